Context: an optimization exercise on an open-source flow, tuned for small area. The choices shown serve that exercise and are no tape-out recipe.
At most, simulation tests tie the RTL to the original design; equivalence was not proved.
The runs stand in the order in which they began. Some may have run side by side, so a run need not build on the results above it, and the first need not be the original design.
The series may have gaps, and a smaller design here may also do less where the tests do not look.
The RTL of run 8 was laid out without a check of its function.
No activity file was given, so power comes from the tool's default toggle rates.

## flow/config.mk

```make
export PLATFORM = sky130hd
export DESIGN_NAME = calc
export DESIGN_NICKNAME = calc
export VERILOG_FILES = /design/flow/design.v
export SDC_FILE = /design/flow/constraint.sdc
export NUM_CORES = 4
export LEC_CHECK = 0
export CAP_MARGIN = 20
export CORE_MARGIN = 2
export CORE_UTILIZATION = 40
export SLEW_MARGIN = 20
```

## flow/constraint.sdc

```tcl
create_clock -name core_clock -period 10.0 [get_ports {clk}]
set_input_delay 2.0000 -clock core_clock [delete_from_list [all_inputs] [get_ports {clk}]]
set_output_delay 2.0000 -clock core_clock [all_outputs]
set_load 0.01 [all_outputs]
```

## flow/design.v

```verilog
`timescale 1ns / 1ps
module timer_1ms(
	input wire clk,
	input wire rst,
	output reg clk_1ms,
	output wire tick);
	reg[1:0] cnt;
	assign tick = (cnt >= 1) & ~clk_1ms;
	always @(posedge clk)
		if (rst) begin
			cnt <= 0;
			clk_1ms <= 0;
		end
		else if (cnt >= 1) begin
			cnt <= 0;
			clk_1ms <= ~clk_1ms;
		end
		else begin
			cnt <= cnt+1;
		end
endmodule
`timescale 1ns / 1ps
module pbdebounce(
	input wire clk,
	input wire rst,
	input wire button,
	output reg pbreg);
	reg[7:0] pbshift;
	wire clk_1ms, tick_1ms;
	timer_1ms m0(clk, rst, clk_1ms, tick_1ms);
	wire[7:0] pbshift_next = {pbshift[6:0], button};
	always @(posedge clk) begin
		if (rst) begin
			pbshift <= 8'h00;
			pbreg <= 1'b0;
		end
		else if (tick_1ms) begin
			pbshift <= pbshift_next;
			if (pbshift_next == 8'h00)
				pbreg <= 1'b0;
			if (pbshift_next == 8'hFF)
				pbreg <= 1'b1;
		end
	end
endmodule
`timescale 1ns / 1ps
module timer_1ps(
	input wire clk,
	input wire rst,
	output reg clk_1ps,
	output wire tick);
	reg[1:0] cnt;
	assign tick = (cnt >= 2) & ~clk_1ps;
	always @(posedge clk)
		if (rst) begin
			cnt <= 0;
			clk_1ps <= 0;
		end
		else if (cnt >= 2) begin
			cnt <= 0;
			clk_1ps <= ~clk_1ps;
		end
		else begin
			cnt <= cnt+1;
		end
endmodule
`timescale 1ns / 1ps
module sw_gen_psec(
	input wire clk,
	input wire reset,
	input wire en,
	output wire carry,
	output reg[3:0] psec_low, psec_high);
	assign carry = en & (psec_low == 9) & (psec_high == 9);
	always @(posedge clk) begin
		if (reset) begin
			psec_low <= 0;
			psec_high <= 0;
		end
		else if (en)
			if (psec_low == 9) begin
				psec_low <= 0;
				if (psec_high == 9)
					psec_high <= 0;
				else
					psec_high <= psec_high + 1;
				end
			else
				psec_low <= psec_low + 1;
	end
endmodule
`timescale 1ns / 1ps
module sw_gen_sec(
	input wire clk,
	input wire reset,
	input wire en,
	output wire carry,
	output reg[3:0] sec_low, sec_high);
	assign carry = en & (sec_low == 9) & (sec_high == 5);
	always @(posedge clk) begin
		if (reset) begin
			sec_low <= 0;
			sec_high <= 0;
		end
		else if (en)
			if (sec_low == 9) begin
				sec_low <= 0;
				if (sec_high == 5)
					sec_high <= 0;
				else
					sec_high <= sec_high + 1;
				end
			else
				sec_low <= sec_low + 1;
	end
endmodule
`timescale 1ns / 1ps
module sw_gen_min(
	input wire clk,
	input wire reset,
	input wire en,
	output reg[3:0] min_low, min_high);
	always @(posedge clk) begin
		if (reset) begin
			min_low <= 0;
			min_high <= 0;
		end
		else if (en)
			if (min_low == 9) begin
				min_low <= 0;
				if (min_high == 9)
					min_high <= 0;
				else
					min_high <= min_high + 1;
				end
			else
				min_low <= min_low + 1;
	end
endmodule
`timescale 1ns / 1ps
module register24(
	input wire clk,
	input wire rst,
	input wire we,
	input wire[23:0] data_in,
	output reg[23:0] data_out);
	always @(posedge clk)
		if (rst)
			data_out <= 24'b0;
		else if (we)
			data_out <= data_in;
endmodule
`timescale 1ns / 1ps
module decoder_4_16(
	input wire[3:0] address,
	input wire wclk,
	output reg[15:0] Yi);
	always @* begin
		if (wclk == 1'b1)
			case (address[3:0])
				4'b0000: Yi = 16'h0001;
				4'b0001: Yi = 16'h0002;
				4'b0010: Yi = 16'h0004;
				4'b0011: Yi = 16'h0008;
				4'b0100: Yi = 16'h0010;
				4'b0101: Yi = 16'h0020;
				4'b0110: Yi = 16'h0040;
				4'b0111: Yi = 16'h0080;
				4'b1000: Yi = 16'h0100;
				4'b1001: Yi = 16'h0200;
				4'b1010: Yi = 16'h0400;
				4'b1011: Yi = 16'h0800;
				4'b1100: Yi = 16'h1000;
				4'b1101: Yi = 16'h2000;
				4'b1110: Yi = 16'h4000;
				4'b1111: Yi = 16'h8000;
			endcase
		else
			Yi = 16'h0000;
	end
endmodule
`timescale 1ns / 1ps
module mux_16_1(
	input wire clk,
	input wire rst,
	input wire rclk,
	input wire[3:0] address,
	input wire[23:0] regQ0, regQ1, regQ2, regQ3, regQ4,
		regQ5, regQ6, regQ7, regQ8, regQ9, regQ10,
		regQ11, regQ12, regQ13, regQ14, regQ15,
	output reg[23:0] data_out);
	always @(posedge clk) begin
		if (rst)
			data_out <= 24'b0;
		else if (rclk)
		case (address[3:0])
			4'b0000: data_out <= regQ0;
			4'b0001: data_out <= regQ1;
			4'b0010: data_out <= regQ2;
			4'b0011: data_out <= regQ3;
			4'b0100: data_out <= regQ4;
			4'b0101: data_out <= regQ5;
			4'b0110: data_out <= regQ6;
			4'b0111: data_out <= regQ7;
			4'b1000: data_out <= regQ8;
			4'b1001: data_out <= regQ9;
			4'b1010: data_out <= regQ10;
			4'b1011: data_out <= regQ11;
			4'b1100: data_out <= regQ12;
			4'b1101: data_out <= regQ13;
			4'b1110: data_out <= regQ14;
			4'b1111: data_out <= regQ15;
		endcase
	end
endmodule
`timescale 1ns / 1ps
module regfile(
	input wire clk, rst,
	input wire wclk, rclk,
	input wire[3:0] address,
	input wire[23:0] data_in,
	output wire[23:0] data_out);
	wire[15:0] Yi;
	wire[23:0] regQ0, regQ1, regQ2, regQ3, regQ4,
		regQ5, regQ6, regQ7, regQ8, regQ9, regQ10,
		regQ11, regQ12, regQ13, regQ14, regQ15;
	decoder_4_16 m0(address, wclk, Yi);
	mux_16_1 m1(clk, rst, rclk, address, regQ0, regQ1, regQ2, regQ3, regQ4,
		regQ5, regQ6, regQ7, regQ8, regQ9, regQ10,
		regQ11, regQ12, regQ13, regQ14, regQ15, data_out);
	register24 r0(clk, rst, Yi[0], data_in, regQ0),
		r1(clk, rst, Yi[1], data_in, regQ1),
		r2(clk, rst, Yi[2], data_in, regQ2),
		r3(clk, rst, Yi[3], data_in, regQ3),
		r4(clk, rst, Yi[4], data_in, regQ4),
		r5(clk, rst, Yi[5], data_in, regQ5),
		r6(clk, rst, Yi[6], data_in, regQ6),
		r7(clk, rst, Yi[7], data_in, regQ7),
		r8(clk, rst, Yi[8], data_in, regQ8),
		r9(clk, rst, Yi[9], data_in, regQ9),
		r10(clk, rst, Yi[10], data_in, regQ10),
		r11(clk, rst, Yi[11], data_in, regQ11),
		r12(clk, rst, Yi[12], data_in, regQ12),
		r13(clk, rst, Yi[13], data_in, regQ13),
		r14(clk, rst, Yi[14], data_in, regQ14),
		r15(clk, rst, Yi[15], data_in, regQ15);
endmodule
`timescale 1ns / 1ps
module display_16(
	input wire clk,
	input wire rst,
	input wire[15:0] digit,
	output reg[3:0] node,
	output reg[7:0] segment);
	reg[3:0] code;
	reg[3:0] count;
	always @(posedge clk) begin
		if (rst) begin
			node <= 4'b1111;
			code <= 4'b0;
			segment <= 8'b11111111;
			count <= 4'b0;
		end
		else begin
		case (count[3:2])
			2'b00: begin
				node <= 4'b1110;
				code <= digit[3:0];
			end
			2'b01: begin
				node <= 4'b1101;
				code <= digit[7:4];
			end
			2'b10: begin
				node <= 4'b1011;
				code <= digit[11:8];
			end
			2'b11: begin
				node <= 4'b0111;
				code <= digit[15:12];
			end
		endcase
		case (code)
			4'b0000: segment <= 8'b11000000;
			4'b0001: segment <= 8'b11111001;
			4'b0010: segment <= 8'b10100100;
			4'b0011: segment <= 8'b10110000;
			4'b0100: segment <= 8'b10011001;
			4'b0101: segment <= 8'b10010010;
			4'b0110: segment <= 8'b10000010;
			4'b0111: segment <= 8'b11111000;
			4'b1000: segment <= 8'b10000000;
			4'b1001: segment <= 8'b10010000;
			4'b1010: segment <= 8'b10001000;
			4'b1011: segment <= 8'b10000011;
			4'b1100: segment <= 8'b11000110;
			4'b1101: segment <= 8'b01111111;
			4'b1110: segment <= 8'b10000110;
			4'b1111: segment <= 8'b10001101;
			default: segment <= 8'b00000000;
		endcase
		count <= count + 1;
		end
	end
endmodule
`timescale 1ns / 1ps
module stop_watch(
	input wire clk,
	input wire rst,
	input wire start_stop, pause_resume,
	input wire record_recall, recall_mode,
	input wire[3:0] reg_address,
	output wire reg_exceed,
	output reg started, paused,
	output wire write, rmode,
	output wire[23:0] result);
	reg[3:0] rec_pos, dis_pos;
	reg start_d, pause_d, record_d;
	wire start_rise  = start_stop & ~start_d;
	wire pause_rise  = pause_resume & ~pause_d;
	wire record_rise = record_recall & ~record_d;
	wire record_fall = ~record_recall & record_d;
	reg reset;
	always @(posedge clk) begin
		if (rst) begin
			start_d <= 0;
			pause_d <= 0;
			record_d <= 0;
			started <= 0;
			paused <= 0;
			rec_pos <= 0;
			dis_pos <= 0;
			reset <= 0;
		end
		else begin
			start_d <= start_stop;
			pause_d <= pause_resume;
			record_d <= record_recall;
			if (start_rise) started <= ~started;
			if (pause_rise) paused <= ~paused;
			if (record_fall) begin
				if (started) begin
					rec_pos <= rec_pos + 1;
					dis_pos <= dis_pos + 1;
				end
				else
					if (dis_pos == rec_pos)
						dis_pos <= 0;
					else
						dis_pos <= dis_pos + 1;
			end
			if (reset) reset <= 0;
			else if (~started & start_stop) reset <= 1;
		end
	end
	wire clk_psec, tick_psec, clock_psec;
	timer_1ps psec_clock(clk, rst, clk_psec, tick_psec);
	assign clock_psec = started & (~paused) & tick_psec;
	wire clk_sec, clk_min;
	wire[3:0] sec_low, sec_high, min_low, min_high, psec_low, psec_high;
	sw_gen_psec PSEC(clk, rst | reset, clock_psec, clk_sec, psec_low, psec_high);
	sw_gen_sec SEC(clk, rst | reset, clk_sec, clk_min, sec_low, sec_high);
	sw_gen_min MIN(clk, rst | reset, clk_min, min_low, min_high);
	wire[23:0] timer_result;
	assign timer_result[23:20] = min_high[3:0] ;
	assign timer_result[19:16] = min_low[3:0] ;
	assign timer_result[15:12] = sec_high[3:0] ;
	assign timer_result[11:8]  = sec_low[3:0] ;
	assign timer_result[7:4]   = psec_high[3:0];
	assign timer_result[3:0]   = psec_low[3:0];
	wire[3:0] address;
	assign reg_exceed = recall_mode & (reg_address > rec_pos);
	assign address = (started) ? rec_pos : ((recall_mode) ? reg_address : dis_pos);
	wire[23:0] reg_out;
	assign write = (started & record_recall) | start_stop;
	regfile registers(clk, rst, started & record_rise, ~started, address, timer_result, reg_out);
	assign result = (started) ? timer_result : reg_out;
	assign rmode = recall_mode;
endmodule
`timescale 1ns / 1ps
module calc(
	input wire clk, 
	input wire rst,
	input wire start_in, pause_in,
	input wire record_in, recall_mode_in,
	input wire display_mode,  
	input wire[3:0] reg_address,
	output wire[3:0] anode,
	output wire[7:0] segment,
	output wire started_LED,
	output wire paused_LED,
	output wire write_LED,
	output wire mode_LED);
	reg[15:0] display_num;
	display_16 seven_seg(clk, rst, display_num, anode[3:0], segment[7:0]);
	wire start_stop, pause_resume, record_recall, recall_mode;
	pbdebounce p0(clk, rst, start_in, start_stop);
	pbdebounce p1(clk, rst, pause_in, pause_resume);
	pbdebounce p2(clk, rst, record_in, record_recall);
	pbdebounce p3(clk, rst, recall_mode_in, recall_mode);
	wire[23:0] result;
	wire reg_exceed;
	stop_watch sw(clk, rst,
		start_stop, pause_resume,
		record_recall, recall_mode,
		reg_address,
		reg_exceed,
		started_LED, paused_LED,
		write_LED, mode_LED,
		result);
	always @* begin
		if (reg_exceed)
			display_num = 16'hEFFD;  
		else
			case(display_mode)
				1'b0: display_num = result[23:8];
				1'b1: display_num = result[15:0];
			endcase
	end
endmodule
```

## flow/run.sh

```bash
#!/bin/bash
# synth_recipe.tcl (not shown) runs the flow's synth.tcl, then flattens the netlist and writes it again
# the make line also repeats each setting of config.mk as NAME=value (left out here)
make -C /OpenROAD-flow-scripts/flow DESIGN_CONFIG=/design/flow/config.mk WORK_HOME=/design/flow/orfs CLKGATE_MAP_FILE= SYNTH_SCRIPT=/design/flow/synth_recipe.tcl finish
```

==> results of run 1 <==
## per-layer routing
metal | vias to the layer above | routed length [microns] | share of wire [%]
met3 | 168 | 5950 | 8.0
met5 | - | 14 | 0.019
met2 | 852 | 32800 | 44
li1 | 9571 | - | -
met1 | 9722 | 31900 | 43
met4 | 2 | 3620 | 4.9
## per-stage QoR
step,hold WS (ps),std cells,total power (uW),setup WS [ps],utilization [%]
floorplan,398,2858,2270,6250,-
global placement,404,3425,2310,4400,41.6
detailed placement,413,3426,2320,4530,41.7
CTS,422,3528,4300,5140,44.9
global route,435,3531,4400,4930,45.0
finish,417,3532,4260,5060,45.0
## cells by family after synthesis
group / count (synthesis)
simple gates: 1175
compound gates: 772
flops: 513
buf+inv: 291
mux: 61
xor+xnor: 27
fa+ha+maj: 19
## where the power goes
group | switching, uW | leakage (uW) | internal, uW | total [uW]
Combinational | 114 | 0.00282 | 55.3 | 169
Clock | 856 | 0.000869 | 1130 | 1990
Sequential | 29.5 | 0.00414 | 2080 | 2110
## synthesized netlist by cell type, drive strengths merged, types with 5 or more instances
| cell type | instances |
|---|---|
| a2111oi | 23 |
| a211o | 5 |
| a21oi | 436 |
| a221o | 40 |
| a221oi | 21 |
| a222oi | 20 |
| a22oi | 64 |
| a31oi | 23 |
| and2 | 7 |
| and3 | 7 |
| buf | 74 |
| clkbuf | 190 |
| dfxtp | 513 |
| ha | 19 |
| inv | 27 |
| mux2 | 26 |
| mux2i | 17 |
| mux4 | 18 |
| nand2 | 910 |
| nand2b | 10 |
| nand3 | 28 |
| nand4 | 10 |
| nor2 | 96 |
| nor2b | 14 |
| nor3 | 48 |
| nor3b | 8 |
| nor4 | 12 |
| o211ai | 6 |
| o21ai | 85 |
| o22ai | 25 |
| or2 | 8 |
| xnor2 | 12 |
| xor2 | 15 |
## layout by cell type, fill, tap and decap left out, types with 18 or more instances in the layout
master	count
clkdlybuf4s50_1	24
a31oi_1	23
clkbuf_1	18
a221oi_1	21
o22ai_1	25
a21oi_1	435
ha_1	19
o21ai_1	20
inv_1	27
buf_4	56
nor3_1	41
nor2_1	85
nand3_1	27
mux2_2	24
a221o_1	40
dfxtp_1	510
a2111oi_0	23
o21ai_0	62
clkbuf_16	55
mux4_2	18
a22oi_1	64
nand2_1	906
a222oi_1	20
## cell type report
class | instances | share of cell area (%)
multi-input cells | 2054 | 44.3
diodes | 1 | 0.0101
clock inverters | 17 | 0.615
repair buffers | 87 | 3.08
well taps | 748 | 3.77
flip-flops and latches | 513 | 41.4
clock buffers | 85 | 6.48
inverters | 27 | 0.408
## worst max-delay path: stages
cell             delay, ps
clkdlybuf4s50_1        540
mux2i_2                150
a21oi_4                180
buf_4                  650
nor4_1                 240
a22oi_1                510
o211ai_1               160
a2111oi_0              780
o21ai_0                150
## path summary, 6_finish.rpt
check	start	to	slack, ps	cells after the start
worst min register to register	p1.m0.cnt[0]	p1.m0.cnt[0]	420	1
worst max-delay path	reg_address[1]	sw.registers.m1.data_out[1]	5060	9
worst max register to register	sw.started	sw.registers.m1.data_out[1]	6020	8
worst min-delay path	p1.m0.cnt[0]	p1.m0.cnt[0]	420	1
==> flow_summary.ini, run 1 <==
[synthesis]
synth-xor-area-share_pct = 1.05
post_synth_instance_area_sq_um = 22400
synth.top_cells.by_area = dfxtp_1 46%, nand2_1 15%, a21oi_1 9.7%
synth_fa_ha_area_share_pct = 1.06
cell_accounting_for_the_most_synthesized_area = dfxtp_1
main_combinational_cell_family_by_area_after_synthesis = simple AND/OR/NAND/NOR gates
synth_edf_count = 0
post_synthesis_compound_gate_area_fraction_pct = 20.9
synth_sequential_area_ratio_pct = 45.8
ys_ff_latch = 513
share_of_flip_flops_with_an_asynchronous_set_or_reset_pct = 0
most_used_flip_flop_cell_after_synthesis = dfxtp_1
post-synth-top-area-fraction_pct = 45.8
multiplexer_share_of_the_synthesized_area_pct = 3.92
syn_nets = 2888
synth_simple_gate_area_share_pct = 21.8
syn_area_per_cell_sq_um = 7.84
synth.lib_cells_used.distinct = 71
syn-instance-count = 2858
yosys_warnings = 12

[floorplanning]
initial_utilization_pct = 40.6
dieWidth_microns = 241
rows = 86
fp.dieArea_sq_um = 57900
fp.coreArea_sq_um = 55200
die_y_extent_microns = 241
io-pin-count = 27

[sta]
fmaxAchievable_mhz = 203
worst_pin_slew_ps = 1160
post-route-min-period_ps = 4940
post-route-period-util_pct = 49.4
final_number_of_setup_violating_endpoints = 0
drv_slew = 0
tns_ps = 0
grt_setup_unrepaired = false
clock-skew-final_ps = 34.1
finalHoldViolCount = 0
maxSlewHeadroom_pct = 22.4

[clock_tree]
cts.root.buffer_cell = clkbuf_16
htreeDepth = 2
worstSkewPairLatency_ps = 640
clockBufferDepth = 3
cts_num_sinks = 513
post_cts_hold_buffer_count = 0
cts_setup_buffers = 0
worst_setup_hold_path_clk_slew_ps = 60
tritoncts.num_buffers = 55
post_cts.resized_instances = 0
clock_tree_from_tritoncts = yes

[drt]
route.final.wire_length_microns = 74300
vias = 20315
drt_pre_antenna_iters = 6
routedWlPerCell_microns = 21.0
drt-initial-drc-count = 2367
drt_drc_violations_left = 0
avgViaCountPerCell = 5.75
route.antenna.remaining_nets = 0

[min_path]
min-delay-path-class = reg2reg

[cells_and_area]
area_taken_by_multi_input_logic_gates_sq_um = 11000
share_of_layout_cells_above_drive_strength_1_pct = 8.55
nets = 2768
flow.area_growth_from_synthesis_pct = 10.8
final.fill_count = 5372
post-route-cell-area_sq_um = 24800
seq_area_sq_um = 10300

[power_and_ir_drop]
power_density_nw_per_um2 = 172
ir_drop_v = 0.000117
power.static_leakage_uw = 0.00782

[setup_path]
critical_path_required_ps = 10470
critPathKind = in2reg
path_max_fanout = 61
crit_path_end_kind = flop
cp_data_arrival_time_ps = 5410
worst_setup_path_start_kind = primary input

[grt]
grt_pass1_wl_microns = 113000
grtUsageMet1_pct = 34.1
first_global_vias = 18663
initial_antenna_violation_count = 1
grt_busiest_layer = met2
grt_usage_pct = 25.2
overflow = 0
globalRouteMet2Util_pct = 38.9
maximum_number_of_pins_on_one_net_before_global_route_repair = 245
grt.met3_usage_pct = 4.44

[placement]
place.gp.congestion = 0.903
place.port_buffers = 26
post-dp-hpwl_microns = 45800
placement_stage_cell_area_sq_um = 23000

[status]
run_status = no timing/DRC/antenna violations

[flow_run]
drv_cap = 0
==> inputs of run 2 (changes only) <==
==> flow/design.v (replaced) <==
`timescale 1ns / 1ps
module calc(
	input wire clk,
	input wire rst,
	input wire start_in, pause_in,
	input wire record_in, recall_mode_in,
	input wire display_mode,
	input wire[3:0] reg_address,
	output wire[3:0] anode,
	output wire[7:0] segment,
	output wire started_LED,
	output wire paused_LED,
	output wire write_LED,
	output wire mode_LED);
	reg[3:0] count;
	reg done;	 
	always @(posedge clk) begin
		if (rst) count <= 4'd0;
		else count <= count + 4'd1;
		done <= ~rst & (done | (count == 4'd15));
	end
	wire first = ~done & (count == 4'd0);	 
	wire tick4 = (count[1:0] == 2'd1);
	reg[2:0] j6;
	always @(posedge clk)
		if (rst) j6 <= 3'b000;
		else j6 <= {j6[1:0], ~j6[2]};
	wire tick6 = j6[1] & ~j6[2];
	wire[3:0] btn = {recall_mode_in, record_in, pause_in, start_in};
	reg[3:0] pb;
	reg[2:0] dc0, dc1, dc2, dc3;
	wire[11:0] dc = {dc3, dc2, dc1, dc0};
	reg[11:0] dc_n;
	reg[3:0] pb_n;
	integer b;
	always @* begin
		dc_n = dc;
		pb_n = pb;
		for (b = 0; b < 4; b = b + 1)
			if (tick4) begin
				if (btn[b] == pb[b])
					dc_n[3*b +: 3] = 3'd0;
				else if (dc[3*b +: 3] == 3'd7) begin
					dc_n[3*b +: 3] = 3'd0;
					pb_n[b] = btn[b];
				end
				else
					dc_n[3*b +: 3] = dc[3*b +: 3] + 3'd1;
			end
	end
	always @(posedge clk)
		if (rst) begin
			pb <= 4'd0;
			{dc3, dc2, dc1, dc0} <= 12'd0;
		end
		else begin
			pb <= pb_n;
			{dc3, dc2, dc1, dc0} <= dc_n;
		end
	wire start_stop = pb[0], pause_resume = pb[1];
	wire record_recall = pb[2], recall_mode = pb[3];
	reg start_d, pause_d, record_d;
	reg started, paused;
	reg[3:0] rec_pos, dis_pos;
	wire start_rise  = start_stop & ~start_d;
	wire pause_rise  = pause_resume & ~pause_d;
	wire record_rise = record_recall & ~record_d;
	wire record_fall = ~record_recall & record_d;
	always @(posedge clk) begin
		start_d <= start_stop;
		pause_d <= pause_resume;
		if (rst) begin
			record_d <= 1'b0;
			started <= 1'b0;
			paused <= 1'b0;
			rec_pos <= 4'd0;
			dis_pos <= 4'd0;
		end
		else begin
			record_d <= record_recall;
			if (start_rise) started <= ~started;
			if (pause_rise) paused <= ~paused;
			if (record_fall) begin
				if (started) begin
					rec_pos <= rec_pos + 4'd1;
					dis_pos <= dis_pos + 4'd1;
				end
				else if (dis_pos == rec_pos)
					dis_pos <= 4'd0;
				else
					dis_pos <= dis_pos + 4'd1;
			end
		end
	end
	reg[6:0] hs;	 
	reg[5:0] sc;	 
	reg[6:0] mn;	 
	wire inc = started & ~paused & tick6;
	always @(posedge clk)
		if (~started) begin
			hs <= 7'd0;
			sc <= 6'd0;
			mn <= 7'd0;
		end
		else if (inc) begin
			if (hs == 7'd99) begin
				hs <= 7'd0;
				if (sc == 6'd59) begin
					sc <= 6'd0;
					if (mn == 7'd99) mn <= 7'd0;
					else mn <= mn + 7'd1;
				end
				else sc <= sc + 6'd1;
			end
			else hs <= hs + 7'd1;
		end
	wire[19:0] timer = {mn, sc, hs};
	wire we = started & record_rise;
	reg pend;
	reg[3:0] pa;
	reg[19:0] pdata;
	reg[319:0] ring;
	wire ins = pend & (pa == ~count);
	always @(posedge clk) begin
		if (rst) pend <= 1'b0;
		else if (we) pend <= 1'b1;
		else if (ins) pend <= 1'b0;
		if (we) begin
			pa <= rec_pos;
			pdata <= timer;
		end
	end
	wire[19:0] ring_in = ins ? pdata : (done ? ring[319:300] : 20'd0);
	always @(posedge clk)
		ring <= {ring[299:0], ring_in};
	wire[3:0] raddr = recall_mode ? reg_address : dis_pos;
	wire[4:0] rsum = {1'b0, raddr} + {1'b0, count};
	wire cleared = done | rsum[4];
	wire bypass = pend & (pa == raddr);
	wire[19:0] ring_rd = ring[20*rsum[3:0] +: 20];
	wire[19:0] rd = bypass ? pdata : (cleared ? ring_rd : 20'd0);
	reg[19:0] reg_out;
	always @(posedge clk)
		if (rst) reg_out <= 20'd0;
		else if (~started) reg_out <= rd;
	wire[19:0] result = started ? timer : reg_out;
	wire reg_exceed = recall_mode & (reg_address > rec_pos);
	wire[1:0] dj = count[3:2];
	reg[6:0] pair;
	always @*
		case ({display_mode, dj[1]})
			2'b00: pair = {1'b0, result[12:7]};	 
			2'b01: pair = result[19:13];		 
			2'b10: pair = result[6:0];		 
			default: pair = {1'b0, result[12:7]};	 
		endcase
	wire[3:0] tens = pair / 7'd10;
	wire[3:0] ones = pair % 7'd10;
	reg[3:0] errd;
	always @*
		case (dj)
			2'd0: errd = 4'hD;
			2'd1: errd = 4'hF;
			2'd2: errd = 4'hF;
			default: errd = 4'hE;
		endcase
	wire[3:0] code_n = reg_exceed ? errd : (dj[0] ? tens : ones);
	reg[3:0] code, code2;
	always @(posedge clk) begin
		if (rst) code <= 4'd0;
		else code <= code_n;
		code2 <= code;
	end
	reg[7:0] seg7;
	always @*
		case (code2)
			4'b0000: seg7 = 8'b11000000;
			4'b0001: seg7 = 8'b11111001;
			4'b0010: seg7 = 8'b10100100;
			4'b0011: seg7 = 8'b10110000;
			4'b0100: seg7 = 8'b10011001;
			4'b0101: seg7 = 8'b10010010;
			4'b0110: seg7 = 8'b10000010;
			4'b0111: seg7 = 8'b11111000;
			4'b1000: seg7 = 8'b10000000;
			4'b1001: seg7 = 8'b10010000;
			4'b1010: seg7 = 8'b10001000;
			4'b1011: seg7 = 8'b10000011;
			4'b1100: seg7 = 8'b11000110;
			4'b1101: seg7 = 8'b01111111;
			4'b1110: seg7 = 8'b10000110;
			default: seg7 = 8'b10001101;
		endcase
	assign segment = first ? 8'hFF : seg7;
	wire[3:0] cprev = count - 4'd1;
	assign anode = first ? 4'b1111 : ~(4'b0001 << cprev[3:2]);
	assign started_LED = started;
	assign paused_LED = paused;
	assign write_LED = (started & record_recall) | start_stop;
	assign mode_LED = recall_mode;
endmodule
==> flow_summary.ini, run 2 <==
[cells_and_area]
share_of_layout_cells_above_drive_strength_1_pct = 15.4
register_containing_the_most_flip_flops_in_the_final_layout = ring
antenna_cells_inserted = 0
flow.area_growth_from_synthesis_pct = 14.1
largest_reg_flops = 320
post-route-cell-area_sq_um = 17400
layout_commonest_cell = dfxtp_1
layout_common_cells = 409 x dfxtp_1, 154 x nand2_1, 91 x nor2_1
final_cell_count_no_fill = 1842
post-route-util_pct = 46.3
nets = 1349

[flow_run]
drv_cap = 0

[placement]
post-dp-hpwl_microns = 18100
place.gp.congestion = 0.826
placement_stage_cell_area_sq_um = 16100
dpl.cell_count = 1765
place.port_buffers = 26
place_worst_setup_slack_ps = 3040

[synthesis]
syn_nets = 1333
synth_sequential_area_ratio_pct = 58.5
synth.lib_cells_used.distinct = 70
syn-instance-count = 1284
yosys_warnings = 1
most_used_flip_flop_cell_after_synthesis = dfxtp_1
ys_ff_latch = 434
post-synth-top-area-fraction_pct = 53.8
cell_accounting_for_the_most_synthesized_area = dfxtp_1
most_instantiated_library_cell_after_synthesis = dfxtp_1
synth.top_cells.by_area = dfxtp_1 54%, mux4_2 12%, edfxtp_1 4.7%
synth_edf_count = 24
post_synth_instance_area_sq_um = 15300
syn_area_per_cell_sq_um = 11.9
synth_top_cells_by_count = 410 x dfxtp_1, 155 x nand2_1, 91 x nor2_1
share_of_flip_flops_with_an_asynchronous_set_or_reset_pct = 0

[clock_tree]
cts_num_sinks = 434
post_cts.resized_instances = 0
cts_setup_buffers = 0
htreeDepth = 2
cts.root.buffer_cell = clkbuf_16
clockBufferDepth = 3
worstSkewPairLatency_ps = 530
tritoncts.num_buffers = 44
clock_tree_from_tritoncts = yes
post_cts_hold_buffer_count = 0
worst_setup_hold_path_clk_slew_ps = 60

[setup_path]
crit_slowest_cell = a222oi_1
crit_path_cell_trace = clkdlybuf4s50_1 > inv_1 > ha_1 > nor2b_1 > a222oi_1 > o21ai_2 > o221ai_1 > inv_1 > ha_1 > o31ai_1 > o31a_1 > nor2_2 > xnor2_1 > ha_1 > inv_1 > o211ai_1 > nand4_1 > a211o_1 > a31oi_1
crit_path_end_kind = flop
cp_top_family = compound AO/OA/AOI/OAI gates
cp_data_arrival_time_ps = 6970
critPathKind = in2reg
cp_num_buf_inv = 4
path_max_fanout = 13
critPathMaxStageDelay_ps = 940
worst_setup_path_start_kind = primary input
critical_path_required_ps = 10460

[grt]
grt_pass1_wl_microns = 50100
maximum_number_of_pins_on_one_net_before_global_route_repair = 58
initial_antenna_violation_count = 0
first_global_vias = 9421
grt_usage_pct = 15.8
overflow = 0

[sta]
grt_setup_unrepaired = false
tns_ps = 0
fmaxAchievable_mhz = 154
drv_slew = 0
post_route_worst_setup_slack_ps = 3490
maxSlewHeadroom_pct = 24.4
finalHoldViolCount = 0
post-route-min-period_ps = 6510
post-route-period-util_pct = 65.1
worst_pin_slew_ps = 1130
final_number_of_setup_violating_endpoints = 0
clock-skew-final_ps = 6.97

[drt]
avgViaCountPerCell = 5.10
route.final.wire_length_microns = 30500
routedWlPerCell_microns = 16.6
route.antenna.remaining_nets = 0
drt-initial-drc-count = 615
drt_pre_antenna_iters = 5
vias = 9392
drt_drc_violations_left = 0

[power_and_ir_drop]
ir_drop_v = 0.000100
power_density_nw_per_um2 = 197
power.static_leakage_uw = 0.00643

[floorplanning]
fp.dieArea_sq_um = 39700
die_y_extent_microns = 199
io-pin-count = 27
fp.coreArea_sq_um = 37600
rows = 71
initial_utilization_pct = 40.6
dieWidth_microns = 199

[min_path]
min-delay-path-class = reg2reg

[status]
run_status = no timing/DRC/antenna violations
==> run 2: cell count changes in the layout (fill, tap and decap cells not counted), sizes merged, moves of 64 or more <==
cell   previous run  this run
nand2           910       155
a21oi           436        46
o21ai            85        15
a22oi            64         0
dfxtp           513       410
mux4             18        82
==> run 2: area by class of cell <==
cell class,instances,area (sq um)
fill,3402,20200
sequential,434,8930
timing repair buffer,41,368
inverter,27,101
tap,511,639
clock inverter,14,90.1
clock buffer,63,1260
multi-input combinational,752,6020
==> run 2: per-stage QoR <==
| stage | total power, uW | hold WS (ps) |
|---|---|---|
| finish | 3430 | 344 |
| global route | 3560 | 350 |
| CTS | 3470 | 343 |
| detailed placement | 1950 | 331 |
| global placement | 1950 | 329 |
| floorplan | 1900 | 326 |
==> run 2: path summary, 6_finish.rpt <==
| check | end | startpoint | depth (start not counted) | slack, ps |
|---|---|---|---|---|
| worst max-delay path | code[1] | display_mode | 19 | 3490 |
| worst max register to register | code[1] | started | 17 | 4750 |
| worst min-delay path | ring[248] | ring[228] | 0 | 340 |
| worst min register to register | ring[248] | ring[228] | 0 | 340 |
==> run 2: cell families (layout without fill, tap and decap cells) <==
| kind of cell | Yosys count | count (layout) | synth area share, % |
|---|---|---|---|
| simple gates | 425 | 425 | 13.1 |
| compound gates | 132 | 132 | 5.99 |
| flops | 434 | 434 | 58.5 |
| buf+inv | 98 | 145 | 2.48 |
| xor+xnor | 45 | 45 | 2.58 |
| fa+ha+maj | 39 | 39 | 3.23 |
| mux | 111 | 111 | 14.1 |
==> run 2: report_power, final <==
part | total, uW | internal [uW] | switching (uW)
combinational | 150 | 68.9 | 80.7
clock | 1520 | 880 | 640
sequential | 1760 | 1750 | 9.84
==> run 2: per-layer routing <==
metal | vias up | share of wire [%] | track usage (%)
met5 | - | 0 | 0
met2 | 177 | 45 | 25.5
met1 | 4587 | 49 | 22.4
met4 | 0 | 2.1 | 4.26
li1 | 4580 | - | -
met3 | 48 | 3.9 | 2.18
==> inputs of run 3 (changes only) <==
--- a/flow/design.v
+++ b/flow/design.v
@@ -139,4 +139,10 @@
 	wire bypass = pend & (pa == raddr);
-	wire[19:0] ring_rd = ring[20*rsum[3:0] +: 20];
-	wire[19:0] rd = bypass ? pdata : (cleared ? ring_rd : 20'd0);
+	wire[15:0] rsel = (cleared & ~bypass) ? (16'd1 << rsum[3:0]) : 16'd0;
+	reg[19:0] rd;
+	integer k;
+	always @* begin
+		rd = bypass ? pdata : 20'd0;
+		for (k = 0; k < 16; k = k + 1)
+			rd = rd | (ring[20*k +: 20] & {20{rsel[k]}});
+	end
 	reg[19:0] reg_out;
--- a/flow/config.mk
+++ b/flow/config.mk
@@ -9,3 +9,6 @@
 export CORE_MARGIN = 2
-export CORE_UTILIZATION = 40
+export CORE_UTILIZATION = 60
+export CTS_BUF_LIST = sky130_fd_sc_hd__clkbuf_8
+export CTS_CLUSTER_DIAMETER = 100
+export CTS_CLUSTER_SIZE = 18
 export SLEW_MARGIN = 20
==> flow_summary.ini, run 3 <==
[status]
run_status = no timing/DRC/antenna violations

[clock_tree]
htreeDepth = 1
worst_setup_hold_path_clk_slew_ps = 120
post_cts_hold_buffer_count = 0
clockBufferDepth = 3
worstSkewPairLatency_ps = 640
cts_setup_buffers = 0
clock_tree_from_tritoncts = yes
tritoncts.num_buffers = 28
post_cts.resized_instances = 0
cts.root.buffer_cell = clkbuf_8
cts_num_sinks = 434

[drt]
drt_drc_violations_left = 0
vias = 10341
drt_pre_antenna_iters = 5
drt-initial-drc-count = 1071
routedWlPerCell_microns = 22.0
route.antenna.remaining_nets = 0
avgViaCountPerCell = 6.10
route.final.wire_length_microns = 37300

[synthesis]
synth.lib_cells_used.distinct = 80
synth_top_cells_by_count = 410 x dfxtp_1, 91 x nand2_1, 81 x nand3_1
syn_nets = 1394
share_of_flip_flops_with_an_asynchronous_set_or_reset_pct = 0
most_instantiated_library_cell_after_synthesis = dfxtp_1
synth_edf_count = 24
most_used_flip_flop_cell_after_synthesis = dfxtp_1
synth.top_cells.by_area = dfxtp_1 55%, edfxtp_1 4.9%, a22oi_1 3.9%
yosys_warnings = 1
cell_accounting_for_the_most_synthesized_area = dfxtp_1
ys_ff_latch = 434
syn-instance-count = 1345
post_synth_instance_area_sq_um = 14800
post-synth-top-area-fraction_pct = 55.3
synth_sequential_area_ratio_pct = 60.2
syn_area_per_cell_sq_um = 11.0

[flow_run]
drv_cap = 0

[grt]
grt_pass1_wl_microns = 57900
overflow = 0
maximum_number_of_pins_on_one_net_before_global_route_repair = 62
initial_antenna_violation_count = 0
first_global_vias = 10170
grt_usage_pct = 28.7

[placement]
placement_stage_cell_area_sq_um = 15500
place.port_buffers = 26
place.gp.congestion = 0.854
post-dp-hpwl_microns = 23500

[setup_path]
path_max_fanout = 13
cp_data_arrival_time_ps = 7440
timing.critical_path.mode_cell = inv_1
critPathMaxStageDelay_ps = 880
critical_path_required_ps = 10530
critPathKind = in2reg
crit_path_cell_trace = clkdlybuf4s50_1 > inv_1 > ha_1 > nor2b_1 > a222oi_1 > o21ai_1 > a221o_1 > inv_1 > ha_1 > inv_1 > a41o_1 > and2b_1 > a211oi_2 > and2_1 > xnor2_1 > ha_1 > inv_1 > nand4_1 > o311a_4 > o21ai_1 > a311oi_2
crit_path_end_kind = flop
crit_slowest_cell = a222oi_1
worst_setup_path_start_kind = primary input

[floorplanning]
io-pin-count = 27
dieWidth_microns = 161
initial_utilization_pct = 61.0
fp.coreArea_sq_um = 24300
die_y_extent_microns = 161
rows = 57
fp.dieArea_sq_um = 26000

[cells_and_area]
antenna_cells_inserted = 0
post-route-util_pct = 65.7
layout_common_cells = 409 x dfxtp_1, 91 x nand2_1, 81 x nand3_1
nets = 1412
largest_reg_flops = 320
post-route-cell-area_sq_um = 16000
register_containing_the_most_flip_flops_in_the_final_layout = ring
layout_commonest_cell = dfxtp_1
flow.area_growth_from_synthesis_pct = 7.68
share_of_layout_cells_above_drive_strength_1_pct = 7.51

[sta]
post-route-period-util_pct = 69.1
timing.hold.ws_ps = 316
fmaxAchievable_mhz = 145
tns_ps = 0
grt_setup_unrepaired = false
maxSlewHeadroom_pct = 30.3
worst_pin_slew_ps = 1040
clock-skew-final_ps = 64.5
final_number_of_setup_violating_endpoints = 0
drv_slew = 0
post-route-min-period_ps = 6910
finalHoldViolCount = 0

[power_and_ir_drop]
power_density_nw_per_um2 = 166
ir_drop_v = 0.000112
power.static_leakage_uw = 0.00592

[min_path]
min-delay-path-class = reg2reg
run 3: cell types whose count changed after synthesis, sizes merged, moves of 19 or more:
cell,previous run,this run
a22oi,0,78
nor3,8,29
nand3b,21,2
nand2,155,91
nor2,92,66
mux4,82,2
a32oi,20,1
nand2b,5,24
a221oi,4,34
run 3: layer usage:
metal	GRT usage (%)	vias to the layer above	wire length (microns)
met5	0	-	0
met4	8.32	0	957
met3	4.21	66	2300
met2	47.1	360	17100
met1	39.7	5011	16900
li1	-	4904	-
run 3: final timing paths:
path                            depth (start not counted)  slack, ps         start        end
worst max register to register                         19       4020       started    code[2]
worst max-delay path                                   21       3090  display_mode    code[2]
worst min register to register                          0        320     ring[248]  ring[268]
worst min-delay path                                    0        320     ring[248]  ring[268]
run 3: logic make-up after synthesis:
logic type      share of synthesized area, %
xor+xnor                                2.83
buf+inv                                 2.89
flops                                   60.2
mux                                     3.36
fa+ha+maj                               3.26
compound gates                          14.6
simple gates                            12.9
run 3: layout make-up:
class | count | area [sq um]
Sequential cell | 434 | 8930
Fill cell | 1918 | 8350
Multi-Input combinational cell | 803 | 5560
Timing Repair Buffer | 54 | 463
Tap cell | 324 | 405
Clock buffer | 28 | 385
Inverter | 42 | 158
Clock inverter | 10 | 63.8
run 3: per-stage QoR:
step	setup WS, ps	cells	power [uW]
finish	3090	1695	2650
floorplan	3870	1345	1850
global placement	2710	1656	1890
detailed placement	2530	1656	1890
CTS	3140	1694	2660
global route	2590	1695	2730
run 3: worst max-delay path: cells and delay by family:
family | cells | cell delay [ps]
compound gates | 8 | 2770
fa+ha+maj | 3 | 950
buf+inv | 5 | 810
simple gates | 4 | 720
xor+xnor | 1 | 180
run 3: report_power, final:
part	internal [uW]	switching, uW	leakage, uW	total, uW
logic	41.1	56.5	0.00212	97.5
registers	1750	7.42	0.00355	1750
clock network	262	532	0.000256	794
==> inputs of run 4 (changes only) <==
==> flow/flow/run.sh (new file) <==
#!/bin/bash
# Standard ORFS layout, except that synthesis maps the logic with an
# area-oriented ABC script (flow/area.abc) and without the adder cell
# mapping. Registers, flattening and renaming are as in the standard flow's synthesis.
set -euo pipefail
HERE=$(pwd)
export MY_ABC_SCRIPT=$HERE/flow/area.abc
{ echo "source $HERE/flow/abc_hook.tcl"; cat synth_recipe.tcl; } > my_synth.tcl
bash standard.sh SYNTH_SCRIPT=$HERE/my_synth.tcl ADDER_MAP_FILE= finish > standard.log 2>&1
==> flow/flow/abc_hook.tcl (new file) <==
# Make every abc call use the script named by MY_ABC_SCRIPT.
proc abc {args} {
  set i [lsearch $args -script]
  if {$i >= 0} { lset args [expr {$i + 1}] $::env(MY_ABC_SCRIPT) }
  yosys abc {*}$args
}
==> flow/flow/area.abc (new file) <==
strash
&get -n
&dch -f
&nf -R 1000 -p -F 8
&put
==> flow/standard.sh (new file) <==
#!/bin/bash
# synth_recipe.tcl (not shown) runs the flow's synth.tcl, then flattens the netlist and writes it again
# the make line also repeats each setting of config.mk as NAME=value (left out here)
make -C /OpenROAD-flow-scripts/flow DESIGN_CONFIG=/design/flow/config.mk WORK_HOME=/design/flow/orfs CLKGATE_MAP_FILE= SYNTH_SCRIPT=/design/flow/synth_recipe.tcl "${@:-finish}"
--- a/flow/config.mk
+++ b/flow/config.mk
@@ -12,3 +12,3 @@
 export CTS_CLUSTER_DIAMETER = 100
-export CTS_CLUSTER_SIZE = 18
+export CTS_CLUSTER_SIZE = 15
 export SLEW_MARGIN = 20
removed: flow/run.sh
==> flow_summary.ini, run 4 <==
[grt]
initial_antenna_violation_count = 0
maximum_number_of_pins_on_one_net_before_global_route_repair = 61
first_global_vias = 8527
grt_usage_pct = 27.1
overflow = 0
grt_pass1_wl_microns = 49200

[sta]
post-route-period-util_pct = 61.3
final_number_of_setup_violating_endpoints = 0
finalHoldViolCount = 0
timing.hold.ws_ps = 338
worst_pin_slew_ps = 905
grt_setup_unrepaired = false
clock-skew-final_ps = 24.0
drv_slew = 0
maxSlewHeadroom_pct = 39.5
post-route-min-period_ps = 6130
fmaxAchievable_mhz = 163
tns_ps = 0

[placement]
place.gp.congestion = 0.916
place.port_buffers = 26
post-dp-hpwl_microns = 18900

[power_and_ir_drop]
power_density_nw_per_um2 = 185
power.static_leakage_uw = 0.00514
ir_drop_v = 0.000109

[drt]
drt_drc_violations_left = 0
routedWlPerCell_microns = 21.4
route.antenna.remaining_nets = 0
vias = 9012
drt_pre_antenna_iters = 8
avgViaCountPerCell = 6.11
route.final.wire_length_microns = 31500
drt-initial-drc-count = 1037

[clock_tree]
tritoncts.num_buffers = 34
clockBufferDepth = 3
worst_setup_hold_path_clk_slew_ps = 100
cts_setup_buffers = 0
post_cts.resized_instances = 0
post_cts_hold_buffer_count = 0
htreeDepth = 2
cts.root.buffer_cell = clkbuf_8
cts_num_sinks = 434
clock_tree_from_tritoncts = yes
worstSkewPairLatency_ps = 550

[floorplanning]
rows = 54
fp.coreArea_sq_um = 21700
fp.dieArea_sq_um = 23100
initial_utilization_pct = 60.6
dieWidth_microns = 152
die_y_extent_microns = 152
io-pin-count = 27

[cells_and_area]
share_of_layout_cells_above_drive_strength_1_pct = 6.03
final.fill_count = 1699
layout_common_cells = 409 x dfxtp_1, 93 x nand2_1, 93 x a222oi_1
post-route-util_pct = 66.8
layout_commonest_cell = dfxtp_1
nets = 1195
antenna_cells_inserted = 0
register_containing_the_most_flip_flops_in_the_final_layout = ring
largest_reg_flops = 320
flow.area_growth_from_synthesis_pct = 10.2

[synthesis]
share_of_flip_flops_with_an_asynchronous_set_or_reset_pct = 0
ys_ff_latch = 434
yosys_warnings = 1
post-synth-top-area-fraction_pct = 62.4
most_used_flip_flop_cell_after_synthesis = dfxtp_1
post_synth_instance_area_sq_um = 13200
synth_top_cells_by_count = 410 x dfxtp_1, 93 x a222oi_1, 93 x nand2_1
syn_area_per_cell_sq_um = 11.9
syn_nets = 1114
synth_sequential_area_ratio_pct = 67.9
synth.top_cells.by_area = dfxtp_1 62%, a222oi_1 7.1%, edfxtp_1 5.5%
synth.lib_cells_used.distinct = 44
syn-instance-count = 1103
cell_accounting_for_the_most_synthesized_area = dfxtp_1
synth_edf_count = 24
most_instantiated_library_cell_after_synthesis = dfxtp_1

[min_path]
min-delay-start = ring[156]
hold-path-endpoint = ring[176]
worst_hold_path.num_cells = 0
min-delay-path-class = reg2reg

[setup_path]
crit-reg2reg-capture = code[2]
critical_path_required_ps = 10410
critPathMaxStageDelay_ps = 540
crit_slowest_cell = mux4_2
crit-reg2reg-launch = started
rr_worst_depth = 21
path_max_fanout = 8
timing.critical_path.mode_cell = nand2_1
critPathKind = in2reg
crit_path_cell_trace = clkdlybuf4s50_1 > nand2_1 > mux4_2 > o21ai_0 > nand2_1 > nand2_1 > xor2_1 > nand2b_1 > clkinv_1 > o21ai_0 > xor2_1 > nand2_1 > a21oi_1 > xor2_1 > nand2b_1 > nand2_1 > nand2_1 > nand2_1 > xor2_1 > nor2_1 > a211oi_1 > nor2_1
reg2reg_setup_slack_ps = 4580
cp_num_cells = 22
worst_setup_path_start_kind = primary input
cp_data_arrival_time_ps = 6530
cp_top_family = simple AND/OR/NAND/NOR gates
crit_path_end_kind = flop
cp_num_buf_inv = 2

[flow_run]
drv_cap = 0

[status]
run_status = no timing/DRC/antenna violations
run 4: how the worst max path moves through the flow:
stage            startpoint  endpoint  slack (ps)
2_1_floorplan  display_mode   code[2]        4430
3_3_place_gp   display_mode   code[2]        3600
6_report       display_mode   code[2]        3870
4_1_cts        display_mode   code[2]        4000
3_5_place_dp   display_mode   code[2]        3430
5_1_grt        display_mode   code[2]        3440
run 4: cells by family after synthesis:
logic type | count (synthesis) | share of synthesized area [%]
flops | 434 | 67.9
simple gates | 363 | 13.3
compound gates | 228 | 13.6
xor+xnor | 35 | 2.33
buf+inv | 11 | 0.314
mux | 29 | 2.35
fa+ha+maj | 3 | 0.228
run 4: metrics by stage:
| stage | instances | instance area, sq um | total power, uW | worst slack (ps) |
|---|---|---|---|---|
| 2_1_floorplan | 1103 | 13200 | 1840 | 4430 |
| 3_3_place_gp | 1428 | 14000 | 1880 | 3600 |
| 3_5_place_dp | 1428 | 14000 | 1880 | 3430 |
| 4_1_cts | 1474 | 14500 | 2700 | 4000 |
| 5_1_grt | 1474 | 14500 | 2770 | 3440 |
| 6_report | 1474 | 14500 | 2690 | 3870 |
run 4: area by class of cell:
class	count	area, sq um	area share [%]
clock buffers	35	482	3.32
inverters	11	41.3	0.285
clock inverters	11	45.0	0.311
repair buffers	45	398	2.75
well taps	280	350	2.42
flip-flops and latches	434	8930	61.6
multi-input cells	658	4250	29.3
run 4: power breakdown:
| group | switching (uW) | internal (uW) |
|---|---|---|
| Combinational | 39.8 | 37.8 |
| Clock | 528 | 322 |
| Sequential | 10.8 | 1750 |
| Total | 579 | 2110 |
run 4: routing by layer:
| metal | track usage, % | up-vias | part of all wire, % |
|---|---|---|---|
| met1 | 40.0 | 4329 | 45 |
| met2 | 41.8 | 331 | 45 |
| met4 | 7.97 | 0 | 2.2 |
| li1 | - | 4302 | - |
| met5 | 0 | - | 0 |
| met3 | 4.05 | 50 | 7.9 |
==> inputs of run 5 (changes only) <==
--- a/flow/flow/run.sh
+++ b/flow/flow/run.sh
@@ -7,2 +7,5 @@
 export MY_ABC_SCRIPT=$HERE/flow/area.abc
+# smallest buffers on the ports; clock tree without dummy loads
+export BUFFER_PORTS_ARGS="-buffer_cell sky130_fd_sc_hd__buf_1"
+export CTS_ARGS="-sink_clustering_enable -repair_clock_nets -sink_clustering_size 15 -sink_clustering_max_diameter 100 -buf_list sky130_fd_sc_hd__clkbuf_8 -dont_use_dummy_load"
 { echo "source $HERE/flow/abc_hook.tcl"; cat synth_recipe.tcl; } > my_synth.tcl
--- a/flow/config.mk
+++ b/flow/config.mk
@@ -7,5 +7,5 @@
 export LEC_CHECK = 0
-export CAP_MARGIN = 20
+export CAP_MARGIN = 0
 export CORE_MARGIN = 2
-export CORE_UTILIZATION = 60
+export CORE_UTILIZATION = 70
 export CTS_BUF_LIST = sky130_fd_sc_hd__clkbuf_8
@@ -13,2 +13,2 @@
 export CTS_CLUSTER_SIZE = 15
-export SLEW_MARGIN = 20
+export SLEW_MARGIN = 0
==> flow_summary.ini, run 5 <==
[status]
run_status = no timing/DRC/antenna violations

[setup_path]
worst_setup_path_startpoint = display_mode
rr_worst_depth = 21
worst_setup_path_start_kind = primary input
crit_path_end_kind = flop
crit_slowest_cell = mux4_2
crit-reg2reg-launch = started
critPathKind = in2reg
crit-reg2reg-capture = code[2]
reg2reg_setup_slack_ps = 4550
critPathMaxStageDelay_ps = 540
path_max_fanout = 8
crit_path_cell_trace = buf_1 > nand2_1 > mux4_2 > o21ai_0 > nand2_1 > nand2_1 > xor2_1 > nand2b_1 > clkinv_1 > o21ai_0 > xor2_1 > nand2_1 > a21oi_1 > xor2_1 > nand2b_1 > nand2_1 > nand2_1 > nand2_1 > xor2_1 > nor2_1 > a211oi_1 > nor2_1
crit_path_end = code[2]
critical_path_required_ps = 10390
cp_data_arrival_time_ps = 6130
timing.critical_path.mode_cell = nand2_1

[cells_and_area]
share_of_layout_cells_above_drive_strength_1_pct = 6.07
area_taken_by_multi_input_logic_gates_sq_um = 4210
final_cell_count_no_fill = 1422
largest_reg_flops = 320
register_containing_the_most_flip_flops_in_the_final_layout = ring
seq_area_sq_um = 8930
final.fill_count = 1249
flow.area_growth_from_synthesis_pct = 8.16
layout_commonest_cell = dfxtp_1
post-route-util_pct = 76.6
post-route-cell-area_sq_um = 14200
layout_common_cells = 409 x dfxtp_1, 93 x nand2_1, 93 x a222oi_1
nets = 1200

[sta]
post-route-min-period_ps = 5740
drv_slew = 0
tns_ps = 0
post-route-period-util_pct = 57.4
fmaxAchievable_mhz = 174
grt_setup_unrepaired = false
final_number_of_setup_violating_endpoints = 0
finalHoldViolCount = 0
maxSlewHeadroom_pct = 22.5
clock-skew-final_ps = 34.9
worst_pin_slew_ps = 1160

[synthesis]
synth.lib_cells_used.distinct = 44
yosys_warnings = 1
post-synth-top-area-fraction_pct = 62.4
cell_accounting_for_the_most_synthesized_area = dfxtp_1
synth_edf_count = 24
post_synth_instance_area_sq_um = 13200
most_instantiated_library_cell_after_synthesis = dfxtp_1
share_of_flip_flops_with_an_asynchronous_set_or_reset_pct = 0
synth.top_cells.by_area = dfxtp_1 62%, a222oi_1 7.1%, edfxtp_1 5.5%
syn_area_per_cell_sq_um = 11.9
ys_ff_latch = 434
synth_top_cells_by_count = 410 x dfxtp_1, 93 x a222oi_1, 93 x nand2_1
synth_sequential_area_ratio_pct = 67.9
most_used_flip_flop_cell_after_synthesis = dfxtp_1
syn-instance-count = 1103
syn_nets = 1114

[clock_tree]
clock_tree_from_tritoncts = yes
worst_setup_hold_path_clk_slew_ps = 100
htreeDepth = 2
post_cts_hold_buffer_count = 0
cts.root.buffer_cell = clkbuf_8
post_cts.resized_instances = 0
tritoncts.num_buffers = 34
clockBufferDepth = 3
cts_num_sinks = 434
cts_setup_buffers = 0
worstSkewPairLatency_ps = 550

[drt]
route.antenna.remaining_nets = 0
drt-initial-drc-count = 1485
vias = 9250
avgViaCountPerCell = 6.50
route.final.wire_length_microns = 31300
drt_pre_antenna_iters = 9
routedWlPerCell_microns = 22.0
drt_drc_violations_left = 0

[min_path]
min-delay-start = ring[136]
min-delay-path-class = reg2reg
worst_hold_path.num_cells = 0

[grt]
overflow = 0
globalRouteMet2Util_pct = 47.0
grt_pass1_wl_microns = 48000
grtUsageMet1_pct = 45.4
first_global_vias = 8778
grt_busiest_layer = met2
grt.met3_usage_pct = 7.24
maximum_number_of_pins_on_one_net_before_global_route_repair = 61
grt_usage_pct = 31.4
initial_antenna_violation_count = 1

[flow_run]
drv_cap = 0

[placement]
place.gp.congestion = 0.892
dpl.cell_count = 1387
place.port_buffers = 26
placement_stage_cell_area_sq_um = 13800
post-dp-hpwl_microns = 18800

[floorplanning]
fp.dieArea_sq_um = 19900
initial_utilization_pct = 70.8
io-pin-count = 27
rows = 50
fp.coreArea_sq_um = 18600
die_y_extent_microns = 141
dieWidth_microns = 141

[power_and_ir_drop]
power.static_leakage_uw = 0.00504
power_density_nw_per_um2 = 185
design_power_total_uw = 2640
ir_drop_v = 0.000125
run 5: layout make-up:
class | count | share of cell area [%]
flip-flops and latches | 434 | 62.8
multi-input cells | 658 | 29.6
clock buffers | 34 | 3.29
well taps | 234 | 2.06
repair buffers | 50 | 1.96
inverters | 11 | 0.290
diodes | 1 | 0.0176
run 5: critical path, delay by kind of cell:
kind	cells	cell delay, ps
and+or+nand+nor	11	1320
AOI/OAI and AO/OA	4	1140
xor gates and xnor gates	4	970
muxes	1	540
buffers and inverters	2	170
run 5: power breakdown:
| part | total (uW) | internal [uW] | switching [uW] |
|---|---|---|---|
| registers | 1760 | 1750 | 10.7 |
| clock network | 811 | 307 | 504 |
| logic | 64.6 | 26.0 | 38.7 |
run 5: layer usage:
layer	wire [microns]	vias up
met1	13400	4418
li1	-	4289
met4	866	0
met2	13600	475
met5	0	-
met3	3480	68
run 5: cells by family after synthesis:
family / count (synthesis) / synth area share (%)
flip-flops: 434 / 67.9
AND/OR/NAND/NOR: 363 / 13.3
AO/OA/AOI/OAI: 228 / 13.6
XOR/XNOR: 35 / 2.33
multiplexers: 29 / 2.35
buffers and inverters: 11 / 0.314
adder cells (fa/ha/maj): 3 / 0.228
run 5: worst min path at each step:
stage           endpoint  slack [ps]
5_1_grt        ring[156]         330
3_3_place_gp    ring[46]         330
3_5_place_dp    ring[58]         340
4_1_cts        ring[156]         320
2_1_floorplan  ring[106]         330
6_report       ring[156]         330
run 5: through the flow:
stage	setup slack (ps)	hold WS [ps]
after detailed placement	3840	336
after floorplan	4430	330
final	4260	334
after CTS	4350	320
after global placement	3970	331
after global routing	3820	331
==> inputs of run 6 (changes only) <==
==> flow/flow/area.abc (replaced) <==
strash
 &get -n
 &dch -f
 &nf -R 1000 -p -F 16 -A 8 -C 32
 &put
==> flow_summary.ini, run 6 <==
[power_and_ir_drop]
design_power_total_uw = 2640
seq_power_share_pct = 66.7
power.static_leakage_uw = 0.00494
pwr-share-comb_pct = 2.6
power_density_nw_per_um2 = 187
ir_drop_v = 0.000161
sw_frac_of_total_pct = 21.0
power_report.internal_total_uw = 2080
net-switching-power_uw = 554
share_clk_of_total_power_pct = 30.7

[synthesis]
syn-instance-count = 1075
syn_area_per_cell_sq_um = 12.1
post-synth-top-area-fraction_pct = 62.9
synth.top_cells.by_area = dfxtp_1 63%, a222oi_1 7.1%, edfxtp_1 5.5%
cell_accounting_for_the_most_synthesized_area = dfxtp_1
synth_edf_count = 24
most_instantiated_library_cell_after_synthesis = dfxtp_1
ys_ff_latch = 434
synth_top_cells_by_count = 410 x dfxtp_1, 95 x nor2_1, 93 x a222oi_1
synth_sequential_area_ratio_pct = 68.4
synth.lib_cells_used.distinct = 42
yosys_warnings = 1
syn_nets = 1086
post_synth_instance_area_sq_um = 13100
most_used_flip_flop_cell_after_synthesis = dfxtp_1
share_of_flip_flops_with_an_asynchronous_set_or_reset_pct = 0

[setup_path]
critPathKind = in2reg
crit_path_cell_trace = buf_1 > nor2b_1 > mux4_2 > o21ai_0 > nand2_1 > nand2_1 > xor2_1 > nand2b_1 > clkinv_1 > o21ai_0 > xor2_1 > nand2_1 > a21oi_1 > xnor2_1 > nand2_1 > nand2_1 > o21ai_0 > nand2_1 > xnor2_1 > nor2_1 > a211oi_1 > nor2_1
critical_path_required_ps = 10380
crit_slowest_cell = nor2b_1
cp_data_arrival_time_ps = 6630
reg2reg_setup_slack_ps = 4920
critPathMaxStageDelay_ps = 580
worst_setup_path_start_kind = primary input
cp_num_cells = 22
cp_num_buf_inv = 2
path_max_fanout = 10
timing.critical_path.mode_cell = nand2_1
cp_top_family = simple AND/OR/NAND/NOR gates
rr_worst_depth = 21
crit_path_end_kind = flop

[clock_tree]
worstSkewPairLatency_ps = 560
worst_setup_hold_path_clk_slew_ps = 90
clock_tree_from_tritoncts = yes
clockBufferDepth = 3
htreeDepth = 2
post_cts.resized_instances = 0
post_cts_hold_buffer_count = 0
cts.root.buffer_cell = clkbuf_8
tritoncts.num_buffers = 34
cts_num_sinks = 434
cts_setup_buffers = 0

[cells_and_area]
share_of_layout_cells_above_drive_strength_1_pct = 6.04
layout_common_cells = 410 x dfxtp_1, 93 x a222oi_1, 85 x nor2_1
final_cell_count_no_fill = 1388
register_containing_the_most_flip_flops_in_the_final_layout = ring
final.fill_count = 1184
flow.area_growth_from_synthesis_pct = 8.15
largest_reg_flops = 320
antenna_cells_inserted = 0
seq_area_sq_um = 8930
layout_commonest_cell = dfxtp_1
area_taken_by_multi_input_logic_gates_sq_um = 4100
nets = 1172
post-route-util_pct = 77.8
post-route-cell-area_sq_um = 14100

[sta]
clock-skew-final_ps = 59.5
worst_pin_slew_ps = 1180
drv_slew = 0
post-route-min-period_ps = 6250
tns_ps = 0
grt_setup_unrepaired = false
post-route-period-util_pct = 62.5
fmaxAchievable_mhz = 160
finalHoldViolCount = 0
maxSlewHeadroom_pct = 20.7
final_number_of_setup_violating_endpoints = 0

[grt]
first_global_vias = 9035
overflow = 0
grt_usage_pct = 32.3
maximum_number_of_pins_on_one_net_before_global_route_repair = 42
grt_pass1_wl_microns = 49100
initial_antenna_violation_count = 0

[min_path]
worst_hold_path.num_cells = 0
min-delay-path-class = reg2reg

[drt]
wl_met1_microns = 13000
drt_drc_violations_left = 0
routedWlPerCell_microns = 22.9
route.antenna.remaining_nets = 0
vias = 9184
max_used_layer = met4
drt-initial-drc-count = 1294
drt_pre_antenna_iters = 7
avgViaCountPerCell = 6.62
met2RoutedLength_microns = 14800
route.final.wire_length_microns = 31800
met3WireLength_microns = 2870

[floorplanning]
initial_utilization_pct = 71.9
io-pin-count = 27
die_y_extent_microns = 141
rows = 49
fp.coreArea_sq_um = 18100
fp.dieArea_sq_um = 19800
dieWidth_microns = 141

[status]
run_status = no timing/DRC/antenna violations

[flow_run]
drv_cap = 0

[placement]
place.gp.congestion = 0.873
place.port_buffers = 26
post-dp-hpwl_microns = 19700
dpl.cell_count = 1354
placement_stage_cell_area_sq_um = 13600
## run 6: layout make-up
cell class / count / area share [%]
clock buffers: 34 / 3.32
flip-flops and latches: 434 / 63.3
repair buffers: 50 / 1.97
well taps: 229 / 2.03
multi-input cells: 628 / 29.1
inverters: 13 / 0.346
## run 6: power groups by stage
stage | logic (uW) | registers, uW | clock network [uW]
6_report | 67.4 | 1760 | 810
5_1_grt | 76.3 | 1760 | 879
4_1_cts | 67.4 | 1760 | 818
3_5_place_dp | 67.2 | 1800 | 0
3_3_place_gp | 65.4 | 1800 | 0
2_1_floorplan | 48.4 | 1800 | 0
## run 6: cells by family (layout without fill, tap and decap cells)
logic type | Yosys count | in the layout | synth area share [%]
AND/OR/NAND/NOR | 313 | 313 | 11.3
AO/OA/AOI/OAI | 257 | 257 | 15.7
adder cells (fa/ha/maj) | 3 | 3 | 0.230
flip-flops | 434 | 434 | 68.4
multiplexers | 20 | 20 | 1.66
XOR/XNOR | 35 | 35 | 2.35
buffers and inverters | 13 | 97 | 0.374
## run 6: worst paths after layout
| kind | startpoint | to |
|---|---|---|
| setup / recovery | display_mode | code[2] |
| hold / removal | ring[258] | ring[278] |
| setup reg to reg | count[3] | code[2] |
| hold reg to reg | ring[258] | ring[278] |
## run 6: stage by stage
stage	setup WS [ps]	hold slack, ps
after floorplan	3470	330
after global placement	3520	331
after detailed placement	3320	335
after CTS	3830	339
after global routing	3200	339
final	3750	331
## run 6: routing by layer
layer	vias to the layer above	track usage [%]
li1	4250	-
met1	4403	42.6
met2	439	52.9
met3	92	5.44
met4	0	14.2
met5	-	0
==> inputs of run 7 (changes only) <==
--- a/flow/flow/run.sh
+++ b/flow/flow/run.sh
@@ -9,3 +9,3 @@
 export BUFFER_PORTS_ARGS="-buffer_cell sky130_fd_sc_hd__buf_1"
-export CTS_ARGS="-sink_clustering_enable -repair_clock_nets -sink_clustering_size 15 -sink_clustering_max_diameter 100 -buf_list sky130_fd_sc_hd__clkbuf_8 -dont_use_dummy_load"
+export CTS_ARGS='-sink_clustering_enable -repair_clock_nets -sink_clustering_size 15 -sink_clustering_max_diameter 100 -buf_list {sky130_fd_sc_hd__clkbuf_4 sky130_fd_sc_hd__clkbuf_8} -dont_use_dummy_load'
 { echo "source $HERE/flow/abc_hook.tcl"; cat synth_recipe.tcl; } > my_synth.tcl
--- a/flow/config.mk
+++ b/flow/config.mk
@@ -13,2 +13,3 @@
 export CTS_CLUSTER_SIZE = 15
+export GPL_TIMING_DRIVEN = 0
 export SLEW_MARGIN = 0
==> flow_summary.ini, run 7 <==
[drt]
route.final.wire_length_microns = 31100
avgViaCountPerCell = 6.63
routedWlPerCell_microns = 22.5
vias = 9171
drt_pre_antenna_iters = 7
drt_drc_violations_left = 0
drt-initial-drc-count = 1210
route.antenna.remaining_nets = 0

[clock_tree]
cts_setup_buffers = 0
cts.root.buffer_cell = clkbuf_8
clock_tree_from_tritoncts = yes
post_cts_hold_buffer_count = 0
htreeDepth = 2
post_cts.resized_instances = 0
cts_num_sinks = 434
worstSkewPairLatency_ps = 540
worst_setup_hold_path_clk_slew_ps = 90
clockBufferDepth = 3
tritoncts.num_buffers = 34

[sta]
post-route-period-util_pct = 71.7
grt_setup_unrepaired = false
drv_slew = 0
timing.hold.ws_ps = 340
finalHoldViolCount = 0
tns_ps = 0
fmaxAchievable_mhz = 139
maxSlewHeadroom_pct = 17.7
worst_pin_slew_ps = 1230
clock-skew-final_ps = 24.2
final_number_of_setup_violating_endpoints = 0
post-route-min-period_ps = 7170

[cells_and_area]
largest_reg_flops = 320
layout_common_cells = 409 x dfxtp_1, 93 x a222oi_1, 79 x nand2_1
post-route-util_pct = 79.0
register_containing_the_most_flip_flops_in_the_final_layout = ring
layout_commonest_cell = dfxtp_1
flow.area_growth_from_synthesis_pct = 9.85
share_of_layout_cells_above_drive_strength_1_pct = 6.59
nets = 1167
antenna_cells_inserted = 0

[grt]
initial_antenna_violation_count = 0
grt_usage_pct = 31.2
overflow = 0
maximum_number_of_pins_on_one_net_before_global_route_repair = 54
grt_pass1_wl_microns = 48100
first_global_vias = 8847

[setup_path]
rr_worst_depth = 21
critPathKind = in2reg
worst_setup_path_startpoint = display_mode
crit-reg2reg-capture = code[2]
path_max_fanout = 10
worst_setup_path_start_kind = primary input
cp_data_arrival_time_ps = 7560
critical_path_required_ps = 10390
crit_path_end_kind = flop
crit-reg2reg-launch = started
reg2reg_setup_slack_ps = 3760

[status]
run_status = no timing/DRC/antenna violations

[placement]
post-dp-hpwl_microns = 19800
place.gp.congestion = 0.810
place.port_buffers = 26

[power_and_ir_drop]
net-switching-power_uw = 548
share_clk_of_total_power_pct = 30.5
power_density_nw_per_um2 = 184
seq_power_share_pct = 66.9
power.static_leakage_uw = 0.00499
power_report.internal_total_uw = 2080
pwr-share-comb_pct = 2.7
ir_drop_v = 0.000145
sw_frac_of_total_pct = 20.8

[synthesis]
post-synth-top-area-fraction_pct = 62.9
cell_accounting_for_the_most_synthesized_area = dfxtp_1
synth_top_cells_by_count = 410 x dfxtp_1, 95 x nor2_1, 93 x a222oi_1
most_used_flip_flop_cell_after_synthesis = dfxtp_1
share_of_flip_flops_with_an_asynchronous_set_or_reset_pct = 0
post_synth_instance_area_sq_um = 13100
syn_area_per_cell_sq_um = 12.1
synth.lib_cells_used.distinct = 42
ys_ff_latch = 434
yosys_warnings = 1
synth_sequential_area_ratio_pct = 68.4
synth_edf_count = 24
syn-instance-count = 1075
most_instantiated_library_cell_after_synthesis = dfxtp_1
syn_nets = 1086
synth.top_cells.by_area = dfxtp_1 63%, a222oi_1 7.1%, edfxtp_1 5.5%

[min_path]
min-delay-path-class = reg2reg
hold-path-endpoint = ring[193]
min-delay-start = ring[173]
worst_hold_path.num_cells = 0

[floorplanning]
fp.coreArea_sq_um = 18100
initial_utilization_pct = 71.9
dieWidth_microns = 141
fp.dieArea_sq_um = 19800
die_y_extent_microns = 141
rows = 49
io-pin-count = 27

[flow_run]
drv_cap = 0
-- run 7: logic make-up (layout without fill, tap and decap cells) --
group	after synthesis	after routing	share of synthesized area, %
multiplexers	20	20	1.66
AO/OA/AOI/OAI	257	257	15.7
AND/OR/NAND/NOR	313	313	11.3
flip-flops	434	434	68.4
adder cells (fa/ha/maj)	3	3	0.230
buffers and inverters	13	92	0.374
XOR/XNOR	35	35	2.35
-- run 7: final cells by class --
type / instances / area [sq um]
clock buffers: 34 / 468
repair buffers: 45 / 472
multi-input cells: 628 / 4130
flip-flops and latches: 434 / 8930
fillers: 1136 / 3810
inverters: 13 / 50.0
well taps: 229 / 287
-- run 7: power groups by stage --
| stage | Combinational, uW | Sequential (uW) | Clock, uW |
|---|---|---|---|
| final | 70.2 | 1760 | 802 |
| after global routing | 78.3 | 1760 | 875 |
| after CTS | 70.0 | 1760 | 815 |
| after detailed placement | 69.5 | 1800 | 0 |
| after global placement | 66.1 | 1800 | 0 |
| after floorplan | 48.4 | 1800 | 0 |
-- run 7: per-layer routing --
layer  GRT usage, %  part of all wire [%]  vias up
met5              0                     0        -
met4           12.7                   3.3        0
met3           6.53                   9.3       81
met2           50.3                    46      430
met1           41.6                    41     4410
li1               -                     -     4250
-- run 7: metrics by stage --
stage                     instances  instance area [sq um]  power, uW  worst slack [ps]
final                          1383                  14300       2630              2830
after global routing           1383                  14300       2720              2520
after CTS                      1383                  14300       2640              3070
after detailed placement       1349                  13900       1870              2540
after global placement         1330                  13400       1870             -1010
after floorplan                1075                  13100       1850              3470
-- run 7: critical path: stages --
cell and delay [ps]:
buf_1 140, nor2b_1 970, nor2b_1 510, a21oi_1 390, o21ai_0 290, nand2_1 160, nand2_1 120, xor2_1 310
nand2b_1 210, clkinv_1 80, o21ai_0 430, xor2_1 300, nand2_1 110, a21oi_1 320, nor2b_1 100, xnor2_1 190
nand2_1 90, o21ai_0 210, nand2_1 140, xnor2_1 170, nor2_1 50, a211oi_1 220, nor2_1 70
-- run 7: worst max path at each step --
stage | to | slack, ps | cells past startpoint
6_report | code[2] | 2830 | 23
5_1_grt | code[2] | 2520 | 23
2_1_floorplan | reg_out[0] | 3470 | 11
4_1_cts | code[2] | 3070 | 23
3_3_place_gp | reg_out[16] | -1010 | 12
3_5_place_dp | code[2] | 2540 | 23
==> inputs of run 8 (changes only) <==
--- a/flow/design.v
+++ b/flow/design.v
@@ -99,3 +99,3 @@
 	always @(posedge clk)
-		if (~started) begin
+		if (~started & start_rise) begin
 			hs <= 7'd0;
@@ -120,3 +120,3 @@
 	reg[3:0] pa;
-	reg[19:0] pdata;
+	reg[1:0] pk;	 
 	reg[319:0] ring;
@@ -129,5 +129,13 @@
 			pa <= rec_pos;
-			pdata <= timer;
-		end
-	end
+			pk <= {1'b0, inc};
+		end
+		else if (inc) pk <= pk + 2'd1;
+	end
+	wire hs_b = hs < {5'd0, pk};
+	wire[6:0] hs_d = hs - {5'd0, pk};
+	wire sc_b = hs_b & (sc == 6'd0);
+	wire[6:0] pd_hs = hs_b ? hs_d + 7'd100 : hs_d;
+	wire[5:0] pd_sc = hs_b ? ((sc == 6'd0) ? 6'd59 : sc - 6'd1) : sc;
+	wire[6:0] pd_mn = sc_b ? ((mn == 7'd0) ? 7'd99 : mn - 7'd1) : mn;
+	wire[19:0] pdata = {pd_mn, pd_sc, pd_hs};
 	wire[19:0] ring_in = ins ? pdata : (done ? ring[319:300] : 20'd0);
--- a/flow/flow/run.sh
+++ b/flow/flow/run.sh
@@ -9,3 +9,3 @@
 export BUFFER_PORTS_ARGS="-buffer_cell sky130_fd_sc_hd__buf_1"
-export CTS_ARGS='-sink_clustering_enable -repair_clock_nets -sink_clustering_size 15 -sink_clustering_max_diameter 100 -buf_list {sky130_fd_sc_hd__clkbuf_4 sky130_fd_sc_hd__clkbuf_8} -dont_use_dummy_load'
+export CTS_ARGS="-sink_clustering_enable -repair_clock_nets -sink_clustering_size 15 -sink_clustering_max_diameter 100 -buf_list sky130_fd_sc_hd__clkbuf_8 -dont_use_dummy_load"
 { echo "source $HERE/flow/abc_hook.tcl"; cat synth_recipe.tcl; } > my_synth.tcl
--- a/flow/config.mk
+++ b/flow/config.mk
@@ -13,3 +13,2 @@
 export CTS_CLUSTER_SIZE = 15
-export GPL_TIMING_DRIVEN = 0
 export SLEW_MARGIN = 0
==> flow_summary.ini, run 8 <==
[synthesis]
synth_top_cells_by_count = 411 x dfxtp_1, 91 x nand2_1, 87 x nor2_1
yosys_warnings = 1
share_of_flip_flops_with_an_asynchronous_set_or_reset_pct = 0
synth_edf_count = 5
syn_nets = 1149
post_synth_instance_area_sq_um = 12900
most_used_flip_flop_cell_after_synthesis = dfxtp_1
ys_ff_latch = 416
syn_area_per_cell_sq_um = 11.4
most_instantiated_library_cell_after_synthesis = dfxtp_1
synth.lib_cells_used.distinct = 45
cell_accounting_for_the_most_synthesized_area = dfxtp_1
syn-instance-count = 1138
synth.top_cells.by_area = dfxtp_1 64%, a222oi_1 5.4%, xnor2_1 2.7%
synth_sequential_area_ratio_pct = 64.8
post-synth-top-area-fraction_pct = 63.6

[sta]
worst_pin_slew_ps = 1070
post_route_worst_setup_slack_ps = 4800
clock-skew-final_ps = 37.3
finalHoldViolCount = 0
fmaxAchievable_mhz = 192
maxSlewHeadroom_pct = 28.4
grt_setup_unrepaired = false
drv_slew = 0
tns_ps = 0
post-route-period-util_pct = 52.0
timing.hold.ws_ps = 338
final_number_of_setup_violating_endpoints = 0
post-route-min-period_ps = 5200

[setup_path]
rr_worst_depth = 19
critPathMaxStageDelay_ps = 870
worst_setup_path_startpoint = reg_address[1]
crit_path_cell_trace = buf_1 > mux2i_1 > xor2_1 > o21ai_0 > a21oi_1 > maj3_1 > a21oi_1 > nand2_1 > nor2_1 > buf_4 > a22o_1 > a221oi_1 > nand4_1 > nor3_1 > nor3_1
cp_data_arrival_time_ps = 5710
crit_path_end_kind = flop
path_max_fanout = 12
worst_setup_path_start_kind = primary input
critical_path_required_ps = 10500
crit-reg2reg-launch = hs[1]
reg2reg_setup_slack_ps = 4840
critPathKind = in2reg
cp_num_buf_inv = 2
crit_slowest_cell = nor2_1
crit-reg2reg-capture = reg_out[18]
cp_top_family = simple AND/OR/NAND/NOR gates

[floorplanning]
fp.dieArea_sq_um = 19600
fp.coreArea_sq_um = 18000
initial_utilization_pct = 71.7
die_y_extent_microns = 140
rows = 49
dieWidth_microns = 140
io-pin-count = 27

[clock_tree]
post_cts_hold_buffer_count = 0
clockBufferDepth = 3
worst_setup_hold_path_clk_slew_ps = 90
cts.root.buffer_cell = clkbuf_8
tritoncts.num_buffers = 31
clock_tree_from_tritoncts = yes
cts_num_sinks = 416
worstSkewPairLatency_ps = 610
cts_setup_buffers = 0
htreeDepth = 1
post_cts.resized_instances = 0

[cells_and_area]
share_of_layout_cells_above_drive_strength_1_pct = 4.77
post-route-cell-area_sq_um = 13900
flow.area_growth_from_synthesis_pct = 7.60
antenna_cells_inserted = 0
register_containing_the_most_flip_flops_in_the_final_layout = ring
layout_commonest_cell = dfxtp_1
nets = 1229
largest_reg_flops = 320
layout_common_cells = 410 x dfxtp_1, 91 x nand2_1, 84 x nor2_1

[drt]
routedWlPerCell_microns = 21.7
drt-initial-drc-count = 1105
drt_drc_violations_left = 0
drt_pre_antenna_iters = 8
vias = 9382
route.final.wire_length_microns = 31400
avgViaCountPerCell = 6.49
route.antenna.remaining_nets = 0

[flow_run]
drv_cap = 0

[grt]
grt_usage_pct = 31.6
maximum_number_of_pins_on_one_net_before_global_route_repair = 61
grt_pass1_wl_microns = 49300
overflow = 0
first_global_vias = 9269
initial_antenna_violation_count = 0

[power_and_ir_drop]
power.static_leakage_uw = 0.00510
power_density_nw_per_um2 = 181
design_power_total_uw = 2520
ir_drop_v = 0.000179

[placement]
placement_stage_cell_area_sq_um = 13500
post-dp-hpwl_microns = 18900
place.port_buffers = 26
place_worst_setup_slack_ps = 4250
place.gp.congestion = 0.904

[min_path]
min-delay-start = ring[178]
hold-path-endpoint = ring[198]
min-delay-path-class = reg2reg
worst_hold_path.num_cells = 0

[status]
run_status = no timing/DRC/antenna violations
==> run 8: area by class of cell <==
type / instances / area [sq um]
sequential: 416 / 8380
multi-input combinational: 706 / 4500
fill: 1249 / 4110
clock buffer: 31 / 427
tap: 229 / 287
timing repair buffer: 47 / 256
inverter: 16 / 60.1
==> run 8: worst max-delay path by stage <==
| stage | endpoint | slack, ps | cells past startpoint |
|---|---|---|---|
| floorplan | code[1] | 4840 | 18 |
| global placement | reg_out[2] | 4350 | 15 |
| detailed placement | reg_out[2] | 4250 | 15 |
| CTS | reg_out[2] | 4840 | 15 |
| global route | code[2] | 4310 | 19 |
| finish | reg_out[2] | 4800 | 15 |
==> run 8: power breakdown <==
group | total, uW | internal [uW] | leakage, uW | switching [uW]
Clock | 754 | 276 | 0.000223 | 478
Sequential | 1680 | 1670 | 0.00336 | 12.8
Combinational | 80.4 | 32.1 | 0.00152 | 48.3
Total | 2520 | 1980 | 0.00510 | 539
==> run 8: cell families (layout without fill, tap and decap cells) <==
kind of cell / count (synthesis) / count (layout) / share of synthesized area [%]
AOI/OAI and AO/OA: 258 / 258 / 15.3
xor gates and xnor gates: 53 / 53 / 3.59
adders and majority gates: 3 / 3 / 0.232
buffers and inverters: 16 / 94 / 0.465
DFF: 416 / 416 / 64.8
muxes: 23 / 23 / 1.82
and+or+nand+nor: 369 / 369 / 13.8
==> run 8: per-layer routing <==
layer,part of all wire (%),GRT usage (%),wire length [microns],up-vias
met3,8.5,4.79,2660,58
met5,0,0,0,-
li1,-,-,-,4398
met4,3.1,10.9,966,0
met2,46,49.9,14300,434
met1,43,45.1,13400,4492
==> run 8: worst reg2reg max path: cells and delay by family, from the launching register on <==
| family | cells | cell delay, ps |
|---|---|---|
| AO/OA/AOI/OAI | 4 | 770 |
| buffers and inverters | 1 | 140 |
| XOR/XNOR | 1 | 130 |
| flip-flops | 1 | 430 |
| AND/OR/NAND/NOR | 13 | 3550 |
==> run 8: stage by stage <==
step / utilization [%] / cells
4_1_cts: 77.2 / 1445
5_1_grt: 77.2 / 1445
3_5_place_dp: 74.8 / 1414
6_report: 77.2 / 1445
3_3_place_gp: 74.8 / 1414
2_1_floorplan: - / 1138
==> inputs of run 9 (changes only) <==
--- a/flow/design.v
+++ b/flow/design.v
@@ -23,7 +23,7 @@
 	wire tick4 = (count[1:0] == 2'd1);
-	reg[2:0] j6;
-	always @(posedge clk)
-		if (rst) j6 <= 3'b000;
-		else j6 <= {j6[1:0], ~j6[2]};
-	wire tick6 = j6[1] & ~j6[2];
+	reg[1:0] m3;
+	always @(posedge clk)
+		if (rst) m3 <= 2'd0;
+		else m3 <= {m3[0], ~m3[0] & ~m3[1]};
+	wire tick6 = ~count[0] & m3[1];
 	wire[3:0] btn = {recall_mode_in, record_in, pause_in, start_in};
==> flow_summary.ini, run 9 <==
[sta]
post-route-period-util_pct = 56.7
final_number_of_setup_violating_endpoints = 0
grt_setup_unrepaired = false
drv_slew = 0
clock-skew-final_ps = 35.5
post-route-min-period_ps = 5670
fmaxAchievable_mhz = 176
worst_pin_slew_ps = 1320
tns_ps = 0
finalHoldViolCount = 0
maxSlewHeadroom_pct = 11.4

[placement]
post-dp-hpwl_microns = 19800
place.gp.congestion = 0.908
place.port_buffers = 26
dpl.cell_count = 1402
placement_stage_cell_area_sq_um = 13500

[clock_tree]
htreeDepth = 1
clock_tree_from_tritoncts = yes
post_cts_hold_buffer_count = 0
post_cts.resized_instances = 0
tritoncts.num_buffers = 31
cts_setup_buffers = 0
worst_setup_hold_path_clk_slew_ps = 90
cts_num_sinks = 415
cts.root.buffer_cell = clkbuf_8
clockBufferDepth = 3
worstSkewPairLatency_ps = 600

[grt]
overflow = 0
maximum_number_of_pins_on_one_net_before_global_route_repair = 72
grt_pass1_wl_microns = 49600
initial_antenna_violation_count = 0
first_global_vias = 9140
grt_usage_pct = 32.0

[floorplanning]
rows = 49
fp.dieArea_sq_um = 19500
io-pin-count = 27
dieWidth_microns = 140
die_y_extent_microns = 140
fp.coreArea_sq_um = 18000
initial_utilization_pct = 71.5

[synthesis]
syn_nets = 1137
syn-instance-count = 1126
post-synth-top-area-fraction_pct = 63.7
synth_sequential_area_ratio_pct = 64.9
ys_ff_latch = 415
most_instantiated_library_cell_after_synthesis = dfxtp_1
synth_edf_count = 5
post_synth_instance_area_sq_um = 12900
syn_area_per_cell_sq_um = 11.4
yosys_warnings = 1
share_of_flip_flops_with_an_asynchronous_set_or_reset_pct = 0
synth_top_cells_by_count = 410 x dfxtp_1, 85 x nand2_1, 84 x nor2_1
synth.top_cells.by_area = dfxtp_1 64%, a222oi_1 6.1%, nor3_1 3.0%
most_used_flip_flop_cell_after_synthesis = dfxtp_1
cell_accounting_for_the_most_synthesized_area = dfxtp_1
synth.lib_cells_used.distinct = 41

[setup_path]
crit-reg2reg-capture = code[1]
crit_path_end_kind = flop
reg2reg_setup_slack_ps = 4880
crit-reg2reg-launch = count[3]
worst_setup_path_start_kind = primary input
critical_path_required_ps = 10430
critPathKind = in2reg
path_max_fanout = 10
cp_data_arrival_time_ps = 6110
rr_worst_depth = 19

[power_and_ir_drop]
ir_drop_v = 0.000238
power_density_nw_per_um2 = 180
power.static_leakage_uw = 0.00509
design_power_total_uw = 2510

[cells_and_area]
register_containing_the_most_flip_flops_in_the_final_layout = ring
layout_common_cells = 409 x dfxtp_1, 85 x nand2_1, 79 x a222oi_1
antenna_cells_inserted = 0
layout_commonest_cell = dfxtp_1
share_of_layout_cells_above_drive_strength_1_pct = 5.32
post-route-util_pct = 77.0
largest_reg_flops = 320
nets = 1217
flow.area_growth_from_synthesis_pct = 7.77
final_cell_count_no_fill = 1433
post-route-cell-area_sq_um = 13900

[min_path]
min-delay-start = ring[201]
worst_hold_path.num_cells = 0
hold-path-endpoint = ring[221]
min-delay-path-class = reg2reg

[drt]
drt_pre_antenna_iters = 6
drt-initial-drc-count = 1205
routedWlPerCell_microns = 22.2
drt_drc_violations_left = 0
avgViaCountPerCell = 6.58
route.antenna.remaining_nets = 0
vias = 9433
route.final.wire_length_microns = 31800

[flow_run]
drv_cap = 0

[status]
run_status = no timing/DRC/antenna violations
run 9: changes by cell type in the layout (fill, tap and decap cells not counted), sizes merged, moves of 5 or more:
cell	change
a22o	+7
nand2	-6
a221oi	-10
a222oi	+9
nor2b	-5
o21ai	-6
nor3	+7
a22oi	+5
run 9: worst max-delay path by stage:
stage / startpoint / to / slack (ps) / cells after the start
floorplan: display_mode / code[1] / 4830 / 18
global route: display_mode / code[1] / 4050 / 19
detailed placement: display_mode / code[1] / 3950 / 19
finish: display_mode / code[1] / 4330 / 19
CTS: display_mode / code[1] / 4550 / 19
global placement: display_mode / code[1] / 4060 / 19
run 9: report_power, final:
| group | switching [uW] | total [uW] | internal, uW | leakage [uW] |
|---|---|---|---|---|
| Combinational | 45.7 | 75.1 | 29.4 | 0.00152 |
| Sequential | 11.4 | 1680 | 1660 | 0.00335 |
| Clock | 478 | 754 | 276 | 0.000223 |
| Total | 535 | 2510 | 1970 | 0.00509 |
run 9: final cells by class:
type,count,area [sq um]
clock buffers,31,427
inverters,13,48.8
fillers,1263,4140
repair buffers,47,256
well taps,229,287
flip-flops and latches,415,8360
multi-input cells,698,4510
run 9: metrics by stage:
| stage | worst slack [ps] | hold WS [ps] |
|---|---|---|
| CTS | 4550 | 339 |
| global route | 4050 | 344 |
| detailed placement | 3950 | 336 |
| finish | 4330 | 335 |
| global placement | 4060 | 331 |
| floorplan | 4830 | 330 |
run 9: critical path: stages:
cell and delay, ps:
buf_1 90, nand2b_1 360, nand2_1 240, o221ai_1 370, nand2_1 100, nand2_1 170
xor2_1 150, nand2b_1 210, a22oi_1 480, xor2_1 290, nor2b_1 110, o21ai_0 410
xor2_1 260, nand2_1 120, a21o_1 250, nand2_1 110, nand2_1 70, o221ai_1 190
a21oi_1 120
run 9: kinds of logic after synthesis:
| logic type | synth area share, % |
|---|---|
| xor+xnor | 3.60 |
| simple gates | 13.7 |
| buf+inv | 0.379 |
| compound gates | 15.3 |
| mux | 1.90 |
| fa+ha+maj | 0.233 |
| flops | 64.9 |
run 9: routing by layer:
| metal | wire length [microns] | vias to the layer above | GRT usage, % |
|---|---|---|---|
| li1 | - | 4367 | - |
| met1 | 13700 | 4510 | 45.0 |
| met2 | 14200 | 474 | 50.3 |
| met3 | 3140 | 82 | 6.92 |
| met4 | 833 | 0 | 9.53 |
| met5 | 0 | - | 0 |
==> inputs of run 10 (changes only) <==
--- a/flow/design.v
+++ b/flow/design.v
@@ -119,6 +119,5 @@
 	reg pend;
-	reg[3:0] pa;
 	reg[1:0] pk;	 
 	reg[319:0] ring;
-	wire ins = pend & (pa == ~count);
+	wire ins = pend & (rec_pos == ~count);
 	always @(posedge clk) begin
@@ -127,6 +126,3 @@
 		else if (ins) pend <= 1'b0;
-		if (we) begin
-			pa <= rec_pos;
-			pk <= {1'b0, inc};
-		end
+		if (we) pk <= {1'b0, inc};
 		else if (inc) pk <= pk + 2'd1;
@@ -146,3 +142,3 @@
 	wire cleared = done | rsum[4];
-	wire bypass = pend & (pa == raddr);
+	wire bypass = pend & (rec_pos == raddr);
 	wire[15:0] rsel = (cleared & ~bypass) ? (16'd1 << rsum[3:0]) : 16'd0;
==> flow_summary.ini, run 10 <==
[status]
run_status = no timing/DRC/antenna violations

[floorplanning]
die_y_extent_microns = 139
fp.coreArea_sq_um = 18000
dieWidth_microns = 139
initial_utilization_pct = 71.3
fp.dieArea_sq_um = 19400
rows = 49
io-pin-count = 27

[min_path]
min-delay-start = ring[71]
worst_hold_path.num_cells = 0
hold-path-endpoint = ring[91]
min-delay-path-class = reg2reg

[cells_and_area]
layout_common_cells = 409 x dfxtp_1, 89 x nand2_1, 87 x nor2_1
largest_reg_flops = 320
flow.area_growth_from_synthesis_pct = 7.60
layout_commonest_cell = dfxtp_1
nets = 1223
post-route-util_pct = 76.7
register_containing_the_most_flip_flops_in_the_final_layout = ring
post-route-cell-area_sq_um = 13800
final.fill_count = 1232
antenna_cells_inserted = 0
final_cell_count_no_fill = 1439
share_of_layout_cells_above_drive_strength_1_pct = 4.55

[sta]
grt_setup_unrepaired = false
final_number_of_setup_violating_endpoints = 0
tns_ps = 0
post_route_worst_setup_slack_ps = 4280
maxSlewHeadroom_pct = 28.2
drv_slew = 0
clock-skew-final_ps = 63.5
fmaxAchievable_mhz = 175
post-route-period-util_pct = 57.2
worst_pin_slew_ps = 1070
post-route-min-period_ps = 5720
finalHoldViolCount = 0

[drt]
drt-initial-drc-count = 1142
drt_pre_antenna_iters = 8
route.final.wire_length_microns = 30800
avgViaCountPerCell = 6.43
drt_drc_violations_left = 0
routedWlPerCell_microns = 21.4
route.antenna.remaining_nets = 0
vias = 9246

[setup_path]
timing.critical_path.mode_cell = nand2_1
crit-reg2reg-capture = code[3]
cp_num_buf_inv = 2
crit_slowest_cell = nor2b_1
crit_path_end_kind = flop
critPathKind = in2reg
critPathMaxStageDelay_ps = 470
rr_worst_depth = 21
crit_path_cell_trace = buf_1 > nand2b_1 > nor2b_1 > a22oi_1 > o21ai_0 > nand2_1 > nand2_1 > xor2_1 > nand2b_1 > a22oi_1 > xor2_1 > nor2b_1 > o21ai_0 > xor2_1 > nand2_1 > nand2_1 > and3_1 > clkinv_1 > a21oi_1 > nor3b_1 > a31oi_1 > a21oi_1
cp_data_arrival_time_ps = 6150
critical_path_required_ps = 10430
reg2reg_setup_slack_ps = 4820
path_max_fanout = 9
crit-reg2reg-launch = started
cp_top_family = simple AND/OR/NAND/NOR gates
worst_setup_path_start_kind = primary input

[synthesis]
multiplexer_share_of_the_synthesized_area_pct = 2.23
synth_sequential_area_ratio_pct = 64.3
yosys_warnings = 1
ys_ff_latch = 411
most_used_flip_flop_cell_after_synthesis = dfxtp_1
synth_top_cells_by_count = 410 x dfxtp_1, 89 x nand2_1, 88 x nor2_1
post-synth-top-area-fraction_pct = 64.1
post_synthesis_compound_gate_area_fraction_pct = 14.7
main_combinational_cell_family_by_area_after_synthesis = compound AO/OA/AOI/OAI gates
synth_simple_gate_area_share_pct = 14.5
synth_fa_ha_area_share_pct = 0.234
syn-instance-count = 1132
synth-xor-area-share_pct = 3.62
syn_nets = 1143
syn_area_per_cell_sq_um = 11.3
share_of_flip_flops_with_an_asynchronous_set_or_reset_pct = 0
post_synth_instance_area_sq_um = 12800
cell_accounting_for_the_most_synthesized_area = dfxtp_1
synth_edf_count = 1
synth.lib_cells_used.distinct = 41
most_instantiated_library_cell_after_synthesis = dfxtp_1
synth.top_cells.by_area = dfxtp_1 64%, a222oi_1 6.1%, nor3_1 2.9%

[clock_tree]
clockBufferDepth = 3
clock_tree_from_tritoncts = yes
tritoncts.num_buffers = 31
htreeDepth = 1
post_cts.resized_instances = 0
cts_setup_buffers = 0
worstSkewPairLatency_ps = 620
cts.root.buffer_cell = clkbuf_8
worst_setup_hold_path_clk_slew_ps = 90
cts_num_sinks = 411
post_cts_hold_buffer_count = 0

[placement]
place.gp.congestion = 0.928
placement_stage_cell_area_sq_um = 13400
dpl.cell_count = 1408
place_worst_setup_slack_ps = 3800
place.port_buffers = 26
post-dp-hpwl_microns = 18400

[power_and_ir_drop]
power.static_leakage_uw = 0.00506
seq_power_share_pct = 66.9
share_clk_of_total_power_pct = 30.1
sw_frac_of_total_pct = 21.3
power_density_nw_per_um2 = 180
net-switching-power_uw = 527
ir_drop_v = 0.000181
power_report.internal_total_uw = 1950
pwr-share-comb_pct = 3.0

[grt]
grt_pass1_wl_microns = 48300
initial_antenna_violation_count = 0
first_global_vias = 8964
maximum_number_of_pins_on_one_net_before_global_route_repair = 60
overflow = 0
grt_usage_pct = 31.4

[flow_run]
drv_cap = 0
[run 10: layer usage]
layer  vias up  share of wire (%)  global-route usage (%)
met1      4410                 42                    42.7
li1       4380                  -                       -
met4         0                2.7                    9.09
met2       391                 46                    51.3
met5         -                  0                       0
met3        65                8.9                    6.61
[run 10: power groups by stage]
stage / clock [uW] / combinational (uW) / sequential, uW
floorplan: 0 / 54.1 / 1690
global placement: 0 / 72.2 / 1700
detailed placement: 0 / 73.8 / 1700
CTS: 757 / 74.1 / 1660
global route: 810 / 84.2 / 1660
finish: 747 / 74.3 / 1660
[run 10: worst max path at each step]
stage | depth (start not counted) | startpoint | end | slack (ps)
after floorplan | 21 | display_mode | code[3] | 4510
after global placement | 22 | display_mode | code[3] | 4040
after detailed placement | 22 | display_mode | code[3] | 3800
after CTS | 22 | display_mode | code[3] | 4390
after global routing | 22 | display_mode | code[3] | 3790
final | 22 | display_mode | code[3] | 4280
[run 10: cell type report]
cell class	count	area (sq um)	share of cell area [%]
Inverter	14	52.6	0.381
Multi-Input combinational cell	707	4520	32.8
Clock buffer	31	427	3.10
Tap cell	229	287	2.08
Sequential cell	411	8240	59.8
Timing Repair Buffer	47	256	1.86
[run 10: cell families (layout without fill, tap and decap cells)]
kind of cell / count (synthesis) / count (layout)
flip-flops: 411 / 411
AO/OA/AOI/OAI: 240 / 240
adder cells (fa/ha/maj): 3 / 3
multiplexers: 28 / 28
XOR/XNOR: 53 / 53
buffers and inverters: 14 / 92
AND/OR/NAND/NOR: 383 / 383
[run 10: metrics by stage]
stage                     hold WS, ps  power, uW
after global routing              319       2560
after CTS                         301       2490
after global placement            330       1770
after floorplan                   330       1750
final                             316       2480
after detailed placement          336       1770
==> inputs of run 11 (changes only) <==
--- a/flow/config.mk
+++ b/flow/config.mk
@@ -9,3 +9,3 @@
 export CORE_MARGIN = 2
-export CORE_UTILIZATION = 70
+export CORE_UTILIZATION = 80
 export CTS_BUF_LIST = sky130_fd_sc_hd__clkbuf_8
@@ -13,2 +13,3 @@
 export CTS_CLUSTER_SIZE = 15
+export PLACE_DENSITY = 0.85
 export SLEW_MARGIN = 0
==> flow_summary.ini, run 11 <==
[power_and_ir_drop]
power.static_leakage_uw = 0.00507
share_clk_of_total_power_pct = 30.5
net-switching-power_uw = 545
power_report.internal_total_uw = 1950
sw_frac_of_total_pct = 21.8
seq_power_share_pct = 66.4
power_density_nw_per_um2 = 181
ir_drop_v = 0.000201
pwr-share-comb_pct = 3.1

[synthesis]
syn_area_per_cell_sq_um = 11.3
post-synth-top-area-fraction_pct = 64.1
post_synth_instance_area_sq_um = 12800
synth.lib_cells_used.distinct = 41
most_instantiated_library_cell_after_synthesis = dfxtp_1
yosys_warnings = 1
syn-instance-count = 1132
synth_edf_count = 1
share_of_flip_flops_with_an_asynchronous_set_or_reset_pct = 0
cell_accounting_for_the_most_synthesized_area = dfxtp_1
ys_ff_latch = 411
synth.top_cells.by_area = dfxtp_1 64%, a222oi_1 6.1%, nor3_1 2.9%
synth_sequential_area_ratio_pct = 64.3
synth_top_cells_by_count = 410 x dfxtp_1, 89 x nand2_1, 88 x nor2_1
most_used_flip_flop_cell_after_synthesis = dfxtp_1
syn_nets = 1143

[floorplanning]
initial_utilization_pct = 81.2
fp.coreArea_sq_um = 15800
fp.dieArea_sq_um = 17000
die_y_extent_microns = 131
dieWidth_microns = 131
io-pin-count = 27
rows = 46

[status]
run_status = no timing/DRC/antenna violations

[cells_and_area]
layout_common_cells = 409 x dfxtp_1, 89 x nand2_1, 88 x nor2_1
post-route-util_pct = 87.4
antenna_cells_inserted = 0
share_of_layout_cells_above_drive_strength_1_pct = 4.62
layout_commonest_cell = dfxtp_1
final.fill_count = 787
post-route-cell-area_sq_um = 13800
register_containing_the_most_flip_flops_in_the_final_layout = ring
final_cell_count_no_fill = 1428
nets = 1225
flow.area_growth_from_synthesis_pct = 7.57
largest_reg_flops = 320

[setup_path]
cp_data_arrival_time_ps = 6090
crit_slowest_cell = nor2b_1
critical_path_required_ps = 10450
crit_path_end_kind = flop
crit_path_cell_trace = buf_1 > nand2b_1 > nor2b_1 > a22oi_1 > o21ai_0 > nand2_1 > nand2_1 > xor2_1 > nand2b_1 > a22oi_1 > xor2_1 > nor2b_1 > o21ai_0 > xor2_1 > nand2_1 > nand2_1 > and3_1 > clkinv_1 > a21oi_1 > nor3b_1 > a31oi_1 > a21oi_1
path_max_fanout = 9
critPathMaxStageDelay_ps = 460
rr_worst_depth = 20
critPathKind = in2reg
timing.critical_path.mode_cell = nand2_1
worst_setup_path_start_kind = primary input

[clock_tree]
post_cts.resized_instances = 0
tritoncts.num_buffers = 31
cts_num_sinks = 411
clock_tree_from_tritoncts = yes
post_cts_hold_buffer_count = 0
clockBufferDepth = 3
cts.root.buffer_cell = clkbuf_8
htreeDepth = 1
worstSkewPairLatency_ps = 610
worst_setup_hold_path_clk_slew_ps = 100
cts_setup_buffers = 0

[sta]
post-route-period-util_pct = 56.4
post-route-min-period_ps = 5640
fmaxAchievable_mhz = 177
grt_setup_unrepaired = false
tns_ps = 0
finalHoldViolCount = 0
clock-skew-final_ps = 35.9
timing.hold.ws_ps = 308
drv_slew = 0
worst_pin_slew_ps = 1310
maxSlewHeadroom_pct = 12.0
final_number_of_setup_violating_endpoints = 0

[placement]
place.gp.congestion = 0.988
placement_stage_cell_area_sq_um = 13400
place.port_buffers = 26
dpl.cell_count = 1397
post-dp-hpwl_microns = 21600

[min_path]
worst_hold_path.num_cells = 0
min-delay-path-class = reg2reg

[drt]
drt-initial-drc-count = 1341
routedWlPerCell_microns = 23.6
avgViaCountPerCell = 6.90
drt_drc_violations_left = 0
vias = 9852
drt_pre_antenna_iters = 6
route.antenna.remaining_nets = 0
route.final.wire_length_microns = 33600

[grt]
first_global_vias = 9684
maximum_number_of_pins_on_one_net_before_global_route_repair = 60
initial_antenna_violation_count = 0
overflow = 0
grt_usage_pct = 39.3
grt_pass1_wl_microns = 51400

[flow_run]
drv_cap = 0
## run 11: cell counts after synthesis
No cell type changed its count.
## run 11: critical path: cells and delay by family
| kind | cells | cell delay [ps] |
|---|---|---|
| buffers and inverters | 2 | 220 |
| AOI/OAI and AO/OA | 7 | 1550 |
| xor gates and xnor gates | 3 | 620 |
| and+or+nand+nor | 10 | 1670 |
## run 11: stage by stage
step,worst slack [ps],total power [uW]
6_report,4360,2500
5_1_grt,4010,2550
4_1_cts,4460,2490
3_5_place_dp,3850,1770
3_3_place_gp,4000,1770
2_1_floorplan,4510,1750
## run 11: power by group through the flow
stage,Combinational (uW),Clock [uW],Sequential (uW)
3_5_place_dp,75.6,0,1700
2_1_floorplan,54.1,0,1690
4_1_cts,75.9,751,1660
3_3_place_gp,72.0,0,1700
6_report,76.3,762,1660
5_1_grt,84.9,801,1660
## run 11: cell type report
class                      instances  area (sq um)  area share, %
tap                              216           270           1.96
multi-input combinational        707          4520           32.8
clock buffer                      31           427           3.10
sequential                       411          8240           59.8
inverter                          14          52.6          0.381
timing repair buffer              49           272           1.97
## run 11: final timing paths
path | from | end | slack, ps
worst max-delay path | display_mode | code[3] | 4360
worst min-delay path | ring[160] | ring[180] | 310
worst max register to register | started | code[3] | 4850
worst min register to register | ring[160] | ring[180] | 310
## run 11: kinds of logic (layout without fill, tap and decap cells)
kind of cell | count (synthesis) | count (layout) | share of synthesized area [%]
AO/OA/AOI/OAI | 240 | 240 | 14.7
AND/OR/NAND/NOR | 383 | 383 | 14.5
XOR/XNOR | 53 | 53 | 3.62
multiplexers | 28 | 28 | 2.23
flip-flops | 411 | 411 | 64.3
buffers and inverters | 14 | 94 | 0.410
adder cells (fa/ha/maj) | 3 | 3 | 0.234
## run 11: routing by layer
metal	GRT usage [%]	share of wire, %	up-vias
met1	49.0	38	4686
met5	0	0	-
met3	6.47	9.0	157
li1	-	-	4385
met4	23.2	5.3	0
met2	64.9	47	624
==> inputs of run 12 (changes only) <==
==> flow/flow/run.sh (replaced) <==
#!/bin/bash
# Standard ORFS layout, except:
# - synthesis maps the logic with area-oriented ABC scripts (flow/abc/*.abc)
#   and without the adder cell mapping; it is run once per script and the
#   script giving the smallest cell area is kept. Registers, flattening and
#   renaming are as in the standard flow's synthesis.
# - ports get the smallest buffer, and the clock tree has no dummy loads.
set -euo pipefail
HERE=$(pwd)
export BUFFER_PORTS_ARGS="-buffer_cell sky130_fd_sc_hd__buf_1"
export CTS_ARGS="-sink_clustering_enable -repair_clock_nets -sink_clustering_size 15 -sink_clustering_max_diameter 100 -buf_list sky130_fd_sc_hd__clkbuf_8 -dont_use_dummy_load"
{ echo "source $HERE/flow/abc_hook.tcl"; cat synth_recipe.tcl; } > my_synth.tcl
STAT=orfs/reports/sky130hd/calc/base/synth_stat.txt
best=""; best_area=""
for s in flow/abc/*.abc; do
  n=$(basename $s .abc)
  export MY_ABC_SCRIPT=$HERE/$s
  bash standard.sh SYNTH_SCRIPT=$HERE/my_synth.tcl ADDER_MAP_FILE= clean_synth synth > synth_$n.log 2>&1
  a=$(awk '/Chip area for module/ {print $NF}' $STAT | tail -1)
  echo "$n $a" >> synth_areas.log
  if [ -z "$best" ] || awk -v a="$a" -v b="$best_area" 'BEGIN{exit !(a < b)}'; then best=$n; best_area=$a; fi
done
echo "best $best $best_area" >> synth_areas.log
export MY_ABC_SCRIPT=$HERE/flow/abc/$best.abc
bash standard.sh SYNTH_SCRIPT=$HERE/my_synth.tcl ADDER_MAP_FILE= clean_synth finish > standard.log 2>&1
==> flow/flow/abc/s_nfp.abc (new file) <==
strash
&get -n
&dch -f
&nf -R 1000 -p -F 8
&put
==> flow/flow/abc/t12.abc (new file) <==
strash
&get -n
&fraig -x
&put
scorr
dc2
dc2
strash
&get -n
&dch -f
&nf -R 1000 -p -F 8 -A 4 -C 32
&put
==> flow/flow/abc/t16.abc (new file) <==
strash
&get -n
&fraig -x
&put
scorr
dc2
dc2
dc2
dc2
strash
&get -n
&dch -f
&nf -R 1000 -p -F 8 -A 4 -C 32
&put
==> flow/flow/abc/t18.abc (new file) <==
strash
&get -n
&fraig -x
&put
scorr
dc2
dc2
balance
rewrite
refactor
dc2
strash
&get -n
&dch -f
&nf -R 1000 -p -F 8 -A 4 -C 32
&put
==> flow/flow/abc/t7.abc (new file) <==
strash
&get -n
&fraig -x
&put
scorr
dc2
strash
&get -n
&dch -f
&nf -R 1000 -p -F 8 -A 4 -C 32
&put
==> flow/flow/abc/t8.abc (new file) <==
strash
&get -n
&dch -f
&nf -R 1000 -p -F 16 -A 8 -C 32
&put
removed: flow/flow/area.abc
==> flow_summary.ini, run 12 <==
[status]
run_status = no timing/DRC/antenna violations

[setup_path]
crit_slowest_cell = nor2_1
crit-reg2reg-capture = code[2]
cp_data_arrival_time_ps = 6290
critPathKind = in2reg
crit_path_cell_trace = buf_1 > nor2_1 > nor2_1 > a221oi_1 > o22ai_1 > a21oi_1 > nand2b_1 > nor2_1 > o31ai_1 > xor2_1 > and2_0 > o21ai_0 > xnor2_1 > nor2b_1 > o21ai_0 > a21oi_1 > a222oi_1 > a21oi_1
worst_setup_path_start_kind = primary input
crit-reg2reg-launch = count[3]
reg2reg_setup_slack_ps = 4600
rr_worst_depth = 18
critical_path_required_ps = 10480
crit_path_end_kind = flop
critPathMaxStageDelay_ps = 480
path_max_fanout = 10

[clock_tree]
clock_tree_from_tritoncts = yes
cts_num_sinks = 411
htreeDepth = 1
worst_setup_hold_path_clk_slew_ps = 100
tritoncts.num_buffers = 31
post_cts_hold_buffer_count = 0
cts_setup_buffers = 0
worstSkewPairLatency_ps = 610
clockBufferDepth = 3
cts.root.buffer_cell = clkbuf_8
post_cts.resized_instances = 0

[sta]
clock-skew-final_ps = 36.8
maxSlewHeadroom_pct = 6.44
grt_setup_unrepaired = false
post-route-min-period_ps = 5810
drv_slew = 0
fmaxAchievable_mhz = 172
worst_pin_slew_ps = 1400
final_number_of_setup_violating_endpoints = 0
post-route-period-util_pct = 58.1
post_route_worst_setup_slack_ps = 4190
tns_ps = 0
finalHoldViolCount = 0

[grt]
maximum_number_of_pins_on_one_net_before_global_route_repair = 39
initial_antenna_violation_count = 0
grt.met3_usage_pct = 9.45
first_global_vias = 10281
grtUsageMet1_pct = 54.3
grt_busiest_layer = met2
overflow = 0
grt_pass1_wl_microns = 56200
grt_usage_pct = 43.9
globalRouteMet2Util_pct = 71.6

[power_and_ir_drop]
ir_drop_v = 0.000171
sw_frac_of_total_pct = 21.5
net-switching-power_uw = 530
power.static_leakage_uw = 0.00485
pwr-share-comb_pct = 2.6
seq_power_share_pct = 66.8
share_clk_of_total_power_pct = 30.6
power_density_nw_per_um2 = 182
power_report.internal_total_uw = 1940

[synthesis]
most_used_flip_flop_cell_after_synthesis = dfxtp_1
post_synth_instance_area_sq_um = 12600
share_of_flip_flops_with_an_asynchronous_set_or_reset_pct = 0
synth.lib_cells_used.distinct = 48
cell_accounting_for_the_most_synthesized_area = dfxtp_1
syn_area_per_cell_sq_um = 11.4
synth.top_cells.by_area = dfxtp_1 65%, a222oi_1 5.8%, a21oi_1 2.7%
synth_edf_count = 1
post-synth-top-area-fraction_pct = 65.2
ys_ff_latch = 411
syn-instance-count = 1109
synth_top_cells_by_count = 410 x dfxtp_1, 86 x nor2_1, 73 x a222oi_1
yosys_warnings = 1
syn_nets = 1120
synth_sequential_area_ratio_pct = 65.4
most_instantiated_library_cell_after_synthesis = dfxtp_1

[cells_and_area]
antenna_cells_inserted = 0
layout_common_cells = 410 x dfxtp_1, 78 x nor2_1, 73 x a222oi_1
post-route-cell-area_sq_um = 13600
final_cell_count_no_fill = 1399
register_containing_the_most_flip_flops_in_the_final_layout = ring
share_of_layout_cells_above_drive_strength_1_pct = 5.22
nets = 1201
largest_reg_flops = 320
flow.area_growth_from_synthesis_pct = 7.76
layout_commonest_cell = dfxtp_1

[floorplanning]
fp.dieArea_sq_um = 16800
dieWidth_microns = 129
rows = 45
io-pin-count = 27
fp.coreArea_sq_um = 15300
die_y_extent_microns = 129
initial_utilization_pct = 82.2

[placement]
place_worst_setup_slack_ps = 3760
dpl.cell_count = 1368
place.gp.congestion = 0.980
post-dp-hpwl_microns = 23100
place.port_buffers = 26
placement_stage_cell_area_sq_um = 13100

[drt]
drt-initial-drc-count = 1661
route.antenna.remaining_nets = 0
routedWlPerCell_microns = 26.2
vias = 10230
avgViaCountPerCell = 7.31
drt_pre_antenna_iters = 9
drt_drc_violations_left = 0
route.final.wire_length_microns = 36700

[min_path]
hold-path-endpoint = ring[86]
worst_hold_path.num_cells = 0
min-delay-start = ring[66]
min-delay-path-class = reg2reg

[flow_run]
drv_cap = 0
## run 12: cell count changes in the layout (fill, tap and decap cells not counted), sizes merged, moves of 20 or more
cell / previous run / this run
a21oi: 36 / 68
nand2: 89 / 69
nor2b: 34 / 12
nor3: 75 / 38
o21ai: 30 / 65
## run 12: power groups by stage
| stage | Combinational, uW | Sequential [uW] | Clock [uW] |
|---|---|---|---|
| 2_1_floorplan | 40.6 | 1690 | 0 |
| 3_3_place_gp | 56.5 | 1690 | 0 |
| 3_5_place_dp | 61.0 | 1690 | 0 |
| 4_1_cts | 62.2 | 1650 | 745 |
| 5_1_grt | 69.5 | 1650 | 799 |
| 6_report | 63.9 | 1650 | 755 |
## run 12: layout make-up
type                    instances  area (sq um)
clock buffers                  31           427
fillers                       711          1750
inverters                      19          71.3
multi-input cells             679          4300
flip-flops and latches        411          8240
well taps                     211           264
repair buffers                 48           263
## run 12: cell families (layout without fill, tap and decap cells)
| family | count (synthesis) | after routing | synth area share [%] |
|---|---|---|---|
| simple gates | 300 | 300 | 11.3 |
| buf+inv | 19 | 98 | 0.567 |
| compound gates | 335 | 335 | 19.5 |
| xor+xnor | 34 | 34 | 2.37 |
| fa+ha+maj | 3 | 3 | 0.239 |
| flops | 411 | 411 | 65.4 |
| mux | 7 | 7 | 0.576 |
## run 12: routing by layer
layer,share of wire [%],up-vias
li1,-,4379
met1,36,4856
met2,47,793
met3,11,202
met4,5.7,0
met5,0,-
## run 12: worst max path at each step
stage                  from      end
2_1_floorplan  display_mode  code[2]
3_3_place_gp   display_mode  code[2]
3_5_place_dp   display_mode  code[2]
4_1_cts        display_mode  code[2]
5_1_grt        display_mode  code[2]
6_report       display_mode  code[2]
## run 12: critical path, delay by kind of cell
| family | cells | cell delay (ps) |
|---|---|---|
| xor gates and xnor gates | 2 | 360 |
| buffers and inverters | 1 | 120 |
| and+or+nand+nor | 6 | 1400 |
| AOI/OAI and AO/OA | 9 | 2400 |
## run 12: stage by stage
stage / hold WS (ps) / utilization (%) / total power (uW)
CTS: 319 / 88.6 / 2460
global placement: 333 / 85.8 / 1750
global route: 317 / 88.6 / 2520
detailed placement: 335 / 85.8 / 1750
floorplan: 327 / - / 1730
finish: 321 / 88.6 / 2470
==> inputs of run 13 (changes only) <==
==> flow/flow/run.sh (replaced) <==
#!/bin/bash
# Standard ORFS layout, except that synthesis maps the logic with an
# area-oriented ABC script (flow/area.abc) and without the adder cell
# mapping. Registers, flattening and renaming are as in the standard flow's synthesis.
set -euo pipefail
HERE=$(pwd)
export MY_ABC_SCRIPT=$HERE/flow/area.abc
# smallest buffers on the ports; clock tree without dummy loads
export BUFFER_PORTS_ARGS="-buffer_cell sky130_fd_sc_hd__buf_1"
export CTS_ARGS="-sink_clustering_enable -repair_clock_nets -sink_clustering_size 15 -sink_clustering_max_diameter 100 -buf_list sky130_fd_sc_hd__clkbuf_8 -dont_use_dummy_load"
{ echo "source $HERE/flow/abc_hook.tcl"; cat synth_recipe.tcl; } > my_synth.tcl
bash standard.sh SYNTH_SCRIPT=$HERE/my_synth.tcl ADDER_MAP_FILE= finish > standard.log 2>&1
==> flow/flow/area.abc (new file) <==
strash
&get -n
&fraig -x
&put
scorr
dc2
dc2
strash
&get -n
&dch -f
&nf -R 1000 -p -F 8 -A 4 -C 32
&put
removed: flow/flow/abc/s_nfp.abc
removed: flow/flow/abc/t12.abc
removed: flow/flow/abc/t16.abc
removed: flow/flow/abc/t18.abc
removed: flow/flow/abc/t7.abc
removed: flow/flow/abc/t8.abc
==> flow_summary.ini, run 13 <==
[synthesis]
ys_ff_latch = 411
synth_sequential_area_ratio_pct = 65.4
share_of_flip_flops_with_an_asynchronous_set_or_reset_pct = 0
post-synth-top-area-fraction_pct = 65.2
synth_top_cells_by_count = 410 x dfxtp_1, 77 x nand2_1, 76 x a222oi_1, 76 x nor2_1, 67 x a21oi_1
syn-instance-count = 1100
post_synth_instance_area_sq_um = 12600
yosys_warnings = 1
synth.lib_cells_used.distinct = 50
syn_nets = 1111
syn_area_per_cell_sq_um = 11.4
synth.top_cells.by_area = dfxtp_1 65%, a222oi_1 6.0%, a21oi_1 2.7%
cell_accounting_for_the_most_synthesized_area = dfxtp_1
most_instantiated_library_cell_after_synthesis = dfxtp_1
most_used_flip_flop_cell_after_synthesis = dfxtp_1
synth_edf_count = 1

[clock_tree]
worst_setup_hold_path_clk_slew_ps = 90
cts_setup_buffers = 0
clockBufferDepth = 3
htreeDepth = 1
cts_num_sinks = 411
cts.root.buffer_cell = clkbuf_8
post_cts_hold_buffer_count = 0
worstSkewPairLatency_ps = 620
post_cts.resized_instances = 0
clock_tree_from_tritoncts = yes
tritoncts.num_buffers = 31

[sta]
fmaxAchievable_mhz = 185
drv_slew = 0
post-route-min-period_ps = 5400
finalHoldViolCount = 0
post-route-period-util_pct = 54.0
tns_ps = 0
final_number_of_setup_violating_endpoints = 0
clock-skew-final_ps = 76.7
maxSlewHeadroom_pct = 13.2
worst_pin_slew_ps = 1300
grt_setup_unrepaired = false

[floorplanning]
dieWidth_microns = 129
rows = 45
io-pin-count = 27
fp.dieArea_sq_um = 16800
die_y_extent_microns = 129
fp.coreArea_sq_um = 15300
initial_utilization_pct = 82.2

[setup_path]
worst_setup_path_start_kind = primary input
crit_path_end_kind = flop
cp_top_family = simple AND/OR/NAND/NOR gates
cp_num_buf_inv = 2
critPathMaxStageDelay_ps = 1030
timing.critical_path.mode_cell = o21ai_0
crit_path_cell_trace = buf_1 > mux2i_1 > xor2_1 > o21ai_0 > o21ai_0 > maj3_1 > a21oi_1 > nand2b_1 > nor2_1 > buf_4 > a222oi_1 > and4_1 > a31oi_1
critical_path_required_ps = 10470
cp_data_arrival_time_ps = 5870
critPathKind = in2reg
path_max_fanout = 12
crit_slowest_cell = nor2_1

[cells_and_area]
antenna_cells_inserted = 0
layout_commonest_cell = dfxtp_1
final.fill_count = 721
layout_common_cells = 409 x dfxtp_1, 77 x nand2_1, 76 x a222oi_1
largest_reg_flops = 320
nets = 1192
flow.area_growth_from_synthesis_pct = 7.65
register_containing_the_most_flip_flops_in_the_final_layout = ring
area_taken_by_multi_input_logic_gates_sq_um = 4290
final_cell_count_no_fill = 1390
seq_area_sq_um = 8240
share_of_layout_cells_above_drive_strength_1_pct = 4.92

[grt]
initial_antenna_violation_count = 0
maximum_number_of_pins_on_one_net_before_global_route_repair = 45
first_global_vias = 9932
grt_pass1_wl_microns = 54100
grt_usage_pct = 42.3
overflow = 0

[drt]
route.antenna.remaining_nets = 0
routedWlPerCell_microns = 25.5
avgViaCountPerCell = 7.24
drt_drc_violations_left = 0
drt-initial-drc-count = 1937
route.final.wire_length_microns = 35400
vias = 10061
drt_pre_antenna_iters = 12

[placement]
dpl.cell_count = 1359
post-dp-hpwl_microns = 22500
place.port_buffers = 26
place.gp.congestion = 0.917

[status]
run_status = no timing/DRC/antenna violations

[min_path]
min-delay-path-class = reg2reg

[flow_run]
drv_cap = 0

[power_and_ir_drop]
power.static_leakage_uw = 0.00488
ir_drop_v = 0.000199
power_density_nw_per_um2 = 182
-- run 13: cell types whose count changed after synthesis, sizes merged, moves of 4 or more --
| cell | delta |
|---|---|
| a22oi | -15 |
| nor2 | -10 |
| nand2 | +8 |
| o221a | +6 |
| o22ai | -6 |
| o211ai | +5 |
| xor2 | +4 |
-- run 13: report_power, final --
part	internal, uW	switching (uW)	leakage, uW
sequential	1640	8.73	0.00331
clock	276	470	0.000223
combinational	22.3	42.0	0.00134
total	1940	521	0.00488
-- run 13: logic make-up after synthesis --
logic type               after synthesis  synth area share, %
multiplexers                           8                0.745
flip-flops                           411                 65.4
buffers and inverters                 19                0.567
AO/OA/AOI/OAI                        328                 19.4
XOR/XNOR                              37                 2.57
adder cells (fa/ha/maj)                3                0.239
AND/OR/NAND/NOR                      294                 11.0
-- run 13: area by class of cell --
type	instances	share of cell area, %
timing repair buffer	48	1.94
multi-input combinational	670	31.6
clock buffer	31	3.15
sequential	411	60.8
tap	211	1.95
inverter	19	0.526
-- run 13: metal layers --
metal | global-route usage [%] | up-vias | share of wire [%] | routed length, microns
met5 | 0 | - | 0 | 0
met4 | 24.0 | 0 | 5.7 | 2020
met3 | 9.91 | 177 | 13 | 4480
met2 | 68.4 | 819 | 46 | 16300
met1 | 52.6 | 4719 | 35 | 12600
li1 | - | 4346 | - | -
-- run 13: stage by stage --
stage / setup WS, ps / hold slack [ps] / power [uW] / util (%) / area, sq um
5_1_grt: 4270 / 299 / 2530 / 88.5 / 13600
3_5_place_dp: 4190 / 336 / 1750 / 85.7 / 13100
2_1_floorplan: 4860 / 330 / 1730 / - / 12600
6_report: 4600 / 288 / 2460 / 88.5 / 13600
3_3_place_gp: 4310 / 331 / 1750 / 85.7 / 13100
4_1_cts: 4730 / 292 / 2460 / 88.5 / 13600
-- run 13: worst paths after layout --
kind	startpoint	end	slack (ps)	depth (start not counted)
setup / recovery	reg_address[1]	reg_out[11]	4600	13
hold / removal	ring[71]	ring[91]	290	0
setup reg to reg	started	code[1]	4750	20
hold reg to reg	ring[71]	ring[91]	290	0
==> inputs of run 14 (changes only) <==
--- a/flow/design.v
+++ b/flow/design.v
@@ -143,3 +143,7 @@
 	wire bypass = pend & (rec_pos == raddr);
-	wire[15:0] rsel = (cleared & ~bypass) ? (16'd1 << rsum[3:0]) : 16'd0;
+	wire ld = ~started & ~rst;
+	wire[15:0] rsel = (ld & cleared & ~bypass) ? (16'd1 << rsum[3:0]) : 16'd0;
+	wire bsel = ld & bypass;
+	wire hsel = started & ~rst;
+	reg[19:0] reg_out;
 	reg[19:0] rd;
@@ -147,3 +151,3 @@
 	always @* begin
-		rd = bypass ? pdata : 20'd0;
+		rd = ({20{bsel}} & pdata) | ({20{hsel}} & reg_out);
 		for (k = 0; k < 16; k = k + 1)
@@ -151,17 +155,16 @@
 	end
-	reg[19:0] reg_out;
-	always @(posedge clk)
-		if (rst) reg_out <= 20'd0;
-		else if (~started) reg_out <= rd;
-	wire[19:0] result = started ? timer : reg_out;
+	always @(posedge clk)
+		reg_out <= rd;
 	wire reg_exceed = recall_mode & (reg_address > rec_pos);
 	wire[1:0] dj = count[3:2];
-	reg[6:0] pair;
-	always @*
-		case ({display_mode, dj[1]})
-			2'b00: pair = {1'b0, result[12:7]};	 
-			2'b01: pair = result[19:13];		 
-			2'b10: pair = result[6:0];		 
-			default: pair = {1'b0, result[12:7]};	 
-		endcase
+	wire selmn = ~display_mode & dj[1];
+	wire selhs = display_mode & ~dj[1];
+	wire selsc = ~selmn & ~selhs;
+	wire[6:0] pair =
+		({7{started & selmn}} & mn) |
+		({7{started & selsc}} & {1'b0, sc}) |
+		({7{started & selhs}} & hs) |
+		({7{~started & selmn}} & reg_out[19:13]) |
+		({7{~started & selsc}} & {1'b0, reg_out[12:7]}) |
+		({7{~started & selhs}} & reg_out[6:0]);
 	wire[3:0] tens = pair / 7'd10;
==> flow/flow/run.sh (replaced) <==
#!/bin/bash
# Standard ORFS layout, except:
# - synthesis maps the logic with area-oriented ABC scripts (flow/abc/*.abc)
#   and without the adder cell mapping; it is run once per script and the
#   script giving the smallest cell area is kept. Registers, flattening and
#   renaming are as in the standard flow's synthesis.
# - ports get the smallest buffer, and the clock tree has no dummy loads.
set -euo pipefail
HERE=$(pwd)
export BUFFER_PORTS_ARGS="-buffer_cell sky130_fd_sc_hd__buf_1"
export CTS_ARGS="-sink_clustering_enable -repair_clock_nets -sink_clustering_size 15 -sink_clustering_max_diameter 100 -buf_list sky130_fd_sc_hd__clkbuf_8 -dont_use_dummy_load"
{ echo "source $HERE/flow/abc_hook.tcl"; cat synth_recipe.tcl; } > my_synth.tcl
STAT=orfs/reports/sky130hd/calc/base/synth_stat.txt
best=""; best_area=""
for s in flow/abc/*.abc; do
  n=$(basename $s .abc)
  export MY_ABC_SCRIPT=$HERE/$s
  bash standard.sh SYNTH_SCRIPT=$HERE/my_synth.tcl ADDER_MAP_FILE= clean_synth synth > synth_$n.log 2>&1
  a=$(awk '/Chip area for module/ {print $NF}' $STAT | tail -1)
  echo "$n $a" >> synth_areas.log
  if [ -z "$best" ] || awk -v a="$a" -v b="$best_area" 'BEGIN{exit !(a < b)}'; then best=$n; best_area=$a; fi
done
echo "best $best $best_area" >> synth_areas.log
export MY_ABC_SCRIPT=$HERE/flow/abc/$best.abc
bash standard.sh SYNTH_SCRIPT=$HERE/my_synth.tcl ADDER_MAP_FILE= clean_synth finish > standard.log 2>&1
==> flow/flow/abc/s_nfp.abc (new file) <==
strash
&get -n
&dch -f
&nf -R 1000 -p -F 8
&put
==> flow/flow/abc/t12.abc (new file) <==
strash
&get -n
&fraig -x
&put
scorr
dc2
dc2
strash
&get -n
&dch -f
&nf -R 1000 -p -F 8 -A 4 -C 32
&put
==> flow/flow/abc/t16.abc (new file) <==
strash
&get -n
&fraig -x
&put
scorr
dc2
dc2
dc2
dc2
strash
&get -n
&dch -f
&nf -R 1000 -p -F 8 -A 4 -C 32
&put
==> flow/flow/abc/t18.abc (new file) <==
strash
&get -n
&fraig -x
&put
scorr
dc2
dc2
balance
rewrite
refactor
dc2
strash
&get -n
&dch -f
&nf -R 1000 -p -F 8 -A 4 -C 32
&put
==> flow/flow/abc/t7.abc (new file) <==
strash
&get -n
&fraig -x
&put
scorr
dc2
strash
&get -n
&dch -f
&nf -R 1000 -p -F 8 -A 4 -C 32
&put
==> flow/flow/abc/t8.abc (new file) <==
strash
&get -n
&dch -f
&nf -R 1000 -p -F 16 -A 8 -C 32
&put
removed: flow/flow/area.abc
==> flow_summary.ini, run 14 <==
[setup_path]
crit_path_end_kind = flop
path_max_fanout = 7
cp_num_buf_inv = 2
critPathKind = in2reg
critical_path_required_ps = 10440
worst_setup_path_start_kind = primary input
cp_data_arrival_time_ps = 5990
timing.critical_path.mode_cell = nor2_1
critPathMaxStageDelay_ps = 500
cp_top_family = simple AND/OR/NAND/NOR gates
crit_path_cell_trace = buf_1 > nand2b_1 > nor2_1 > a222oi_1 > nand2_1 > nand4_1 > nor2b_1 > a31oi_1 > nor2b_1 > o21ai_0 > xor2_1 > nor2_1 > clkinv_1 > a21boi_0 > xnor2_1 > nor2_1 > nor2_1 > or2_0 > nor2b_1 > xnor2_1 > nor2_1 > a211oi_1 > nor2_1
crit_slowest_cell = a222oi_1

[sta]
drv_slew = 0
tns_ps = 0
fmaxAchievable_mhz = 180
final_number_of_setup_violating_endpoints = 0
post-route-period-util_pct = 55.4
maxSlewHeadroom_pct = 23.4
clock-skew-final_ps = 54.1
finalHoldViolCount = 0
post-route-min-period_ps = 5540
grt_setup_unrepaired = false
worst_pin_slew_ps = 1150

[clock_tree]
tritoncts.num_buffers = 31
cts.root.buffer_cell = clkbuf_8
clock_tree_from_tritoncts = yes
worstSkewPairLatency_ps = 620
post_cts_hold_buffer_count = 0
cts_setup_buffers = 0
htreeDepth = 1
worst_setup_hold_path_clk_slew_ps = 100
clockBufferDepth = 3
post_cts.resized_instances = 0
cts_num_sinks = 411

[cells_and_area]
flow.area_growth_from_synthesis_pct = 7.18
share_of_layout_cells_above_drive_strength_1_pct = 4.46
nets = 1179
seq_area_sq_um = 8240
layout_common_cells = 410 x dfxtp_1, 86 x nor2_1, 83 x a222oi_1
post-route-util_pct = 88.0
final.fill_count = 698
area_taken_by_multi_input_logic_gates_sq_um = 4190
register_containing_the_most_flip_flops_in_the_final_layout = ring
largest_reg_flops = 320
antenna_cells_inserted = 0
layout_commonest_cell = dfxtp_1

[power_and_ir_drop]
power.static_leakage_uw = 0.00480
power_density_nw_per_um2 = 182
ir_drop_v = 0.000201

[drt]
avgViaCountPerCell = 7.21
routedWlPerCell_microns = 25.5
drt_drc_violations_left = 0
drt_pre_antenna_iters = 6
route.antenna.remaining_nets = 0
route.final.wire_length_microns = 34500
vias = 9756
drt-initial-drc-count = 1646

[floorplanning]
fp.coreArea_sq_um = 15200
fp.dieArea_sq_um = 16600
dieWidth_microns = 129
initial_utilization_pct = 82.1
io-pin-count = 27
rows = 45
die_y_extent_microns = 129

[synthesis]
post_synth_instance_area_sq_um = 12500
yosys_warnings = 1
syn_nets = 1103
share_of_flip_flops_with_an_asynchronous_set_or_reset_pct = 0
synth_sequential_area_ratio_pct = 66.0
most_instantiated_library_cell_after_synthesis = dfxtp_1
synth_edf_count = 1
synth_top_cells_by_count = 410 x dfxtp_1, 89 x nor2_1, 83 x a222oi_1
syn-instance-count = 1092
synth.top_cells.by_area = dfxtp_1 66%, a222oi_1 6.7%, a22oi_1 2.7%
most_used_flip_flop_cell_after_synthesis = dfxtp_1
cell_accounting_for_the_most_synthesized_area = dfxtp_1
post-synth-top-area-fraction_pct = 65.8
ys_ff_latch = 411
synth.lib_cells_used.distinct = 44
syn_area_per_cell_sq_um = 11.4

[grt]
first_global_vias = 9625
grt_pass1_wl_microns = 52700
overflow = 0
grt_usage_pct = 41.6
initial_antenna_violation_count = 0
maximum_number_of_pins_on_one_net_before_global_route_repair = 40

[placement]
post-dp-hpwl_microns = 21100
place.gp.congestion = 0.938
place.port_buffers = 26

[flow_run]
drv_cap = 0

[status]
run_status = no timing/DRC/antenna violations

[min_path]
min-delay-path-class = reg2reg
## run 14: report_power, final
group | internal [uW] | switching [uW] | leakage, uW
combinational | 15.0 | 29.2 | 0.00127
sequential | 1640 | 6.27 | 0.00331
clock | 276 | 471 | 0.000223
total | 1930 | 506 | 0.00480
## run 14: cells by family after synthesis
family | count (synthesis) | share of synthesized area (%)
and+or+nand+nor | 328 | 12.7
xor gates and xnor gates | 38 | 2.67
DFF | 411 | 66.0
buffers and inverters | 15 | 0.451
adders and majority gates | 3 | 0.241
AOI/OAI and AO/OA | 292 | 17.5
muxes | 5 | 0.401
## run 14: final timing paths
check | cells after the start | to | from | slack, ps
max reg2reg | 23 | code[2] | count[3] | 5110
max | 23 | code[2] | display_mode | 4460
min reg2reg | 0 | ring[118] | ring[98] | 320
min | 0 | ring[118] | ring[98] | 320
## run 14: through the flow
stage / std cells / total power (uW) / area (sq um) / worst slack [ps] / hold slack (ps)
after detailed placement: 1323 / 1730 / 12900 / 3960 / 337
after floorplan: 1092 / 1710 / 12500 / 4650 / 330
final: 1354 / 2440 / 13400 / 4460 / 323
after global routing: 1354 / 2500 / 13400 / 3870 / 317
after global placement: 1323 / 1720 / 12900 / 4150 / 332
after CTS: 1354 / 2430 / 13400 / 4540 / 317
## run 14: cell type report
| cell class | count | share of cell area [%] |
|---|---|---|
| Inverter | 15 | 0.421 |
| Sequential cell | 411 | 61.6 |
| Multi-Input combinational cell | 666 | 31.3 |
| Tap cell | 188 | 1.76 |
| Timing Repair Buffer | 43 | 1.69 |
| Clock buffer | 31 | 3.19 |
## run 14: layer usage
metal | track usage, % | wire length, microns
met1 | 53.2 | 12200
met2 | 68.8 | 16200
met3 | 8.23 | 4340
met4 | 18.9 | 1670
met5 | 0 | 0
==> inputs of run 15 (changes only) <==
--- a/flow/flow/run.sh
+++ b/flow/flow/run.sh
@@ -10,3 +10,3 @@
 export BUFFER_PORTS_ARGS="-buffer_cell sky130_fd_sc_hd__buf_1"
-export CTS_ARGS="-sink_clustering_enable -repair_clock_nets -sink_clustering_size 15 -sink_clustering_max_diameter 100 -buf_list sky130_fd_sc_hd__clkbuf_8 -dont_use_dummy_load"
+export CTS_ARGS="-sink_clustering_enable -repair_clock_nets -sink_clustering_size 17 -sink_clustering_max_diameter 80 -buf_list sky130_fd_sc_hd__clkbuf_8 -dont_use_dummy_load"
 { echo "source $HERE/flow/abc_hook.tcl"; cat synth_recipe.tcl; } > my_synth.tcl
--- a/flow/config.mk
+++ b/flow/config.mk
@@ -11,4 +11,4 @@
 export CTS_BUF_LIST = sky130_fd_sc_hd__clkbuf_8
-export CTS_CLUSTER_DIAMETER = 100
-export CTS_CLUSTER_SIZE = 15
+export CTS_CLUSTER_DIAMETER = 80
+export CTS_CLUSTER_SIZE = 17
 export PLACE_DENSITY = 0.85
==> flow_summary.ini, run 15 <==
[setup_path]
path_max_fanout = 7
crit_path_end_kind = flop
reg2reg_setup_slack_ps = 5150
crit_path_cell_trace = buf_1 > nand2b_1 > nor2_1 > a222oi_1 > nand2_1 > nand4_1 > nor2b_1 > a31oi_1 > nor2b_1 > o21ai_0 > xor2_1 > nor2_1 > clkinv_1 > a21boi_0 > xnor2_1 > nor2_1 > nor2_1 > or2_0 > nor2b_1 > xnor2_1 > nor2_1 > a211oi_1 > nor2_1
critPathMaxStageDelay_ps = 500
rr_worst_depth = 23
cp_num_buf_inv = 2
worst_setup_path_start_kind = primary input
cp_data_arrival_time_ps = 6020
crit_slowest_cell = a222oi_1
critPathKind = in2reg
critical_path_required_ps = 10480
crit-reg2reg-capture = code[2]
timing.critical_path.mode_cell = nor2_1
crit-reg2reg-launch = count[3]
cp_top_family = simple AND/OR/NAND/NOR gates

[clock_tree]
clock_tree_from_tritoncts = yes
post_cts.resized_instances = 0
clockBufferDepth = 3
worstSkewPairLatency_ps = 600
cts.root.buffer_cell = clkbuf_8
worst_setup_hold_path_clk_slew_ps = 110
tritoncts.num_buffers = 28
post_cts_hold_buffer_count = 0
cts_num_sinks = 411
cts_setup_buffers = 0
htreeDepth = 1

[placement]
place.port_buffers = 26
place.gp.congestion = 0.938
place_worst_setup_slack_ps = 3960
dpl.cell_count = 1323
post-dp-hpwl_microns = 21100

[synthesis]
syn_area_per_cell_sq_um = 11.4
post_synth_instance_area_sq_um = 12500
synth_edf_count = 1
yosys_warnings = 1
post-synth-top-area-fraction_pct = 65.8
synth_top_cells_by_count = 410 x dfxtp_1, 89 x nor2_1, 83 x a222oi_1
share_of_flip_flops_with_an_asynchronous_set_or_reset_pct = 0
most_used_flip_flop_cell_after_synthesis = dfxtp_1
synth.top_cells.by_area = dfxtp_1 66%, a222oi_1 6.7%, a22oi_1 2.7%
synth.lib_cells_used.distinct = 44
synth_sequential_area_ratio_pct = 66.0
syn_nets = 1103
ys_ff_latch = 411
cell_accounting_for_the_most_synthesized_area = dfxtp_1
syn-instance-count = 1092
most_instantiated_library_cell_after_synthesis = dfxtp_1

[sta]
clock-skew-final_ps = 56.5
post-route-min-period_ps = 5540
grt_setup_unrepaired = false
worst_pin_slew_ps = 1060
post_route_worst_setup_slack_ps = 4460
tns_ps = 0
fmaxAchievable_mhz = 181
final_number_of_setup_violating_endpoints = 0
maxSlewHeadroom_pct = 29.0
drv_slew = 0
post-route-period-util_pct = 55.4
finalHoldViolCount = 0

[drt]
avgViaCountPerCell = 7.19
routedWlPerCell_microns = 25.1
vias = 9715
route.antenna.remaining_nets = 0
drt_pre_antenna_iters = 9
route.final.wire_length_microns = 33900
drt-initial-drc-count = 1648
drt_drc_violations_left = 0

[min_path]
min-delay-path-class = reg2reg
hold-path-endpoint = ring[118]
worst_hold_path.num_cells = 0
min-delay-start = ring[98]

[status]
run_status = no timing/DRC/antenna violations

[grt]
first_global_vias = 9487
grt_pass1_wl_microns = 51500
maximum_number_of_pins_on_one_net_before_global_route_repair = 40
grt_usage_pct = 40.5
overflow = 0
initial_antenna_violation_count = 0

[flow_run]
drv_cap = 0

[cells_and_area]
layout_commonest_cell = dfxtp_1
antenna_cells_inserted = 0
layout_common_cells = 410 x dfxtp_1, 86 x nor2_1, 83 x a222oi_1
largest_reg_flops = 320
share_of_layout_cells_above_drive_strength_1_pct = 4.21
post-route-util_pct = 87.7
final_cell_count_no_fill = 1351
nets = 1176
register_containing_the_most_flip_flops_in_the_final_layout = ring
flow.area_growth_from_synthesis_pct = 6.85

[floorplanning]
dieWidth_microns = 129
fp.coreArea_sq_um = 15200
fp.dieArea_sq_um = 16600
die_y_extent_microns = 129
rows = 45
initial_utilization_pct = 82.1
io-pin-count = 27

[power_and_ir_drop]
ir_drop_v = 0.000167
power.static_leakage_uw = 0.00478
power_density_nw_per_um2 = 181
[run 15: cell counts after synthesis]
Identical to the previous run, type by type.
[run 15: power by group]
part,switching (uW),internal [uW]
sequential,6.11,1640
combinational,28.9,15.0
clock,469,251
[run 15: metrics by stage]
stage	power (uW)	hold WS [ps]	cell area, sq um
global placement	1720	332	12900
finish	2410	293	13300
global route	2470	282	13300
detailed placement	1730	337	12900
floorplan	1710	330	12500
CTS	2410	290	13300
[run 15: how the worst max path moves through the flow]
stage / from / end / cells after the start
after floorplan: display_mode / code[2] / 22
after detailed placement: display_mode / code[2] / 23
after global placement: display_mode / code[2] / 23
after global routing: display_mode / code[2] / 23
after CTS: display_mode / code[2] / 23
final: display_mode / code[2] / 23
[run 15: cell families after synthesis]
family / Yosys count / share of synthesized area (%)
flip-flops: 411 / 66.0
AND/OR/NAND/NOR: 328 / 12.7
AO/OA/AOI/OAI: 292 / 17.5
XOR/XNOR: 38 / 2.67
buffers and inverters: 15 / 0.451
multiplexers: 5 / 0.401
adder cells (fa/ha/maj): 3 / 0.241
[run 15: metal layers]
metal  global-route usage (%)  routed length (microns)
met1                     51.6                    12400
met2                     66.9                    15900
met3                     8.23                     3970
met4                     18.7                     1590
met5                        0                        0
[run 15: area by class of cell]
class / count / area, sq um
timing repair buffer: 43 / 226
tap: 188 / 235
inverter: 15 / 56.3
sequential: 411 / 8240
multi-input combinational: 666 / 4190
clock buffer: 28 / 385
fill: 725 / 1870
==> inputs of run 16 (changes only) <==
--- a/flow/flow/run.sh
+++ b/flow/flow/run.sh
@@ -10,3 +10,3 @@
 export BUFFER_PORTS_ARGS="-buffer_cell sky130_fd_sc_hd__buf_1"
-export CTS_ARGS="-sink_clustering_enable -repair_clock_nets -sink_clustering_size 17 -sink_clustering_max_diameter 80 -buf_list sky130_fd_sc_hd__clkbuf_8 -dont_use_dummy_load"
+export CTS_ARGS="-sink_clustering_enable -repair_clock_nets -sink_clustering_size 19 -sink_clustering_max_diameter 60 -buf_list sky130_fd_sc_hd__clkbuf_8 -dont_use_dummy_load"
 { echo "source $HERE/flow/abc_hook.tcl"; cat synth_recipe.tcl; } > my_synth.tcl
--- a/flow/config.mk
+++ b/flow/config.mk
@@ -11,4 +11,4 @@
 export CTS_BUF_LIST = sky130_fd_sc_hd__clkbuf_8
-export CTS_CLUSTER_DIAMETER = 80
-export CTS_CLUSTER_SIZE = 17
+export CTS_CLUSTER_DIAMETER = 60
+export CTS_CLUSTER_SIZE = 19
 export PLACE_DENSITY = 0.85
==> flow_summary.ini, run 16 <==
[placement]
place.port_buffers = 26
post-dp-hpwl_microns = 21100
dpl.cell_count = 1323
place.gp.congestion = 0.938
place_worst_setup_slack_ps = 3960

[synthesis]
post_synth_instance_area_sq_um = 12500
syn_area_per_cell_sq_um = 11.4
ys_ff_latch = 411
synth_top_cells_by_count = 410 x dfxtp_1, 89 x nor2_1, 83 x a222oi_1
synth.lib_cells_used.distinct = 44
cell_accounting_for_the_most_synthesized_area = dfxtp_1
synth_edf_count = 1
yosys_warnings = 1
syn_nets = 1103
synth.top_cells.by_area = dfxtp_1 66%, a222oi_1 6.7%, a22oi_1 2.7%
most_instantiated_library_cell_after_synthesis = dfxtp_1
synth_sequential_area_ratio_pct = 66.0
syn-instance-count = 1092
most_used_flip_flop_cell_after_synthesis = dfxtp_1
share_of_flip_flops_with_an_asynchronous_set_or_reset_pct = 0
post-synth-top-area-fraction_pct = 65.8

[sta]
maxSlewHeadroom_pct = 25.3
post-route-min-period_ps = 5570
grt_setup_unrepaired = false
final_number_of_setup_violating_endpoints = 0
tns_ps = 0
post-route-period-util_pct = 55.7
fmaxAchievable_mhz = 180
finalHoldViolCount = 0
drv_slew = 0
post_route_worst_setup_slack_ps = 4430
worst_pin_slew_ps = 1120
clock-skew-final_ps = 34.5

[clock_tree]
htreeDepth = 1
worst_setup_hold_path_clk_slew_ps = 110
clock_tree_from_tritoncts = yes
worstSkewPairLatency_ps = 590
cts_num_sinks = 411
cts.root.buffer_cell = clkbuf_8
clockBufferDepth = 3
tritoncts.num_buffers = 25
post_cts.resized_instances = 0
post_cts_hold_buffer_count = 0
cts_setup_buffers = 0

[setup_path]
critical_path_required_ps = 10440
crit-reg2reg-launch = count[3]
crit_path_end_kind = flop
crit_slowest_cell = nor2_1
worst_setup_path_start_kind = primary input
timing.critical_path.mode_cell = nor2_1
critPathMaxStageDelay_ps = 410
worst_setup_path_startpoint = display_mode
path_max_fanout = 7
reg2reg_setup_slack_ps = 5130
critPathKind = in2reg
crit_path_cell_trace = buf_1 > nand2b_1 > nor2_1 > a222oi_1 > nand2_1 > nand4_1 > nor2b_1 > a31oi_1 > nor2b_1 > o21ai_0 > xor2_1 > nor2_1 > clkinv_1 > a21boi_0 > xnor2_1 > nor2_1 > nor2_1 > or2_0 > nor2b_1 > xnor2_1 > nor2_1 > a211oi_1 > nor2_1
cp_data_arrival_time_ps = 6010

[min_path]
min-delay-path-class = reg2reg
min-delay-start = ring[76]

[grt]
grt_usage_pct = 41.1
overflow = 0
grt_pass1_wl_microns = 52100
first_global_vias = 9585
maximum_number_of_pins_on_one_net_before_global_route_repair = 40
initial_antenna_violation_count = 0

[drt]
route.final.wire_length_microns = 34400
route.antenna.remaining_nets = 0
drt_pre_antenna_iters = 8
avgViaCountPerCell = 7.27
drt-initial-drc-count = 1712
vias = 9796
drt_drc_violations_left = 0
routedWlPerCell_microns = 25.5

[cells_and_area]
area_taken_by_multi_input_logic_gates_sq_um = 4190
layout_common_cells = 410 x dfxtp_1, 86 x nor2_1, 83 x a222oi_1
final_cell_count_no_fill = 1348
antenna_cells_inserted = 0
share_of_layout_cells_above_drive_strength_1_pct = 3.97
post-route-util_pct = 87.4
layout_commonest_cell = dfxtp_1
flow.area_growth_from_synthesis_pct = 6.52
register_containing_the_most_flip_flops_in_the_final_layout = ring
seq_area_sq_um = 8240
final.fill_count = 727
largest_reg_flops = 320
nets = 1173

[floorplanning]
fp.dieArea_sq_um = 16600
initial_utilization_pct = 82.1
io-pin-count = 27
dieWidth_microns = 129
die_y_extent_microns = 129
fp.coreArea_sq_um = 15200
rows = 45

[status]
run_status = no timing/DRC/antenna violations

[power_and_ir_drop]
ir_drop_v = 0.000189
power.static_leakage_uw = 0.00476
power_density_nw_per_um2 = 179
design_power_total_uw = 2380

[flow_run]
drv_cap = 0
run 16: path summary, 6_finish.rpt:
kind	to	cells past startpoint
setup / recovery	code[2]	23
hold / removal	ring[96]	0
setup reg to reg	code[2]	23
hold reg to reg	ring[96]	0
run 16: final cells by class:
type | count | share of cell area [%]
flip-flops and latches | 411 | 62.0
inverters | 15 | 0.424
repair buffers | 43 | 1.70
multi-input cells | 666 | 31.5
well taps | 188 | 1.77
clock buffers | 25 | 2.59
run 16: routing by layer:
metal | track usage, % | vias to the layer above | part of all wire (%)
met5 | 0 | - | 0
met4 | 19.9 | 0 | 4.9
met3 | 9.02 | 160 | 12
met2 | 67.6 | 704 | 47
met1 | 51.9 | 4687 | 36
li1 | - | 4245 | -
run 16: cell families (layout without fill, tap and decap cells):
| group | after synthesis | after routing | synth area share (%) |
|---|---|---|---|
| flip-flops | 411 | 411 | 66.0 |
| AND/OR/NAND/NOR | 328 | 328 | 12.7 |
| AO/OA/AOI/OAI | 292 | 292 | 17.5 |
| XOR/XNOR | 38 | 38 | 2.67 |
| buffers and inverters | 15 | 83 | 0.451 |
| multiplexers | 5 | 5 | 0.401 |
| adder cells (fa/ha/maj) | 3 | 3 | 0.241 |
run 16: per-stage QoR:
stage,hold slack [ps],instance area [sq um]
final,347,13300
after detailed placement,337,12900
after global placement,332,12900
after global routing,347,13300
after CTS,349,13300
after floorplan,330,12500
run 16: where the power goes:
part | internal [uW] | total (uW) | switching (uW)
sequential | 1640 | 1650 | 6.06
combinational | 15.0 | 44.0 | 29.0
clock | 226 | 685 | 459
run 16: worst max-delay path, delay by kind of cell:
kind / cells / cell delay (ps)
AOI/OAI and AO/OA: 5 / 1170
xor gates and xnor gates: 3 / 520
and+or+nand+nor: 13 / 2110
buffers and inverters: 2 / 220
==> inputs of run 17 (changes only) <==
--- a/flow/design.v
+++ b/flow/design.v
@@ -29,32 +29,12 @@
 	wire[3:0] btn = {recall_mode_in, record_in, pause_in, start_in};
-	reg[3:0] pb;
-	reg[2:0] dc0, dc1, dc2, dc3;
-	wire[11:0] dc = {dc3, dc2, dc1, dc0};
-	reg[11:0] dc_n;
-	reg[3:0] pb_n;
+	reg[15:0] db;
 	integer b;
-	always @* begin
-		dc_n = dc;
-		pb_n = pb;
+	always @(posedge clk)
 		for (b = 0; b < 4; b = b + 1)
-			if (tick4) begin
-				if (btn[b] == pb[b])
-					dc_n[3*b +: 3] = 3'd0;
-				else if (dc[3*b +: 3] == 3'd7) begin
-					dc_n[3*b +: 3] = 3'd0;
-					pb_n[b] = btn[b];
-				end
-				else
-					dc_n[3*b +: 3] = dc[3*b +: 3] + 3'd1;
+			if (rst) db[4*b +: 4] <= 4'd0;
+			else if (tick4) begin
+				if (btn[b] != db[4*b+3]) db[4*b +: 4] <= db[4*b +: 4] + 4'd1;
+				else db[4*b +: 3] <= 3'd0;
 			end
-	end
-	always @(posedge clk)
-		if (rst) begin
-			pb <= 4'd0;
-			{dc3, dc2, dc1, dc0} <= 12'd0;
-		end
-		else begin
-			pb <= pb_n;
-			{dc3, dc2, dc1, dc0} <= dc_n;
-		end
+	wire[3:0] pb = {db[15], db[11], db[7], db[3]};
 	wire start_stop = pb[0], pause_resume = pb[1];
@@ -184,3 +164,4 @@
 		else code <= code_n;
-		code2 <= code;
+		if (rst) code2 <= 4'hA;
+		else code2 <= code;
 	end
@@ -199,3 +180,3 @@
 			4'b1001: seg7 = 8'b10010000;
-			4'b1010: seg7 = 8'b10001000;
+			4'b1010: seg7 = 8'b11111111;
 			4'b1011: seg7 = 8'b10000011;
@@ -206,3 +187,3 @@
 		endcase
-	assign segment = first ? 8'hFF : seg7;
+	assign segment = seg7;
 	wire[3:0] cprev = count - 4'd1;
--- a/flow/flow/run.sh
+++ b/flow/flow/run.sh
@@ -10,3 +10,3 @@
 export BUFFER_PORTS_ARGS="-buffer_cell sky130_fd_sc_hd__buf_1"
-export CTS_ARGS="-sink_clustering_enable -repair_clock_nets -sink_clustering_size 19 -sink_clustering_max_diameter 60 -buf_list sky130_fd_sc_hd__clkbuf_8 -dont_use_dummy_load"
+export CTS_ARGS="-sink_clustering_enable -repair_clock_nets -sink_clustering_size 17 -sink_clustering_max_diameter 80 -buf_list sky130_fd_sc_hd__clkbuf_8 -dont_use_dummy_load"
 { echo "source $HERE/flow/abc_hook.tcl"; cat synth_recipe.tcl; } > my_synth.tcl
--- a/flow/config.mk
+++ b/flow/config.mk
@@ -11,4 +11,4 @@
 export CTS_BUF_LIST = sky130_fd_sc_hd__clkbuf_8
-export CTS_CLUSTER_DIAMETER = 60
-export CTS_CLUSTER_SIZE = 19
+export CTS_CLUSTER_DIAMETER = 80
+export CTS_CLUSTER_SIZE = 17
 export PLACE_DENSITY = 0.85
==> flow_summary.ini, run 17 <==
[status]
run_status = no timing/DRC/antenna violations

[drt]
drt-initial-drc-count = 1399
vias = 9764
avgViaCountPerCell = 7.29
route.final.wire_length_microns = 34600
drt_drc_violations_left = 0
drt_pre_antenna_iters = 8
routedWlPerCell_microns = 25.8
route.antenna.remaining_nets = 0

[clock_tree]
post_cts_hold_buffer_count = 0
cts_setup_buffers = 0
tritoncts.num_buffers = 28
htreeDepth = 1
worstSkewPairLatency_ps = 600
worst_setup_hold_path_clk_slew_ps = 100
cts.root.buffer_cell = clkbuf_8
cts_num_sinks = 411
post_cts.resized_instances = 0
clockBufferDepth = 3
clock_tree_from_tritoncts = yes

[sta]
finalHoldViolCount = 0
final_number_of_setup_violating_endpoints = 0
fmaxAchievable_mhz = 186
clock-skew-final_ps = 60.1
timing.hold.ws_ps = 287
maxSlewHeadroom_pct = 22.3
tns_ps = 0
grt_setup_unrepaired = false
drv_slew = 0
worst_pin_slew_ps = 1160
post-route-min-period_ps = 5370
post-route-period-util_pct = 53.7
post_route_worst_setup_slack_ps = 4630

[floorplanning]
die_y_extent_microns = 129
dieWidth_microns = 129
initial_utilization_pct = 81.8
fp.dieArea_sq_um = 16600
io-pin-count = 27
fp.coreArea_sq_um = 15200
rows = 45

[setup_path]
critPathKind = in2reg
critical_path_required_ps = 10510
worst_setup_path_start_kind = primary input
cp_data_arrival_time_ps = 5880
path_max_fanout = 11
crit_path_end_kind = flop

[synthesis]
synth.lib_cells_used.distinct = 43
share_of_flip_flops_with_an_asynchronous_set_or_reset_pct = 0
yosys_warnings = 1
post_synth_instance_area_sq_um = 12400
post-synth-top-area-fraction_pct = 66.0
ys_ff_latch = 411
syn_nets = 1090
most_used_flip_flop_cell_after_synthesis = dfxtp_1
synth.top_cells.by_area = dfxtp_1 66%, a222oi_1 7.1%, nor2_1 2.7%
synth_edf_count = 1
syn-instance-count = 1079
synth_top_cells_by_count = 410 x dfxtp_1, 90 x nor2_1, 88 x a222oi_1
cell_accounting_for_the_most_synthesized_area = dfxtp_1
most_instantiated_library_cell_after_synthesis = dfxtp_1
synth_sequential_area_ratio_pct = 66.3
syn_area_per_cell_sq_um = 11.5

[cells_and_area]
largest_reg_flops = 320
final_cell_count_no_fill = 1339
layout_commonest_cell = dfxtp_1
final.fill_count = 721
register_containing_the_most_flip_flops_in_the_final_layout = ring
seq_area_sq_um = 8240
share_of_layout_cells_above_drive_strength_1_pct = 4.87
layout_common_cells = 410 x dfxtp_1, 88 x a222oi_1, 81 x nor2_1
flow.area_growth_from_synthesis_pct = 7.05
antenna_cells_inserted = 0
nets = 1164
area_taken_by_multi_input_logic_gates_sq_um = 4170

[placement]
place_worst_setup_slack_ps = 4200
place.port_buffers = 26
dpl.cell_count = 1311
post-dp-hpwl_microns = 22000
place.gp.congestion = 0.954

[grt]
grtUsageMet1_pct = 53.6
overflow = 0
grt_usage_pct = 41.4
grt_busiest_layer = met2
globalRouteMet2Util_pct = 67.3
grt.met3_usage_pct = 7.28
maximum_number_of_pins_on_one_net_before_global_route_repair = 50
initial_antenna_violation_count = 0
grt_pass1_wl_microns = 52600
first_global_vias = 9578

[min_path]
min-delay-path-class = reg2reg

[flow_run]
drv_cap = 0

[power_and_ir_drop]
power_density_nw_per_um2 = 182
design_power_total_uw = 2420
ir_drop_v = 0.000219
power.static_leakage_uw = 0.00479
==> run 17: cell types whose count changed after synthesis, moves of 4 or more <==
| cell | delta |
|---|---|
| o21ai_0 | +6 |
| a21oi_1 | -10 |
| o21a_1 | -4 |
| nor3_1 | +4 |
| nand2_1 | -4 |
| a22oi_1 | -7 |
| a22o_1 | +6 |
| nand2b_1 | -4 |
| a222oi_1 | +5 |
| or2_0 | -9 |
| and2_0 | +4 |
==> run 17: report_power, final <==
part	internal (uW)	total, uW	switching (uW)
Sequential	1640	1650	7.22
Combinational	14.5	43.7	29.2
Clock	251	724	473
Total	1910	2420	510
==> run 17: kinds of logic after synthesis <==
kind of cell | count (synthesis) | synth area share (%)
DFF | 411 | 66.3
and+or+nand+nor | 319 | 12.4
AOI/OAI and AO/OA | 290 | 17.6
xor gates and xnor gates | 37 | 2.61
buffers and inverters | 14 | 0.423
muxes | 5 | 0.413
adders and majority gates | 3 | 0.242
==> run 17: layout make-up <==
type                    instances  area share, %
clock buffers                  28           2.90
inverters                      14          0.395
multi-input cells             654           31.3
flip-flops and latches        411           61.9
well taps                     188           1.77
repair buffers                 44           1.76
==> run 17: worst paths after layout <==
| path | startpoint | to | slack [ps] | cells past startpoint |
|---|---|---|---|---|
| worst max register to register | count[3] | code[2] | 5370 | 18 |
| worst min-delay path | ring[204] | ring[224] | 290 | 0 |
| worst min register to register | ring[204] | ring[224] | 290 | 0 |
| worst max-delay path | reg_address[1] | reg_out[18] | 4630 | 14 |
==> run 17: through the flow <==
stage,instance area [sq um],utilization [%]
6_report,13300,87.6
5_1_grt,13300,87.6
4_1_cts,13300,87.6
3_5_place_dp,12900,85.0
3_3_place_gp,12900,85.0
2_1_floorplan,12400,-
==> run 17: layer usage <==
| layer | vias up | wire length [microns] |
|---|---|---|
| met5 | - | 0 |
| met4 | 0 | 1780 |
| met3 | 166 | 3790 |
| met2 | 732 | 16300 |
| met1 | 4617 | 12700 |
| li1 | 4249 | - |
==> run 17: critical path, cell delays in order <==
cell and delay [ps]:
buf_1 80, mux2i_1 280, xor2_1 180, o21ai_0 390, o21ai_0 220, a21oi_1 150, nor3_1 70, nor4_1 330
nand2b_1 290, nor2_1 960, buf_4 410, a222oi_1 150, and4_1 250, o2111ai_1 120
==> inputs of run 18 (changes only) <==
--- a/flow/flow/run.sh
+++ b/flow/flow/run.sh
@@ -10,3 +10,3 @@
 export BUFFER_PORTS_ARGS="-buffer_cell sky130_fd_sc_hd__buf_1"
-export CTS_ARGS="-sink_clustering_enable -repair_clock_nets -sink_clustering_size 17 -sink_clustering_max_diameter 80 -buf_list sky130_fd_sc_hd__clkbuf_8 -dont_use_dummy_load"
+export CTS_ARGS="-sink_clustering_enable -repair_clock_nets -sink_clustering_size 19 -sink_clustering_max_diameter 60 -buf_list sky130_fd_sc_hd__clkbuf_8 -dont_use_dummy_load"
 { echo "source $HERE/flow/abc_hook.tcl"; cat synth_recipe.tcl; } > my_synth.tcl
--- a/flow/config.mk
+++ b/flow/config.mk
@@ -11,4 +11,4 @@
 export CTS_BUF_LIST = sky130_fd_sc_hd__clkbuf_8
-export CTS_CLUSTER_DIAMETER = 80
-export CTS_CLUSTER_SIZE = 17
+export CTS_CLUSTER_DIAMETER = 60
+export CTS_CLUSTER_SIZE = 19
 export PLACE_DENSITY = 0.85
==> flow_summary.ini, run 18 <==
[status]
run_status = no timing/DRC/antenna violations

[synthesis]
multiplexer_share_of_the_synthesized_area_pct = 0.413
synth-xor-area-share_pct = 2.61
post_synth_instance_area_sq_um = 12400
cell_accounting_for_the_most_synthesized_area = dfxtp_1
main_combinational_cell_family_by_area_after_synthesis = compound AO/OA/AOI/OAI gates
share_of_flip_flops_with_an_asynchronous_set_or_reset_pct = 0
yosys_warnings = 1
synth_sequential_area_ratio_pct = 66.3
syn_area_per_cell_sq_um = 11.5
ys_ff_latch = 411
synth.lib_cells_used.distinct = 43
post-synth-top-area-fraction_pct = 66.0
most_used_flip_flop_cell_after_synthesis = dfxtp_1
post_synthesis_compound_gate_area_fraction_pct = 17.6
synth_top_cells_by_count = 410 x dfxtp_1, 90 x nor2_1, 88 x a222oi_1
syn_nets = 1090
synth_edf_count = 1
most_instantiated_library_cell_after_synthesis = dfxtp_1
synth.top_cells.by_area = dfxtp_1 66%, a222oi_1 7.1%, nor2_1 2.7%
synth_fa_ha_area_share_pct = 0.241
syn-instance-count = 1079
synth_simple_gate_area_share_pct = 12.4

[cells_and_area]
final.fill_count = 725
area_taken_by_multi_input_logic_gates_sq_um = 4170
post-route-util_pct = 87.3
final_cell_count_no_fill = 1336
share_of_layout_cells_above_drive_strength_1_pct = 4.62
flow.area_growth_from_synthesis_pct = 6.72
largest_reg_flops = 320
layout_common_cells = 410 x dfxtp_1, 88 x a222oi_1, 81 x nor2_1
nets = 1161
register_containing_the_most_flip_flops_in_the_final_layout = ring
layout_commonest_cell = dfxtp_1
post-route-cell-area_sq_um = 13300
antenna_cells_inserted = 0
seq_area_sq_um = 8240

[setup_path]
critPathKind = in2reg
timing.critical_path.mode_cell = o21ai_0
critPathMaxStageDelay_ps = 1010
path_max_fanout = 11
worst_setup_path_startpoint = reg_address[1]
crit_path_cell_trace = buf_1 > mux2i_1 > xor2_1 > o21ai_0 > o21ai_0 > a21oi_1 > nor3_1 > nor4_1 > nand2b_1 > nor2_1 > buf_4 > a222oi_1 > and4_1 > o2111ai_1
crit-reg2reg-capture = code[2]
crit_slowest_cell = nor2_1
rr_worst_depth = 18
crit_path_end_kind = flop
worst_setup_path_start_kind = primary input
critical_path_required_ps = 10500
crit_path_end = reg_out[18]
cp_data_arrival_time_ps = 5900
reg2reg_setup_slack_ps = 5340
crit-reg2reg-launch = count[3]

[clock_tree]
cts.root.buffer_cell = clkbuf_8
clockBufferDepth = 3
tritoncts.num_buffers = 25
htreeDepth = 1
worstSkewPairLatency_ps = 580
cts_setup_buffers = 0
post_cts.resized_instances = 0
cts_num_sinks = 411
post_cts_hold_buffer_count = 0
clock_tree_from_tritoncts = yes
worst_setup_hold_path_clk_slew_ps = 110

[floorplanning]
dieWidth_microns = 129
io-pin-count = 27
fp.coreArea_sq_um = 15200
die_y_extent_microns = 129
rows = 45
initial_utilization_pct = 81.8
fp.dieArea_sq_um = 16600

[sta]
grt_setup_unrepaired = false
clock-skew-final_ps = 31.4
fmaxAchievable_mhz = 185
drv_slew = 0
post-route-min-period_ps = 5400
finalHoldViolCount = 0
timing.hold.ws_ps = 327
tns_ps = 0
maxSlewHeadroom_pct = 17.4
final_number_of_setup_violating_endpoints = 0
worst_pin_slew_ps = 1230
post-route-period-util_pct = 54.0

[drt]
drt_pre_antenna_iters = 11
route.antenna.remaining_nets = 0
drt-initial-drc-count = 1711
avgViaCountPerCell = 7.41
drt_drc_violations_left = 0
route.final.wire_length_microns = 35300
routedWlPerCell_microns = 26.4
vias = 9902

[min_path]
min-delay-start = ring[224]
min-delay-path-class = reg2reg

[placement]
post-dp-hpwl_microns = 22000
dpl.cell_count = 1311
placement_stage_cell_area_sq_um = 12900
place.gp.congestion = 0.954
place.port_buffers = 26

[power_and_ir_drop]
power.static_leakage_uw = 0.00477
ir_drop_v = 0.000202
power_density_nw_per_um2 = 180

[grt]
maximum_number_of_pins_on_one_net_before_global_route_repair = 50
overflow = 0
first_global_vias = 9640
grt_pass1_wl_microns = 53700
initial_antenna_violation_count = 0
grt_usage_pct = 42.2

[flow_run]
drv_cap = 0
run 18: cell counts after synthesis:
No cell type changed its count.
run 18: how the worst min path moves through the flow:
| stage | cells after the start | to | slack (ps) |
|---|---|---|---|
| after floorplan | 0 | ring[102] | 330 |
| after global placement | 0 | ring[97] | 330 |
| after detailed placement | 0 | ring[66] | 340 |
| after CTS | 0 | ring[244] | 330 |
| after global routing | 0 | ring[244] | 330 |
| final | 0 | ring[244] | 330 |
run 18: worst max-delay path, delay by kind of cell:
family / cells / cell delay, ps
AND/OR/NAND/NOR: 5 / 1920
AO/OA/AOI/OAI: 5 / 1020
buffers and inverters: 2 / 480
multiplexers: 1 / 280
XOR/XNOR: 1 / 180
run 18: kinds of logic after synthesis:
family          after synthesis
fa+ha+maj                     3
flops                       411
xor+xnor                     37
buf+inv                      14
compound gates              290
mux                           5
simple gates                319
run 18: cell type report:
| class | count | area share [%] |
|---|---|---|
| sequential | 411 | 62.1 |
| multi-input combinational | 654 | 31.4 |
| clock buffer | 25 | 2.59 |
| tap | 188 | 1.77 |
| timing repair buffer | 44 | 1.76 |
| inverter | 14 | 0.396 |
run 18: power by group:
part           internal [uW]  switching, uW
registers               1640           7.30
logic                   14.5           29.1
clock network            226            467
run 18: metal layers:
layer,share of wire [%],vias up,track usage [%]
li1,-,4249,-
met4,5.8,0,23.3
met2,47,744,68.8
met1,36,4716,53.4
met5,0,-,0
met3,11,193,8.40
run 18: stage by stage:
step / power, uW / setup WS, ps
2_1_floorplan: 1710 / 5000
3_3_place_gp: 1730 / 4290
3_5_place_dp: 1730 / 4200
5_1_grt: 2440 / 4270
6_report: 2390 / 4600
4_1_cts: 2370 / 4730

-- re-timing with driven ports --
No port has a modelled driver above. Below, the same layouts with a new extraction and two added sets of constraints.
Step 1 (the two cells are an assumption about what drives the block):
set clk [get_ports {clk}]
set_driving_cell -lib_cell sky130_fd_sc_hd__clkbuf_16 $clk
set_driving_cell -lib_cell sky130_fd_sc_hd__buf_2 [delete_from_list [all_inputs] $clk]
Step 2 times the ports against the registers' clock, not the clock port: input delays grow and output delays shrink by t, the midpoint of the rising clock arrivals with the driver on.
a / b / c = ideal ports / drivers / drivers and shift; a / b = the first two.
run | t, ns | slack for setup (ns) | worst setup path after step 2 | latest minus earliest clock arrival (ns) | worst slew at a driven data input, ns
run 1 | 0.681 | 5.064 / 5.095 / 4.414 | input to register | 0.035 / 0.035 | 0.09
run 2 | 0.577 | 3.488 / 3.514 / 2.937 | input to register | 0.012 / 0.011 | 0.03
run 3 | 0.653 | 3.094 / 3.093 / 2.439 | input to register | 0.064 / 0.065 | 0.05
run 4 | 0.583 | 3.873 / 3.871 / 3.288 | input to register | 0.025 / 0.026 | 0.06
run 5 | 0.573 | 4.259 / 4.261 / 3.689 | input to register | 0.036 / 0.037 | 0.05
run 6 | 0.573 | 3.750 / 3.767 / 3.194 | input to register | 0.061 / 0.060 | 0.03
run 7 | 0.571 | 2.825 / 2.844 / 2.274 | input to register | 0.030 / 0.029 | 0.03
run 8 | 0.631 | 4.795 / 4.790 / 4.158 | input to register | 0.041 / 0.041 | 0.06
run 9 | 0.621 | 4.327 / 4.337 / 3.716 | input to register | 0.036 / 0.036 | 0.03
run 10 | 0.632 | 4.278 / 4.270 / 3.638 | input to register | 0.065 / 0.064 | 0.05
run 11 | 0.641 | 4.362 / 4.352 / 3.711 | input to register | 0.039 / 0.039 | 0.05
run 12 | 0.635 | 4.190 / 4.190 / 3.556 | input to register | 0.041 / 0.041 | 0.05
run 13 | 0.619 | 4.595 / 4.611 / 3.992 | input to register | 0.079 / 0.080 | 0.06
run 14 | 0.629 | 4.459 / 4.461 / 3.832 | input to register | 0.060 / 0.060 | 0.04
run 15 | 0.620 | 4.464 / 4.465 / 3.845 | input to register | 0.064 / 0.064 | 0.05
run 16 | 0.609 | 4.430 / 4.439 / 3.831 | input to register | 0.037 / 0.037 | 0.04
run 17 | 0.610 | 4.626 / 4.643 / 4.033 | input to register | 0.060 / 0.060 | 0.05
run 18 | 0.607 | 4.597 / 4.614 / 4.007 | input to register | 0.032 / 0.033 | 0.05
After both steps setup and hold are still met in every run listed. The setup slack of run 3, which loses most, moves by -0.001 ns with the drivers and by -0.655 ns with both steps.
